Context: an optimization exercise on an open-source flow, tuned for small area. The choices shown serve that exercise and are no tape-out recipe. The RTL was checked by simulation tests, not by an equivalence proof against the original design. The runs stand in the order in which they began. Some may have run side by side, so a run need not build on the results above it, and the first need not be the original design. Not every run is shown, and edits may drop behaviour that the tests do not exercise.

### run.sh
#!/bin/bash
# synth_recipe.tcl (not shown) runs the flow's synth.tcl, then flattens the netlist and writes it again
# the make line also repeats each setting of config.mk as NAME=value (left out here)
make -C /OpenROAD-flow-scripts/flow DESIGN_CONFIG=/design/flow/config.mk WORK_HOME=/design/flow/orfs CLKGATE_MAP_FILE= SYNTH_SCRIPT=/design/flow/synth_recipe.tcl finish
### constraint.sdc
create_clock -name core_clock -period 10.0 [get_ports {clk}]
set_input_delay 2.0000 -clock core_clock [delete_from_list [all_inputs] [get_ports {clk}]]
set_output_delay 2.0000 -clock core_clock [all_outputs]
set_load 0.01 [all_outputs]
### config.mk
export PLATFORM = sky130hd
export DESIGN_NAME = FFT
export DESIGN_NICKNAME = FFT
export VERILOG_FILES = /design/flow/design.v
export SDC_FILE = /design/flow/constraint.sdc
export NUM_CORES = 4
export LEC_CHECK = 0
export CAP_MARGIN = 20
export CORE_MARGIN = 2
export CORE_UTILIZATION = 40
export SLEW_MARGIN = 20
### design.v
module butterfly#(parameter WIDTH = 8,
                  parameter ROUND = 1)
                 (input clk,
                  input signed [WIDTH-1:0] in_a_re,
                  input signed [WIDTH-1:0] in_a_im,
                  input signed [WIDTH-1:0] in_b_re,
                  input signed [WIDTH-1:0] in_b_im,
                  output reg signed [WIDTH-1:0] out_a_re,
                  output reg signed [WIDTH-1:0] out_a_im,
                  output reg signed [WIDTH-1:0] out_b_re,
                  output reg signed [WIDTH-1:0] out_b_im);
    generate if (ROUND == 1) begin
    always @(posedge clk) begin
        out_a_re <= (in_a_re + in_b_re+ROUND) >>> 1;
        out_a_im <= (in_a_im + in_b_im+ROUND) >>> 1;
        out_b_re <= (in_a_re - in_b_re+ROUND) >>> 1;
        out_b_im <= (in_a_im - in_b_im+ROUND) >>> 1;
    end
    end else begin
    always @(posedge clk) begin
        out_a_re <= (in_a_re + in_b_re) >>> 1;
        out_a_im <= (in_a_im + in_b_im) >>> 1;
        out_b_re <= (in_a_re - in_b_re) >>> 1;
        out_b_im <= (in_a_im - in_b_im) >>> 1;
    end
    end
    endgenerate
endmodule
module delay#(parameter DEPTH = 32,
              parameter WIDTH = 8)
             (input clk,
              input signed [WIDTH-1:0] in_re,
              input signed [WIDTH-1:0] in_im,
              output reg signed [WIDTH-1:0] out_re,
              output reg signed [WIDTH-1:0] out_im);
    generate if (DEPTH > 1) begin
    integer i;
    localparam DEPTH_ = DEPTH <= 1 ? 1 : DEPTH - 1;
    reg signed [WIDTH-1:0] buffer_re[0:DEPTH_-1];
    reg signed [WIDTH-1:0] buffer_im[0:DEPTH_-1];
    always @(posedge clk) begin
        buffer_re[0] <= in_re;
        buffer_im[0] <= in_im;
        for(i = 1; i < DEPTH_; i = i + 1) begin
            buffer_re[i] <= buffer_re[i-1];
            buffer_im[i] <= buffer_im[i-1];
        end
        out_re <= buffer_re[DEPTH_-1];
        out_im <= buffer_im[DEPTH_-1];
    end
    end
    else begin
    always @(posedge clk) begin
        out_re <= in_re;
        out_im <= in_im;
    end
    end
    endgenerate
endmodule
module MulComplex#(parameter WIDTH = 8,
                   parameter ROUND = 1)
                  (input clk,
                   input signed [WIDTH-1:0] in_a_re,
                   input signed [WIDTH-1:0] in_a_im,
                   input signed [WIDTH-1:0] in_b_re,
                   input signed [WIDTH-1:0] in_b_im,
                   output reg signed [WIDTH-1:0] out_re,
                   output reg signed [WIDTH-1:0] out_im);
    reg signed [2 * WIDTH-1:0] out_re1;
    reg signed [2 * WIDTH-1:0] out_im1;
    reg signed [2 * WIDTH-1:0] out_re2;
    reg signed [2 * WIDTH-1:0] out_im2;
    generate if (ROUND == 0) begin
    always @(posedge clk) begin
        out_re1 <= (in_a_re * in_b_re+ (1 << (WIDTH-1)))>>>(WIDTH-1);
        out_re2 <= (in_a_im * in_b_im+ (1 << (WIDTH-1)))>>>(WIDTH-1);
        out_im1 <= (in_a_re * in_b_im+ (1 << (WIDTH-1)))>>>(WIDTH-1);
        out_im2 <= (in_a_im * in_b_re+ (1 << (WIDTH-1)))>>>(WIDTH-1);
    end
    end
    else begin
    always @(posedge clk) begin
        out_re1 <= (in_a_re * in_b_re)>>>(WIDTH-1);
        out_re2 <= (in_a_im * in_b_im)>>>(WIDTH-1);
        out_im1 <= (in_a_re * in_b_im)>>>(WIDTH-1);
        out_im2 <= (in_a_im * in_b_re)>>>(WIDTH-1);
    end
    end
    endgenerate
    always @(posedge clk) begin
        out_re <= out_re1 - out_re2;
        out_im <= out_im1 + out_im2;
    end
endmodule
module twiddlefactors#(parameter N = 64,
                       parameter ADDR_WIDTH =  ( $clog2(N) < 4 ) ? 4 : $clog2(N))
                      (input clk,
                       input [ADDR_WIDTH-1:0] addr,
                       output reg signed [15:0] twiddle_re,
                       output reg signed [15:0] twiddle_im);
    localparam WIDTH = 16;
    localparam signed [WIDTH-1:0] COS_SIN_PI_4 = (((32'h5A82799A<<1) >> (32-WIDTH)) + 1)>>>1;  
    localparam signed [WIDTH-1:0] SIN_PI_2 = (32'h80000000-1) >>> (32-WIDTH);  
    wire signed [WIDTH-1:0]  wn_re[0:(N>>3)-1]; 
    wire signed [WIDTH-1:0]  wn_im[0:(N>>3)-1]; 
    reg [ADDR_WIDTH-4:0]  select_addr;
    reg [2:0]  select_addr_m;
    generate if (N > 8) begin
    always @(posedge clk) begin
        select_addr_m <= addr[ADDR_WIDTH-1:ADDR_WIDTH-3];
        if(addr[ADDR_WIDTH-3]) begin
            select_addr <= -addr[ADDR_WIDTH-4:0];
        end
        else begin
            select_addr <= addr[ADDR_WIDTH-4:0];
        end
    end
    end
    else if (N == 8) begin
    always @(posedge clk) begin
        select_addr_m <= addr[2:0];
        select_addr <= 0;
    end
    end
    else begin
    end
    endgenerate
    always @(posedge clk) begin
        if(select_addr == 0) begin
            case(select_addr_m)
                3'b000: {twiddle_re, twiddle_im} <= { SIN_PI_2, {WIDTH{1'b0}} };
                3'b001: {twiddle_re, twiddle_im} <= { COS_SIN_PI_4, -COS_SIN_PI_4 };
                3'b010: {twiddle_re, twiddle_im} <= { {WIDTH{1'b0}}, -SIN_PI_2 };
                3'b011: {twiddle_re, twiddle_im} <= { -COS_SIN_PI_4, -COS_SIN_PI_4} ;
                default: {twiddle_re, twiddle_im} <= { {WIDTH{1'b0}}, {WIDTH{1'b0}} };
            endcase
        end
        else begin
            case(select_addr_m)
                3'b000: {twiddle_re, twiddle_im} <= { wn_re[select_addr], wn_im[select_addr] };
                3'b001: {twiddle_re, twiddle_im} <= { -wn_im[select_addr], -wn_re[select_addr] };
                3'b010: {twiddle_re, twiddle_im} <= { wn_im[select_addr], -wn_re[select_addr] };
                3'b011: {twiddle_re, twiddle_im} <= { -wn_re[select_addr], wn_im[select_addr] };
                3'b100: {twiddle_re, twiddle_im} <= { -wn_re[select_addr], -wn_im[select_addr] };
                3'b101: {twiddle_re, twiddle_im} <= { wn_im[select_addr], wn_re[select_addr] };
                default: {twiddle_re, twiddle_im} <= { {WIDTH{1'b0}}, {WIDTH{1'b0}} };
            endcase
        end
    end
    generate if (N == 8) begin
    assign wn_re[0] = 16'sd32768;assign wn_im[0] = -16'sd0;
    end
    else if (N == 16) begin
    assign wn_re[0] = 16'sd32768;assign wn_im[0] = -16'sd0;
    assign wn_re[1] = 16'sd30274;assign wn_im[1] = -16'sd12540;
    end
    else if (N == 32) begin
    assign wn_re[0] = 16'sd32768;assign wn_im[0] = -16'sd0;
    assign wn_re[1] = 16'sd32138;assign wn_im[1] = -16'sd6393;
    assign wn_re[2] = 16'sd30274;assign wn_im[2] = -16'sd12540;
    assign wn_re[3] = 16'sd27246;assign wn_im[3] = -16'sd18205;
    end
    else if (N == 64) begin
    assign wn_re[0] = 16'sd32768;assign wn_im[0] = -16'sd0;
    assign wn_re[1] = 16'sd32610;assign wn_im[1] = -16'sd3212;
    assign wn_re[2] = 16'sd32138;assign wn_im[2] = -16'sd6393;
    assign wn_re[3] = 16'sd31357;assign wn_im[3] = -16'sd9512;
    assign wn_re[4] = 16'sd30274;assign wn_im[4] = -16'sd12540;
    assign wn_re[5] = 16'sd28899;assign wn_im[5] = -16'sd15447;
    assign wn_re[6] = 16'sd27246;assign wn_im[6] = -16'sd18205;
    assign wn_re[7] = 16'sd25330;assign wn_im[7] = -16'sd20788;
    end
    else if (N == 128) begin
    assign wn_re[0] = 16'sd32768;assign wn_im[0] = -16'sd0;
    assign wn_re[1] = 16'sd32729;assign wn_im[1] = -16'sd1608;
    assign wn_re[2] = 16'sd32610;assign wn_im[2] = -16'sd3212;
    assign wn_re[3] = 16'sd32413;assign wn_im[3] = -16'sd4808;
    assign wn_re[4] = 16'sd32138;assign wn_im[4] = -16'sd6393;
    assign wn_re[5] = 16'sd31786;assign wn_im[5] = -16'sd7962;
    assign wn_re[6] = 16'sd31357;assign wn_im[6] = -16'sd9512;
    assign wn_re[7] = 16'sd30853;assign wn_im[7] = -16'sd11039;
    assign wn_re[8] = 16'sd30274;assign wn_im[8] = -16'sd12540;
    assign wn_re[9] = 16'sd29622;assign wn_im[9] = -16'sd14010;
    assign wn_re[10] = 16'sd28899;assign wn_im[10] = -16'sd15447;
    assign wn_re[11] = 16'sd28106;assign wn_im[11] = -16'sd16846;
    assign wn_re[12] = 16'sd27246;assign wn_im[12] = -16'sd18205;
    assign wn_re[13] = 16'sd26320;assign wn_im[13] = -16'sd19520;
    assign wn_re[14] = 16'sd25330;assign wn_im[14] = -16'sd20788;
    assign wn_re[15] = 16'sd24279;assign wn_im[15] = -16'sd22006;
    end
    else if (N == 256) begin
    assign wn_re[0] = 16'sd32768;assign wn_im[0] = -16'sd0;
    assign wn_re[1] = 16'sd32758;assign wn_im[1] = -16'sd804;
    assign wn_re[2] = 16'sd32729;assign wn_im[2] = -16'sd1608;
    assign wn_re[3] = 16'sd32679;assign wn_im[3] = -16'sd2411;
    assign wn_re[4] = 16'sd32610;assign wn_im[4] = -16'sd3212;
    assign wn_re[5] = 16'sd32522;assign wn_im[5] = -16'sd4011;
    assign wn_re[6] = 16'sd32413;assign wn_im[6] = -16'sd4808;
    assign wn_re[7] = 16'sd32286;assign wn_im[7] = -16'sd5602;
    assign wn_re[8] = 16'sd32138;assign wn_im[8] = -16'sd6393;
    assign wn_re[9] = 16'sd31972;assign wn_im[9] = -16'sd7180;
    assign wn_re[10] = 16'sd31786;assign wn_im[10] = -16'sd7962;
    assign wn_re[11] = 16'sd31581;assign wn_im[11] = -16'sd8740;
    assign wn_re[12] = 16'sd31357;assign wn_im[12] = -16'sd9512;
    assign wn_re[13] = 16'sd31114;assign wn_im[13] = -16'sd10279;
    assign wn_re[14] = 16'sd30853;assign wn_im[14] = -16'sd11039;
    assign wn_re[15] = 16'sd30572;assign wn_im[15] = -16'sd11793;
    assign wn_re[16] = 16'sd30274;assign wn_im[16] = -16'sd12540;
    assign wn_re[17] = 16'sd29957;assign wn_im[17] = -16'sd13279;
    assign wn_re[18] = 16'sd29622;assign wn_im[18] = -16'sd14010;
    assign wn_re[19] = 16'sd29269;assign wn_im[19] = -16'sd14733;
    assign wn_re[20] = 16'sd28899;assign wn_im[20] = -16'sd15447;
    assign wn_re[21] = 16'sd28511;assign wn_im[21] = -16'sd16151;
    assign wn_re[22] = 16'sd28106;assign wn_im[22] = -16'sd16846;
    assign wn_re[23] = 16'sd27684;assign wn_im[23] = -16'sd17531;
    assign wn_re[24] = 16'sd27246;assign wn_im[24] = -16'sd18205;
    assign wn_re[25] = 16'sd26791;assign wn_im[25] = -16'sd18868;
    assign wn_re[26] = 16'sd26320;assign wn_im[26] = -16'sd19520;
    assign wn_re[27] = 16'sd25833;assign wn_im[27] = -16'sd20160;
    assign wn_re[28] = 16'sd25330;assign wn_im[28] = -16'sd20788;
    assign wn_re[29] = 16'sd24812;assign wn_im[29] = -16'sd21403;
    assign wn_re[30] = 16'sd24279;assign wn_im[30] = -16'sd22006;
    assign wn_re[31] = 16'sd23732;assign wn_im[31] = -16'sd22595;
    end
    else if (N == 512) begin
    assign wn_re[0] = 16'sd32768;assign wn_im[0] = -16'sd0;
    assign wn_re[1] = 16'sd32766;assign wn_im[1] = -16'sd402;
    assign wn_re[2] = 16'sd32758;assign wn_im[2] = -16'sd804;
    assign wn_re[3] = 16'sd32746;assign wn_im[3] = -16'sd1206;
    assign wn_re[4] = 16'sd32729;assign wn_im[4] = -16'sd1608;
    assign wn_re[5] = 16'sd32706;assign wn_im[5] = -16'sd2009;
    assign wn_re[6] = 16'sd32679;assign wn_im[6] = -16'sd2411;
    assign wn_re[7] = 16'sd32647;assign wn_im[7] = -16'sd2811;
    assign wn_re[8] = 16'sd32610;assign wn_im[8] = -16'sd3212;
    assign wn_re[9] = 16'sd32568;assign wn_im[9] = -16'sd3612;
    assign wn_re[10] = 16'sd32522;assign wn_im[10] = -16'sd4011;
    assign wn_re[11] = 16'sd32470;assign wn_im[11] = -16'sd4410;
    assign wn_re[12] = 16'sd32413;assign wn_im[12] = -16'sd4808;
    assign wn_re[13] = 16'sd32352;assign wn_im[13] = -16'sd5205;
    assign wn_re[14] = 16'sd32286;assign wn_im[14] = -16'sd5602;
    assign wn_re[15] = 16'sd32214;assign wn_im[15] = -16'sd5998;
    assign wn_re[16] = 16'sd32138;assign wn_im[16] = -16'sd6393;
    assign wn_re[17] = 16'sd32058;assign wn_im[17] = -16'sd6787;
    assign wn_re[18] = 16'sd31972;assign wn_im[18] = -16'sd7180;
    assign wn_re[19] = 16'sd31881;assign wn_im[19] = -16'sd7571;
    assign wn_re[20] = 16'sd31786;assign wn_im[20] = -16'sd7962;
    assign wn_re[21] = 16'sd31686;assign wn_im[21] = -16'sd8351;
    assign wn_re[22] = 16'sd31581;assign wn_im[22] = -16'sd8740;
    assign wn_re[23] = 16'sd31471;assign wn_im[23] = -16'sd9127;
    assign wn_re[24] = 16'sd31357;assign wn_im[24] = -16'sd9512;
    assign wn_re[25] = 16'sd31238;assign wn_im[25] = -16'sd9896;
    assign wn_re[26] = 16'sd31114;assign wn_im[26] = -16'sd10279;
    assign wn_re[27] = 16'sd30986;assign wn_im[27] = -16'sd10660;
    assign wn_re[28] = 16'sd30853;assign wn_im[28] = -16'sd11039;
    assign wn_re[29] = 16'sd30715;assign wn_im[29] = -16'sd11417;
    assign wn_re[30] = 16'sd30572;assign wn_im[30] = -16'sd11793;
    assign wn_re[31] = 16'sd30425;assign wn_im[31] = -16'sd12167;
    assign wn_re[32] = 16'sd30274;assign wn_im[32] = -16'sd12540;
    assign wn_re[33] = 16'sd30118;assign wn_im[33] = -16'sd12910;
    assign wn_re[34] = 16'sd29957;assign wn_im[34] = -16'sd13279;
    assign wn_re[35] = 16'sd29792;assign wn_im[35] = -16'sd13646;
    assign wn_re[36] = 16'sd29622;assign wn_im[36] = -16'sd14010;
    assign wn_re[37] = 16'sd29448;assign wn_im[37] = -16'sd14373;
    assign wn_re[38] = 16'sd29269;assign wn_im[38] = -16'sd14733;
    assign wn_re[39] = 16'sd29086;assign wn_im[39] = -16'sd15091;
    assign wn_re[40] = 16'sd28899;assign wn_im[40] = -16'sd15447;
    assign wn_re[41] = 16'sd28707;assign wn_im[41] = -16'sd15800;
    assign wn_re[42] = 16'sd28511;assign wn_im[42] = -16'sd16151;
    assign wn_re[43] = 16'sd28311;assign wn_im[43] = -16'sd16500;
    assign wn_re[44] = 16'sd28106;assign wn_im[44] = -16'sd16846;
    assign wn_re[45] = 16'sd27897;assign wn_im[45] = -16'sd17190;
    assign wn_re[46] = 16'sd27684;assign wn_im[46] = -16'sd17531;
    assign wn_re[47] = 16'sd27467;assign wn_im[47] = -16'sd17869;
    assign wn_re[48] = 16'sd27246;assign wn_im[48] = -16'sd18205;
    assign wn_re[49] = 16'sd27020;assign wn_im[49] = -16'sd18538;
    assign wn_re[50] = 16'sd26791;assign wn_im[50] = -16'sd18868;
    assign wn_re[51] = 16'sd26557;assign wn_im[51] = -16'sd19195;
    assign wn_re[52] = 16'sd26320;assign wn_im[52] = -16'sd19520;
    assign wn_re[53] = 16'sd26078;assign wn_im[53] = -16'sd19841;
    assign wn_re[54] = 16'sd25833;assign wn_im[54] = -16'sd20160;
    assign wn_re[55] = 16'sd25583;assign wn_im[55] = -16'sd20475;
    assign wn_re[56] = 16'sd25330;assign wn_im[56] = -16'sd20788;
    assign wn_re[57] = 16'sd25073;assign wn_im[57] = -16'sd21097;
    assign wn_re[58] = 16'sd24812;assign wn_im[58] = -16'sd21403;
    assign wn_re[59] = 16'sd24548;assign wn_im[59] = -16'sd21706;
    assign wn_re[60] = 16'sd24279;assign wn_im[60] = -16'sd22006;
    assign wn_re[61] = 16'sd24008;assign wn_im[61] = -16'sd22302;
    assign wn_re[62] = 16'sd23732;assign wn_im[62] = -16'sd22595;
    assign wn_re[63] = 16'sd23453;assign wn_im[63] = -16'sd22884;
    end
    else if (N == 1024) begin
    assign wn_re[0] = 16'sd32768;assign wn_im[0] = -16'sd0;
    assign wn_re[1] = 16'sd32767;assign wn_im[1] = -16'sd201;
    assign wn_re[2] = 16'sd32766;assign wn_im[2] = -16'sd402;
    assign wn_re[3] = 16'sd32762;assign wn_im[3] = -16'sd603;
    assign wn_re[4] = 16'sd32758;assign wn_im[4] = -16'sd804;
    assign wn_re[5] = 16'sd32753;assign wn_im[5] = -16'sd1005;
    assign wn_re[6] = 16'sd32746;assign wn_im[6] = -16'sd1206;
    assign wn_re[7] = 16'sd32738;assign wn_im[7] = -16'sd1407;
    assign wn_re[8] = 16'sd32729;assign wn_im[8] = -16'sd1608;
    assign wn_re[9] = 16'sd32718;assign wn_im[9] = -16'sd1809;
    assign wn_re[10] = 16'sd32706;assign wn_im[10] = -16'sd2009;
    assign wn_re[11] = 16'sd32693;assign wn_im[11] = -16'sd2210;
    assign wn_re[12] = 16'sd32679;assign wn_im[12] = -16'sd2411;
    assign wn_re[13] = 16'sd32664;assign wn_im[13] = -16'sd2611;
    assign wn_re[14] = 16'sd32647;assign wn_im[14] = -16'sd2811;
    assign wn_re[15] = 16'sd32629;assign wn_im[15] = -16'sd3012;
    assign wn_re[16] = 16'sd32610;assign wn_im[16] = -16'sd3212;
    assign wn_re[17] = 16'sd32590;assign wn_im[17] = -16'sd3412;
    assign wn_re[18] = 16'sd32568;assign wn_im[18] = -16'sd3612;
    assign wn_re[19] = 16'sd32546;assign wn_im[19] = -16'sd3812;
    assign wn_re[20] = 16'sd32522;assign wn_im[20] = -16'sd4011;
    assign wn_re[21] = 16'sd32496;assign wn_im[21] = -16'sd4211;
    assign wn_re[22] = 16'sd32470;assign wn_im[22] = -16'sd4410;
    assign wn_re[23] = 16'sd32442;assign wn_im[23] = -16'sd4609;
    assign wn_re[24] = 16'sd32413;assign wn_im[24] = -16'sd4808;
    assign wn_re[25] = 16'sd32383;assign wn_im[25] = -16'sd5007;
    assign wn_re[26] = 16'sd32352;assign wn_im[26] = -16'sd5205;
    assign wn_re[27] = 16'sd32319;assign wn_im[27] = -16'sd5404;
    assign wn_re[28] = 16'sd32286;assign wn_im[28] = -16'sd5602;
    assign wn_re[29] = 16'sd32251;assign wn_im[29] = -16'sd5800;
    assign wn_re[30] = 16'sd32214;assign wn_im[30] = -16'sd5998;
    assign wn_re[31] = 16'sd32177;assign wn_im[31] = -16'sd6195;
    assign wn_re[32] = 16'sd32138;assign wn_im[32] = -16'sd6393;
    assign wn_re[33] = 16'sd32099;assign wn_im[33] = -16'sd6590;
    assign wn_re[34] = 16'sd32058;assign wn_im[34] = -16'sd6787;
    assign wn_re[35] = 16'sd32015;assign wn_im[35] = -16'sd6983;
    assign wn_re[36] = 16'sd31972;assign wn_im[36] = -16'sd7180;
    assign wn_re[37] = 16'sd31927;assign wn_im[37] = -16'sd7376;
    assign wn_re[38] = 16'sd31881;assign wn_im[38] = -16'sd7571;
    assign wn_re[39] = 16'sd31834;assign wn_im[39] = -16'sd7767;
    assign wn_re[40] = 16'sd31786;assign wn_im[40] = -16'sd7962;
    assign wn_re[41] = 16'sd31737;assign wn_im[41] = -16'sd8157;
    assign wn_re[42] = 16'sd31686;assign wn_im[42] = -16'sd8351;
    assign wn_re[43] = 16'sd31634;assign wn_im[43] = -16'sd8546;
    assign wn_re[44] = 16'sd31581;assign wn_im[44] = -16'sd8740;
    assign wn_re[45] = 16'sd31527;assign wn_im[45] = -16'sd8933;
    assign wn_re[46] = 16'sd31471;assign wn_im[46] = -16'sd9127;
    assign wn_re[47] = 16'sd31415;assign wn_im[47] = -16'sd9319;
    assign wn_re[48] = 16'sd31357;assign wn_im[48] = -16'sd9512;
    assign wn_re[49] = 16'sd31298;assign wn_im[49] = -16'sd9704;
    assign wn_re[50] = 16'sd31238;assign wn_im[50] = -16'sd9896;
    assign wn_re[51] = 16'sd31177;assign wn_im[51] = -16'sd10088;
    assign wn_re[52] = 16'sd31114;assign wn_im[52] = -16'sd10279;
    assign wn_re[53] = 16'sd31050;assign wn_im[53] = -16'sd10469;
    assign wn_re[54] = 16'sd30986;assign wn_im[54] = -16'sd10660;
    assign wn_re[55] = 16'sd30920;assign wn_im[55] = -16'sd10850;
    assign wn_re[56] = 16'sd30853;assign wn_im[56] = -16'sd11039;
    assign wn_re[57] = 16'sd30784;assign wn_im[57] = -16'sd11228;
    assign wn_re[58] = 16'sd30715;assign wn_im[58] = -16'sd11417;
    assign wn_re[59] = 16'sd30644;assign wn_im[59] = -16'sd11605;
    assign wn_re[60] = 16'sd30572;assign wn_im[60] = -16'sd11793;
    assign wn_re[61] = 16'sd30499;assign wn_im[61] = -16'sd11980;
    assign wn_re[62] = 16'sd30425;assign wn_im[62] = -16'sd12167;
    assign wn_re[63] = 16'sd30350;assign wn_im[63] = -16'sd12354;
    assign wn_re[64] = 16'sd30274;assign wn_im[64] = -16'sd12540;
    assign wn_re[65] = 16'sd30196;assign wn_im[65] = -16'sd12725;
    assign wn_re[66] = 16'sd30118;assign wn_im[66] = -16'sd12910;
    assign wn_re[67] = 16'sd30038;assign wn_im[67] = -16'sd13095;
    assign wn_re[68] = 16'sd29957;assign wn_im[68] = -16'sd13279;
    assign wn_re[69] = 16'sd29875;assign wn_im[69] = -16'sd13463;
    assign wn_re[70] = 16'sd29792;assign wn_im[70] = -16'sd13646;
    assign wn_re[71] = 16'sd29707;assign wn_im[71] = -16'sd13828;
    assign wn_re[72] = 16'sd29622;assign wn_im[72] = -16'sd14010;
    assign wn_re[73] = 16'sd29535;assign wn_im[73] = -16'sd14192;
    assign wn_re[74] = 16'sd29448;assign wn_im[74] = -16'sd14373;
    assign wn_re[75] = 16'sd29359;assign wn_im[75] = -16'sd14553;
    assign wn_re[76] = 16'sd29269;assign wn_im[76] = -16'sd14733;
    assign wn_re[77] = 16'sd29178;assign wn_im[77] = -16'sd14912;
    assign wn_re[78] = 16'sd29086;assign wn_im[78] = -16'sd15091;
    assign wn_re[79] = 16'sd28993;assign wn_im[79] = -16'sd15269;
    assign wn_re[80] = 16'sd28899;assign wn_im[80] = -16'sd15447;
    assign wn_re[81] = 16'sd28803;assign wn_im[81] = -16'sd15624;
    assign wn_re[82] = 16'sd28707;assign wn_im[82] = -16'sd15800;
    assign wn_re[83] = 16'sd28610;assign wn_im[83] = -16'sd15976;
    assign wn_re[84] = 16'sd28511;assign wn_im[84] = -16'sd16151;
    assign wn_re[85] = 16'sd28411;assign wn_im[85] = -16'sd16326;
    assign wn_re[86] = 16'sd28311;assign wn_im[86] = -16'sd16500;
    assign wn_re[87] = 16'sd28209;assign wn_im[87] = -16'sd16673;
    assign wn_re[88] = 16'sd28106;assign wn_im[88] = -16'sd16846;
    assign wn_re[89] = 16'sd28002;assign wn_im[89] = -16'sd17018;
    assign wn_re[90] = 16'sd27897;assign wn_im[90] = -16'sd17190;
    assign wn_re[91] = 16'sd27791;assign wn_im[91] = -16'sd17361;
    assign wn_re[92] = 16'sd27684;assign wn_im[92] = -16'sd17531;
    assign wn_re[93] = 16'sd27576;assign wn_im[93] = -16'sd17700;
    assign wn_re[94] = 16'sd27467;assign wn_im[94] = -16'sd17869;
    assign wn_re[95] = 16'sd27357;assign wn_im[95] = -16'sd18037;
    assign wn_re[96] = 16'sd27246;assign wn_im[96] = -16'sd18205;
    assign wn_re[97] = 16'sd27133;assign wn_im[97] = -16'sd18372;
    assign wn_re[98] = 16'sd27020;assign wn_im[98] = -16'sd18538;
    assign wn_re[99] = 16'sd26906;assign wn_im[99] = -16'sd18703;
    assign wn_re[100] = 16'sd26791;assign wn_im[100] = -16'sd18868;
    assign wn_re[101] = 16'sd26674;assign wn_im[101] = -16'sd19032;
    assign wn_re[102] = 16'sd26557;assign wn_im[102] = -16'sd19195;
    assign wn_re[103] = 16'sd26439;assign wn_im[103] = -16'sd19358;
    assign wn_re[104] = 16'sd26320;assign wn_im[104] = -16'sd19520;
    assign wn_re[105] = 16'sd26199;assign wn_im[105] = -16'sd19681;
    assign wn_re[106] = 16'sd26078;assign wn_im[106] = -16'sd19841;
    assign wn_re[107] = 16'sd25956;assign wn_im[107] = -16'sd20001;
    assign wn_re[108] = 16'sd25833;assign wn_im[108] = -16'sd20160;
    assign wn_re[109] = 16'sd25708;assign wn_im[109] = -16'sd20318;
    assign wn_re[110] = 16'sd25583;assign wn_im[110] = -16'sd20475;
    assign wn_re[111] = 16'sd25457;assign wn_im[111] = -16'sd20632;
    assign wn_re[112] = 16'sd25330;assign wn_im[112] = -16'sd20788;
    assign wn_re[113] = 16'sd25202;assign wn_im[113] = -16'sd20943;
    assign wn_re[114] = 16'sd25073;assign wn_im[114] = -16'sd21097;
    assign wn_re[115] = 16'sd24943;assign wn_im[115] = -16'sd21251;
    assign wn_re[116] = 16'sd24812;assign wn_im[116] = -16'sd21403;
    assign wn_re[117] = 16'sd24680;assign wn_im[117] = -16'sd21555;
    assign wn_re[118] = 16'sd24548;assign wn_im[118] = -16'sd21706;
    assign wn_re[119] = 16'sd24414;assign wn_im[119] = -16'sd21856;
    assign wn_re[120] = 16'sd24279;assign wn_im[120] = -16'sd22006;
    assign wn_re[121] = 16'sd24144;assign wn_im[121] = -16'sd22154;
    assign wn_re[122] = 16'sd24008;assign wn_im[122] = -16'sd22302;
    assign wn_re[123] = 16'sd23870;assign wn_im[123] = -16'sd22449;
    assign wn_re[124] = 16'sd23732;assign wn_im[124] = -16'sd22595;
    assign wn_re[125] = 16'sd23593;assign wn_im[125] = -16'sd22740;
    assign wn_re[126] = 16'sd23453;assign wn_im[126] = -16'sd22884;
    assign wn_re[127] = 16'sd23312;assign wn_im[127] = -16'sd23028;
    end
    else begin
    end
    endgenerate
endmodule
module sdf4 #(parameter N = 64,
              parameter S = 64,
              parameter WIDTH = 8)
             (input wire clk,
              input wire rst,
              input wire enable_in,
              input wire [WIDTH-1:0] in_re,
              input wire [WIDTH-1:0] in_im,
              output wire enable_out,
              output wire [WIDTH-1:0] out_re,
              output wire [WIDTH-1:0] out_im);
    localparam LOGN = $clog2(N);
    localparam LOGS = $clog2(S);
    reg [LOGN-1:0] in_cnt;
    wire S1_half;
    reg S1_half_d1;
    wire [WIDTH-1:0] delay1_in_re;
    wire [WIDTH-1:0] delay1_in_im;
    wire [WIDTH-1:0] delay1_out_re;
    wire [WIDTH-1:0] delay1_out_im;
    wire [WIDTH-1:0] butterfly1_out_a_re;
    wire [WIDTH-1:0] butterfly1_out_a_im;
    wire [WIDTH-1:0] butterfly1_out_b_re;
    wire [WIDTH-1:0] butterfly1_out_b_im;
    reg signed [WIDTH-1:0] delay1_out_re_last;
    reg signed [WIDTH-1:0] delay1_out_im_last;
    reg [LOGN-1:0] stage1_out_cnt;
    reg stage1_out_en;
    reg signed [WIDTH-1:0] stage1_out_re;
    reg signed [WIDTH-1:0] stage1_out_im;
    always @(posedge clk) begin
        if (rst) begin
            in_cnt <= 0;
        end
        else if (enable_in) begin
            in_cnt <= in_cnt + 1;
        end
        else begin
            in_cnt <= 0;
        end
    end
    assign S1_half = in_cnt[LOGS-1]; 
    always @(posedge clk) begin
        S1_half_d1 <= S1_half & ~rst;
    end
    assign delay1_in_re = S1_half ? butterfly1_out_b_re : in_re;
    assign delay1_in_im = S1_half ? butterfly1_out_b_im : in_im;
    delay #(.DEPTH((S>>1)), .WIDTH(WIDTH)) u_delay1(
    .clk    (clk),
    .in_re  (delay1_in_re),
    .in_im  (delay1_in_im),
    .out_re (delay1_out_re),
    .out_im (delay1_out_im)
    );
    butterfly#(.WIDTH(WIDTH)) u1_butterfly(
    .clk      (clk),
    .in_a_re  (delay1_out_re),
    .in_a_im  (delay1_out_im),
    .in_b_re  (in_re),
    .in_b_im  (in_im),
    .out_a_re (butterfly1_out_a_re),
    .out_a_im (butterfly1_out_a_im),
    .out_b_re (butterfly1_out_b_re),
    .out_b_im (butterfly1_out_b_im)
    );
    always @(posedge clk) begin
        if (~S1_half&&S1_half_d1)
        begin
            delay1_out_re_last <= butterfly1_out_b_re;
            delay1_out_im_last <= butterfly1_out_b_im;
        end
        else
        begin
            delay1_out_re_last <= delay1_out_re_last;
            delay1_out_im_last <= delay1_out_im_last;
        end
    end
    always @(posedge clk) begin
        if (rst)
        begin
            stage1_out_en <= 0;
        end
        else if (S1_half_d1)
        begin
            stage1_out_en <= 1;
        end
        else if (stage1_out_cnt == N - 1)
        begin
            stage1_out_en <= 0;
        end
        else
        begin
            stage1_out_en <= stage1_out_en;
        end
    end
    reg [LOGS-1:0] stage1_out_cnt_ad;
    always @(posedge clk) begin
        if (stage1_out_en && !rst)
        begin
            stage1_out_cnt <= stage1_out_cnt + 1;
            stage1_out_cnt_ad <= stage1_out_cnt+2;
        end
        else
        begin
            stage1_out_cnt <= 0;
            stage1_out_cnt_ad <= 0;
        end
    end
    always @(posedge clk) begin
        if (S1_half_d1)
        begin
            stage1_out_re <= butterfly1_out_a_re;
            stage1_out_im <= butterfly1_out_a_im;
        end
        else if (stage1_out_cnt[LOGS-1:0] == S - 2)
        begin
            stage1_out_re <= delay1_out_im_last;
            stage1_out_im <= -delay1_out_re_last;
        end
        else if(stage1_out_cnt_ad[LOGS-1:LOGS-2] == 2'b11)
        begin
            stage1_out_re <= delay1_out_im;
            stage1_out_im <= -delay1_out_re;
        end
        else
        begin
            stage1_out_re <= delay1_out_re;
            stage1_out_im <= delay1_out_im;
        end
    end
    wire S2_half;
    reg S2_half_d1;
    wire [WIDTH-1:0] delay2_in_re;
    wire [WIDTH-1:0] delay2_in_im;
    wire [WIDTH-1:0] delay2_out_re;
    wire [WIDTH-1:0] delay2_out_im;
    wire [WIDTH-1:0] butterfly2_out_a_re;
    wire [WIDTH-1:0] butterfly2_out_a_im;
    wire [WIDTH-1:0] butterfly2_out_b_re;
    wire [WIDTH-1:0] butterfly2_out_b_im;
    reg [WIDTH-1:0] delay2_out_re_last;
    reg [WIDTH-1:0] delay2_out_im_last;
    reg [LOGN-1:0] stage2_out_cnt;
    reg stage2_out_en;
    reg [WIDTH-1:0] stage2_out_re;
    reg [WIDTH-1:0] stage2_out_im;
    assign S2_half = stage1_out_cnt[LOGS-2]; 
    always @(posedge clk) begin
        S2_half_d1 <= S2_half & ~rst;
    end
    assign delay2_in_re = S2_half ? butterfly2_out_b_re : stage1_out_re;
    assign delay2_in_im = S2_half ? butterfly2_out_b_im : stage1_out_im;
    delay #(.DEPTH((S>>2)), .WIDTH(WIDTH)) u_delay2(
    .clk    (clk),
    .in_re  (delay2_in_re),
    .in_im  (delay2_in_im),
    .out_re (delay2_out_re),
    .out_im (delay2_out_im)
    );
    butterfly#(.WIDTH(WIDTH)) u2_butterfly(
    .clk      (clk),
    .in_a_re  (delay2_out_re),
    .in_a_im  (delay2_out_im),
    .in_b_re  (stage1_out_re),
    .in_b_im  (stage1_out_im),
    .out_a_re (butterfly2_out_a_re),
    .out_a_im (butterfly2_out_a_im),
    .out_b_re (butterfly2_out_b_re),
    .out_b_im (butterfly2_out_b_im)
    );
    always @(posedge clk) begin
        if (~S2_half&&S2_half_d1)
        begin
            delay2_out_re_last <= butterfly2_out_b_re;
            delay2_out_im_last <= butterfly2_out_b_im;
        end
        else
        begin
            delay2_out_re_last <= delay2_out_re_last;
            delay2_out_im_last <= delay2_out_im_last;
        end
    end
    always @(posedge clk) begin
        if (rst)
        begin
            stage2_out_en <= 0;
        end
        else if (S2_half_d1)
        begin
            stage2_out_en <= 1;
        end
        else if (stage2_out_cnt == N - 1)
        begin
            stage2_out_en <= 0;
        end
        else
        begin
            stage2_out_en <= stage2_out_en;
        end
    end
    always @(posedge clk) begin
        if (stage2_out_en && !rst)
        begin
            stage2_out_cnt <= stage2_out_cnt + 1;
        end
        else
        begin
            stage2_out_cnt <= 0;
        end
    end
    always @(posedge clk) begin
        if (S2_half_d1)
        begin
            stage2_out_re <= butterfly2_out_a_re;
            stage2_out_im <= butterfly2_out_a_im;
        end
        else if (stage2_out_cnt[LOGS-2:0] == (S>>1) - 2)
        begin
            stage2_out_re <= delay2_out_re_last;
            stage2_out_im <= delay2_out_im_last;
        end
        else
        begin
            stage2_out_re <= delay2_out_re;
            stage2_out_im <= delay2_out_im;
        end
    end
    generate if (LOGS>2) begin : g_mul
    wire [1:0] S2_bank;
    wire [WIDTH-1:0] twiddle_re;
    wire [WIDTH-1:0] twiddle_im;
    reg [LOGS-1:0] tw_addr;  
    reg tw_addr_syn_en;
    reg [LOGN-1:0] tw_addr_syn_cnt;
    always @(posedge clk) begin
        if (rst) begin
            tw_addr_syn_cnt <= 0;
            tw_addr_syn_en  <= 0;
        end
        else if (S2_half_d1&&~tw_addr_syn_en) begin
            tw_addr_syn_cnt <= 3;
            tw_addr_syn_en  <= 1;
        end
        else if (tw_addr_syn_cnt == N-1) begin
            tw_addr_syn_en <= 0;
            tw_addr_syn_cnt <= 0;
        end
            else if (tw_addr_syn_en)
            begin
            tw_addr_syn_cnt <= tw_addr_syn_cnt + 1;
            end
        else
        begin
            tw_addr_syn_cnt <= 0;
        end
    end
    assign S2_bank = {tw_addr_syn_cnt[LOGS-2], tw_addr_syn_cnt[LOGS-1]};
    always @(posedge clk) begin
        tw_addr <= S2_bank*tw_addr_syn_cnt[LOGS-3:0];
    end
    twiddlefactors #(.N(S)) u_twiddlefactors(
    .clk        (clk),
    .addr       (tw_addr),
    .twiddle_re (twiddle_re),
    .twiddle_im (twiddle_im)
    );
    MulComplex #(.WIDTH(WIDTH)) u_MulComplex(
    .clk     (clk),
    .in_a_re (stage2_out_re),
    .in_a_im (stage2_out_im),
    .in_b_re (twiddle_re),
    .in_b_im (twiddle_im),
    .out_re  (out_re),
    .out_im  (out_im)
    );
    reg stage2_out_en_d1;
    reg stage2_out_en_d2;
    always @(posedge clk) begin
        stage2_out_en_d1 <= stage2_out_en & ~rst;
        stage2_out_en_d2 <= stage2_out_en_d1 & ~rst;
    end
    assign enable_out = stage2_out_en_d2;
    end
    else
    begin
    assign out_re = stage2_out_re;
    assign out_im = stage2_out_im;
    assign enable_out = stage2_out_en;
    end
    endgenerate
endmodule
module FFT#(parameter N = 64,
            parameter WIDTH = 16)
           (input clk,
            input rst,
            input enable_in,
            input signed [WIDTH-1:0] in_re,
            input signed [WIDTH-1:0] in_im,
            output reg enable_out,
            output reg signed [WIDTH-1:0] out_re,
            output reg signed [WIDTH-1:0] out_im);
    generate
    localparam DEPTH_DATA = ($clog2(N)+1)>>1;
    localparam STAGE_NUM  = $clog2(N)>>1;
    reg [DEPTH_DATA-1:0] buffer_enable_in;
    reg [WIDTH-1:0] buffer_in_re[0:DEPTH_DATA-1];
    reg [WIDTH-1:0] buffer_in_im[0:DEPTH_DATA-1];
    wire [DEPTH_DATA-1:0] buffer_enable_out;
    wire [WIDTH-1:0] buffer_out_re[0:DEPTH_DATA-1];
    wire [WIDTH-1:0] buffer_out_im[0:DEPTH_DATA-1];
    always @(posedge clk) begin
        buffer_enable_in[0] <= enable_in & ~rst;
        buffer_in_re[0]     <= in_re;
        buffer_in_im[0]     <= in_im;
        enable_out          <= buffer_enable_out[DEPTH_DATA-1] & ~rst;
        out_re              <= buffer_out_re[DEPTH_DATA-1];
        out_im              <= buffer_out_im[DEPTH_DATA-1];
    end
    genvar i;
    for(i = 0; i < DEPTH_DATA-1; i = i + 1) begin
        always @(posedge clk) begin
            buffer_in_re[i+1]     <= buffer_out_re[i];
            buffer_in_im[i+1]     <= buffer_out_im[i];
            buffer_enable_in[i+1] <= buffer_enable_out[i] & ~rst;
        end
    end
    for(i = 0; i < STAGE_NUM; i = i + 1) begin : sdf4_gen
    sdf4 #(.N(N), .S(N>>(2*i)), .WIDTH(WIDTH)) u_sdf4(
    .clk        (clk),
    .rst        (rst),
    .enable_in  (buffer_enable_in[i]),
    .in_re      (buffer_in_re[i]),
    .in_im      (buffer_in_im[i]),
    .enable_out (buffer_enable_out[i]),
    .out_re     (buffer_out_re[i]),
    .out_im     (buffer_out_im[i])
    );
    end
    if (DEPTH_DATA!= STAGE_NUM) begin : sdf2_gen
    sdf2 #(.WIDTH(WIDTH)) u_sdf2(
    .clk        (clk),
    .enable_in  (buffer_enable_in[STAGE_NUM-1]),
    .in_re      (buffer_in_re[STAGE_NUM-1]),
    .in_im      (buffer_in_im[STAGE_NUM-1]),
    .enable_out (buffer_enable_out[STAGE_NUM]),
    .out_re     (buffer_out_re[STAGE_NUM]),
    .out_im     (buffer_out_im[STAGE_NUM])
    );
    end
    endgenerate
endmodule
==> impl_results.md, run 1 <==
- Status: complete, no violations
- Yosys synthesis warning count: 28
- Unrepaired setup endpoints after global routing: false
- Main synth FF type: dfxtp_1
- Crit. End Element: flip-flop
- Area grow syn2layout: 10.7%
- Register bit total from synthesis: 3268
- Post-route setup TNS: 0 ns
- Synth top cells by count: 3076 x dfxtp_1, 2837 x inv_1, 2061 x fa_1, 1604 x nand2_1, 1246 x ha_1
- Tot GR Track Use: 17.5%
- Post-Syn Area per Cell: 10.6 µm²
- CTS tree: done
- Number of enable flip-flop cells after synthesis: 192
- Crit Reg-Reg Endpoint: sdf4_gen[1].u_sdf4.g_mul.u_MulComplex.out_im2[15]$_DFF_P_
- Synth top area cells: dfxtp_1 36%, fa_1 24%, ha_1 9.1%
- Vias: 104519
- Crit-path max FO: 19
- DRC viols: 0
- FFs w/ async S/R, synth: 0%
- I/O pin count: 68
- Die Area: 0.436 mm²
- Post-Syn Area: 0.172 mm²
- DR vias/cell: 4.71
- Required @ worst endpoint: 10.78 ns
- Core Region: 0.428 mm²
- CTS buffer count: 323
- GP Congestion: 0.871
- First-pass GRT wire length: 605 mm
- Post-route minimum period: 7.66 ns
- R2r setup slk: 2.34 ns
- WP data arrival: 8.44 ns
- Endpoints failing hold: 0
- CTS Sinks: 3268
- Maxcap violations: 0
- WS Path Type: reg2reg
- Hold Path Class: reg2reg
- Hold depth: 0
- Synthesized instance count: 16193
- Post-CTS Setup Repair Bufs: 0
- Yosys cell types: 88
- Post_cts resized: 0
- Area fraction of the dominant cell type after synthesis: 35.8%
- Final Util: 44.5%
- DP HPWL: 286 mm
- Worst slew pin tran: 1.18 ns
- Sequential area share after synthesis: 39.1%
- H-tree Lvls: 5
- Die height: 660 µm
- Final Max Tran Viols: 0
- Fmax: 131 MHz
- Worst setup SP type: flip-flop
- Post-DRT Antenna Nets: 0
- 1st-iter DRT viols: 5469
- Reg2Reg Depth: 23
- Antenna violations before repair: 19
- Ratio of cells with drive above 1 in the final layout: 5.06%
- Cell with the most instances after synthesis: dfxtp_1
- Final Cycle Share: 76.6%
- WL final: 375 mm
- Hold buffers post-CTS: 0
- Drt first pass iters: 6
- Routed len/inst: 16.9 µm
- Hold path endpoint: sdf4_gen[0].u_sdf4.u_delay2.out_im[5]$_DFF_P_
- Syn nets: 19535
- Worst clock skew: 0.0564 ns
- Effective utilization at floorplan: 40.2%
- HP Start: sdf4_gen[0].u_sdf4.u_delay2.genblk1.buffer_im[14][5]$_DFF_P_
- Largest net degree at the start of global routing: 66
- Max-slew headroom: 21.0%
- # setup viols final: 0
- Global route overflow: 0
- Die X-Extent: 660 µm
- Vias in the first global route: 111165
- Nets@finish: 19542
- Clock buffer depth: 4
- Clock transition at the registers of the reported paths: 0.06 ns
- Worst skew pair latency: 0.96 ns
- Synth area leader: dfxtp_1
- Root Buffer Master: clkbuf_16
- Row cnt: 240
- Buffers on Ports: 67
per-stage QoR:
| step | hold slack, ns | cell area [µm²] | std cells | setup slack [ns] |
|---|---|---|---|---|
| global placement | 0.310 | 179000 | 21562 | 2.34 |
| finish | 0.287 | 191000 | 22180 | 2.34 |
| detailed placement | 0.312 | 179000 | 21562 | 2.38 |
| floorplan | 0.310 | 172000 | 16193 | 3.51 |
| CTS | 0.286 | 191000 | 22156 | 2.34 |
| global route | 0.283 | 191000 | 22172 | 2.00 |
final cells by class:
cell class	count	area (µm²)
antenna	24	60.1
fill	40153	237000
clock buffer	447	9370
tap	5687	7120
timing repair buffer	225	1850
sequential	3268	67400
inverter	2851	10700
clock inverter	147	1960
multi-input combinational	9531	92200
cell families after synthesis:
group	after synthesis	share of synthesized area [%]
buf+inv	3394	7.43
simple gates	3701	10.1
fa+ha+maj	3307	33.0
mux	159	0.962
compound gates	1689	5.97
flops	3268	39.1
xor+xnor	675	3.43
routing by layer:
layer	track usage [%]	up-vias	wire, µm
met1	21.8	51736	160000
met5	0	-	20
met2	31.2	1922	186000
met4	6.08	2	13400
li1	-	50178	-
met3	1.95	681	14600
how the worst max path moves through the flow:
stage | startpoint | cells past startpoint | to
3_3_place_gp | flip-flop | 23 | sdf4_gen[1].u_sdf4.g_mul.u_MulComplex.out_im2[15]$_DFF_P_
3_5_place_dp | flip-flop | 23 | sdf4_gen[1].u_sdf4.g_mul.u_MulComplex.out_im2[15]$_DFF_P_
6_report | flip-flop | 23 | sdf4_gen[1].u_sdf4.g_mul.u_MulComplex.out_im2[15]$_DFF_P_
2_1_floorplan | flip-flop | 23 | sdf4_gen[1].u_sdf4.g_mul.u_MulComplex.out_im2[15]$_DFF_P_
4_1_cts | flip-flop | 23 | sdf4_gen[1].u_sdf4.g_mul.u_MulComplex.out_im2[15]$_DFF_P_
5_1_grt | flip-flop | 23 | sdf4_gen[1].u_sdf4.g_mul.u_MulComplex.out_im2[15]$_DFF_P_
critical path, cell delays in order (launching register included):
cell and delay (ns):
dfxtp_1 0.94, buf_4 0.37, nand2_1 0.20, fa_1 0.58
fa_1 0.52, fa_1 0.52, inv_1 0.05, fa_1 0.49
fa_1 0.50, inv_1 0.05, fa_1 0.47, inv_1 0.04
ha_1 0.28, a21o_1 0.17, a21o_1 0.19, a21o_1 0.17
a31oi_1 0.44, o21ai_1 0.14, buf_4 0.18, a221o_1 0.36
o31a_1 0.29, a211oi_1 0.32, o21bai_1 0.12, xnor2_1 0.13
placed cells by master, fill, tap and decap left out, types with 129 or more instances in the layout:
cell / n
and2_1: 714
edfxtp_1: 192
xnor2_1: 474
nand2_1: 1602
inv_1: 2837
nor2_1: 591
buf_4: 159
fa_1: 2061
dfxtp_1: 3050
ha_1: 1245
o21ai_0: 392
xor2_1: 201
nand3_1: 186
nor3_1: 129
o21ai_1: 244
clkbuf_16: 335
a21oi_1: 433
state kept, by name, indices dropped and copies added (netlist names), 288 cells and up:
register	count
sdf4_gen.u_sdf4.u_delay2.genblk1.buffer_re	288
sdf4_gen.u_sdf4.u_delay1.genblk1.buffer_re	624
sdf4_gen.u_sdf4.u_delay1.genblk1.buffer_im	624
sdf4_gen.u_sdf4.u_delay2.genblk1.buffer_im	288
Power of run 1 is not shown: the default activity estimate is doubtful for this run.
## Run 2: large edit since run 1, in outline
design.v: 775 -> 2096 lines; modules unchanged: 0
  butterfly: edited, 28 -> 50 lines
  halfsum: new, 13 lines
  sub: new, 13 lines
  delay: edited, 31 -> 17 lines
  MulComplex: edited, 35 -> 1846 lines, shown in part
  twiddlefactors: edited, 330 -> 97 lines
  sdf4: edited, 291 -> 32 lines
  FFT: edited, 60 -> 28 lines
==> module butterfly as of run 2 <==
module butterfly #(parameter L = 32,
                   parameter ROT = 0,
                   parameter WIDTH = 16)
                  (input clk,
                   input rst,
                   input v_in,
                   input [5:0] cnt_in,
                   input [WIDTH-1:0] x_re,
                   input [WIDTH-1:0] x_im,
                   output reg v_out,
                   output reg [5:0] cnt_out,
                   output reg [WIDTH-1:0] y_re,
                   output reg [WIDTH-1:0] y_im);
    localparam LG = $clog2(L);
    wire ph  = cnt_in[LG];
    wire rot = (ROT != 0) && (L > 1) && cnt_in[LG] && cnt_in[(LG > 0) ? LG-1 : 0];
    wire [WIDTH-1:0] d_re, d_im;
    wire [WIDTH-1:0] a_re, a_im, b_re, b_im, nb_re;
    halfsum #(.WIDTH(WIDTH)) u_sr (.a(d_re), .b(x_re), .s(a_re));
    halfsum #(.WIDTH(WIDTH)) u_si (.a(d_im), .b(x_im), .s(a_im));
    sub     #(.WIDTH(WIDTH)) u_br (.a(a_re), .b(x_re), .s(b_re));
    sub     #(.WIDTH(WIDTH)) u_bi (.a(a_im), .b(x_im), .s(b_im));
    generate if (ROT != 0 && L > 1) begin : g_rot
        sub #(.WIDTH(WIDTH)) u_nb (.a(x_re), .b(a_re), .s(nb_re));
    end else begin : g_norot
        assign nb_re = b_re;
    end endgenerate
    delay #(.DEPTH(L), .WIDTH(WIDTH)) u_delay (
        .clk(clk),
        .in_re(ph ? (rot ? b_im : b_re) : x_re),
        .in_im(ph ? (rot ? nb_re : b_im) : x_im),
        .out_re(d_re),
        .out_im(d_im));
    always @(posedge clk) begin
        y_re <= ph ? a_re : d_re;
        y_im <= ph ? a_im : d_im;
    end
    always @(posedge clk) begin
        if (rst)
            v_out <= 1'b0;
        else if (v_in && cnt_in == L)
            v_out <= 1'b1;
        else if (cnt_out == 6'd63)
            v_out <= 1'b0;
        if (rst || !v_out)
            cnt_out <= 6'd0;
        else
            cnt_out <= cnt_out + 1'b1;
    end
endmodule
==> module halfsum as of run 2 <==
module halfsum #(parameter WIDTH = 16)
               (input [WIDTH-1:0] a,
                input [WIDTH-1:0] b,
                output [WIDTH-1:0] s);
    wire [WIDTH:0] c;
    assign c[1] = a[0] | b[0];
    genvar i;
    for (i = 1; i < WIDTH; i = i + 1) begin : g
        assign s[i-1] = a[i] ^ b[i] ^ c[i];
        assign c[i+1] = (a[i] & b[i]) | (a[i] & c[i]) | (b[i] & c[i]);
    end
    assign s[WIDTH-1] = a[WIDTH-1] ^ b[WIDTH-1] ^ c[WIDTH];
endmodule
==> module sub as of run 2 <==
module sub #(parameter WIDTH = 16)
           (input [WIDTH-1:0] a,
            input [WIDTH-1:0] b,
            output [WIDTH-1:0] s);
    wire [WIDTH:0] c;
    wire [WIDTH-1:0] nb = ~b;
    assign c[0] = 1'b1;
    genvar i;
    for (i = 0; i < WIDTH; i = i + 1) begin : g
        assign s[i] = a[i] ^ nb[i] ^ c[i];
        assign c[i+1] = (a[i] & nb[i]) | (a[i] & c[i]) | (nb[i] & c[i]);
    end
endmodule
==> module delay as of run 2 <==
module delay #(parameter DEPTH = 32,
               parameter WIDTH = 16)
              (input clk,
               input [WIDTH-1:0] in_re,
               input [WIDTH-1:0] in_im,
               output [WIDTH-1:0] out_re,
               output [WIDTH-1:0] out_im);
    reg [2*WIDTH-1:0] buffer [0:DEPTH-1];
    integer i;
    always @(posedge clk) begin
        buffer[0] <= {in_re, in_im};
        for (i = 1; i < DEPTH; i = i + 1)
            buffer[i] <= buffer[i-1];
    end
    assign out_re = buffer[DEPTH-1][2*WIDTH-1:WIDTH];
    assign out_im = buffer[DEPTH-1][WIDTH-1:0];
endmodule
==> module MulComplex, changes in run 2, first 38 of 1877 lines <==
@@ -1,35 +1,1846 @@
-module MulComplex#(parameter WIDTH = 8,
-                   parameter ROUND = 1)
-                  (input clk,
-                   input signed [WIDTH-1:0] in_a_re,
-                   input signed [WIDTH-1:0] in_a_im,
-                   input signed [WIDTH-1:0] in_b_re,
-                   input signed [WIDTH-1:0] in_b_im,
-                   output reg signed [WIDTH-1:0] out_re,
-                   output reg signed [WIDTH-1:0] out_im);
-    reg signed [2 * WIDTH-1:0] out_re1;
-    reg signed [2 * WIDTH-1:0] out_im1;
-    reg signed [2 * WIDTH-1:0] out_re2;
-    reg signed [2 * WIDTH-1:0] out_im2;
-    generate if (ROUND == 0) begin
+module MulComplex #(parameter S = 64,
+                    parameter WIDTH = 16)
+                   (input clk,
+                    input rst,
+                    input v_in,
+                    input [5:0] cnt_in,
+                    input [WIDTH-1:0] x_re,
+                    input [WIDTH-1:0] x_im,
+                    output reg v_out,
+                    output reg [5:0] cnt_out,
+                    output reg [WIDTH-1:0] y_re,
+                    output reg [WIDTH-1:0] y_im);
+    wire [15:0] xr = x_re;
+    wire [15:0] xi = x_im;
+    wire [51:0] w;
+    twiddlefactors #(.S(S)) u_tw (.p(cnt_in), .w(w));
+    wire [7:0] dwr_one = w[7:0], dwr_two = w[15:8], dwr_neg = w[23:16];
+    wire [7:0] dwi_one = w[31:24], dwi_two = w[39:32], dwi_neg = w[47:40];
+    wire [7:0] dnwi_one = dwi_one, dnwi_two = dwi_two;
+    wire [7:0] dnwi_neg = ~dwi_neg & (dwi_one | dwi_two);
+    wire e2 = w[48] & ((|xi[11:0]) | (w[49] & xi[12]) | (w[50] & xi[13]) | (w[51] & xi[14]));
+    wire m1 = ((dwr_one[0] & xr[0])) ^ dwr_neg[0];
+    wire m2 = ((dwr_one[0] & xr[1]) | (dwr_two[0] & xr[0])) ^ dwr_neg[0];
==> module twiddlefactors as of run 2 <==
module twiddlefactors #(parameter S = 64)
                      (input [5:0] p,
                       output reg [51:0] w);
    generate if (S == 64) begin : g64
    always @(*) begin
        case (p[5:0])
        6'd0: w = 52'he000000018001;  
        6'd1: w = 52'he000000018001;  
        6'd2: w = 52'he000000018001;  
        6'd3: w = 52'he000000018001;  
        6'd4: w = 52'he000000018001;  
        6'd5: w = 52'he000000018001;  
        6'd6: w = 52'he000000018001;  
        6'd7: w = 52'he000000018001;  
        6'd8: w = 52'he000000018001;  
        6'd9: w = 52'he000000018001;  
        6'd10: w = 52'he000000018001;  
        6'd11: w = 52'he000000018001;  
        6'd12: w = 52'he000000018001;  
        6'd13: w = 52'he000000018001;  
        6'd14: w = 52'he000000018001;  
        6'd15: w = 52'he000000018001;  
        6'd16: w = 52'he000000018001;  
        6'd17: w = 52'hf5162112b9926;  
        6'd18: w = 52'h39000d251b14a;  
        6'd19: w = 52'hfa52493759964;  
        6'd20: w = 52'h7c149b03949b2;  
        6'd21: w = 52'h7899966122493;  
        6'd22: w = 52'h7a9b1484200d2;  
        6'd23: w = 52'h7959b24226211;  
        6'd24: w = 52'hf808001000000;  
        6'd25: w = 52'h7959b24516211;  
        6'd26: w = 52'h7a9b1489000d2;  
        6'd27: w = 52'h7899966a52493;  
        6'd28: w = 52'h7c149b0c149b0;  
        6'd29: w = 52'hfa52493899966;  
        6'd30: w = 52'h39000d2a9b148;  
        6'd31: w = 52'hf516211959b24;  
        6'd32: w = 52'he000000018001;  
        6'd33: w = 52'h3540876158d12;  
        6'd34: w = 52'hf5162112b9926;  
        6'd35: w = 52'h1ba46b8329823;  
        6'd36: w = 52'h39000d251b14a;  
        6'd37: w = 52'hf8e02ad458453;  
        6'd38: w = 52'hfa52493759964;  
        6'd39: w = 52'h3da00de55c136;  
        6'd40: w = 52'h7c149b03949b2;  
        6'd41: w = 52'h7a1c1340400de;  
        6'd42: w = 52'h7899966122493;  
        6'd43: w = 52'hf9284532102ad;  
        6'd44: w = 52'h7a9b1484200d2;  
        6'd45: w = 52'hf8998234642bc;  
        6'd46: w = 52'h7959b24226211;  
        6'd47: w = 52'h7898d102a0876;  
        6'd48: w = 52'he000000018001;  
        6'd49: w = 52'h1ba46b8329823;  
        6'd50: w = 52'hfa52493759964;  
        6'd51: w = 52'h7a1c1340400de;  
        6'd52: w = 52'h7a9b1484200d2;  
        6'd53: w = 52'h7898d102a0876;  
        6'd54: w = 52'h7959b24516211;  
        6'd55: w = 52'hf9284538e02ad;  
        6'd56: w = 52'h7c149b0c149b0;  
        6'd57: w = 52'hf8e02ad928453;  
        6'd58: w = 52'hf516211959b24;  
        6'd59: w = 52'h32a0876898d10;  
        6'd60: w = 52'h34200d2a9b148;  
        6'd61: w = 52'h30400dea1c134;  
        6'd62: w = 52'h7759964a52493;  
        6'd63: w = 52'hf329823ba46b8;  
        default: w = 52'h0;
        endcase
    end
    end else begin : g16
    always @(*) begin
        case (p[3:0])
        4'd0: w = 52'he000000018001;  
        4'd1: w = 52'he000000018001;  
        4'd2: w = 52'he000000018001;  
        4'd3: w = 52'he000000018001;  
        4'd4: w = 52'he000000018001;  
        4'd5: w = 52'h7c149b03949b2;  
        4'd6: w = 52'hf808001000000;  
        4'd7: w = 52'h7c149b0c149b0;  
        4'd8: w = 52'he000000018001;  
        4'd9: w = 52'h39000d251b14a;  
        4'd10: w = 52'h7c149b03949b2;  
        4'd11: w = 52'h7a9b1484200d2;  
        4'd12: w = 52'he000000018001;  
        4'd13: w = 52'h7a9b1484200d2;  
        4'd14: w = 52'h7c149b0c149b0;  
        4'd15: w = 52'h34200d2a9b148;  
        default: w = 52'h0;
        endcase
    end
    end endgenerate
endmodule
==> module sdf4 as of run 2 <==
module sdf4 #(parameter S = 64,
              parameter WIDTH = 16)
             (input clk,
              input rst,
              input v_in,
              input [5:0] cnt_in,
              input [WIDTH-1:0] x_re,
              input [WIDTH-1:0] x_im,
              output v_out,
              output [5:0] cnt_out,
              output [WIDTH-1:0] y_re,
              output [WIDTH-1:0] y_im);
    wire va, vb;
    wire [5:0] ca, cb;
    wire [WIDTH-1:0] ar, ai, br, bi;
    butterfly #(.L(S/2), .ROT(1), .WIDTH(WIDTH)) u_bf1 (
        .clk(clk), .rst(rst), .v_in(v_in), .cnt_in(cnt_in), .x_re(x_re), .x_im(x_im),
        .v_out(va), .cnt_out(ca), .y_re(ar), .y_im(ai));
    butterfly #(.L(S/4), .ROT(0), .WIDTH(WIDTH)) u_bf2 (
        .clk(clk), .rst(rst), .v_in(va), .cnt_in(ca), .x_re(ar), .x_im(ai),
        .v_out(vb), .cnt_out(cb), .y_re(br), .y_im(bi));
    generate if (S > 4) begin : g_mul
        MulComplex #(.S(S), .WIDTH(WIDTH)) u_mul (
            .clk(clk), .rst(rst), .v_in(vb), .cnt_in(cb), .x_re(br), .x_im(bi),
            .v_out(v_out), .cnt_out(cnt_out), .y_re(y_re), .y_im(y_im));
    end else begin : g_nomul
        assign v_out = vb;
        assign cnt_out = cb;
        assign y_re = br;
        assign y_im = bi;
    end endgenerate
endmodule
==> module FFT as of run 2 <==
module FFT #(parameter N = 64,
             parameter WIDTH = 16)
            (input clk,
             input rst,
             input enable_in,
             input signed [WIDTH-1:0] in_re,
             input signed [WIDTH-1:0] in_im,
             output enable_out,
             output signed [WIDTH-1:0] out_re,
             output signed [WIDTH-1:0] out_im);
    reg [5:0] cnt0;
    always @(posedge clk) begin
        if (rst | ~enable_in) cnt0 <= 0;
        else                  cnt0 <= cnt0 + 1'b1;
    end
    wire v1, v2;
    wire [5:0] c1, c2, c3;
    wire [WIDTH-1:0] r1, i1, r2, i2;
    sdf4 #(.S(64), .WIDTH(WIDTH)) u_s1 (
        .clk(clk), .rst(rst), .v_in(enable_in), .cnt_in(cnt0), .x_re(in_re), .x_im(in_im),
        .v_out(v1), .cnt_out(c1), .y_re(r1), .y_im(i1));
    sdf4 #(.S(16), .WIDTH(WIDTH)) u_s2 (
        .clk(clk), .rst(rst), .v_in(v1), .cnt_in(c1), .x_re(r1), .x_im(i1),
        .v_out(v2), .cnt_out(c2), .y_re(r2), .y_im(i2));
    sdf4 #(.S(4), .WIDTH(WIDTH)) u_s3 (
        .clk(clk), .rst(rst), .v_in(v2), .cnt_in(c2), .x_re(r2), .x_im(i2),
        .v_out(enable_out), .cnt_out(c3), .y_re(out_re), .y_im(out_im));
endmodule
==> impl_results.md, run 2 <==
- Core Region: 0.288 mm²
- Post-Synth Simple-Gate Area: 6.17%
- Cell with the most instances after synthesis: dfxtp_1
- Largest reg by FF count: u_s1.u_bf1.u_delay.buffer
- Global route overflow: 0
- Post_cts resized: 0
- Hold path endpoint: u_s1.u_bf1.u_delay.buffer[25][29]$_DFF_P_
- Max-slew headroom: 21.6%
- Worst clock skew: 0.131 ns
- Critical path buffers and inverters: 3
- Mux contribution to synthesized area: 0.670%
- Final Max Tran Viols: 0
- Sequential area share after synthesis: 43.6%
- Post-Syn Area: 0.116 mm²
- H-tree Lvls: 4
- Tot GR Track Use: 19.8%
- Die height: 542 µm
- Crit Reg-Reg Endpoint: u_s1.u_bf2.u_delay.buffer[0][31]$_DFF_P_
- Number of enable flip-flop cells after synthesis: 0
- Yosys synthesis warning count: 23
- Antenna violations before repair: 8
- 1st-iter DRT viols: 5995
- Post-Syn Area per Cell: 10.5 µm²
- R2r setup slk: 1.49 ns
- First-pass GRT wire length: 456 mm
- CTS buffer count: 236
- Vias in the first global route: 79060
- Compound-Gate Fraction of Synth Area: 11.1%
- DP Area: 0.120 mm²
- Post-CTS Setup Repair Bufs: 0
- Final Cycle Share: 97.4%
- Worst path top cell family by delay: adder cells
- Synth top cells by count: 2519 x dfxtp_1, 1661 x inv_1, 1198 x fa_1, 842 x nand2_1, 580 x clkbuf_1
- DP HPWL: 200 mm
- Area grow syn2layout: 11.1%
- Hold buffers post-CTS: 0
- I/O pin count: 68
- Synthesized instance count: 11039
- Ratio of cells with drive above 1 in the final layout: 6.55%
- Worst slew pin tran: 1.17 ns
- Worst skew pair latency: 0.93 ns
- Yosys cell types: 78
- # setup viols final: 0
- Drt first pass iters: 6
- Fmax: 103 MHz
- Register bit total from synthesis: 2519
- Area fraction of the dominant cell type after synthesis: 43.6%
- Largest net degree at the start of global routing: 103
- Routed len/inst: 19.6 µm
- Crit. End Element: flip-flop
- FFs w/ async S/R, synth: 0%
- Post-route minimum period: 9.74 ns
- Buffers on Ports: 67
- Critical Path Most Common Cell: fa_1
- HP Start: u_s1.u_bf1.u_delay.buffer[24][29]$_DFF_P_
- R2r startpoint: u_s1.u_bf1.y_re[0]$_DFF_P_
- Clock transition at the registers of the reported paths: 0.06 ns
- Post-DRT Antenna Nets: 0
- Worst setup SP type: primary input
- Most common cell after layout, fill and taps aside: dfxtp_1
- Root Buffer Master: clkbuf_16
- Vias: 74883
- Syn nets: 12534
- CP cell instances: clkdlybuf4s50_1, inv_1, fa_1, fa_1, fa_1, fa_1, fa_1, fa_1, fa_1, fa_1, fa_1, fa_1, fa_1, fa_1, fa_1, fa_1, fa_1, inv_1, ha_1, a311oi_2, xor2_1, mux2i_1, o221ai_1
- Biggest regs: u_s1.u_bf1.u_delay.buffer x1024, u_s1.u_bf2.u_delay.buffer x512, u_s2.u_bf1.u_delay.buffer x256
- Most frequent cells in the layout: 2467 x dfxtp_1, 1661 x inv_1, 1198 x fa_1, 841 x nand2_1, 562 x a22oi_1
- Status: complete, no violations
- WP data arrival: 10.48 ns
- Synth top area cells: dfxtp_1 44%, fa_1 21%, inv_1 5.4%
- Reg2Reg Depth: 22
- Maxcap violations: 0
- Max reg flops: 1024
- Design Area, Final: 0.129 mm²
- Hold depth: 0
- Hold Path Class: reg2reg
- Synth Area in XOR/XNOR: 7.11%
- Main synth FF type: dfxtp_1
- Main combinational cell family by area after synthesis: adder cells
- Required @ worst endpoint: 10.75 ns
- Die Area: 0.294 mm²
- Clock buffer depth: 4
- DR vias/cell: 5.06
- Slowest Stage Delay on Critical Path: 0.57 ns
- Synth area leader: dfxtp_1
- Row cnt: 197
- CTS Sinks: 2519
- WS Path Type: in2reg
- CP max-delay cell: fa_1
- DRC viols: 0
- Die X-Extent: 542 µm
- Nets@finish: 12325
- WL final: 291 mm
- Crit-path max FO: 3
- Post-route setup TNS: 0 ns
- Effective utilization at floorplan: 40.2%
- Unrepaired setup endpoints after global routing: false
- CTS tree: done
- Synth Area in Adders: 23.7%
- Endpoints failing hold: 0
- GP Congestion: 0.910
==> run 2: cells by family (layout without fill, tap and decap cells) <==
family | after synthesis | in the layout
mux | 73 | 73
fa+ha+maj | 1482 | 1482
other cells | 0 | 4
buf+inv | 2364 | 2350
compound gates | 2010 | 2010
xor+xnor | 939 | 939
simple gates | 1652 | 1652
flops | 2519 | 2519
==> run 2: how the worst max path moves through the flow <==
stage                   from                                  endpoint  cells after the start
floorplan           in_re[1]  u_s1.u_bf1.u_delay.buffer[0][31]$_DFF_P_                     22
global placement    in_re[1]  u_s1.u_bf1.u_delay.buffer[0][31]$_DFF_P_                     23
detailed placement  in_re[1]  u_s1.u_bf1.u_delay.buffer[0][31]$_DFF_P_                     23
CTS                 in_re[1]  u_s1.u_bf1.u_delay.buffer[0][31]$_DFF_P_                     23
global route        in_re[1]  u_s1.u_bf1.u_delay.buffer[0][31]$_DFF_P_                     23
finish              in_re[1]  u_s1.u_bf1.u_delay.buffer[0][31]$_DFF_P_                     23
==> run 2: worst register-to-register path, delay by kind of cell, from the launching register on <==
| kind | cells | cell delay (ns) |
|---|---|---|
| DFF | 1 | 0.35 |
| adders and majority gates | 16 | 7.34 |
| buffers and inverters | 2 | 0.13 |
| xor gates and xnor gates | 2 | 0.33 |
| and+or+nand+nor | 2 | 0.22 |
==> run 2: cell type report <==
class	instances	area, µm²
repair buffers	248	2040
well taps	3781	4730
clock inverters	115	1840
inverters	1669	6260
multi-input cells	6156	56500
clock buffers	318	6710
flip-flops and latches	2519	50500
fillers	26754	159000
diodes	4	10.0
==> run 2: per-layer routing <==
layer | wire, µm | track usage (%) | vias to the layer above
li1 | - | - | 34313
met3 | 19700 | 3.01 | 739
met5 | 40 | 0 | -
met2 | 137000 | 32.9 | 2781
met4 | 13900 | 8.98 | 6
met1 | 121000 | 25.3 | 37044
==> run 2: metrics by stage <==
stage	hold slack, ns	instances	worst slack [ns]	util [%]
2_1_floorplan	0.310	11039	0.302	-
3_3_place_gp	0.310	14371	-0.743	41.7
3_5_place_dp	0.312	14372	-0.691	41.7
4_1_cts	0.249	14805	0.188	44.6
5_1_grt	0.251	14809	0.0426	44.7
6_report	0.258	14810	0.264	44.7
Power of run 2 is not shown: the default activity estimate is doubtful for this run.
==> run 3: too many edits to list; what changed since run 2 <==
design.v: 2096 -> 3704 lines; modules unchanged: 3
  butterfly: edited, 50 -> 72 lines
  fa: new, 4 lines
  ha: new, 4 lines
  MulComplex: edited, 1846 -> 3547 lines, shown in part
  removed: halfsum, sub, twiddlefactors
==> module butterfly as of run 3 <==
module butterfly #(parameter L = 32,
                   parameter ROT = 0,
                   parameter WIDTH = 16)
                  (input clk,
                   input rst,
                   input v_in,
                   input [5:0] cnt_in,
                   input [WIDTH-1:0] x_re,
                   input [WIDTH-1:0] x_im,
                   output reg v_out,
                   output reg [5:0] cnt_out,
                   output reg [WIDTH-1:0] y_re,
                   output reg [WIDTH-1:0] y_im);
    localparam LG = $clog2(L);
    wire ph  = cnt_in[LG];
    wire rot = (ROT != 0) && (L > 1) && cnt_in[LG] && cnt_in[(LG > 0) ? LG-1 : 0];
    wire [WIDTH-1:0] d_re, d_im;
    wire [WIDTH-1:0] a_re, a_im, b_re, b_im, nb_re;
    wire [WIDTH:0] ca_re, ca_im, cb_re, cb_im, cn_re;
    wire [WIDTH-1:0] nx_re = ~x_re, nx_im = ~x_im, na_re = ~a_re;
    assign ca_re[1] = d_re[0] | x_re[0];
    assign ca_im[1] = d_im[0] | x_im[0];
    assign b_re[0] = a_re[0] ^ x_re[0];
    assign b_im[0] = a_im[0] ^ x_im[0];
    assign cb_re[1] = a_re[0] | nx_re[0];
    assign cb_im[1] = a_im[0] | nx_im[0];
    genvar i;
    for (i = 1; i < WIDTH; i = i + 1) begin : g_add
        fa u_ar (.a(d_re[i]), .b(x_re[i]), .c(ca_re[i]), .s(a_re[i-1]), .co(ca_re[i+1]));
        fa u_ai (.a(d_im[i]), .b(x_im[i]), .c(ca_im[i]), .s(a_im[i-1]), .co(ca_im[i+1]));
    end
    assign a_re[WIDTH-1] = d_re[WIDTH-1] ^ x_re[WIDTH-1] ^ ca_re[WIDTH];
    assign a_im[WIDTH-1] = d_im[WIDTH-1] ^ x_im[WIDTH-1] ^ ca_im[WIDTH];
    for (i = 1; i < WIDTH-1; i = i + 1) begin : g_sub
        fa u_br (.a(a_re[i]), .b(nx_re[i]), .c(cb_re[i]), .s(b_re[i]), .co(cb_re[i+1]));
        fa u_bi (.a(a_im[i]), .b(nx_im[i]), .c(cb_im[i]), .s(b_im[i]), .co(cb_im[i+1]));
    end
    assign b_re[WIDTH-1] = a_re[WIDTH-1] ^ nx_re[WIDTH-1] ^ cb_re[WIDTH-1];
    assign b_im[WIDTH-1] = a_im[WIDTH-1] ^ nx_im[WIDTH-1] ^ cb_im[WIDTH-1];
    generate if (ROT != 0 && L > 1) begin : g_rot
        assign nb_re[0] = x_re[0] ^ a_re[0];
        assign cn_re[1] = x_re[0] | na_re[0];
        for (i = 1; i < WIDTH-1; i = i + 1) begin : g_nb
            fa u_nb (.a(x_re[i]), .b(na_re[i]), .c(cn_re[i]), .s(nb_re[i]), .co(cn_re[i+1]));
        end
        assign nb_re[WIDTH-1] = x_re[WIDTH-1] ^ na_re[WIDTH-1] ^ cn_re[WIDTH-1];
    end else begin : g_norot
        assign nb_re = b_re;
    end endgenerate
    delay #(.DEPTH(L), .WIDTH(WIDTH)) u_delay (
        .clk(clk),
        .in_re(ph ? (rot ? b_im : b_re) : x_re),
        .in_im(ph ? (rot ? nb_re : b_im) : x_im),
        .out_re(d_re),
        .out_im(d_im));
    always @(posedge clk) begin
        y_re <= ph ? a_re : d_re;
        y_im <= ph ? a_im : d_im;
    end
    always @(posedge clk) begin
        if (rst)
            v_out <= 1'b0;
        else if (v_in && cnt_in == L)
            v_out <= 1'b1;
        else if (cnt_out == 6'd63)
            v_out <= 1'b0;
        if (rst || !v_out)
            cnt_out <= 6'd0;
        else
            cnt_out <= cnt_out + 1'b1;
    end
endmodule
==> module fa as of run 3 <==
module fa (input a, input b, input c, output s, output co);
    assign s = a ^ b ^ c;
    assign co = (a & b) | (a & c) | (b & c);
endmodule
==> module ha as of run 3 <==
module ha (input a, input b, output s, output co);
    assign s = a ^ b;
    assign co = a & b;
endmodule
==> module MulComplex, changes in run 3, first 21 of 5267 lines <==
@@ -10,1661 +10,1717 @@
                     output reg [5:0] cnt_out,
                     output reg [WIDTH-1:0] y_re,
                     output reg [WIDTH-1:0] y_im);
-    wire [15:0] xr = x_re;
-    wire [15:0] xi = x_im;
+    wire [15:0] re_s, im_s;
+    generate if (S == 64) begin : g64
     wire [51:0] w;
-    twiddlefactors #(.S(S)) u_tw (.p(cnt_in), .w(w));
+    wire [63:0] e;
+    genvar i;
+    for (i = 0; i < 64; i = i + 1) begin : g_dec
+        assign e[i] = (cnt_in[5:0] == i);
+    end
+    assign w[0] = e[0] | e[1] | e[2] | e[3] | e[4] | e[5] | e[6] | e[7] | e[8] | e[9] | e[10] | e[11] | e[12] | e[13] | e[14] | e[15] | e[16] | e[21] | e[23] | e[25] | e[27] | e[32] | e[35] | e[37] | e[42] | e[43] | e[46] | e[48] | e[49] | e[54] | e[55] | e[57] | e[62];
+    assign w[1] = e[17] | e[18] | e[20] | e[21] | e[22] | e[26] | e[27] | e[29] | e[33] | e[34] | e[35] | e[36] | e[37] | e[39] | e[40] | e[41] | e[42] | e[44] | e[47] | e[49] | e[51] | e[52] | e[53] | e[57] | e[62];
+    assign w[2] = e[17] | e[19] | e[29] | e[31] | e[34] | e[38] | e[39] | e[41] | e[43] | e[45] | e[47] | e[50] | e[51] | e[53] | e[55] | e[58] | e[61];
+    assign w[3] = e[18] | e[30] | e[36] | e[41] | e[43] | e[45] | e[51] | e[55] | e[60] | e[63];
+    assign w[4] = e[20] | e[21] | e[22] | e[23] | e[25] | e[26] | e[27] | e[28] | e[33] | e[37] | e[39] | e[40] | e[41] | e[42] | e[44] | e[45] | e[46] | e[47] | e[51] | e[52] | e[53] | e[54] | e[56] | e[57] | e[59] | e[61] | e[62] | e[63];
+    assign w[5] = e[17] | e[19] | e[20] | e[28] | e[29] | e[31] | e[34] | e[35] | e[38] | e[39] | e[40] | e[43] | e[45] | e[47] | e[49] | e[50] | e[53] | e[55] | e[56] | e[58] | e[61] | e[63];
--- a/config.mk
+++ b/config.mk
@@ -8,4 +8,6 @@
 export CAP_MARGIN = 20
 export CORE_MARGIN = 2
 export CORE_UTILIZATION = 40
+export CTS_BUF_LIST = sky130_fd_sc_hd__clkbuf_4 sky130_fd_sc_hd__clkbuf_8
+export CTS_CLUSTER_SIZE = 30
 export SLEW_MARGIN = 20
==> impl_results.md, run 3 <==
- Status: complete, no violations
- Worst slew pin tran: 1.22 ns
- Worst skew pair latency: 1.03 ns
- Largest net degree at the start of global routing: 124
- Main synth FF type: dfxtp_1
- Main combinational cell family by area after synthesis: adder cells
- Die Area: 0.279 mm²
- Nets@finish: 11486
- Post-Syn Area per Cell: 11.1 µm²
- Synth Area in XOR/XNOR: 5.74%
- Synth area leader: dfxtp_1
- Crit-path max FO: 48
- Die height: 528 µm
- Row cnt: 192
- CTS buffer count: 366
- Hold buffers post-CTS: 0
- Post-Synth Simple-Gate Area: 5.33%
- Post-Syn Area: 0.110 mm²
- Number of enable flip-flop cells after synthesis: 0
- Largest reg by FF count: u_s1.u_bf1.u_delay.buffer
- I/O pin count: 68
- FF+latch area: 0.0489 mm²
- GRT met1 Usage: 25.8%
- Worst setup SP type: flip-flop
- Post_cts resized: 0
- Required @ worst endpoint: 10.82 ns
- Yosys cell types: 96
- Fmax: 106 MHz
- Drt first pass iters: 8
- Routed len/inst: 21.1 µm
- Tot GR Track Use: 21.1%
- Filler Cell Count: 25230
- Non-filler cells, final: 13915
- Most frequent cells in the layout: 2417 x dfxtp_1, 1524 x inv_1, 1308 x fa_1, 508 x a22oi_1
- Root Buffer Master: clkbuf_8
- Global route overflow: 0
- WL final: 294 mm
- CTS Sinks: 2442
- Synth top area cells: dfxtp_1 44%, fa_1 24%, inv_1 5.2%
- Post-DRT Antenna Nets: 0
- Final Util: 44.9%
- WS Path Type: reg2reg
- H-tree Lvls: 5
- DR vias/cell: 5.06
- Compound-Gate Fraction of Synth Area: 10.1%
- Synth top cells by count: 2442 x dfxtp_1, 1525 x inv_1, 1308 x fa_1, 508 x a22oi_1, 507 x a21oi_1
- DRC viols: 0
- Crit. End Element: flip-flop
- DP HPWL: 207 mm
- Biggest regs: u_s1.u_bf1.u_delay.buffer x1024, u_s1.u_bf2.u_delay.buffer x512, u_s2.u_bf1.u_delay.buffer x256
- Area of the multi-input gates: 0.0526 mm²
- Placed Cells: 13265
- FFs w/ async S/R, synth: 0%
- Slowest Stage Delay on Critical Path: 0.95 ns
- Max reg flops: 1024
- Ratio of cells with drive above 1 in the final layout: 10.7%
- Met3 Usage GRT: 3.62%
- Final Max Tran Viols: 0
- Cell with the most instances after synthesis: dfxtp_1
- Hold Path Class: reg2reg
- Post-route minimum period: 9.40 ns
- Vias in the first global route: 75656
- Area grow syn2layout: 11.9%
- DP Area: 0.115 mm²
- Unrepaired setup endpoints after global routing: false
- Mux contribution to synthesized area: 1.70%
- Die X-Extent: 528 µm
- Clock buffer depth: 4
- Design Area, Final: 0.123 mm²
- Global route hottest layer: met2
- GP Congestion: 0.940
- First-pass GRT wire length: 453 mm
- Most common cell after layout, fill and taps aside: dfxtp_1
- Vias: 70402
- Clock transition at the registers of the reported paths: 0.07 ns
- Maxcap violations: 0
- Max-slew headroom: 18.3%
- Post-CTS Setup Repair Bufs: 0
- Buffers on Ports: 67
- Register bit total from synthesis: 2442
- Final Cycle Share: 94.0%
- Synthesized instance count: 9940
- 1st-iter DRT viols: 5534
- CP max-delay cell: dfxtp_2
- Syn nets: 11381
- Worst hold margin: 0.249 ns
- Synth Area in Adders: 24.9%
- Effective utilization at floorplan: 40.2%
- # setup viols final: 0
- Worst clock skew: 0.103 ns
- Endpoints failing hold: 0
- CTS tree: done
- Sequential area share after synthesis: 44.5%
- WP data arrival: 10.22 ns
- Core Region: 0.274 mm²
- Antenna violations before repair: 8
- Critical Path Most Common Cell: fa_1
- Met2 usage: 35.5%
- Area fraction of the dominant cell type after synthesis: 44.5%
- Yosys synthesis warning count: 21
-- run 3: final timing paths --
path	from	to	slack [ns]	depth (start not counted)
setup / recovery	u_s1.u_bf2.cnt_out[2]$_SDFF_PN0_	u_s1.g_mul.u_mul.g64.im_2_0$_DFF_P_	0.60	36
hold / removal	u_s1.u_bf2.u_delay.buffer[8][25]$_DFF_P_	u_s1.u_bf2.u_delay.buffer[9][25]$_DFF_P_	0.25	0
setup reg to reg	u_s1.u_bf2.cnt_out[2]$_SDFF_PN0_	u_s1.g_mul.u_mul.g64.im_2_0$_DFF_P_	0.60	36
hold reg to reg	u_s1.u_bf2.u_delay.buffer[8][25]$_DFF_P_	u_s1.u_bf2.u_delay.buffer[9][25]$_DFF_P_	0.25	0
-- run 3: per-stage QoR --
stage / setup TNS (ns) / setup WS, ns
after floorplan: 0 / 0.483
after global placement: -1.49 / -0.519
after detailed placement: -1.43 / -0.496
after CTS: 0 / 0.595
after global routing: 0 / 0.172
final: 0 / 0.601
-- run 3: worst max-delay path, delay by kind of cell (launching register included) --
kind / cells / cell delay [ns]
xor+xnor: 1 / 0.23
flops: 1 / 0.95
compound gates: 4 / 1.50
simple gates: 5 / 0.98
fa+ha+maj: 15 / 4.79
buf+inv: 11 / 0.85
-- run 3: final cells by class --
| class | instances | share of cell area, % |
|---|---|---|
| inverters | 1538 | 4.70 |
| repair buffers | 402 | 2.64 |
| clock inverters | 81 | 0.696 |
| clock buffers | 563 | 5.71 |
| diodes | 5 | 0.0102 |
| well taps | 3589 | 3.65 |
| multi-input cells | 5295 | 42.8 |
| flip-flops and latches | 2442 | 39.8 |
-- run 3: logic make-up after synthesis --
logic type,after synthesis
mux,185
compound gates,1708
xor+xnor,720
simple gates,1276
flops,2442
buf+inv,2203
fa+ha+maj,1406
-- run 3: layer usage --
metal	part of all wire, %	wire length, µm
met2	48	141000
met5	0.014	41
met3	6.9	20400
met4	5.7	16800
met1	39	115000
Power of run 3 is not shown: the default activity estimate is doubtful for this run.
==> run 4: changes to the inputs <==
--- a/config.mk
+++ b/config.mk
@@ -7,7 +7,7 @@
 export LEC_CHECK = 0
 export CAP_MARGIN = 20
 export CORE_MARGIN = 2
-export CORE_UTILIZATION = 40
-export CTS_BUF_LIST = sky130_fd_sc_hd__clkbuf_4 sky130_fd_sc_hd__clkbuf_8
-export CTS_CLUSTER_SIZE = 30
+export CORE_UTILIZATION = 60
+export CTS_BUF_LIST = sky130_fd_sc_hd__clkbuf_8
+export CTS_CLUSTER_SIZE = 24
 export SLEW_MARGIN = 20
==> impl_results.md, run 4 <==
- I/O pin count: 68
- Post-route setup TNS: 0 ns
- H-tree Lvls: 5
- Max-slew headroom: 21.1%
- Synthesized instance count: 9940
- Vias in the first global route: 74075
- Crit-path max FO: 2
- Crit. End Element: flip-flop
- Worst skew pair latency: 1.10 ns
- Area grow syn2layout: 9.58%
- Post-Syn Area per Cell: 11.1 µm²
- Synth top cells by count: 2442 x dfxtp_1, 1525 x inv_1, 1308 x fa_1, 508 x a22oi_1, 507 x a21oi_1
- Status: complete, no violations
- Cell with the most instances after synthesis: dfxtp_1
- Filler Cell Count: 14170
- Root Buffer Master: clkbuf_8
- Main synth FF type: dfxtp_1
- GP Congestion: 0.955
- Global route overflow: 0
- Unrepaired setup endpoints after global routing: false
- WL final: 283 mm
- Tot GR Track Use: 30.9%
- Area fraction of the dominant cell type after synthesis: 44.5%
- Number of enable flip-flop cells after synthesis: 0
- Largest reg by FF count: u_s1.u_bf1.u_delay.buffer
- CTS tree: done
- FF+latch area: 0.0489 mm²
- Yosys cell types: 96
- Register bit total from synthesis: 2442
- Area of the multi-input gates: 0.0526 mm²
- CP max-delay cell: clkdlybuf4s50_1
- Max reg flops: 1024
- Worst slew pin tran: 1.18 ns
- Die height: 432 µm
- Largest net degree at the start of global routing: 116
- Vias: 70387
- 1st-iter DRT viols: 6496
- Synth top area cells: dfxtp_1 44%, fa_1 24%, inv_1 5.2%
- Post_cts resized: 0
- Post-Syn Area: 0.110 mm²
- Most frequent cells in the layout: 2422 x dfxtp_1, 1643 x inv_1, 1308 x fa_1, 508 x a22oi_1
- Yosys synthesis warning count: 21
- Routed len/inst: 22.4 µm
- Antenna violations before repair: 8
- FFs w/ async S/R, synth: 0%
- Critical Path Most Common Cell: fa_1
- Sequential area share after synthesis: 44.5%
- Hold Path Class: reg2reg
- R2r startpoint: u_s1.u_bf2.cnt_out[2]$_SDFF_PN0_
- HP Start: u_s1.u_bf1.u_delay.buffer[17][17]$_DFF_P_
- DRC viols: 0
- Nets@finish: 11446
- WS Path Type: in2reg
- Drt first pass iters: 7
- Die X-Extent: 432 µm
- Die Area: 0.187 mm²
- Most common cell after layout, fill and taps aside: dfxtp_1
- WP data arrival: 10.47 ns
- Required @ worst endpoint: 10.94 ns
- Fmax: 105 MHz
- Clock buffer depth: 4
- Maxcap violations: 0
- Buffers on Ports: 67
- Effective utilization at floorplan: 60.2%
- Clock transition at the registers of the reported paths: 0.06 ns
- # setup viols final: 0
- Hold depth: 0
- Row cnt: 157
- First-pass GRT wire length: 437 mm
- Worst clock skew: 0.0891 ns
- Ratio of cells with drive above 1 in the final layout: 9.02%
- Syn nets: 11381
- Post-DRT Antenna Nets: 0
- Core Region: 0.182 mm²
- Hold path endpoint: u_s1.u_bf1.u_delay.buffer[18][17]$_DFF_P_
- CP cell instances: clkdlybuf4s50_1, inv_1, fa_1, fa_1, fa_1, fa_1, fa_1, fa_1, fa_1, fa_1, fa_1, fa_1, fa_1, fa_1, fa_1, fa_1, inv_1, fa_1, fa_1, xnor2_1, xnor2_1, o21ai_0, a22oi_1
- Post-route minimum period: 9.53 ns
- Synth area leader: dfxtp_1
- Hold buffers post-CTS: 0
- R2r setup slk: 0.71 ns
- Slowest Stage Delay on Critical Path: 0.59 ns
- Crit Reg-Reg Endpoint: u_s1.g_mul.u_mul.g64.im_2_0$_DFF_P_
- Reg2Reg Depth: 38
- Final Cycle Share: 95.3%
- Worst setup SP type: primary input
- CTS Sinks: 2442
- Final Max Tran Viols: 0
- DR vias/cell: 5.56
- CTS buffer count: 365
- Endpoints failing hold: 0
- Biggest regs: u_s1.u_bf1.u_delay.buffer x1024, u_s1.u_bf2.u_delay.buffer x512, u_s2.u_bf1.u_delay.buffer x256
- DP HPWL: 196 mm
- Post-CTS Setup Repair Bufs: 0
run 4: cell counts after synthesis:
No cell type changed its count.
run 4: critical path, delay by kind of cell:
kind | cells | cell delay (ns)
compound gates | 2 | 0.31
xor+xnor | 2 | 0.39
fa+ha+maj | 16 | 6.98
buf+inv | 3 | 0.76
run 4: through the flow:
stage	hold slack, ns	instance area, µm²	util (%)	setup slack (ns)	cells
after global placement	0.310	113000	62.0	-0.539	12021
after floorplan	0.310	110000	-	0.483	9940
after CTS	0.244	120000	66.0	0.508	12648
after detailed placement	0.312	113000	62.0	-0.590	12021
final	0.255	120000	66.0	0.470	12660
after global routing	0.258	120000	66.0	0.103	12655
run 4: area by class of cell:
cell class,instances,share of cell area (%)
Inverter,1538,4.80
Sequential cell,2442,40.6
Clock buffer,441,5.04
Tap cell,2385,2.48
Clock inverter,186,0.920
Timing Repair Buffer,363,2.44
Multi-Input combinational cell,5295,43.7
Antenna cell,10,0.0208
run 4: per-layer routing:
layer / part of all wire (%) / GRT usage, % / up-vias
li1: - / - / 31516
met1: 39 / 39.6 / 34569
met2: 46 / 49.1 / 3319
met3: 8.7 / 7.13 / 975
met4: 5.7 / 16.0 / 8
met5: 0.019 / 0 / -
run 4: worst max path at each step:
stage                     slack [ns]  depth (start not counted)  startpoint                                        to
final                           0.47                         23    in_im[1]  u_s1.u_bf1.u_delay.buffer[0][31]$_DFF_P_
after CTS                       0.51                         23    in_im[0]  u_s1.u_bf1.u_delay.buffer[0][31]$_DFF_P_
after global placement         -0.54                         23    in_im[0]  u_s1.u_bf1.u_delay.buffer[0][31]$_DFF_P_
after global routing            0.10                         23    in_im[1]  u_s1.u_bf1.u_delay.buffer[0][31]$_DFF_P_
after detailed placement       -0.59                         23    in_im[0]  u_s1.u_bf1.u_delay.buffer[0][31]$_DFF_P_
after floorplan                 0.48                         22    in_im[1]  u_s1.u_bf1.u_delay.buffer[0][31]$_DFF_P_
run 4: cell families after synthesis:
kind of cell	after synthesis	share of synthesized area, %
flops	2442	44.5
fa+ha+maj	1406	24.9
buf+inv	2203	7.77
mux	185	1.70
xor+xnor	720	5.74
simple gates	1276	5.33
compound gates	1708	10.1
Power of run 4 is not shown: the default activity estimate is doubtful for this run.
==> run 5: changes to the inputs <==
--- a/design.v
+++ b/design.v
@@ -105,8 +105,8 @@
                     input [WIDTH-1:0] x_im,
                     output reg v_out,
                     output reg [5:0] cnt_out,
-                    output reg [WIDTH-1:0] y_re,
-                    output reg [WIDTH-1:0] y_im);
+                    output [WIDTH-1:0] y_re,
+                    output [WIDTH-1:0] y_im);
     wire [15:0] re_s, im_s;
     generate if (S == 64) begin : g64
     wire [51:0] w;
@@ -3631,15 +3631,11 @@
     wire im_c16;
     fa u_im_c16 (.a(im_15_0), .b(im_15_1), .c(im_c15), .s(im_s[15]), .co(im_c16));
     end endgenerate
-    reg v1;
-    reg [5:0] c1;
+    assign y_re = re_s;
+    assign y_im = im_s;
     always @(posedge clk) begin
-        v1 <= v_in & ~rst;
-        c1 <= rst ? 6'd0 : cnt_in;
-        v_out <= v1 & ~rst;
-        cnt_out <= rst ? 6'd0 : c1;
-        y_re <= re_s;
-        y_im <= im_s;
+        v_out <= v_in & ~rst;
+        cnt_out <= rst ? 6'd0 : cnt_in;
     end
 endmodule
 module sdf4 #(parameter S = 64,
--- a/config.mk
+++ b/config.mk
@@ -9,5 +9,6 @@
 export CORE_MARGIN = 2
 export CORE_UTILIZATION = 60
 export CTS_BUF_LIST = sky130_fd_sc_hd__clkbuf_8
-export CTS_CLUSTER_SIZE = 24
+export CTS_CLUSTER_DIAMETER = 60
+export CTS_CLUSTER_SIZE = 16
 export SLEW_MARGIN = 20
==> impl_results.md, run 5 <==
- Post-route minimum period: 9.36 ns
- CP max-delay cell: fa_1
- Die X-Extent: 430 µm
- Worst skew pair latency: 1.02 ns
- Most common cell after layout, fill and taps aside: dfxtp_1
- Synth top area cells: dfxtp_1 44%, fa_1 24%, inv_1 4.7%
- DR vias/cell: 5.68
- Clock buffer depth: 3
- Worst slew pin tran: 1.20 ns
- Fmax: 107 MHz
- Yosys synthesis warning count: 21
- Synth top cells by count: 2364 x dfxtp_1, 1368 x inv_1, 1308 x fa_1, 562 x xnor2_1, 501 x nand2_1
- GP Congestion: 0.982
- Die height: 430 µm
- Register bit total from synthesis: 2364
- Post-CTS Setup Repair Bufs: 0
- Root Buffer Master: clkbuf_8
- Largest reg by FF count: u_s1.u_bf1.u_delay.buffer
- DP Worst Slack: -0.467 ns
- CTS Sinks: 2364
- I/O pin count: 68
- Yosys cell types: 108
- Syn nets: 11119
- Crit. End Element: flip-flop
- Nets@finish: 11007
- Post-DRT Antenna Nets: 0
- Worst path top cell family by delay: adder cells
- Required @ worst endpoint: 10.86 ns
- Buffers on Ports: 67
- Endpoints failing hold: 0
- Ratio of cells with drive above 1 in the final layout: 8.58%
- Status: complete, no violations
- Hold Path Class: reg2reg
- Vias in the first global route: 71277
- CTS tree: done
- Global route overflow: 0
- WP data arrival: 10.22 ns
- Area grow syn2layout: 5.91%
- Tot GR Track Use: 30.7%
- Post-route setup TNS: 0 ns
- Crit-path max FO: 3
- Final Cycle Share: 93.6%
- Number of enable flip-flop cells after synthesis: 0
- Post_cts resized: 0
- Effective utilization at floorplan: 60.3%
- Synthesized instance count: 9678
- H-tree Lvls: 4
- Row cnt: 156
- Post-Syn Area: 0.109 mm²
- Hold depth: 0
- Synth area leader: dfxtp_1
- Sequential area share after synthesis: 43.5%
- Area fraction of the dominant cell type after synthesis: 43.5%
- Post-Syn Area per Cell: 11.2 µm²
- Filler Cell Count: 14336
- Largest net degree at the start of global routing: 121
- FFs w/ async S/R, synth: 0%
- Critical Path Most Common Cell: fa_1
- Cell with the most instances after synthesis: dfxtp_1
- Unrepaired setup endpoints after global routing: false
- First-pass GRT wire length: 429 mm
- Design Area, Final: 0.115 mm²
- WS Path Type: in2reg
- Die Area: 0.185 mm²
- Most frequent cells in the layout: 2351 x dfxtp_1, 1375 x inv_1, 1308 x fa_1, 562 x xnor2_1, 498 x nand2_1
- Critical path buffers and inverters: 3
- Hold buffers post-CTS: 0
- Fin worst setup slack: 0.639 ns
- Worst clock skew: 0.0773 ns
- Routed len/inst: 23.3 µm
- Core Region: 0.180 mm²
- Slowest Stage Delay on Critical Path: 0.59 ns
- Maxcap violations: 0
- # setup viols final: 0
- CTS buffer count: 181
- DP HPWL: 200 mm
- Antenna violations before repair: 12
- DRC viols: 0
- Drt first pass iters: 6
- Max reg flops: 1024
- Reg2Reg Depth: 37
- Vias: 68074
- Worst setup SP type: primary input
- 1st-iter DRT viols: 6329
- Stages on worst setup path: 23
- Clock transition at the registers of the reported paths: 0.09 ns
- Biggest regs: u_s1.u_bf1.u_delay.buffer x1024, u_s1.u_bf2.u_delay.buffer x512, u_s2.u_bf1.u_delay.buffer x256
- DP Area: 0.112 mm²
- WL final: 279 mm
- CP cell instances: clkdlybuf4s50_1, inv_1, fa_1, fa_1, fa_1, fa_1, fa_1, fa_1, fa_1, fa_1, fa_1, fa_1, fa_1, fa_1, fa_1, fa_1, inv_1, fa_1, fa_1, xor2_1, nand3_1, o21ai_0, a22oi_1
- Main synth FF type: dfxtp_1
- Final Max Tran Viols: 0
- Max-slew headroom: 20.2%
==> run 5: cell count changes in the layout (fill, tap and decap cells not counted), moves of 60 or more <==
cell	delta
dfxtp_1	-71
nor2_1	-97
nand2_1	+61
a22oi_1	-60
mux2_2	+84
a21oi_1	-113
clkbuf_8	-255
inv_1	-268
==> run 5: per-stage QoR <==
stage	hold WS (ns)	util (%)	instances
after floorplan	0.310	-	9678
after global routing	0.273	63.9	11994
final	0.274	63.9	11994
after detailed placement	0.312	62.1	11753
after CTS	0.263	63.9	11992
after global placement	0.310	62.1	11753
==> run 5: final timing paths <==
check | endpoint | slack (ns) | start
setup / recovery | u_s1.u_bf1.u_delay.buffer[0][31]$_DFF_P_ | 0.64 | in_re[1]
hold / removal | u_s1.u_bf2.u_delay.buffer[5][15]$_DFF_P_ | 0.27 | u_s1.u_bf2.u_delay.buffer[4][15]$_DFF_P_
setup reg to reg | u_s1.g_mul.u_mul.g64.im_2_0$_DFF_P_ | 0.72 | u_s1.u_bf2.cnt_out[0]$_SDFF_PN0_
hold reg to reg | u_s1.u_bf2.u_delay.buffer[5][15]$_DFF_P_ | 0.27 | u_s1.u_bf2.u_delay.buffer[4][15]$_DFF_P_
==> run 5: logic make-up (layout without fill, tap and decap cells) <==
kind of cell	count (synthesis)	count (layout)	synth area share, %
adder cells (fa/ha/maj)	1406	1406	25.2
buffers and inverters	2049	1993	7.52
other	0	2	0
AND/OR/NAND/NOR	1248	1248	5.38
AO/OA/AOI/OAI	1636	1636	10.1
multiplexers	256	256	2.47
flip-flops	2364	2364	43.5
XOR/XNOR	719	719	5.80
==> run 5: worst reg2reg max path: cells and delay by family, from the launching register on <==
kind | cells | cell delay [ns]
XOR/XNOR | 1 | 0.18
multiplexers | 1 | 0.43
AO/OA/AOI/OAI | 3 | 0.87
flip-flops | 1 | 0.43
adder cells (fa/ha/maj) | 16 | 5.10
AND/OR/NAND/NOR | 4 | 1.10
buffers and inverters | 12 | 1.05
==> run 5: cell type report <==
| class | instances | area (µm²) | area share, % |
|---|---|---|---|
| multi-input combinational | 5265 | 53400 | 46.4 |
| sequential | 2364 | 47400 | 41.1 |
| inverter | 1382 | 5190 | 4.50 |
| timing repair buffer | 372 | 3010 | 2.61 |
| tap | 2370 | 2970 | 2.57 |
| clock buffer | 186 | 2560 | 2.22 |
| clock inverter | 53 | 708 | 0.615 |
| antenna | 2 | 5.00 | 0.00434 |
==> run 5: layer usage <==
layer	global-route usage, %	part of all wire [%]
met5	0	0.028
met4	15.7	5.8
met3	6.96	8.9
met2	47.9	45
met1	40.4	40
Power of run 5 is not shown: the default activity estimate is doubtful for this run.
==> run 6: changes to the inputs <==
--- a/config.mk
+++ b/config.mk
@@ -12,3 +12,5 @@
 export CTS_CLUSTER_DIAMETER = 60
 export CTS_CLUSTER_SIZE = 16
 export SLEW_MARGIN = 20
+export SYNTH_HIERARCHICAL = 1
+export SYNTH_MINIMUM_KEEP_SIZE = 0
==> impl_results.md, run 6 <==
- Worst hold margin: 0.304 ns
- I/O pin count: 68
- Clock buffer depth: 3
- Global route overflow: 0
- Filler Cell Count: 14296
- Final Util: 63.4%
- Hold buffers post-CTS: 0
- Area fraction of the dominant cell type after synthesis: 42.8%
- Buffers on Ports: 67
- Synthesized instance count: 9373
- WP data arrival: 10.54 ns
- Worst slew pin tran: 1.21 ns
- Vias: 72527
- Ratio of cells with drive above 1 in the final layout: 10.2%
- Number of enable flip-flop cells after synthesis: 0
- Crit Reg-Reg Endpoint: u_s1.g_mul.u_mul.g64.re_0_0$_DFF_P_
- Hold path endpoint: u_s1.u_bf1.u_delay.buffer[12][2]$_DFF_P_
- Post-CTS Setup Repair Bufs: 0
- Final Max Tran Viols: 0
- Crit. End Element: flip-flop
- Yosys synthesis warning count: 27
- H-tree Lvls: 4
- Worst skew pair latency: 1.01 ns
- WS Path Type: reg2reg
- Post_cts resized: 0
- Vias in the first global route: 73435
- Core Region: 0.183 mm²
- Fin worst setup slack: 0.334 ns
- Drt first pass iters: 9
- Hold Path Class: reg2reg
- HP Start: u_s1.u_bf1.u_delay.buffer[11][2]$_DFF_P_
- Synth top area cells: dfxtp_1 43%, fa_1 24%, xnor2_1 3.8%
- WL final: 317 mm
- DP HPWL: 229 mm
- # setup viols final: 0
- CTS Sinks: 2364
- Largest reg by FF count: u_s1.u_bf1.u_delay.buffer
- Largest net degree at the start of global routing: 100
- FFs w/ async S/R, synth: 0%
- Worst setup SP type: flip-flop
- Biggest regs: u_s1.u_bf1.u_delay.buffer x1024, u_s1.u_bf2.u_delay.buffer x512, u_s2.u_bf1.u_delay.buffer x256
- Post-route setup TNS: 0 ns
- R2r startpoint: u_s1.u_bf2.cnt_out[3]$_SDFF_PP0_
- Syn nets: 10824
- Routed len/inst: 27.2 µm
- Post-Syn Area: 0.111 mm²
- Post-route minimum period: 9.67 ns
- Fmax: 103 MHz
- 1st-iter DRT viols: 8541
- Die X-Extent: 433 µm
- Area grow syn2layout: 4.99%
- Endpoints failing hold: 0
- Max reg flops: 1024
- Root Buffer Master: clkbuf_8
- DRC viols: 0
- Row cnt: 157
- CTS buffer count: 180
- DR vias/cell: 6.23
- Sequential area share after synthesis: 42.8%
- Yosys cell types: 103
- Hold depth: 0
- Required @ worst endpoint: 10.87 ns
- Status: complete, no violations
- R2r setup slk: 0.33 ns
- Worst clock skew: 0.0521 ns
- GP Congestion: 1.02
- Maxcap violations: 0
- Antenna violations before repair: 16
- Max-slew headroom: 19.2%
- First-pass GRT wire length: 475 mm
- DP Worst Slack: 0.0527 ns
- Effective utilization at floorplan: 60.4%
- Synth area leader: dfxtp_1
- Reg2Reg Depth: 24
- Clock transition at the registers of the reported paths: 0.09 ns
- Unrepaired setup endpoints after global routing: false
- Main synth FF type: dfxtp_1
- Final Cycle Share: 96.7%
- Post-DRT Antenna Nets: 0
- Crit-path max FO: 18
- Nets@finish: 10579
- Register bit total from synthesis: 2364
- Die height: 433 µm
- Post-Syn Area per Cell: 11.8 µm²
- Die Area: 0.188 mm²
- Most common cell after layout, fill and taps aside: dfxtp_1
- Most frequent cells in the layout: 2333 x dfxtp_1, 1328 x fa_1, 495 x o21ai_0, 484 x xnor2_1, 463 x nand2_1
- Cell with the most instances after synthesis: dfxtp_1
- Synth top cells by count: 2364 x dfxtp_1, 1328 x fa_1, 496 x o21ai_0, 484 x xnor2_1, 463 x nand2_1
- Tot GR Track Use: 34.1%
- CTS tree: done
-- run 6: cell types whose count changed in the layout (fill, tap and decap cells not counted), moves of 51 or more --
cell,previous run,this run
o22ai_1,25,166
nand2b_1,29,110
a31oi_1,96,24
xnor2_1,562,484
mux2_2,97,200
inv_1,1375,354
a221oi_1,10,120
o22a_1,20,91
o21ai_0,274,495
nor2_1,365,314
-- run 6: per-stage QoR --
| step | std cells | instance area [µm²] |
|---|---|---|
| 2_1_floorplan | 9373 | 111000 |
| 3_3_place_gp | 11409 | 113000 |
| 3_5_place_dp | 11409 | 113000 |
| 4_1_cts | 11634 | 116000 |
| 5_1_grt | 11636 | 116000 |
| 6_report | 11646 | 116000 |
-- run 6: worst max-delay path by stage --
stage	start	end
detailed placement	in_im[0]	u_s1.u_bf1.u_delay.buffer[0][15]$_DFF_P_
global placement	in_re[0]	u_s1.u_bf1.u_delay.buffer[0][31]$_DFF_P_
finish	u_s1.u_bf2.cnt_out[3]$_SDFF_PP0_	u_s1.g_mul.u_mul.g64.re_0_0$_DFF_P_
global route	u_s1.u_bf2.cnt_out[3]$_SDFF_PP0_	u_s1.g_mul.u_mul.g64.re_0_0$_DFF_P_
floorplan	in_re[0]	u_s1.u_bf1.u_delay.buffer[0][15]$_DFF_P_
CTS	u_s1.u_bf2.cnt_out[2]$_SDFF_PP0_	u_s1.g_mul.u_mul.g64.re_0_0$_DFF_P_
-- run 6: Yosys stat by module (local to each module, per instance), a selection --
module  cells  area (µm²)  copies in the design
FFT        23         223                     1
fa          1        20.0                  1328
ha          1        12.5                    36
-- run 6: cells by family after synthesis --
group                      share of synthesized area [%]
DFF                                                 42.8
AOI/OAI and AO/OA                                   13.6
adders and majority gates                           25.1
and+or+nand+nor                                     5.28
buffers and inverters                               4.94
xor gates and xnor gates                            4.93
muxes                                               3.35
-- run 6: worst max-delay path, stage by stage (launching register included) --
cell      delay, ns
dfxtp_2        0.69
buf_4          0.36
or2_1          0.37
nor2_1         0.07
a221oi_1       0.44
o22a_1         0.63
a21oi_1        0.25
fa_1           0.47
fa_1           0.40
fa_1           0.39
fa_1           0.41
fa_1           0.39
fa_1           0.38
fa_1           0.39
fa_1           0.39
fa_1           0.39
fa_1           0.40
fa_1           0.39
fa_1           0.39
fa_1           0.48
nand4_1        0.10
or4_1          0.49
a211oi_1       0.23
buf_4          0.19
fa_1           0.42
-- run 6: area by class of cell --
type | count | area, µm² | share of cell area (%)
well taps | 2464 | 3080 | 2.66
diodes | 11 | 27.5 | 0.0237
inverters | 364 | 1370 | 1.18
clock buffers | 183 | 2520 | 2.17
multi-input cells | 5833 | 57900 | 49.9
repair buffers | 385 | 3190 | 2.74
clock inverters | 42 | 563 | 0.485
flip-flops and latches | 2364 | 47400 | 40.8
-- run 6: per-layer routing --
layer	global-route usage (%)	vias to the layer above	share of wire (%)
li1	-	31133	-
met1	46.3	36387	40
met2	50.7	3983	44
met3	7.77	1020	9.3
met4	18.6	4	6.4
met5	0	-	0.0063
Power of run 6 is not shown: the default activity estimate is doubtful for this run.
==> run 7: changes to the inputs <==
--- a/config.mk
+++ b/config.mk
@@ -5,6 +5,7 @@
 export SDC_FILE = /design/flow/constraint.sdc
 export NUM_CORES = 4
 export LEC_CHECK = 0
+export ABC_AREA = 1
 export CAP_MARGIN = 20
 export CORE_MARGIN = 2
 export CORE_UTILIZATION = 60
@@ -12,5 +13,3 @@
 export CTS_CLUSTER_DIAMETER = 60
 export CTS_CLUSTER_SIZE = 16
 export SLEW_MARGIN = 20
-export SYNTH_HIERARCHICAL = 1
-export SYNTH_MINIMUM_KEEP_SIZE = 0
==> impl_results.md, run 7 <==
- Status: complete, no violations
- Worst clock skew: 0.0636 ns
- CP max-delay cell: fa_1
- Unrepaired setup endpoints after global routing: false
- Largest reg by FF count: u_s1.u_bf1.u_delay.buffer
- Vias: 68308
- Cell with the most instances after synthesis: dfxtp_1
- Endpoints failing hold: 0
- Row cnt: 153
- CTS Sinks: 2364
- Hold buffers post-CTS: 0
- Die Area: 0.178 mm²
- Largest net degree at the start of global routing: 90
- Final Cycle Share: 94.2%
- Clock transition at the registers of the reported paths: 0.09 ns
- Vias in the first global route: 71183
- Synthesized instance count: 9866
- Worst slew pin tran: 1.37 ns
- 1st-iter DRT viols: 7404
- Effective utilization at floorplan: 60.4%
- Syn nets: 11307
- Critical Path Most Common Cell: fa_1
- WS Path Type: reg2reg
- Post-route minimum period: 9.42 ns
- Maxcap violations: 0
- Post-CTS Setup Repair Bufs: 0
- H-tree Lvls: 4
- Root Buffer Master: clkbuf_8
- Sequential area share after synthesis: 45.1%
- Worst hold margin: 0.280 ns
- Synth top cells by count: 2364 x dfxtp_1, 1627 x inv_1, 1308 x fa_1, 1182 x nand2_1, 746 x xor2_1
- Core Region: 0.174 mm²
- Ratio of cells with drive above 1 in the final layout: 5.85%
- WL final: 293 mm
- GP Congestion: 1.03
- Hold Path Class: reg2reg
- DP Worst Slack: -0.282 ns
- Register bit total from synthesis: 2364
- CTS buffer count: 177
- Worst setup SP type: flip-flop
- Post-Syn Area per Cell: 10.6 µm²
- Die height: 422 µm
- Clock buffer depth: 3
- Area of the multi-input gates: 0.0496 mm²
- CTS tree: done
- # setup viols final: 0
- Most frequent cells in the layout: 2360 x dfxtp_1, 1626 x inv_1, 1308 x fa_1, 1180 x nand2_1, 746 x xor2_1
- Yosys synthesis warning count: 21
- Fmax: 106 MHz
- Main synth FF type: dfxtp_1
- DP HPWL: 220 mm
- Filler Cell Count: 13974
- Final Max Tran Viols: 0
- Design Area, Final: 0.112 mm²
- Worst skew pair latency: 0.99 ns
- Global route overflow: 0
- Post-Syn Area: 0.105 mm²
- Buffers on Ports: 67
- FF+latch area: 0.0473 mm²
- Global route hottest layer: met2
- Most common cell after layout, fill and taps aside: dfxtp_1
- Post-DRT Antenna Nets: 0
- Met3 Usage GRT: 9.95%
- Tot GR Track Use: 33.2%
- DP Area: 0.109 mm²
- Die X-Extent: 422 µm
- Biggest regs: u_s1.u_bf1.u_delay.buffer x1024, u_s1.u_bf2.u_delay.buffer x512, u_s2.u_bf1.u_delay.buffer x256
- Post_cts resized: 0
- Crit-path max FO: 10
- Met2 usage: 50.6%
- Routed len/inst: 23.8 µm
- Antenna violations before repair: 8
- Synth top area cells: dfxtp_1 45%, fa_1 25%, xor2_1 6.2%
- I/O pin count: 68
- Nets@finish: 11374
- Yosys cell types: 54
- WP data arrival: 10.24 ns
- DR vias/cell: 5.55
- Drt first pass iters: 10
- Number of enable flip-flop cells after synthesis: 0
- Fin worst setup slack: 0.585 ns
- Synth area leader: dfxtp_1
- First-pass GRT wire length: 441 mm
- Area fraction of the dominant cell type after synthesis: 45.1%
- Max reg flops: 1024
- Required @ worst endpoint: 10.83 ns
- FFs w/ async S/R, synth: 0%
- Area grow syn2layout: 6.60%
- DRC viols: 0
- Slowest Stage Delay on Critical Path: 0.47 ns
- Final Util: 64.3%
- GRT met1 Usage: 43.2%
- Max-slew headroom: 8.85%
- Crit. End Element: flip-flop
[run 7: final cells by class]
type                            count  share of cell area (%)
Antenna cell                        9                  0.0201
Clock buffer                      182                    2.24
Clock inverter                     44                   0.563
Inverter                         1688                    5.67
Multi-Input combinational cell   5402                    44.4
Sequential cell                  2364                    42.3
Tap cell                         2325                    2.60
Timing Repair Buffer              300                    2.20
[run 7: metrics by stage]
step	TNS, ns	cells
floorplan	0	9866
global placement	-0.627	12076
detailed placement	-0.790	12076
CTS	0	12302
global route	0	12308
finish	0	12314
[run 7: kinds of logic (layout without fill, tap and decap cells)]
| logic type | count (synthesis) | count (layout) | share of synthesized area (%) |
|---|---|---|---|
| flops | 2364 | 2364 | 45.1 |
| buf+inv | 2100 | 2214 | 7.70 |
| simple gates | 1977 | 1977 | 7.69 |
| fa+ha+maj | 1406 | 1406 | 26.1 |
| compound gates | 1208 | 1208 | 6.61 |
| xor+xnor | 809 | 809 | 6.75 |
| mux | 2 | 2 | 0.0215 |
| other cells | 0 | 9 | 0 |
[run 7: per-layer routing]
| layer | up-vias | part of all wire, % |
|---|---|---|
| met1 | 33263 | 39 |
| met3 | 1169 | 11 |
| met5 | - | 0.0044 |
| met2 | 3868 | 44 |
| met4 | 2 | 6.4 |
| li1 | 30006 | - |
[run 7: critical path: cells and delay by family (launching register included)]
family	cells	cell delay, ns
compound gates	3	0.51
xor+xnor	1	0.20
fa+ha+maj	16	5.30
buf+inv	13	1.14
flops	1	0.38
simple gates	8	1.71
[run 7: worst paths after layout]
kind | startpoint | endpoint | slack [ns] | cells past startpoint
setup / recovery | u_s1.u_bf2.cnt_out[0]$_SDFF_PN0_ | u_s1.g_mul.u_mul.g64.im_2_0$_DFF_P_ | 0.58 | 41
hold / removal | u_s1.u_bf1.u_delay.buffer[21][24]$_DFF_P_ | u_s1.u_bf1.u_delay.buffer[22][24]$_DFF_P_ | 0.28 | 0
setup reg to reg | u_s1.u_bf2.cnt_out[0]$_SDFF_PN0_ | u_s1.g_mul.u_mul.g64.im_2_0$_DFF_P_ | 0.58 | 41
hold reg to reg | u_s1.u_bf1.u_delay.buffer[21][24]$_DFF_P_ | u_s1.u_bf1.u_delay.buffer[22][24]$_DFF_P_ | 0.28 | 0
Power of run 7 is not shown: the default activity estimate is doubtful for this run.
==> run 8: changes to the inputs <==
--- a/config.mk
+++ b/config.mk
@@ -6,10 +6,10 @@
 export NUM_CORES = 4
 export LEC_CHECK = 0
 export ABC_AREA = 1
-export CAP_MARGIN = 20
+export CAP_MARGIN = 5
 export CORE_MARGIN = 2
 export CORE_UTILIZATION = 60
 export CTS_BUF_LIST = sky130_fd_sc_hd__clkbuf_8
 export CTS_CLUSTER_DIAMETER = 60
 export CTS_CLUSTER_SIZE = 16
-export SLEW_MARGIN = 20
+export SLEW_MARGIN = 5
==> impl_results.md, run 8 <==
- Worst setup SP type: flip-flop
- Cell with the most instances after synthesis: dfxtp_1
- Synth top cells by count: 2364 x dfxtp_1, 1627 x inv_1, 1308 x fa_1, 1182 x nand2_1, 746 x xor2_1
- FFs w/ async S/R, synth: 0%
- Sequential area share after synthesis: 45.1%
- Crit-path max FO: 10
- CTS buffer count: 178
- Die Area: 0.178 mm²
- First-pass GRT wire length: 441 mm
- Post-route minimum period: 9.38 ns
- H-tree Lvls: 4
- Post-Syn Area per Cell: 10.6 µm²
- Area grow syn2layout: 6.54%
- Syn nets: 11307
- Status: complete, no violations
- Synth top area cells: dfxtp_1 45%, fa_1 25%, xor2_1 6.2%
- Largest net degree at the start of global routing: 90
- Main synth FF type: dfxtp_1
- Yosys synthesis warning count: 21
- Die height: 422 µm
- Fmax: 107 MHz
- Crit Reg-Reg Endpoint: u_s1.g_mul.u_mul.g64.im_2_0$_DFF_P_
- Synthesized instance count: 9866
- Global route overflow: 0
- Core Region: 0.174 mm²
- Post-route setup TNS: 0 ns
- R2r startpoint: u_s1.u_bf2.cnt_out[0]$_SDFF_PN0_
- Final Max Tran Viols: 0
- Vias in the first global route: 71136
- Root Buffer Master: clkbuf_8
- Register bit total from synthesis: 2364
- Post-Syn Area: 0.105 mm²
- Most frequent cells in the layout: 2361 x dfxtp_1, 1629 x inv_1, 1308 x fa_1, 1181 x nand2_1, 746 x xor2_1
- Max-slew headroom: 6.47%
- Setup crit start: u_s1.u_bf2.cnt_out[0]$_SDFF_PN0_
- Maxcap violations: 0
- Reg2Reg Depth: 41
- Endpoints failing hold: 0
- Drt first pass iters: 9
- DP HPWL: 220 mm
- CP max-delay cell: fa_1
- CTS Sinks: 2364
- Die X-Extent: 422 µm
- Hold Path Class: reg2reg
- Ratio of cells with drive above 1 in the final layout: 5.80%
- Biggest regs: u_s1.u_bf1.u_delay.buffer x1024, u_s1.u_bf2.u_delay.buffer x512, u_s2.u_bf1.u_delay.buffer x256
- Yosys cell types: 54
- DR vias/cell: 5.55
- Largest reg by FF count: u_s1.u_bf1.u_delay.buffer
- Worst slew pin tran: 1.40 ns
- Max reg flops: 1024
- WL final: 292 mm
- Row cnt: 153
- DRC viols: 0
- Critical Path Most Common Cell: fa_1
- Effective utilization at floorplan: 60.4%
- Post-DRT Antenna Nets: 0
- GP Congestion: 1.03
- Nets@finish: 11374
- Crit. End Element: flip-flop
- Worst Setup EP: u_s1.g_mul.u_mul.g64.im_2_0$_DFF_P_
- # setup viols final: 0
- Worst skew pair latency: 1.00 ns
- Slowest Stage Delay on Critical Path: 0.47 ns
- Number of enable flip-flop cells after synthesis: 0
- Tot GR Track Use: 33.2%
- Required @ worst endpoint: 10.84 ns
- Routed len/inst: 23.8 µm
- R2r setup slk: 0.62 ns
- I/O pin count: 68
- Antenna violations before repair: 8
- Worst clock skew: 0.0696 ns
- Unrepaired setup endpoints after global routing: false
- 1st-iter DRT viols: 7382
- WP data arrival: 10.22 ns
- Vias: 68297
- Most common cell after layout, fill and taps aside: dfxtp_1
- Area fraction of the dominant cell type after synthesis: 45.1%
- Synth area leader: dfxtp_1
- CTS tree: done
- Clock transition at the registers of the reported paths: 0.09 ns
- Final Cycle Share: 93.8%
- Clock buffer depth: 3
- Buffers on Ports: 67
- WS Path Type: reg2reg
- Post_cts resized: 0
[run 8: cells by family (layout without fill, tap and decap cells)]
group                    Yosys count  in the layout  synth area share, %
buffers and inverters           2100           2214                 7.70
adder cells (fa/ha/maj)         1406           1406                 26.1
multiplexers                       2              2               0.0215
other                              0              7                    0
AND/OR/NAND/NOR                 1977           1977                 7.69
AO/OA/AOI/OAI                   1208           1208                 6.61
XOR/XNOR                         809            809                 6.75
flip-flops                      2364           2364                 45.1
[run 8: repair_timing]
action,CTS,global route
hold buffers,0,0
setup buffers,0,1
setup endpoints to repair,0,1
endpoints found under the hold margin,0,0
[run 8: how the worst min path moves through the flow]
| stage | to | start | depth (start not counted) |
|---|---|---|---|
| final | u_s1.u_bf2.u_delay.buffer[15][24]$_DFF_P_ | u_s1.u_bf2.u_delay.buffer[14][24]$_DFF_P_ | 0 |
| after global routing | u_s1.u_bf2.u_delay.buffer[11][24]$_DFF_P_ | u_s1.u_bf2.u_delay.buffer[10][24]$_DFF_P_ | 0 |
| after CTS | u_s1.u_bf2.u_delay.buffer[11][24]$_DFF_P_ | u_s1.u_bf2.u_delay.buffer[10][24]$_DFF_P_ | 0 |
| after detailed placement | u_s1.u_bf1.u_delay.buffer[11][30]$_DFF_P_ | u_s1.u_bf1.u_delay.buffer[10][30]$_DFF_P_ | 0 |
| after global placement | u_s1.u_bf1.u_delay.buffer[20][0]$_DFF_P_ | u_s1.u_bf1.u_delay.buffer[19][0]$_DFF_P_ | 0 |
| after floorplan | u_s1.u_bf1.u_delay.buffer[10][0]$_DFF_P_ | u_s1.u_bf1.u_delay.buffer[9][0]$_DFF_P_ | 0 |
[run 8: worst max-delay path: cells and delay by family, from the launching register on]
kind	cells	cell delay, ns
AO/OA/AOI/OAI	3	0.51
XOR/XNOR	1	0.20
adder cells (fa/ha/maj)	16	5.31
buffers and inverters	13	1.16
flip-flops	1	0.38
AND/OR/NAND/NOR	8	1.66
[run 8: area by class of cell]
type / count / area [µm²]
flip-flops and latches: 2364 / 47300
clock inverters: 46 / 592
fillers: 14017 / 62000
well taps: 2325 / 2910
inverters: 1688 / 6340
clock buffers: 181 / 2490
multi-input cells: 5402 / 49600
diodes: 7 / 17.5
repair buffers: 299 / 2460
[run 8: per-stage QoR]
| stage | cells | instance area, µm² | hold slack [ns] | worst slack (ns) | util [%] |
|---|---|---|---|---|---|
| 3_5_place_dp | 12076 | 109000 | 0.312 | -0.292 | 62.5 |
| 5_1_grt | 12308 | 112000 | 0.294 | 0.112 | 64.3 |
| 6_report | 12312 | 112000 | 0.283 | 0.621 | 64.3 |
| 2_1_floorplan | 9866 | 105000 | 0.310 | 0.562 | - |
| 4_1_cts | 12303 | 112000 | 0.271 | 0.470 | 64.3 |
| 3_3_place_gp | 12076 | 109000 | 0.310 | -0.270 | 62.5 |
[run 8: metal layers]
layer | up-vias | share of wire [%] | track usage [%]
met3 | 1135 | 11 | 9.88
met4 | 9 | 6.2 | 16.5
li1 | 30010 | - | -
met2 | 3859 | 44 | 50.7
met5 | - | 0.033 | 0.296
met1 | 33284 | 39 | 43.2
Power of run 8 is not shown: the default activity estimate is doubtful for this run.
==> run 9: too many edits to list; what changed since run 8 <==
design.v: 3700 -> 3908 lines; modules unchanged: 2
  FFT: edited, 28 -> 3900 lines, shown in part
  removed: butterfly, delay, MulComplex, sdf4
==> module FFT, changes in run 9, first 39 of 3907 lines <==
@@ -8,21 +8,3893 @@
              output enable_out,
              output signed [WIDTH-1:0] out_re,
              output signed [WIDTH-1:0] out_im);
+    genvar i;
+    integer k;
     reg [5:0] cnt0;
     always @(posedge clk) begin
-        if (rst | ~enable_in) cnt0 <= 0;
+        if (rst | ~enable_in) cnt0 <= 6'd0;
         else                  cnt0 <= cnt0 + 1'b1;
     end
-    wire v1, v2;
-    wire [5:0] c1, c2, c3;
-    wire [WIDTH-1:0] r1, i1, r2, i2;
-    sdf4 #(.S(64), .WIDTH(WIDTH)) u_s1 (
-        .clk(clk), .rst(rst), .v_in(enable_in), .cnt_in(cnt0), .x_re(in_re), .x_im(in_im),
-        .v_out(v1), .cnt_out(c1), .y_re(r1), .y_im(i1));
-    sdf4 #(.S(16), .WIDTH(WIDTH)) u_s2 (
-        .clk(clk), .rst(rst), .v_in(v1), .cnt_in(c1), .x_re(r1), .x_im(i1),
-        .v_out(v2), .cnt_out(c2), .y_re(r2), .y_im(i2));
-    sdf4 #(.S(4), .WIDTH(WIDTH)) u_s3 (
-        .clk(clk), .rst(rst), .v_in(v2), .cnt_in(c2), .x_re(r2), .x_im(i2),
-        .v_out(enable_out), .cnt_out(c3), .y_re(out_re), .y_im(out_im));
+    wire s1a_v_in = enable_in;
+    wire [5:0] s1a_cnt_in = cnt0;
+    wire [15:0] s1a_x_re = in_re;
+    wire [15:0] s1a_x_im = in_im;
+    wire s1a_ph = s1a_cnt_in[5];
+    wire s1a_rot = s1a_cnt_in[5] & s1a_cnt_in[4];
+    reg [31:0] s1a_buf [0:31];
+    wire [15:0] s1a_d_re = s1a_buf[31][31:16];
+    wire [15:0] s1a_d_im = s1a_buf[31][15:0];
+    wire [15:0] s1a_a_re, s1a_a_im, s1a_b_re, s1a_b_im, s1a_nb_re;
+    wire [16:0] s1a_ca_re, s1a_ca_im, s1a_cb_re, s1a_cb_im, s1a_cn_re;
+    wire [15:0] s1a_nx_re = ~s1a_x_re, s1a_nx_im = ~s1a_x_im, s1a_na_re = ~s1a_a_re;
+    assign s1a_ca_re[1] = s1a_d_re[0] | s1a_x_re[0];
+    assign s1a_ca_im[1] = s1a_d_im[0] | s1a_x_im[0];
+    assign s1a_b_re[0] = s1a_a_re[0] ^ s1a_x_re[0];
==> config.mk (replaced) <==
export PLATFORM = sky130hd
export DESIGN_NAME = FFT
export DESIGN_NICKNAME = FFT
export VERILOG_FILES = /design/flow/design.v
export SDC_FILE = /design/flow/constraint.sdc
export NUM_CORES = 4
export LEC_CHECK = 0
export CAP_MARGIN = 20
export CORE_MARGIN = 2
export CORE_UTILIZATION = 60
export CTS_BUF_LIST = sky130_fd_sc_hd__clkbuf_8
export CTS_CLUSTER_DIAMETER = 60
export CTS_CLUSTER_SIZE = 16
export SLEW_MARGIN = 20
export SYNTH_HIERARCHICAL = 1
export SYNTH_MINIMUM_KEEP_SIZE = 0
==> impl_results.md, run 9 <==
- Root Buffer Master: clkbuf_8
- Worst setup SP type: flip-flop
- Antenna violations before repair: 8
- Routed len/inst: 26.0 µm
- Synth top area cells: dfxtp_1 45%, fa_1 25%, xnor2_1 5.4%
- Synth top cells by count: 2364 x dfxtp_1, 1328 x fa_1, 645 x xnor2_1, 469 x a22oi_1, 453 x clkbuf_1
- WP data arrival: 10.62 ns
- Final Max Tran Viols: 0
- Yosys synthesis warning count: 13
- Max reg flops: 1024
- Required @ worst endpoint: 10.85 ns
- Vias in the first global route: 67694
- # setup viols final: 0
- Effective utilization at floorplan: 60.2%
- Design Area, Final: 0.112 mm²
- Post-Syn Area: 0.104 mm²
- Crit-path max FO: 6
- Unrepaired setup endpoints after global routing: true
- Clock buffer depth: 3
- Most frequent cells in the layout: 2346 x dfxtp_1, 1327 x fa_1, 645 x xnor2_1, 468 x a22oi_1, 413 x a21oi_1
- WL final: 283 mm
- Biggest regs: s1a_buf x1024, s1b_buf x512, s2a_buf x256
- DP HPWL: 205 mm
- WS Path Type: reg2reg
- Maxcap violations: 0
- Area grow syn2layout: 7.11%
- Post-route setup TNS: 0 ns
- Number of enable flip-flop cells after synthesis: 0
- CTS tree: done
- Largest reg by FF count: s1a_buf
- Synth area leader: dfxtp_1
- Hold buffers post-CTS: 0
- Max-slew headroom: 22.5%
- Tot GR Track Use: 32.3%
- Post-CTS Setup Repair Bufs: 0
- Die height: 421 µm
- DRC viols: 0
- I/O pin count: 68
- Status: complete, no violations
- 1st-iter DRT viols: 5580
- Clock transition at the registers of the reported paths: 0.09 ns
- First-pass GRT wire length: 428 mm
- Sequential area share after synthesis: 45.4%
- Final Cycle Share: 97.7%
- DP Area: 0.108 mm²
- Fmax: 102 MHz
- Post-DRT Antenna Nets: 0
- Core Region: 0.173 mm²
- Buffers on Ports: 67
- Worst skew pair latency: 1.00 ns
- Worst clock skew: 0.0533 ns
- Ratio of cells with drive above 1 in the final layout: 10.9%
- Main synth FF type: dfxtp_1
- Endpoints failing hold: 0
- DR vias/cell: 5.91
- Synthesized instance count: 8492
- Worst hold margin: 0.286 ns
- Area fraction of the dominant cell type after synthesis: 45.4%
- Row cnt: 153
- Global route overflow: 0
- FFs w/ async S/R, synth: 0%
- Hold Path Class: reg2reg
- Largest net degree at the start of global routing: 99
- Yosys cell types: 86
- Most common cell after layout, fill and taps aside: dfxtp_1
- CTS buffer count: 181
- Die X-Extent: 421 µm
- CTS Sinks: 2364
- Post-route minimum period: 9.77 ns
- Vias: 64306
- Syn nets: 9953
- Worst slew pin tran: 1.16 ns
- Post-Syn Area per Cell: 12.3 µm²
- Cell with the most instances after synthesis: dfxtp_1
- Nets@finish: 9963
- Drt first pass iters: 9
- Register bit total from synthesis: 2364
- Die Area: 0.177 mm²
- GP Congestion: 1.00
- Crit. End Element: flip-flop
- H-tree Lvls: 4
-- run 9: layer usage --
| layer | up-vias | global-route usage [%] | routed length, µm |
|---|---|---|---|
| met4 | 0 | 17.3 | 17100 |
| li1 | 27933 | - | - |
| met1 | 32351 | 41.5 | 111000 |
| met2 | 3217 | 51.8 | 133000 |
| met5 | - | 0 | 0 |
| met3 | 805 | 6.47 | 22800 |
-- run 9: Yosys stat by module (local to each module, per instance) --
module / cells / flops+latches / cell area (µm²) / times used
FFT: 7128 / 2364 / 77200 / 1
fa: 1 / 0 / 20.0 / 1328
ha: 1 / 0 / 12.5 / 36
-- run 9: repair_timing --
item / in CTS / in global routing
gates resized for setup: 1 / 9
gates cloned: 0 / 0
endpoints found under the setup margin: 3 / 6
-- run 9: worst max-delay path, cell delays in order (launching register included) --
cell,delay (ns)
dfxtp_2,0.40
inv_1,0.10
ha_2,0.28
nand3b_1,0.13
a21oi_1,0.16
or4_1,0.53
or3_1,0.38
or3_4,0.40
xnor2_1,0.17
fa_1,0.43
fa_1,0.39
fa_1,0.38
fa_1,0.39
fa_1,0.40
fa_1,0.40
fa_1,0.40
fa_1,0.40
fa_1,0.39
fa_1,0.41
fa_1,0.42
fa_1,0.41
fa_1,0.48
fa_1,0.51
fa_1,0.43
fa_1,0.39
fa_1,0.46
-- run 9: cell families after synthesis --
| group | after synthesis | share of synthesized area [%] |
|---|---|---|
| multiplexers | 289 | 3.00 |
| AND/OR/NAND/NOR | 1061 | 4.88 |
| adder cells (fa/ha/maj) | 1426 | 26.7 |
| XOR/XNOR | 739 | 6.21 |
| flip-flops | 2364 | 45.4 |
| buffers and inverters | 1006 | 3.86 |
| AO/OA/AOI/OAI | 1607 | 9.99 |
-- run 9: cell type report --
cell class	instances	area, µm²
diodes	5	12.5
flip-flops and latches	2364	47400
repair buffers	466	3780
well taps	2325	2910
inverters	367	1380
clock inverters	49	583
multi-input cells	5122	53100
fillers	13169	61500
clock buffers	187	2570
-- run 9: final timing paths --
check	from	to	slack (ns)	cells past startpoint
setup / recovery	s1b_cnt_out[0]$_SDFF_PN0_	s1m_im_2_0$_DFF_P_	0.23	25
hold / removal	s1b_buf[8][7]$_DFF_P_	s1b_buf[9][7]$_DFF_P_	0.29	0
setup reg to reg	s1b_cnt_out[0]$_SDFF_PN0_	s1m_im_2_0$_DFF_P_	0.23	25
hold reg to reg	s1b_buf[8][7]$_DFF_P_	s1b_buf[9][7]$_DFF_P_	0.29	0
-- run 9: through the flow --
step | util (%) | worst slack [ns] | instances
3_5_place_dp | 62.6 | -0.265 | 10644
4_1_cts | 64.4 | 0.0176 | 10880
3_3_place_gp | 62.6 | -0.174 | 10644
6_report | 64.5 | 0.231 | 10885
2_1_floorplan | - | 0.504 | 8492
5_1_grt | 64.5 | -0.000951 | 10883
Power of run 9 is not shown: the default activity estimate is doubtful for this run.
==> run 10: changes to the inputs <==
==> design.v: back to that of run 5 <==
==> flow/run.sh (new file) <==
#!/bin/bash
# Standard layout, with one netlist clean-up between synthesis and floorplan:
# flow/fixpol.py flips the polarity of full-adder cells where that removes
# inverters between chained adders (FA(~a,~b,~c) = ~FA(a,b,c)); registers and
# the function are unchanged. Each tool's output goes to a log file here.
set -euo pipefail
R=orfs/results/${FLOW_PLATFORM}/FFT/base
bash standard.sh synth > synth.log 2>&1
python3 flow/fixpol.py "$R/1_2_yosys.v" "$R/1_2_yosys_pol.v" > fixpol.log 2>&1
cp "$R/1_2_yosys.v" "$R/1_2_yosys_std.v"
mv "$R/1_2_yosys_pol.v" "$R/1_2_yosys.v"
rm -f "$R/1_synth.odb" "$R/1_synth.sdc"
bash standard.sh finish > layout.log 2>&1
==> flow/fixpol.py (new file) <==
#!/usr/bin/env python3
"""Remove inverters between full adders in a Yosys gate netlist.

A full adder with all three inputs complemented gives both outputs
complemented: FA(~a,~b,~c) = (~co, ~s). For each fa cell, flipping it
(taking the complements of its inputs and producing the complements of its
outputs) is done when it lowers the inverter count. Only sky130 fa and inv
cells are touched; the function of the netlist is unchanged.
Usage: fixpol.py in.v out.v (a few greedy rounds over all fa cells)
"""
import re, sys, collections

INV = "sky130_fd_sc_hd__inv_1"
src = open(sys.argv[1]).read()

cell_re = re.compile(r'^(\s*)(sky130_fd_sc_hd__\w+)\s+(\S+)\s*\((.*?)\);\n', re.S | re.M)
pin_re = re.compile(r'\.(\w+)\(([^()]*)\)')
OUTP = {"X", "Y", "Q", "Q_N", "SUM", "COUT", "HI", "LO", "GCLK"}

cells = {}      # name -> [type, {pin: net}]
order = []
for m in cell_re.finditer(src):
    typ, name, body = m.group(2), m.group(3), m.group(4)
    pins = {p: n.strip() for p, n in pin_re.findall(body)}
    cells[name] = [typ, pins]
    order.append(name)

# nets used outside cells (assign statements, ports) count as fixed loads
rest = cell_re.sub("", src)
ext = collections.Counter()
for line in rest.split("\n"):
    s = line.strip()
    if s.startswith("assign"):
        for tok in re.findall(r'\\\S+(?:\s*\[\d+\])?|[A-Za-z_][\w$]*(?:\s*\[\d+\])?', s[6:]):
            ext[re.sub(r'\s+', ' ', tok).strip()] += 1
    elif s.startswith("output") or s.startswith("input"):
        pass

def norm(n):
    return re.sub(r'\s+', ' ', n).strip()
def emit(n):
    return n + " " if n.startswith("\\") else n

drv = {}
loads = collections.defaultdict(set)   # net -> set of (cell, pin)
def rebuild():
    drv.clear(); loads.clear()
    for nm, (t, pins) in cells.items():
        for p, n in pins.items():
            n = norm(n)
            if p in OUTP: drv[n] = (nm, p)
            else: loads[n].add((nm, p))
rebuild()

def is_inv(nm): return cells[nm][0] == INV
def inv_out_of(net):
    """an existing inverter driven by net, or None"""
    for (c, p) in loads.get(net, ()):
        if is_inv(c): return c
    return None
def ext_use(net):
    return ext.get(net, 0) > 0 or net.split(" [")[0] in ports

ports = set()
for m in re.finditer(r'^\s*(?:input|output)\s+(?:\[[^\]]*\]\s*)?([^;]+);', src, re.M):
    for nm in m.group(1).split(","):
        ports.add(nm.strip())

newid = [0]
def fresh():
    newid[0] += 1
    return "_pol%d_" % newid[0]
new_wires = []

def gain(fa):
    t, pins = cells[fa]
    g = 0
    for p in ("A", "B", "CIN"):
        n = norm(pins[p])
        d = drv.get(n)
        if d and is_inv(d[0]):
            # the inverter goes away if this is its only load and the net is not used elsewhere
            iv_out = n
            if len(loads[iv_out]) == 1 and not ext_use(iv_out): g += 1
        else:
            if inv_out_of(n) is None: g -= 1
    for p in ("SUM", "COUT"):
        n = norm(pins[p])
        ls = loads[n]
        invs = [c for c, q in ls if is_inv(c)]
        others = [c for c, q in ls if not is_inv(c)]
        g += len(invs)
        if others or ext_use(n): g -= 1
    return g

def flip(fa):
    t, pins = cells[fa]
    for p in ("A", "B", "CIN"):
        n = norm(pins[p])
        d = drv.get(n)
        if d and is_inv(d[0]):
            src_net = norm(cells[d[0]][1]["A"])
            pins[p] = src_net
            loads[n].discard((fa, p)); loads[src_net].add((fa, p))
            if not loads[n] and not ext_use(n):
                del cells[d[0]]; loads[src_net].discard((d[0], "A")); del drv[n]
        else:
            iv = inv_out_of(n)
            if iv is None:
                w = fresh(); new_wires.append(w)
                iv = fresh().replace("_pol", "_polinv")
                cells[iv] = [INV, {"A": n, "Y": w}]
                loads[n].add((iv, "A")); drv[w] = (iv, "Y")
            w = norm(cells[iv][1]["Y"])
            pins[p] = w
            loads[n].discard((fa, p)); loads[w].add((fa, p))
    for p in ("SUM", "COUT"):
        n = norm(pins[p])
        w = fresh(); new_wires.append(w)       # new net: complement of n
        pins[p] = w; drv[w] = (fa, p); del drv[n]
        ls = list(loads[n])
        keep_n = False
        for (c, q) in ls:
            if is_inv(c):
                # inverter n -> m: m equals w now; move m's loads onto w
                m = norm(cells[c][1]["Y"])
                if ext_use(m):
                    # m is used outside cells: keep a buffer-free path by making this
                    # inverter drive n from w instead
                    keep_n = True
                    continue
                for (c2, q2) in list(loads[m]):
                    cells[c2][1][q2] = w; loads[w].add((c2, q2))
                del loads[m]; del drv[m]
                del cells[c]
                loads[n].discard((c, q))
            else:
                keep_n = True
        if keep_n or ext_use(n):
            # n is still needed: an inverter from w
            iv = fresh().replace("_pol", "_polinv")
            cells[iv] = [INV, {"A": w, "Y": n}]
            drv[n] = (iv, "Y"); loads[w].add((iv, "A"))
            # inverters that used to load n and were kept (ext use) still load n
        else:
            if n in loads and not loads[n]: del loads[n]

def count_inv(): return sum(1 for c in cells.values() if c[0] == INV)
rounds = 0
before = count_inv()
for rnd in range(12):
    rounds += 1
    moved = 0
    fas = [c for c in list(cells) if cells.get(c, [None])[0] == "sky130_fd_sc_hd__fa_1"]
    if rnd % 2 == 1:
        fas.reverse()
    for fa in fas:
        if fa in cells:
            g = gain(fa)
            if g > 0 or (g == 0 and rnd < 8 and rnd % 2 == 0):
                flip(fa); moved += 1
    sys.stderr.write("round %d: %d flips, %d inverters\n" % (rnd, moved, count_inv()))
after = count_inv()
sys.stderr.write("inverters %d -> %d in %d rounds\n" % (before, after, rounds))

# write back
out = []
pos = 0
emitted = set()
ms = list(cell_re.finditer(src))
for m in ms:
    out.append(src[pos:m.start()])
    pos = m.end()
    nm = m.group(3)
    if nm in cells:
        t, pins = cells[nm]
        out.append("%s%s %s (\n%s\n%s);\n" % (m.group(1), t, nm, ",\n".join("%s  .%s(%s)" % (m.group(1), p, emit(n)) for p, n in pins.items()), m.group(1)))
        emitted.add(nm)
tail = src[pos:]
extra = []
decl = "".join("  wire %s;\n" % w for w in new_wires)
out[0] = out[0] + decl
for nm, (t, pins) in cells.items():
    if nm not in emitted:
        extra.append("  %s %s (\n%s\n  );\n" % (t, nm, ",\n".join("    .%s(%s)" % (p, emit(n)) for p, n in pins.items())))
i = tail.rindex("endmodule")
tail = tail[:i] + "".join(extra) + tail[i:]
open(sys.argv[2], "w").write("".join(out) + tail)
==> standard.sh (new file) <==
#!/bin/bash
# synth_recipe.tcl (not shown) runs the flow's synth.tcl, then flattens the netlist and writes it again
# the make line also repeats each setting of config.mk as NAME=value (left out here)
make -C /OpenROAD-flow-scripts/flow DESIGN_CONFIG=/design/flow/config.mk WORK_HOME=/design/flow/orfs CLKGATE_MAP_FILE= SYNTH_SCRIPT=/design/flow/synth_recipe.tcl "${@:-finish}"
==> config.mk (replaced) <==
export PLATFORM = sky130hd
export DESIGN_NAME = FFT
export DESIGN_NICKNAME = FFT
export VERILOG_FILES = /design/flow/design.v
export SDC_FILE = /design/flow/constraint.sdc
export NUM_CORES = 4
export LEC_CHECK = 0
export ABC_AREA = 1
export CAP_MARGIN = 5
export CORE_MARGIN = 2
export CORE_UTILIZATION = 60
export CTS_BUF_LIST = sky130_fd_sc_hd__clkbuf_8
export CTS_CLUSTER_DIAMETER = 60
export CTS_CLUSTER_SIZE = 16
export SLEW_MARGIN = 5
removed: run.sh
==> impl_results.md, run 10 <==
- Nets@finish: 10778
- Row cnt: 151
- DP Worst Slack: -0.321 ns
- Fmax: 104 MHz
- Crit. End Element: flip-flop
- DP HPWL: 222 mm
- Effective utilization at floorplan: 60.5%
- Fin worst setup slack: 0.430 ns
- H-tree Lvls: 4
- Ratio of cells with drive above 1 in the final layout: 6.27%
- CTS buffer count: 178
- WS Path Type: reg2reg
- Endpoints failing hold: 0
- Buffers on Ports: 67
- Design Area, Final: 0.109 mm²
- Final Cycle Share: 95.7%
- WP data arrival: 10.43 ns
- Routed len/inst: 25.2 µm
- CP max-delay cell: fa_1
- Worst setup SP type: flip-flop
- Area grow syn2layout: 6.61%
- Hold Path Class: reg2reg
- DR vias/cell: 5.67
- First-pass GRT wire length: 437 mm
- CTS Sinks: 2364
- Max reg flops: 1024
- Required @ worst endpoint: 10.86 ns
- 1st-iter DRT viols: 6670
- Vias: 65772
- Placed Cells: 11375
- Biggest regs: u_s1.u_bf1.u_delay.buffer x1024, u_s1.u_bf2.u_delay.buffer x512, u_s2.u_bf1.u_delay.buffer x256
- Vias in the first global route: 69629
- Post-DRT Antenna Nets: 0
- Clock buffer depth: 3
- Status: complete, no violations
- Post-route minimum period: 9.57 ns
- Most common cell after layout, fill and taps aside: dfxtp_1
- Max-slew headroom: 15.6%
- Core Region: 0.170 mm²
- Die X-Extent: 418 µm
- Die height: 418 µm
- Critical Path Most Common Cell: fa_1
- Worst clock skew: 0.115 ns
- Largest reg by FF count: u_s1.u_bf1.u_delay.buffer
- # setup viols final: 0
- CTS tree: done
- Yosys synthesis warning count: 21
- DP Area: 0.106 mm²
- Tot GR Track Use: 34.1%
- Most frequent cells in the layout: 2359 x dfxtp_1, 1308 x fa_1, 1179 x nand2_1, 1025 x inv_1, 746 x xor2_1
- Global route overflow: 0
- Root Buffer Master: clkbuf_8
- Maxcap violations: 0
- GP Congestion: 1.06
- Post-Syn Area: 0.103 mm²
- Die Area: 0.174 mm²
- Worst skew pair latency: 1.01 ns
- Crit-path max FO: 8
- Slowest Stage Delay on Critical Path: 0.51 ns
- Syn nets: 10708
- Post-CTS Setup Repair Bufs: 0
- Clock transition at the registers of the reported paths: 0.09 ns
- Post-Syn Area per Cell: 11.1 µm²
- Unrepaired setup endpoints after global routing: false
- Filler Cell Count: 13171
- I/O pin count: 68
- WL final: 293 mm
- Worst slew pin tran: 1.26 ns
- Final Max Tran Viols: 0
- Largest net degree at the start of global routing: 92
- DRC viols: 0
- Drt first pass iters: 8
- Synthesized instance count: 9267
- Antenna violations before repair: 7
- Non-filler cells, final: 11600
==> run 10: repair_timing <==
| action | CTS | global route |
|---|---|---|
| resized for setup | 0 | 5 |
| setup endpoints to repair | 0 | 1 |
| hold buffers | 0 | 0 |
==> run 10: worst paths after layout <==
path | cells after the start | end | startpoint | slack (ns)
worst max-delay path | 39 | u_s1.g_mul.u_mul.g64.im_2_0$_DFF_P_ | u_s1.u_bf2.cnt_out[0]$_SDFF_PN0_ | 0.43
worst min-delay path | 0 | u_s1.u_bf1.u_delay.buffer[8][15]$_DFF_P_ | u_s1.u_bf1.u_delay.buffer[7][15]$_DFF_P_ | 0.24
worst max register to register | 39 | u_s1.g_mul.u_mul.g64.im_2_0$_DFF_P_ | u_s1.u_bf2.cnt_out[0]$_SDFF_PN0_ | 0.43
worst min register to register | 0 | u_s1.u_bf1.u_delay.buffer[8][15]$_DFF_P_ | u_s1.u_bf1.u_delay.buffer[7][15]$_DFF_P_ | 0.24
==> run 10: metal layers <==
metal	global-route usage [%]	vias to the layer above	wire, µm
li1	-	28806	-
met1	43.2	32286	111000
met2	52.7	3564	131000
met3	9.36	1108	28700
met4	20.4	8	21100
met5	0	-	219
==> run 10: cell type report <==
cell class / instances / area (µm²) / share of cell area, %
inverter: 1089 / 4090 / 3.74
clock buffer: 181 / 2490 / 2.28
antenna: 4 / 10.0 / 0.00914
multi-input combinational: 5402 / 49700 / 45.4
clock inverter: 40 / 628 / 0.574
sequential: 2364 / 47300 / 43.2
tap: 2218 / 2780 / 2.54
timing repair buffer: 302 / 2470 / 2.26
==> run 10: stage by stage <==
step	hold WS, ns	TNS, ns	utilization (%)
4_1_cts	0.240	0	64.5
3_5_place_dp	0.312	-0.840	62.7
5_1_grt	0.256	0	64.5
3_3_place_gp	0.309	-0.721	62.7
6_report	0.239	0	64.5
2_1_floorplan	0.310	0	-
==> run 10: critical path, delay by kind of cell, from the launching register on <==
family,cells,cell delay (ns)
buf+inv,10,0.84
xor+xnor,1,0.20
fa+ha+maj,16,5.65
flops,1,0.40
simple gates,9,1.96
compound gates,3,0.43
Power of run 10 is not shown: the default activity estimate is doubtful for this run.
==> run 11: changes to the inputs <==
==> flow/run.sh (replaced) <==
#!/bin/bash
# Standard layout, with two changes:
# - between synthesis and floorplan, flow/fixpol.py flips the polarity of
#   full-adder cells where that removes inverters between chained adders
#   (FA(~a,~b,~c) = ~FA(a,b,c)); registers and the function are unchanged;
# - every port still gets a buffer, but the smallest one (buf_1).
# Each tool's output goes to a log file here.
set -euo pipefail
R=orfs/results/${FLOW_PLATFORM}/FFT/base
bash standard.sh synth > synth.log 2>&1
python3 flow/fixpol.py "$R/1_2_yosys.v" "$R/1_2_yosys_pol.v" > fixpol.log 2>&1
cp "$R/1_2_yosys.v" "$R/1_2_yosys_std.v"
mv "$R/1_2_yosys_pol.v" "$R/1_2_yosys.v"
rm -f "$R/1_synth.odb" "$R/1_synth.sdc"
BUFFER_PORTS_ARGS="-buffer_cell sky130_fd_sc_hd__buf_1" bash standard.sh finish > layout.log 2>&1
==> impl_results.md, run 11 <==
- Worst clock skew: 0.0899 ns
- Worst path top cell family by delay: adder cells
- Global route overflow: 0
- Die Area: 0.174 mm²
- Post-route minimum period: 9.47 ns
- Hold Path Class: reg2reg
- DRC viols: 0
- Tot GR Track Use: 34.4%
- Setup crit start: u_s1.u_bf2.cnt_out[4]$_SDFF_PN0_
- Post-Syn Area per Cell: 11.1 µm²
- Drt first pass iters: 8
- HP Start: u_s1.u_bf1.u_delay.buffer[17][15]$_DFF_P_
- Final Cycle Share: 94.7%
- Effective utilization at floorplan: 60.5%
- Endpoints failing hold: 0
- Post-Syn Area: 0.103 mm²
- WL final: 295 mm
- Vias: 65919
- Antenna violations before repair: 12
- Hold buffers post-CTS: 0
- H-tree Lvls: 4
- Most frequent cells in the layout: 2361 x dfxtp_1, 1308 x fa_1, 1180 x nand2_1, 1026 x inv_1, 746 x xor2_1
- Crit. End Element: flip-flop
- Status: complete, no violations
- GP Congestion: 1.07
- Reg2Reg Depth: 40
- Crit Reg-Reg Endpoint: u_s1.g_mul.u_mul.g64.im_2_0$_DFF_P_
- Root Buffer Master: clkbuf_8
- Yosys synthesis warning count: 21
- # setup viols final: 0
- Clock transition at the registers of the reported paths: 0.09 ns
- R2r setup slk: 0.53 ns
- Worst setup SP type: flip-flop
- CTS buffer count: 178
- Die height: 418 µm
- Stages on worst setup path: 40
- Routed len/inst: 25.4 µm
- WS Path Type: reg2reg
- 1st-iter DRT viols: 6869
- Post-CTS Setup Repair Bufs: 0
- R2r startpoint: u_s1.u_bf2.cnt_out[4]$_SDFF_PN0_
- Critical path buffers and inverters: 12
- Max reg flops: 1024
- Core Region: 0.170 mm²
- Largest reg by FF count: u_s1.u_bf1.u_delay.buffer
- Post-DRT Antenna Nets: 0
- Post_cts resized: 0
- Post-route setup TNS: 0 ns
- Maxcap violations: 0
- Buffers on Ports: 67
- Required @ worst endpoint: 10.91 ns
- Vias in the first global route: 69923
- DP HPWL: 224 mm
- Worst Setup EP: u_s1.g_mul.u_mul.g64.im_2_0$_DFF_P_
- Area grow syn2layout: 6.25%
- Crit-path max FO: 16
- Nets@finish: 10776
- Clock buffer depth: 3
- Fmax: 106 MHz
- Largest net degree at the start of global routing: 92
- Biggest regs: u_s1.u_bf1.u_delay.buffer x1024, u_s1.u_bf2.u_delay.buffer x512, u_s2.u_bf1.u_delay.buffer x256
- Worst skew pair latency: 0.99 ns
- Synthesized instance count: 9267
- Final Max Tran Viols: 0
- Slowest Stage Delay on Critical Path: 0.59 ns
- Filler Cell Count: 13208
- Most common cell after layout, fill and taps aside: dfxtp_1
- First-pass GRT wire length: 441 mm
- Worst slew pin tran: 1.23 ns
- Die X-Extent: 418 µm
- Unrepaired setup endpoints after global routing: false
- CTS Sinks: 2364
- Ratio of cells with drive above 1 in the final layout: 6.21%
- CP max-delay cell: dfxtp_1
- Row cnt: 151
- Syn nets: 10708
- I/O pin count: 68
- Max-slew headroom: 17.8%
- CTS tree: done
- Critical Path Most Common Cell: fa_1
- WP data arrival: 10.38 ns
- DR vias/cell: 5.68
[run 11: final cells by class]
| class | count | area [µm²] | area share [%] |
|---|---|---|---|
| clock buffer | 182 | 2500 | 2.30 |
| tap | 2218 | 2780 | 2.54 |
| multi-input combinational | 5402 | 49700 | 45.5 |
| antenna | 18 | 45.0 | 0.0413 |
| timing repair buffer | 300 | 2010 | 1.85 |
| inverter | 1089 | 4090 | 3.75 |
| clock inverter | 42 | 681 | 0.624 |
| sequential | 2364 | 47300 | 43.4 |
[run 11: metrics by stage]
step | instances | hold slack [ns] | cell area, µm² | worst slack, ns | util [%]
finish | 11615 | 0.252 | 109000 | 0.526 | 64.3
global route | 11604 | 0.258 | 109000 | 0.0194 | 64.3
CTS | 11597 | 0.242 | 109000 | 0.532 | 64.3
detailed placement | 11373 | 0.312 | 106000 | 0.00303 | 62.4
global placement | 11373 | 0.310 | 106000 | 0.0386 | 62.4
floorplan | 9267 | 0.310 | 103000 | 0.544 | -
[run 11: metal layers]
metal	wire [µm]	GRT usage (%)	vias up
met5	276	0.972	-
met4	22700	21.3	6
met3	28300	9.61	1180
met2	132000	53.3	3507
met1	112000	43.0	32413
li1	-	-	28813
[run 11: worst min path at each step]
stage / endpoint / slack, ns / cells past startpoint
global route: u_s1.u_bf2.u_delay.buffer[11][20]$_DFF_P_ / 0.26 / 0
floorplan: u_s1.u_bf1.u_delay.buffer[10][0]$_DFF_P_ / 0.31 / 0
finish: u_s1.u_bf1.u_delay.buffer[18][15]$_DFF_P_ / 0.25 / 0
detailed placement: u_s1.u_bf1.u_delay.buffer[11][15]$_DFF_P_ / 0.31 / 0
global placement: u_s1.u_bf2.u_delay.buffer[15][10]$_DFF_P_ / 0.31 / 0
CTS: u_s1.u_bf2.u_delay.buffer[11][20]$_DFF_P_ / 0.24 / 0
Power of run 11 is not shown: the default activity estimate is doubtful for this run.
==> run 12: too many edits to list; what changed since run 11 <==
design.v: 3700 -> 3899 lines; modules unchanged: 2
  FFT: edited, 28 -> 3891 lines, shown in part
  removed: butterfly, delay, MulComplex, sdf4
==> module FFT, changes in run 12, first 40 of 3898 lines <==
@@ -8,21 +8,3884 @@
              output enable_out,
              output signed [WIDTH-1:0] out_re,
              output signed [WIDTH-1:0] out_im);
+    genvar i;
+    integer k;
     reg [5:0] cnt0;
     always @(posedge clk) begin
-        if (rst | ~enable_in) cnt0 <= 0;
+        if (rst | ~enable_in) cnt0 <= 6'd0;
         else                  cnt0 <= cnt0 + 1'b1;
     end
-    wire v1, v2;
-    wire [5:0] c1, c2, c3;
-    wire [WIDTH-1:0] r1, i1, r2, i2;
-    sdf4 #(.S(64), .WIDTH(WIDTH)) u_s1 (
-        .clk(clk), .rst(rst), .v_in(enable_in), .cnt_in(cnt0), .x_re(in_re), .x_im(in_im),
-        .v_out(v1), .cnt_out(c1), .y_re(r1), .y_im(i1));
-    sdf4 #(.S(16), .WIDTH(WIDTH)) u_s2 (
-        .clk(clk), .rst(rst), .v_in(v1), .cnt_in(c1), .x_re(r1), .x_im(i1),
-        .v_out(v2), .cnt_out(c2), .y_re(r2), .y_im(i2));
-    sdf4 #(.S(4), .WIDTH(WIDTH)) u_s3 (
-        .clk(clk), .rst(rst), .v_in(v2), .cnt_in(c2), .x_re(r2), .x_im(i2),
-        .v_out(enable_out), .cnt_out(c3), .y_re(out_re), .y_im(out_im));
+    wire s1a_v_in = enable_in;
+    wire [5:0] s1a_cnt_in = cnt0;
+    wire [15:0] s1a_x_re = in_re;
+    wire [15:0] s1a_x_im = in_im;
+    wire s1a_ph = s1a_cnt_in[5];
+    wire s1a_rot = s1a_cnt_in[5] & s1a_cnt_in[4];
+    reg [31:0] s1a_buf [0:31];
+    wire [15:0] s1a_d_re = s1a_buf[31][31:16];
+    wire [15:0] s1a_d_im = s1a_buf[31][15:0];
+    wire [15:0] s1a_a_re, s1a_a_im, s1a_b_re, s1a_b_im;
+    wire [16:0] s1a_ca_re, s1a_ca_im, s1a_cb_re, s1a_cb_im;
+    wire [15:0] s1a_nx_im = ~s1a_x_im;
+    wire [15:0] s1a_sa_re = s1a_a_re ^ {16{s1a_rot}};
+    wire [15:0] s1a_sx_re = s1a_x_re ^ {16{~s1a_rot}};
+    assign s1a_ca_re[1] = s1a_d_re[0] | s1a_x_re[0];
+    assign s1a_ca_im[1] = s1a_d_im[0] | s1a_x_im[0];
==> impl_results.md, run 12 <==
- Root Buffer Master: clkbuf_8
- Tot GR Track Use: 34.9%
- H-tree Lvls: 4
- Biggest regs: s1a_buf x1024, s1b_buf x512, s2a_buf x256
- GP Congestion: 1.04
- Syn nets: 10600
- CP max-delay cell: fa_1
- Slowest Stage Delay on Critical Path: 0.55 ns
- Row cnt: 151
- CTS buffer count: 178
- Largest reg by FF count: s1a_buf
- Routed len/inst: 25.2 µm
- Crit-path max FO: 9
- Final Cycle Share: 96.3%
- Worst hold margin: 0.281 ns
- Area grow syn2layout: 7.72%
- Fin worst setup slack: 0.369 ns
- Final Max Tran Viols: 0
- Post-route minimum period: 9.63 ns
- Maxcap violations: 0
- Max reg flops: 1024
- Critical Path Most Common Cell: fa_1
- First-pass GRT wire length: 446 mm
- Largest net degree at the start of global routing: 69
- Clock buffer depth: 3
- Drt first pass iters: 6
- Crit. End Element: flip-flop
- Max-slew headroom: 15.1%
- Core Region: 0.169 mm²
- Worst clock skew: 0.0852 ns
- Worst skew pair latency: 1.02 ns
- Status: complete, no violations
- WL final: 297 mm
- Hold Path Class: reg2reg
- WP data arrival: 10.51 ns
- Placed Cells: 11508
- Die height: 416 µm
- 1st-iter DRT viols: 6120
- DP HPWL: 225 mm
- Buffers on Ports: 67
- Die X-Extent: 416 µm
- Design Area, Final: 0.110 mm²
- Hold buffers post-CTS: 0
- Endpoints failing hold: 0
- DP Area: 0.106 mm²
- Most frequent cells in the layout: 2358 x dfxtp_1, 1217 x fa_1, 1092 x inv_1, 1000 x nand2_1, 750 x xor2_1
- Post-DRT Antenna Nets: 0
- Fmax: 104 MHz
- WS Path Type: reg2reg
- DP Worst Slack: -0.116 ns
- Nets@finish: 10825
- Antenna violations before repair: 31
- Effective utilization at floorplan: 60.2%
- Ratio of cells with drive above 1 in the final layout: 7.93%
- Yosys synthesis warning count: 7
- Post-Syn Area: 0.102 mm²
- Most common cell after layout, fill and taps aside: dfxtp_1
- DR vias/cell: 5.66
- Required @ worst endpoint: 10.88 ns
- CTS tree: done
- I/O pin count: 68
- CTS Sinks: 2364
- Die Area: 0.173 mm²
- Non-filler cells, final: 11767
- Worst setup SP type: flip-flop
- Post-Syn Area per Cell: 11.0 µm²
- Worst slew pin tran: 1.27 ns
- # setup viols final: 0
- Global route overflow: 0
- Synthesized instance count: 9249
- Clock transition at the registers of the reported paths: 0.11 ns
- Vias: 66641
- Vias in the first global route: 70253
- DRC viols: 0
[run 12: layout make-up]
type / instances / area, µm²
fill: 13012 / 59400
multi-input combinational: 5320 / 48600
tap: 2218 / 2780
clock inverter: 42 / 553
antenna: 29 / 72.6
inverter: 1156 / 4340
timing repair buffer: 454 / 3310
clock buffer: 184 / 2530
sequential: 2364 / 47300
[run 12: worst paths after layout]
check	from	end	slack [ns]	cells after the start
min reg2reg	s3a_buf[0][30]$_DFF_P_	s3a_buf[1][30]$_DFF_P_	0.28	0
max reg2reg	s1b_cnt_out[4]$_SDFF_PN0_	s1m_im_2_0$_DFF_P_	0.37	35
max	s1b_cnt_out[4]$_SDFF_PN0_	s1m_im_2_0$_DFF_P_	0.37	35
min	s3a_buf[0][30]$_DFF_P_	s3a_buf[1][30]$_DFF_P_	0.28	0
[run 12: critical path: cells and delay by family (launching register included)]
| family | cells | cell delay [ns] |
|---|---|---|
| compound gates | 1 | 0.08 |
| xor+xnor | 1 | 0.17 |
| fa+ha+maj | 15 | 6.45 |
| buf+inv | 11 | 1.33 |
| flops | 1 | 0.45 |
| simple gates | 7 | 1.02 |
[run 12: stage by stage]
| step | util [%] | TNS, ns |
|---|---|---|
| 6_report | 64.9 | 0 |
| 5_1_grt | 64.8 | -0.00360 |
| 4_1_cts | 64.7 | 0 |
| 3_5_place_dp | 62.9 | -0.116 |
| 3_3_place_gp | 62.9 | -0.0923 |
| 2_1_floorplan | - | 0 |
[run 12: routing by layer]
metal	GRT usage [%]	vias up	part of all wire [%]
li1	-	29286	-
met1	42.0	32796	37
met2	56.8	3425	47
met3	7.53	1110	8.3
met4	22.9	24	8.0
met5	0	-	0.052
[run 12: timing repair]
item | 4_1_cts | 5_1_grt
setup endpoints to repair | 2 | 10
gates resized for setup | 8 | 34
gates cloned | 0 | 0
pin swaps | 2 | 7
setup buffers | 1 | 3
Power of run 12 is not shown: the default activity estimate is doubtful for this run.
==> run 13: changes to the inputs <==
--- a/design.v
+++ b/design.v
@@ -62,11 +62,13 @@
             s1a_buf[k] <= s1a_buf[k-1];
     end
     reg [15:0] s1a_y_re, s1a_y_im;
-    reg s1a_v_out;
-    reg [5:0] s1a_cnt_out;
     always @(posedge clk) begin
         s1a_y_re <= s1a_ph ? s1a_a_re : s1a_d_re;
         s1a_y_im <= s1a_ph ? s1a_a_im : s1a_d_im;
+    end
+    reg s1a_v_out;
+    reg [5:0] s1a_cnt_out;
+    always @(posedge clk) begin
         if (rst)
             s1a_v_out <= 1'b0;
         else if (s1a_v_in && s1a_cnt_in == 6'd32)
@@ -117,11 +119,13 @@
             s1b_buf[k] <= s1b_buf[k-1];
     end
     reg [15:0] s1b_y_re, s1b_y_im;
-    reg s1b_v_out;
-    reg [5:0] s1b_cnt_out;
     always @(posedge clk) begin
         s1b_y_re <= s1b_ph ? s1b_a_re : s1b_d_re;
         s1b_y_im <= s1b_ph ? s1b_a_im : s1b_d_im;
+    end
+    reg s1b_v_out;
+    reg [5:0] s1b_cnt_out;
+    always @(posedge clk) begin
         if (rst)
             s1b_v_out <= 1'b0;
         else if (s1b_v_in && s1b_cnt_in == 6'd16)
@@ -2052,11 +2056,13 @@
             s2a_buf[k] <= s2a_buf[k-1];
     end
     reg [15:0] s2a_y_re, s2a_y_im;
-    reg s2a_v_out;
-    reg [5:0] s2a_cnt_out;
     always @(posedge clk) begin
         s2a_y_re <= s2a_ph ? s2a_a_re : s2a_d_re;
         s2a_y_im <= s2a_ph ? s2a_a_im : s2a_d_im;
+    end
+    reg s2a_v_out;
+    reg [5:0] s2a_cnt_out;
+    always @(posedge clk) begin
         if (rst)
             s2a_v_out <= 1'b0;
         else if (s2a_v_in && s2a_cnt_in == 6'd8)
@@ -2107,11 +2113,13 @@
             s2b_buf[k] <= s2b_buf[k-1];
     end
     reg [15:0] s2b_y_re, s2b_y_im;
-    reg s2b_v_out;
-    reg [5:0] s2b_cnt_out;
     always @(posedge clk) begin
         s2b_y_re <= s2b_ph ? s2b_a_re : s2b_d_re;
         s2b_y_im <= s2b_ph ? s2b_a_im : s2b_d_im;
+    end
+    reg s2b_v_out;
+    reg [5:0] s2b_cnt_out;
+    always @(posedge clk) begin
         if (rst)
             s2b_v_out <= 1'b0;
         else if (s2b_v_in && s2b_cnt_in == 6'd4)
@@ -3822,21 +3830,25 @@
             s3a_buf[k] <= s3a_buf[k-1];
     end
     reg [15:0] s3a_y_re, s3a_y_im;
-    reg s3a_v_out;
-    reg [5:0] s3a_cnt_out;
     always @(posedge clk) begin
         s3a_y_re <= s3a_ph ? s3a_a_re : s3a_d_re;
         s3a_y_im <= s3a_ph ? s3a_a_im : s3a_d_im;
+    end
+    reg [2:0] s3a_v_sh;
+    wire s3a_v_out = s3a_v_sh[2];
+    always @(posedge clk) begin
         if (rst)
-            s3a_v_out <= 1'b0;
-        else if (s3a_v_in && s3a_cnt_in == 6'd2)
-            s3a_v_out <= 1'b1;
-        else if (s3a_cnt_out == 6'd63)
-            s3a_v_out <= 1'b0;
+            s3a_v_sh <= {3{1'b0}};
+        else
+            s3a_v_sh <= {s3a_v_sh[1:0], s3a_v_in};
+    end
+    reg s3a_p;
+    wire [5:0] s3a_cnt_out = {5'd0, s3a_p};
+    always @(posedge clk) begin
         if (rst || !s3a_v_out)
-            s3a_cnt_out <= 6'd0;
+            s3a_p <= 1'b0;
         else
-            s3a_cnt_out <= s3a_cnt_out + 1'b1;
+            s3a_p <= ~s3a_p;
     end
     wire s3b_v_in = s3a_v_out;
     wire [5:0] s3b_cnt_in = s3a_cnt_out;
@@ -3877,22 +3889,19 @@
             s3b_buf[k] <= s3b_buf[k-1];
     end
     reg [15:0] s3b_y_re, s3b_y_im;
-    reg s3b_v_out;
-    reg [5:0] s3b_cnt_out;
     always @(posedge clk) begin
         s3b_y_re <= s3b_ph ? s3b_a_re : s3b_d_re;
         s3b_y_im <= s3b_ph ? s3b_a_im : s3b_d_im;
+    end
+    reg [1:0] s3b_v_sh;
+    wire s3b_v_out = s3b_v_sh[1];
+    always @(posedge clk) begin
         if (rst)
-            s3b_v_out <= 1'b0;
-        else if (s3b_v_in && s3b_cnt_in == 6'd1)
-            s3b_v_out <= 1'b1;
-        else if (s3b_cnt_out == 6'd63)
-            s3b_v_out <= 1'b0;
-        if (rst || !s3b_v_out)
-            s3b_cnt_out <= 6'd0;
+            s3b_v_sh <= {2{1'b0}};
         else
-            s3b_cnt_out <= s3b_cnt_out + 1'b1;
+            s3b_v_sh <= {s3b_v_sh[0:0], s3b_v_in};
     end
+    wire [5:0] s3b_cnt_out = 6'd0;
     assign enable_out = s3b_v_out;
     assign out_re = s3b_y_re;
     assign out_im = s3b_y_im;
==> impl_results.md, run 13 <==
- WL final: 293 mm
- CTS Sinks: 2352
- Filler Cell Count: 12767
- Worst clock skew: 0.0460 ns
- H-tree Lvls: 4
- DP HPWL: 222 mm
- Worst path top cell family by delay: adder cells
- Worst hold margin: 0.302 ns
- Clock buffer depth: 3
- Largest net degree at the start of global routing: 73
- CP max-delay cell: fa_1
- Die height: 414 µm
- Post-Syn Area per Cell: 11.0 µm²
- DRC viols: 0
- Maxcap violations: 0
- CTS buffer count: 174
- Die X-Extent: 414 µm
- Endpoints failing hold: 0
- Root Buffer Master: clkbuf_8
- Required @ worst endpoint: 10.87 ns
- Hold buffers post-CTS: 0
- DR vias/cell: 5.68
- Biggest regs: s1a_buf x1024, s1b_buf x512, s2a_buf x256
- Effective utilization at floorplan: 60.4%
- First-pass GRT wire length: 438 mm
- Drt first pass iters: 7
- Area grow syn2layout: 7.73%
- Design Area, Final: 0.109 mm²
- Critical Path Most Common Cell: fa_1
- Area of the multi-input gates: 0.0483 mm²
- Max-slew headroom: 10.8%
- Routed len/inst: 25.1 µm
- Worst slew pin tran: 1.33 ns
- WP data arrival: 10.50 ns
- Tot GR Track Use: 34.5%
- Final Cycle Share: 96.3%
- Post-DRT Antenna Nets: 0
- Final Util: 65.1%
- Worst skew pair latency: 1.00 ns
- 1st-iter DRT viols: 6762
- Ratio of cells with drive above 1 in the final layout: 8.10%
- Vias in the first global route: 69139
- Crit. End Element: flip-flop
- Slowest Stage Delay on Critical Path: 0.54 ns
- HP Start: s1a_buf[24][10]$_DFF_P_
- Row cnt: 150
- R2r startpoint: s1b_cnt_out[1]$_SDFF_PN0_
- Post-route minimum period: 9.63 ns
- Most frequent cells in the layout: 2348 x dfxtp_1, 1217 x fa_1, 1069 x inv_1, 1046 x nand2_1, 705 x xor2_1
- GP Congestion: 1.02
- Final Max Tran Viols: 0
- Critical path buffers and inverters: 12
- Global route overflow: 0
- Crit-path max FO: 15
- I/O pin count: 68
- Status: complete, no violations
- # setup viols final: 0
- Antenna violations before repair: 16
- Largest reg by FF count: s1a_buf
- Clock transition at the registers of the reported paths: 0.10 ns
- WS Path Type: reg2reg
- Max reg flops: 1024
- DP Area: 0.106 mm²
- Synthesized instance count: 9175
- CTS tree: done
- Nets@finish: 10746
- Core Region: 0.167 mm²
- Vias: 66127
- Worst setup SP type: flip-flop
- Yosys synthesis warning count: 7
- Fmax: 104 MHz
- Buffers on Ports: 67
- Hold Path Class: reg2reg
- Most common cell after layout, fill and taps aside: dfxtp_1
- Setup crit start: s1b_cnt_out[1]$_SDFF_PN0_
- FF+latch area: 0.0471 mm²
- Post-Syn Area: 0.101 mm²
- Syn nets: 10523
- Die Area: 0.172 mm²
[run 13: worst paths after layout]
path,endpoint,slack [ns],depth (start not counted)
worst max-delay path,s1m_im_2_0$_DFF_P_,0.37,36
worst min-delay path,s1a_buf[25][10]$_DFF_P_,0.30,0
worst max register to register,s1m_im_2_0$_DFF_P_,0.37,36
worst min register to register,s1a_buf[25][10]$_DFF_P_,0.30,0
[run 13: final cells by class]
| type | count | share of cell area, % |
|---|---|---|
| Antenna cell | 5 | 0.0115 |
| Clock buffer | 175 | 2.21 |
| Clock inverter | 44 | 0.598 |
| Inverter | 1135 | 3.92 |
| Multi-Input combinational cell | 5270 | 44.4 |
| Sequential cell | 2352 | 43.3 |
| Tap cell | 2204 | 2.53 |
| Timing Repair Buffer | 465 | 3.05 |
[run 13: metal layers]
layer  GRT usage (%)  wire length [µm]  vias to the layer above
met5          0.0278                80                        -
met4            21.5             22600                       12
met3            7.54             25400                     1123
met2            55.8            136000                     3628
met1            42.4            109000                    32320
li1                -                 -                    29044
[run 13: timing repair]
item / 4_1_cts / 5_1_grt
cloned: 0 / 0
setup buffers: 0 / 4
gates resized for setup: 15 / 25
pin swaps: 0 / 7
endpoints found under the setup margin: 2 / 6
[run 13: worst reg2reg max path: cells and delay by family (launching register included)]
kind,cells,cell delay [ns]
simple gates,6,1.10
buf+inv,12,1.34
fa+ha+maj,16,6.38
compound gates,1,0.12
flops,1,0.37
xor+xnor,1,0.22
[run 13: through the flow]
| stage | TNS [ns] | setup WS (ns) | cells |
|---|---|---|---|
| CTS | 0 | 0.0319 | 11641 |
| global placement | -0.493 | -0.334 | 11422 |
| global route | -0.000679 | -0.000679 | 11646 |
| floorplan | 0 | 0.444 | 9175 |
| detailed placement | -0.627 | -0.378 | 11422 |
| finish | 0 | 0.372 | 11650 |
Power of run 13 is not shown: the default activity estimate is doubtful for this run.
==> run 14: changes to the inputs <==
--- a/design.v
+++ b/design.v
@@ -32,16 +32,14 @@
     reg [31:0] s1a_buf [0:31];
     wire [15:0] s1a_d_re = s1a_buf[31][31:16];
     wire [15:0] s1a_d_im = s1a_buf[31][15:0];
-    wire [15:0] s1a_a_re, s1a_a_im, s1a_b_re, s1a_b_im;
-    wire [16:0] s1a_ca_re, s1a_ca_im, s1a_cb_re, s1a_cb_im;
-    wire [15:0] s1a_nx_im = ~s1a_x_im;
-    wire [15:0] s1a_sa_re = s1a_a_re ^ {16{s1a_rot}};
-    wire [15:0] s1a_sx_re = s1a_x_re ^ {16{~s1a_rot}};
+    wire [15:0] s1a_a_re, s1a_a_im, s1a_b_re, s1a_b_im, s1a_nb_re;
+    wire [16:0] s1a_ca_re, s1a_ca_im, s1a_cb_re, s1a_cb_im, s1a_cn_re;
+    wire [15:0] s1a_nx_re = ~s1a_x_re, s1a_nx_im = ~s1a_x_im, s1a_na_re = ~s1a_a_re;
     assign s1a_ca_re[1] = s1a_d_re[0] | s1a_x_re[0];
     assign s1a_ca_im[1] = s1a_d_im[0] | s1a_x_im[0];
-    assign s1a_b_re[0] = s1a_sa_re[0] ^ ~s1a_sx_re[0];
+    assign s1a_b_re[0] = s1a_a_re[0] ^ s1a_x_re[0];
     assign s1a_b_im[0] = s1a_a_im[0] ^ s1a_x_im[0];
-    assign s1a_cb_re[1] = s1a_sa_re[0] | s1a_sx_re[0];
+    assign s1a_cb_re[1] = s1a_a_re[0] | s1a_nx_re[0];
     assign s1a_cb_im[1] = s1a_a_im[0] | s1a_nx_im[0];
     for (i = 1; i < 16; i = i + 1) begin : s1a_g_add
         fa u_ar (.a(s1a_d_re[i]), .b(s1a_x_re[i]), .c(s1a_ca_re[i]), .s(s1a_a_re[i-1]), .co(s1a_ca_re[i+1]));
@@ -50,13 +48,19 @@
     assign s1a_a_re[15] = s1a_d_re[15] ^ s1a_x_re[15] ^ s1a_ca_re[16];
     assign s1a_a_im[15] = s1a_d_im[15] ^ s1a_x_im[15] ^ s1a_ca_im[16];
     for (i = 1; i < 15; i = i + 1) begin : s1a_g_sub
-        fa u_br (.a(s1a_sa_re[i]), .b(s1a_sx_re[i]), .c(s1a_cb_re[i]), .s(s1a_b_re[i]), .co(s1a_cb_re[i+1]));
+        fa u_br (.a(s1a_a_re[i]), .b(s1a_nx_re[i]), .c(s1a_cb_re[i]), .s(s1a_b_re[i]), .co(s1a_cb_re[i+1]));
         fa u_bi (.a(s1a_a_im[i]), .b(s1a_nx_im[i]), .c(s1a_cb_im[i]), .s(s1a_b_im[i]), .co(s1a_cb_im[i+1]));
     end
-    assign s1a_b_re[15] = s1a_sa_re[15] ^ s1a_sx_re[15] ^ s1a_cb_re[15];
+    assign s1a_b_re[15] = s1a_a_re[15] ^ s1a_nx_re[15] ^ s1a_cb_re[15];
+    assign s1a_nb_re[0] = s1a_x_re[0] ^ s1a_a_re[0];
+    assign s1a_cn_re[1] = s1a_x_re[0] | s1a_na_re[0];
+    for (i = 1; i < 15; i = i + 1) begin : s1a_g_nb
+        fa u_nb (.a(s1a_x_re[i]), .b(s1a_na_re[i]), .c(s1a_cn_re[i]), .s(s1a_nb_re[i]), .co(s1a_cn_re[i+1]));
+    end
+    assign s1a_nb_re[15] = s1a_x_re[15] ^ s1a_na_re[15] ^ s1a_cn_re[15];
     assign s1a_b_im[15] = s1a_a_im[15] ^ s1a_nx_im[15] ^ s1a_cb_im[15];
     always @(posedge clk) begin
-        s1a_buf[0] <= s1a_ph ? {s1a_rot ? s1a_b_im : s1a_b_re, s1a_rot ? s1a_b_re : s1a_b_im}
+        s1a_buf[0] <= s1a_ph ? {s1a_rot ? s1a_b_im : s1a_b_re, s1a_rot ? s1a_nb_re : s1a_b_im}
                            : {s1a_x_re, s1a_x_im};
         for (k = 1; k < 32; k = k + 1)
             s1a_buf[k] <= s1a_buf[k-1];
@@ -89,16 +93,14 @@
     reg [31:0] s1b_buf [0:15];
     wire [15:0] s1b_d_re = s1b_buf[15][31:16];
     wire [15:0] s1b_d_im = s1b_buf[15][15:0];
-    wire [15:0] s1b_a_re, s1b_a_im, s1b_b_re, s1b_b_im;
-    wire [16:0] s1b_ca_re, s1b_ca_im, s1b_cb_re, s1b_cb_im;
-    wire [15:0] s1b_nx_im = ~s1b_x_im;
-    wire [15:0] s1b_sa_re = s1b_a_re;
-    wire [15:0] s1b_sx_re = ~s1b_x_re;
+    wire [15:0] s1b_a_re, s1b_a_im, s1b_b_re, s1b_b_im, s1b_nb_re;
+    wire [16:0] s1b_ca_re, s1b_ca_im, s1b_cb_re, s1b_cb_im, s1b_cn_re;
+    wire [15:0] s1b_nx_re = ~s1b_x_re, s1b_nx_im = ~s1b_x_im, s1b_na_re = ~s1b_a_re;
     assign s1b_ca_re[1] = s1b_d_re[0] | s1b_x_re[0];
     assign s1b_ca_im[1] = s1b_d_im[0] | s1b_x_im[0];
-    assign s1b_b_re[0] = s1b_sa_re[0] ^ ~s1b_sx_re[0];
+    assign s1b_b_re[0] = s1b_a_re[0] ^ s1b_x_re[0];
     assign s1b_b_im[0] = s1b_a_im[0] ^ s1b_x_im[0];
-    assign s1b_cb_re[1] = s1b_sa_re[0] | s1b_sx_re[0];
+    assign s1b_cb_re[1] = s1b_a_re[0] | s1b_nx_re[0];
     assign s1b_cb_im[1] = s1b_a_im[0] | s1b_nx_im[0];
     for (i = 1; i < 16; i = i + 1) begin : s1b_g_add
         fa u_ar (.a(s1b_d_re[i]), .b(s1b_x_re[i]), .c(s1b_ca_re[i]), .s(s1b_a_re[i-1]), .co(s1b_ca_re[i+1]));
@@ -107,13 +109,14 @@
     assign s1b_a_re[15] = s1b_d_re[15] ^ s1b_x_re[15] ^ s1b_ca_re[16];
     assign s1b_a_im[15] = s1b_d_im[15] ^ s1b_x_im[15] ^ s1b_ca_im[16];
     for (i = 1; i < 15; i = i + 1) begin : s1b_g_sub
-        fa u_br (.a(s1b_sa_re[i]), .b(s1b_sx_re[i]), .c(s1b_cb_re[i]), .s(s1b_b_re[i]), .co(s1b_cb_re[i+1]));
+        fa u_br (.a(s1b_a_re[i]), .b(s1b_nx_re[i]), .c(s1b_cb_re[i]), .s(s1b_b_re[i]), .co(s1b_cb_re[i+1]));
         fa u_bi (.a(s1b_a_im[i]), .b(s1b_nx_im[i]), .c(s1b_cb_im[i]), .s(s1b_b_im[i]), .co(s1b_cb_im[i+1]));
     end
-    assign s1b_b_re[15] = s1b_sa_re[15] ^ s1b_sx_re[15] ^ s1b_cb_re[15];
+    assign s1b_b_re[15] = s1b_a_re[15] ^ s1b_nx_re[15] ^ s1b_cb_re[15];
+    assign s1b_nb_re = s1b_b_re;
     assign s1b_b_im[15] = s1b_a_im[15] ^ s1b_nx_im[15] ^ s1b_cb_im[15];
     always @(posedge clk) begin
-        s1b_buf[0] <= s1b_ph ? {s1b_rot ? s1b_b_im : s1b_b_re, s1b_rot ? s1b_b_re : s1b_b_im}
+        s1b_buf[0] <= s1b_ph ? {s1b_rot ? s1b_b_im : s1b_b_re, s1b_rot ? s1b_nb_re : s1b_b_im}
                            : {s1b_x_re, s1b_x_im};
         for (k = 1; k < 16; k = k + 1)
             s1b_buf[k] <= s1b_buf[k-1];
@@ -2026,16 +2029,14 @@
     reg [31:0] s2a_buf [0:7];
     wire [15:0] s2a_d_re = s2a_buf[7][31:16];
     wire [15:0] s2a_d_im = s2a_buf[7][15:0];
-    wire [15:0] s2a_a_re, s2a_a_im, s2a_b_re, s2a_b_im;
-    wire [16:0] s2a_ca_re, s2a_ca_im, s2a_cb_re, s2a_cb_im;
-    wire [15:0] s2a_nx_im = ~s2a_x_im;
-    wire [15:0] s2a_sa_re = s2a_a_re ^ {16{s2a_rot}};
-    wire [15:0] s2a_sx_re = s2a_x_re ^ {16{~s2a_rot}};
+    wire [15:0] s2a_a_re, s2a_a_im, s2a_b_re, s2a_b_im, s2a_nb_re;
+    wire [16:0] s2a_ca_re, s2a_ca_im, s2a_cb_re, s2a_cb_im, s2a_cn_re;
+    wire [15:0] s2a_nx_re = ~s2a_x_re, s2a_nx_im = ~s2a_x_im, s2a_na_re = ~s2a_a_re;
     assign s2a_ca_re[1] = s2a_d_re[0] | s2a_x_re[0];
     assign s2a_ca_im[1] = s2a_d_im[0] | s2a_x_im[0];
-    assign s2a_b_re[0] = s2a_sa_re[0] ^ ~s2a_sx_re[0];
+    assign s2a_b_re[0] = s2a_a_re[0] ^ s2a_x_re[0];
     assign s2a_b_im[0] = s2a_a_im[0] ^ s2a_x_im[0];
-    assign s2a_cb_re[1] = s2a_sa_re[0] | s2a_sx_re[0];
+    assign s2a_cb_re[1] = s2a_a_re[0] | s2a_nx_re[0];
     assign s2a_cb_im[1] = s2a_a_im[0] | s2a_nx_im[0];
     for (i = 1; i < 16; i = i + 1) begin : s2a_g_add
         fa u_ar (.a(s2a_d_re[i]), .b(s2a_x_re[i]), .c(s2a_ca_re[i]), .s(s2a_a_re[i-1]), .co(s2a_ca_re[i+1]));
@@ -2044,13 +2045,19 @@
     assign s2a_a_re[15] = s2a_d_re[15] ^ s2a_x_re[15] ^ s2a_ca_re[16];
     assign s2a_a_im[15] = s2a_d_im[15] ^ s2a_x_im[15] ^ s2a_ca_im[16];
     for (i = 1; i < 15; i = i + 1) begin : s2a_g_sub
-        fa u_br (.a(s2a_sa_re[i]), .b(s2a_sx_re[i]), .c(s2a_cb_re[i]), .s(s2a_b_re[i]), .co(s2a_cb_re[i+1]));
+        fa u_br (.a(s2a_a_re[i]), .b(s2a_nx_re[i]), .c(s2a_cb_re[i]), .s(s2a_b_re[i]), .co(s2a_cb_re[i+1]));
         fa u_bi (.a(s2a_a_im[i]), .b(s2a_nx_im[i]), .c(s2a_cb_im[i]), .s(s2a_b_im[i]), .co(s2a_cb_im[i+1]));
     end
-    assign s2a_b_re[15] = s2a_sa_re[15] ^ s2a_sx_re[15] ^ s2a_cb_re[15];
+    assign s2a_b_re[15] = s2a_a_re[15] ^ s2a_nx_re[15] ^ s2a_cb_re[15];
+    assign s2a_nb_re[0] = s2a_x_re[0] ^ s2a_a_re[0];
+    assign s2a_cn_re[1] = s2a_x_re[0] | s2a_na_re[0];
+    for (i = 1; i < 15; i = i + 1) begin : s2a_g_nb
+        fa u_nb (.a(s2a_x_re[i]), .b(s2a_na_re[i]), .c(s2a_cn_re[i]), .s(s2a_nb_re[i]), .co(s2a_cn_re[i+1]));
+    end
+    assign s2a_nb_re[15] = s2a_x_re[15] ^ s2a_na_re[15] ^ s2a_cn_re[15];
     assign s2a_b_im[15] = s2a_a_im[15] ^ s2a_nx_im[15] ^ s2a_cb_im[15];
     always @(posedge clk) begin
-        s2a_buf[0] <= s2a_ph ? {s2a_rot ? s2a_b_im : s2a_b_re, s2a_rot ? s2a_b_re : s2a_b_im}
+        s2a_buf[0] <= s2a_ph ? {s2a_rot ? s2a_b_im : s2a_b_re, s2a_rot ? s2a_nb_re : s2a_b_im}
                            : {s2a_x_re, s2a_x_im};
         for (k = 1; k < 8; k = k + 1)
             s2a_buf[k] <= s2a_buf[k-1];
@@ -2083,16 +2090,14 @@
     reg [31:0] s2b_buf [0:3];
     wire [15:0] s2b_d_re = s2b_buf[3][31:16];
     wire [15:0] s2b_d_im = s2b_buf[3][15:0];
-    wire [15:0] s2b_a_re, s2b_a_im, s2b_b_re, s2b_b_im;
-    wire [16:0] s2b_ca_re, s2b_ca_im, s2b_cb_re, s2b_cb_im;
-    wire [15:0] s2b_nx_im = ~s2b_x_im;
-    wire [15:0] s2b_sa_re = s2b_a_re;
-    wire [15:0] s2b_sx_re = ~s2b_x_re;
+    wire [15:0] s2b_a_re, s2b_a_im, s2b_b_re, s2b_b_im, s2b_nb_re;
+    wire [16:0] s2b_ca_re, s2b_ca_im, s2b_cb_re, s2b_cb_im, s2b_cn_re;
+    wire [15:0] s2b_nx_re = ~s2b_x_re, s2b_nx_im = ~s2b_x_im, s2b_na_re = ~s2b_a_re;
     assign s2b_ca_re[1] = s2b_d_re[0] | s2b_x_re[0];
     assign s2b_ca_im[1] = s2b_d_im[0] | s2b_x_im[0];
-    assign s2b_b_re[0] = s2b_sa_re[0] ^ ~s2b_sx_re[0];
+    assign s2b_b_re[0] = s2b_a_re[0] ^ s2b_x_re[0];
     assign s2b_b_im[0] = s2b_a_im[0] ^ s2b_x_im[0];
-    assign s2b_cb_re[1] = s2b_sa_re[0] | s2b_sx_re[0];
+    assign s2b_cb_re[1] = s2b_a_re[0] | s2b_nx_re[0];
     assign s2b_cb_im[1] = s2b_a_im[0] | s2b_nx_im[0];
     for (i = 1; i < 16; i = i + 1) begin : s2b_g_add
         fa u_ar (.a(s2b_d_re[i]), .b(s2b_x_re[i]), .c(s2b_ca_re[i]), .s(s2b_a_re[i-1]), .co(s2b_ca_re[i+1]));
@@ -2101,13 +2106,14 @@
     assign s2b_a_re[15] = s2b_d_re[15] ^ s2b_x_re[15] ^ s2b_ca_re[16];
     assign s2b_a_im[15] = s2b_d_im[15] ^ s2b_x_im[15] ^ s2b_ca_im[16];
     for (i = 1; i < 15; i = i + 1) begin : s2b_g_sub
-        fa u_br (.a(s2b_sa_re[i]), .b(s2b_sx_re[i]), .c(s2b_cb_re[i]), .s(s2b_b_re[i]), .co(s2b_cb_re[i+1]));
+        fa u_br (.a(s2b_a_re[i]), .b(s2b_nx_re[i]), .c(s2b_cb_re[i]), .s(s2b_b_re[i]), .co(s2b_cb_re[i+1]));
         fa u_bi (.a(s2b_a_im[i]), .b(s2b_nx_im[i]), .c(s2b_cb_im[i]), .s(s2b_b_im[i]), .co(s2b_cb_im[i+1]));
     end
-    assign s2b_b_re[15] = s2b_sa_re[15] ^ s2b_sx_re[15] ^ s2b_cb_re[15];
+    assign s2b_b_re[15] = s2b_a_re[15] ^ s2b_nx_re[15] ^ s2b_cb_re[15];
+    assign s2b_nb_re = s2b_b_re;
     assign s2b_b_im[15] = s2b_a_im[15] ^ s2b_nx_im[15] ^ s2b_cb_im[15];
     always @(posedge clk) begin
-        s2b_buf[0] <= s2b_ph ? {s2b_rot ? s2b_b_im : s2b_b_re, s2b_rot ? s2b_b_re : s2b_b_im}
+        s2b_buf[0] <= s2b_ph ? {s2b_rot ? s2b_b_im : s2b_b_re, s2b_rot ? s2b_nb_re : s2b_b_im}
                            : {s2b_x_re, s2b_x_im};
         for (k = 1; k < 4; k = k + 1)
             s2b_buf[k] <= s2b_buf[k-1];
@@ -3800,16 +3806,14 @@
     reg [31:0] s3a_buf [0:1];
     wire [15:0] s3a_d_re = s3a_buf[1][31:16];
     wire [15:0] s3a_d_im = s3a_buf[1][15:0];
-    wire [15:0] s3a_a_re, s3a_a_im, s3a_b_re, s3a_b_im;
-    wire [16:0] s3a_ca_re, s3a_ca_im, s3a_cb_re, s3a_cb_im;
-    wire [15:0] s3a_nx_im = ~s3a_x_im;
-    wire [15:0] s3a_sa_re = s3a_a_re ^ {16{s3a_rot}};
-    wire [15:0] s3a_sx_re = s3a_x_re ^ {16{~s3a_rot}};
+    wire [15:0] s3a_a_re, s3a_a_im, s3a_b_re, s3a_b_im, s3a_nb_re;
+    wire [16:0] s3a_ca_re, s3a_ca_im, s3a_cb_re, s3a_cb_im, s3a_cn_re;
+    wire [15:0] s3a_nx_re = ~s3a_x_re, s3a_nx_im = ~s3a_x_im, s3a_na_re = ~s3a_a_re;
     assign s3a_ca_re[1] = s3a_d_re[0] | s3a_x_re[0];
     assign s3a_ca_im[1] = s3a_d_im[0] | s3a_x_im[0];
-    assign s3a_b_re[0] = s3a_sa_re[0] ^ ~s3a_sx_re[0];
+    assign s3a_b_re[0] = s3a_a_re[0] ^ s3a_x_re[0];
     assign s3a_b_im[0] = s3a_a_im[0] ^ s3a_x_im[0];
-    assign s3a_cb_re[1] = s3a_sa_re[0] | s3a_sx_re[0];
+    assign s3a_cb_re[1] = s3a_a_re[0] | s3a_nx_re[0];
     assign s3a_cb_im[1] = s3a_a_im[0] | s3a_nx_im[0];
     for (i = 1; i < 16; i = i + 1) begin : s3a_g_add
         fa u_ar (.a(s3a_d_re[i]), .b(s3a_x_re[i]), .c(s3a_ca_re[i]), .s(s3a_a_re[i-1]), .co(s3a_ca_re[i+1]));
@@ -3818,13 +3822,19 @@
     assign s3a_a_re[15] = s3a_d_re[15] ^ s3a_x_re[15] ^ s3a_ca_re[16];
     assign s3a_a_im[15] = s3a_d_im[15] ^ s3a_x_im[15] ^ s3a_ca_im[16];
     for (i = 1; i < 15; i = i + 1) begin : s3a_g_sub
-        fa u_br (.a(s3a_sa_re[i]), .b(s3a_sx_re[i]), .c(s3a_cb_re[i]), .s(s3a_b_re[i]), .co(s3a_cb_re[i+1]));
+        fa u_br (.a(s3a_a_re[i]), .b(s3a_nx_re[i]), .c(s3a_cb_re[i]), .s(s3a_b_re[i]), .co(s3a_cb_re[i+1]));
         fa u_bi (.a(s3a_a_im[i]), .b(s3a_nx_im[i]), .c(s3a_cb_im[i]), .s(s3a_b_im[i]), .co(s3a_cb_im[i+1]));
     end
-    assign s3a_b_re[15] = s3a_sa_re[15] ^ s3a_sx_re[15] ^ s3a_cb_re[15];
+    assign s3a_b_re[15] = s3a_a_re[15] ^ s3a_nx_re[15] ^ s3a_cb_re[15];
+    assign s3a_nb_re[0] = s3a_x_re[0] ^ s3a_a_re[0];
+    assign s3a_cn_re[1] = s3a_x_re[0] | s3a_na_re[0];
+    for (i = 1; i < 15; i = i + 1) begin : s3a_g_nb
+        fa u_nb (.a(s3a_x_re[i]), .b(s3a_na_re[i]), .c(s3a_cn_re[i]), .s(s3a_nb_re[i]), .co(s3a_cn_re[i+1]));
+    end
+    assign s3a_nb_re[15] = s3a_x_re[15] ^ s3a_na_re[15] ^ s3a_cn_re[15];
     assign s3a_b_im[15] = s3a_a_im[15] ^ s3a_nx_im[15] ^ s3a_cb_im[15];
     always @(posedge clk) begin
-        s3a_buf[0] <= s3a_ph ? {s3a_rot ? s3a_b_im : s3a_b_re, s3a_rot ? s3a_b_re : s3a_b_im}
+        s3a_buf[0] <= s3a_ph ? {s3a_rot ? s3a_b_im : s3a_b_re, s3a_rot ? s3a_nb_re : s3a_b_im}
                            : {s3a_x_re, s3a_x_im};
         for (k = 1; k < 2; k = k + 1)
             s3a_buf[k] <= s3a_buf[k-1];
@@ -3859,16 +3869,14 @@
     reg [31:0] s3b_buf [0:0];
     wire [15:0] s3b_d_re = s3b_buf[0][31:16];
     wire [15:0] s3b_d_im = s3b_buf[0][15:0];
-    wire [15:0] s3b_a_re, s3b_a_im, s3b_b_re, s3b_b_im;
-    wire [16:0] s3b_ca_re, s3b_ca_im, s3b_cb_re, s3b_cb_im;
-    wire [15:0] s3b_nx_im = ~s3b_x_im;
-    wire [15:0] s3b_sa_re = s3b_a_re;
-    wire [15:0] s3b_sx_re = ~s3b_x_re;
+    wire [15:0] s3b_a_re, s3b_a_im, s3b_b_re, s3b_b_im, s3b_nb_re;
+    wire [16:0] s3b_ca_re, s3b_ca_im, s3b_cb_re, s3b_cb_im, s3b_cn_re;
+    wire [15:0] s3b_nx_re = ~s3b_x_re, s3b_nx_im = ~s3b_x_im, s3b_na_re = ~s3b_a_re;
     assign s3b_ca_re[1] = s3b_d_re[0] | s3b_x_re[0];
     assign s3b_ca_im[1] = s3b_d_im[0] | s3b_x_im[0];
-    assign s3b_b_re[0] = s3b_sa_re[0] ^ ~s3b_sx_re[0];
+    assign s3b_b_re[0] = s3b_a_re[0] ^ s3b_x_re[0];
     assign s3b_b_im[0] = s3b_a_im[0] ^ s3b_x_im[0];
-    assign s3b_cb_re[1] = s3b_sa_re[0] | s3b_sx_re[0];
+    assign s3b_cb_re[1] = s3b_a_re[0] | s3b_nx_re[0];
     assign s3b_cb_im[1] = s3b_a_im[0] | s3b_nx_im[0];
     for (i = 1; i < 16; i = i + 1) begin : s3b_g_add
         fa u_ar (.a(s3b_d_re[i]), .b(s3b_x_re[i]), .c(s3b_ca_re[i]), .s(s3b_a_re[i-1]), .co(s3b_ca_re[i+1]));
@@ -3877,13 +3885,14 @@
     assign s3b_a_re[15] = s3b_d_re[15] ^ s3b_x_re[15] ^ s3b_ca_re[16];
     assign s3b_a_im[15] = s3b_d_im[15] ^ s3b_x_im[15] ^ s3b_ca_im[16];
     for (i = 1; i < 15; i = i + 1) begin : s3b_g_sub
-        fa u_br (.a(s3b_sa_re[i]), .b(s3b_sx_re[i]), .c(s3b_cb_re[i]), .s(s3b_b_re[i]), .co(s3b_cb_re[i+1]));
+        fa u_br (.a(s3b_a_re[i]), .b(s3b_nx_re[i]), .c(s3b_cb_re[i]), .s(s3b_b_re[i]), .co(s3b_cb_re[i+1]));
         fa u_bi (.a(s3b_a_im[i]), .b(s3b_nx_im[i]), .c(s3b_cb_im[i]), .s(s3b_b_im[i]), .co(s3b_cb_im[i+1]));
     end
-    assign s3b_b_re[15] = s3b_sa_re[15] ^ s3b_sx_re[15] ^ s3b_cb_re[15];
+    assign s3b_b_re[15] = s3b_a_re[15] ^ s3b_nx_re[15] ^ s3b_cb_re[15];
+    assign s3b_nb_re = s3b_b_re;
     assign s3b_b_im[15] = s3b_a_im[15] ^ s3b_nx_im[15] ^ s3b_cb_im[15];
     always @(posedge clk) begin
-        s3b_buf[0] <= s3b_ph ? {s3b_rot ? s3b_b_im : s3b_b_re, s3b_rot ? s3b_b_re : s3b_b_im}
+        s3b_buf[0] <= s3b_ph ? {s3b_rot ? s3b_b_im : s3b_b_re, s3b_rot ? s3b_nb_re : s3b_b_im}
                            : {s3b_x_re, s3b_x_im};
         for (k = 1; k < 1; k = k + 1)
             s3b_buf[k] <= s3b_buf[k-1];
==> impl_results.md, run 14 <==
- Post-Syn Area per Cell: 11.3 µm²
- Effective utilization at floorplan: 60.3%
- HP Start: s1b_buf[13][0]$_DFF_P_
- Largest net degree at the start of global routing: 89
- Synthesized instance count: 9050
- CTS buffer count: 177
- Post-route minimum period: 9.55 ns
- Vias: 64051
- Routed len/inst: 25.4 µm
- Max reg flops: 1024
- 1st-iter DRT viols: 6490
- Core Region: 0.169 mm²
- CTS Sinks: 2352
- Post-Syn Area: 0.102 mm²
- Reg2Reg Depth: 37
- Endpoints failing hold: 0
- Worst hold margin: 0.277 ns
- DP Area: 0.105 mm²
- Clock buffer depth: 3
- Post-DRT Antenna Nets: 0
- Global route hottest layer: met2
- Worst setup SP type: flip-flop
- Clock transition at the registers of the reported paths: 0.10 ns
- Buffers on Ports: 67
- Antenna violations before repair: 12
- Tot GR Track Use: 34.3%
- WP data arrival: 10.38 ns
- Vias in the first global route: 68365
- Die Area: 0.173 mm²
- Most frequent cells in the layout: 2343 x dfxtp_1, 1308 x fa_1, 1056 x inv_1, 1046 x nand2_1, 730 x xor2_1
- I/O pin count: 68
- Crit-path max FO: 8
- Worst clock skew: 0.105 ns
- First-pass GRT wire length: 436 mm
- Hold depth: 0
- Die X-Extent: 416 µm
- Met2 usage: 52.6%
- Met3 Usage GRT: 9.73%
- Most common cell after layout, fill and taps aside: dfxtp_1
- Die height: 416 µm
- R2r setup slk: 0.45 ns
- Required @ worst endpoint: 10.83 ns
- DR vias/cell: 5.62
- Ratio of cells with drive above 1 in the final layout: 7.09%
- Fmax: 105 MHz
- GP Congestion: 1.00
- Global route overflow: 0
- # setup viols final: 0
- Largest reg by FF count: s1a_buf
- CP max-delay cell: fa_1
- Filler Cell Count: 13056
- Root Buffer Master: clkbuf_8
- Crit Reg-Reg Endpoint: s1m_im_2_0$_DFF_P_
- Worst slew pin tran: 1.19 ns
- Biggest regs: s1a_buf x1024, s1b_buf x512, s2a_buf x256
- Drt first pass iters: 6
- DRC viols: 0
- Nets@finish: 10580
- Yosys synthesis warning count: 7
- Syn nets: 10488
- Maxcap violations: 0
- Row cnt: 151
- DP HPWL: 222 mm
- Worst skew pair latency: 1.02 ns
- Slowest Stage Delay on Critical Path: 0.55 ns
- Non-filler cells, final: 11407
- Placed Cells: 11176
- WS Path Type: reg2reg
- Status: complete, no violations
- Hold path endpoint: s1b_buf[14][0]$_DFF_P_
- WL final: 290 mm
- Crit. End Element: flip-flop
- CTS tree: done
- Critical Path Most Common Cell: fa_1
- R2r startpoint: s1b_cnt_out[1]$_SDFF_PN0_
- GRT met1 Usage: 45.9%
- Final Cycle Share: 95.5%
- Design Area, Final: 0.109 mm²
- Hold Path Class: reg2reg
- Final Max Tran Viols: 0
- H-tree Lvls: 4
- Area grow syn2layout: 6.42%
- Max-slew headroom: 20.3%
==> run 14: worst max path at each step <==
| stage | startpoint | end | slack [ns] | cells after the start |
|---|---|---|---|---|
| final | s1b_cnt_out[1]$_SDFF_PN0_ | s1m_im_2_0$_DFF_P_ | 0.45 | 37 |
| after global routing | s1b_cnt_out[1]$_SDFF_PN0_ | s1m_im_2_0$_DFF_P_ | -0.004 | 38 |
| after CTS | s1b_cnt_out[0]$_SDFF_PN0_ | s1m_im_2_0$_DFF_P_ | 0.16 | 35 |
| after detailed placement | in_im[0] | s1a_buf[0][15]$_DFF_P_ | -0.20 | 23 |
| after global placement | in_im[0] | s1a_buf[0][15]$_DFF_P_ | -0.1 | 23 |
| after floorplan | in_im[0] | s1a_buf[0][15]$_DFF_P_ | 0.62 | 22 |
==> run 14: layout make-up <==
type	count	area [µm²]	share of cell area (%)
Tap cell	2218	2780	2.56
Timing Repair Buffer	326	2200	2.02
Sequential cell	2352	47100	43.4
Clock inverter	41	631	0.581
Inverter	1112	4180	3.85
Multi-Input combinational cell	5173	49200	45.3
Antenna cell	5	12.5	0.0115
Clock buffer	180	2480	2.28
==> run 14: critical path: cells and delay by family (launching register included) <==
family,cells,cell delay (ns)
and+or+nand+nor,11,1.55
xor gates and xnor gates,1,0.19
adders and majority gates,16,6.44
AOI/OAI and AO/OA,1,0.12
buffers and inverters,8,0.68
DFF,1,0.39
==> run 14: through the flow <==
step           setup TNS [ns]  worst slack (ns)  utilization [%]
2_1_floorplan               0             0.620                -
3_3_place_gp           -0.194           -0.0984             62.3
3_5_place_dp           -0.381            -0.195             62.3
4_1_cts                     0             0.162             64.1
5_1_grt              -0.00400          -0.00400             64.2
6_report                    0             0.449             64.2
==> run 14: per-layer routing <==
| metal | part of all wire (%) | routed length [µm] | vias up |
|---|---|---|---|
| met5 | 0.017 | 49 | - |
| met4 | 4.8 | 13800 | 8 |
| met3 | 10 | 30300 | 822 |
| met2 | 45 | 129000 | 3154 |
| met1 | 40 | 116000 | 31783 |
| li1 | - | - | 28284 |
==> run 14: timing repair <==
action,4_1_cts,5_1_grt
hold buffers,0,0
pin swaps,0,4
endpoints found under the setup margin,1,3
gates resized for setup,1,33
setup buffers,0,5
Power of run 14 is not shown: the default activity estimate is doubtful for this run.
==> run 15: changes to the inputs <==
--- a/config.mk
+++ b/config.mk
@@ -8,7 +8,7 @@
 export ABC_AREA = 1
 export CAP_MARGIN = 5
 export CORE_MARGIN = 2
-export CORE_UTILIZATION = 60
+export CORE_UTILIZATION = 65
 export CTS_BUF_LIST = sky130_fd_sc_hd__clkbuf_8
 export CTS_CLUSTER_DIAMETER = 60
 export CTS_CLUSTER_SIZE = 16
==> impl_results.md, run 15 <==
- Crit. End Element: flip-flop
- R2r setup slk: 0.51 ns
- Vias in the first global route: 69630
- Ratio of cells with drive above 1 in the final layout: 7.12%
- Nets@finish: 10584
- # setup viols final: 0
- WS Path Type: reg2reg
- FF+latch area: 0.0471 mm²
- Most frequent cells in the layout: 2344 x dfxtp_1, 1306 x fa_1, 1057 x inv_1, 1045 x nand2_1, 730 x xor2_1
- Fmax: 105 MHz
- Post-route minimum period: 9.49 ns
- First-pass GRT wire length: 439 mm
- DP HPWL: 222 mm
- Endpoints failing hold: 0
- WL final: 296 mm
- Worst clock skew: 0.0742 ns
- Root Buffer Master: clkbuf_8
- Antenna violations before repair: 15
- Status: complete, no violations
- Post-DRT Antenna Nets: 0
- Hold Path Class: reg2reg
- I/O pin count: 68
- Critical Path Most Common Cell: fa_1
- Slowest Stage Delay on Critical Path: 0.54 ns
- H-tree Lvls: 4
- Max reg flops: 1024
- Drt first pass iters: 9
- Area of the multi-input gates: 0.0492 mm²
- Final Cycle Share: 94.9%
- Core Region: 0.156 mm²
- Max-slew headroom: 26.2%
- Placed Cells: 11019
- Non-filler cells, final: 11258
- Required @ worst endpoint: 10.84 ns
- Hold path endpoint: s1a_buf[8][20]$_DFF_P_
- 1st-iter DRT viols: 6748
- Worst setup SP type: flip-flop
- Maxcap violations: 0
- CTS Sinks: 2352
- Syn nets: 10488
- Clock buffer depth: 3
- HP Start: s1a_buf[7][20]$_DFF_P_
- Vias: 65429
- CTS buffer count: 177
- R2r startpoint: s1b_cnt_out[1]$_SDFF_PN0_
- Crit Reg-Reg Endpoint: s1m_im_2_0$_DFF_P_
- CTS tree: done
- Critical path buffers and inverters: 7
- Clock transition at the registers of the reported paths: 0.09 ns
- GP Congestion: 1.05
- Biggest regs: s1a_buf x1024, s1b_buf x512, s2a_buf x256
- Largest net degree at the start of global routing: 74
- Effective utilization at floorplan: 65.4%
- Worst slew pin tran: 1.11 ns
- Crit-path max FO: 7
- Routed len/inst: 26.2 µm
- Worst skew pair latency: 0.98 ns
- DRC viols: 0
- Final Max Tran Viols: 0
- Tot GR Track Use: 37.6%
- Filler Cell Count: 11099
- Die height: 400 µm
- Synthesized instance count: 9050
- DR vias/cell: 5.81
- Die X-Extent: 400 µm
- WP data arrival: 10.33 ns
- Row cnt: 145
- Post-Syn Area per Cell: 11.3 µm²
- Most common cell after layout, fill and taps aside: dfxtp_1
- Yosys synthesis warning count: 7
- Worst path top cell family by delay: adder cells
- Largest reg by FF count: s1a_buf
- Global route overflow: 0
- Reg2Reg Depth: 36
- Buffers on Ports: 67
- CP max-delay cell: fa_1
- Area grow syn2layout: 6.21%
- Hold depth: 0
- Worst hold margin: 0.270 ns
- Unrepaired setup endpoints after global routing: false
- Die Area: 0.160 mm²
- Post-Syn Area: 0.102 mm²
run 15: layer usage:
layer  GRT usage, %  share of wire (%)  vias to the layer above
met2           59.2                 45                     3758
li1               -                  -                    28305
met5              0              0.021                        -
met3           10.0                9.9                     1262
met1           45.4                 36                    32096
met4           25.9                8.7                        8
run 15: worst max path at each step:
stage / cells after the start / slack (ns) / end / start
floorplan: 22 / 0.62 / s1a_buf[0][15]$_DFF_P_ / in_im[0]
global route: 39 / 0.05 / s1m_im_2_0$_DFF_P_ / s1b_cnt_out[0]$_SDFF_PN0_
CTS: 38 / 0.07 / s1m_im_2_0$_DFF_P_ / s1b_cnt_out[0]$_SDFF_PN0_
detailed placement: 23 / -0.10 / s1a_buf[0][15]$_DFF_P_ / in_im[0]
finish: 36 / 0.51 / s1m_im_2_0$_DFF_P_ / s1b_cnt_out[1]$_SDFF_PN0_
global placement: 23 / -0.02 / s1a_buf[0][15]$_DFF_P_ / in_im[0]
run 15: metrics by stage:
step / setup slack [ns] / cell area, µm² / setup TNS (ns) / util, %
after floorplan: 0.620 / 102000 / 0 / -
after global placement: -0.0152 / 105000 / -0.0152 / 67.4
after detailed placement: -0.102 / 105000 / -0.183 / 67.4
after CTS: 0.0743 / 108000 / 0 / 69.3
after global routing: 0.0451 / 108000 / 0 / 69.4
final: 0.514 / 108000 / 0 / 69.5
run 15: layout make-up:
class | count | area share [%]
multi-input cells | 5173 | 45.4
clock buffers | 180 | 2.29
inverters | 1112 | 3.86
repair buffers | 330 | 2.05
clock inverters | 41 | 0.543
diodes | 12 | 0.0277
flip-flops and latches | 2352 | 43.5
well taps | 2058 | 2.38
run 15: timing repair:
action,4_1_cts,5_1_grt
setup endpoints to repair,0,6
buffers inserted,0,6
hold buffers,0,0
resized for setup,0,36
Power of run 15 is not shown: the default activity estimate is doubtful for this run.

-- afterwards: timing with drivers on the ports --
How much do the figures lean on ideal ports? The routed layouts below were timed once more, with nothing changed but the port constraints.
Step 1 (the two cells are an assumption about what drives the block):
set clk [get_ports {clk}]
set_driving_cell -lib_cell sky130_fd_sc_hd__clkbuf_16 $clk
set_driving_cell -lib_cell sky130_fd_sc_hd__buf_2 [delete_from_list [all_inputs] $clk]
Step 2 adds t to the input delays and takes it off the output delays; t is the mean of the earliest and latest rising clock arrival at the registers after step 1. Input paths then give back, and output paths get back, about the clock's delay inside the block.
Slacks: no drivers / after step 1 / after step 2; pairs: no drivers / after step 1.
run	t, ns	slack for setup (ns)	slew at the worst register clock pin (ns)	cell pins on the clock port's net
run 1	1.032	2.343 / 2.343 / 2.343	0.07 / 0.07	1
run 2	0.975	0.264 / 0.329 / -0.646	0.07 / 0.07	1
run 3	1.050	0.601 / 0.601 / -0.382	0.08 / 0.08	1
run 4	1.099	0.470 / 0.521 / -0.578	0.08 / 0.08	1
run 5	1.075	0.639 / 0.696 / -0.380	0.10 / 0.10	1
run 6	1.069	0.334 / 0.334 / 0.117	0.10 / 0.10	1
run 7	1.042	0.585 / 0.585 / -0.185	0.10 / 0.10	1
run 8	1.043	0.621 / 0.621 / -0.180	0.10 / 0.10	1
run 9	1.056	0.231 / 0.231 / -0.285	0.11 / 0.11	1
run 10	1.028	0.430 / 0.430 / -0.237	0.10 / 0.10	1
run 11	1.035	0.526 / 0.526 / 0.077	0.10 / 0.10	1
run 12	1.054	0.369 / 0.369 / 0.307	0.11 / 0.11	1
run 13	1.061	0.372 / 0.372 / 0.105	0.10 / 0.10	1
run 14	1.055	0.449 / 0.449 / -0.218	0.11 / 0.11	1
run 15	1.035	0.514 / 0.514 / -0.165	0.11 / 0.11	1
Met with ideal ports but missed after step 2: setup timing in 10 of these runs. For run 4, which loses most, drivers alone change the setup slack by +0.051 ns; drivers and shift together by -1.048 ns.
